What follows belongs to an exercise in optimizing a design on an open flow for small area; a production flow would make more cautious choices. In this exercise RTL edits were held to simulation tests only and were not proved equivalent to the original. The runs stand in the order in which they began. Some may have run side by side, so a run need not build on the results above it, and the first need not be the original design. Not every run is shown, and edits may drop behaviour that the tests do not exercise. No activity file was given, so power comes from the tool's default toggle rates.

**ship.hex**
```
de
de
de
de
de
de
de
de
de
de
de
de
de
de
de
de
de
de
de
de
de
de
de
de
de
de
de
de
de
de
de
de
de
de
de
de
de
de
de
de
de
de
de
de
de
de
de
de
de
de
de
de
de
de
de
de
de
de
de
de
de
de
de
de
de
de
de
de
de
de
de
de
de
de
de
de
de
de
de
de
de
de
de
de
de
de
de
de
de
de
de
de
de
de
de
de
de
de
de
de
de
de
de
de
de
de
de
de
de
de
de
de
de
de
de
de
de
de
de
de
de
de
de
de
de
de
de
de
de
de
de
de
de
de
de
de
de
de
de
de
de
de
de
de
de
de
de
de
de
de
de
de
de
de
de
de
de
de
de
de
de
de
de
de
de
de
de
de
de
de
de
de
de
de
de
de
de
de
de
de
de
de
de
de
de
de
de
de
de
de
de
de
de
de
de
de
de
de
de
de
de
de
de
de
de
de
de
de
de
de
de
de
de
de
de
de
de
de
de
de
de
de
de
de
de
de
de
de
de
de
de
de
de
de
de
de
de
de
de
de
de
de
de
de
de
de
de
de
de
de
de
de
de
de
de
de
de
de
de
de
de
de
de
de
de
de
de
de
de
de
de
de
de
de
de
de
de
de
de
de
de
de
de
de
de
de
de
de
de
de
de
de
de
de
de
de
de
de
de
de
de
de
de
de
de
de
de
de
de
de
de
de
de
de
de
de
de
de
de
de
de
de
de
de
de
de
de
de
de
de
de
de
de
de
de
de
de
de
de
de
de
de
de
46
ec
ec
ec
ec
ec
ec
ec
ec
ec
ec
ec
ec
ec
ec
ec
ec
46
de
de
de
de
de
de
de
de
de
de
de
de
de
de
de
de
de
de
de
de
de
de
de
de
de
de
de
de
de
de
de
de
de
de
de
de
de
de
de
de
de
de
de
de
de
de
ec
ec
ec
ec
ec
ec
ec
ec
ec
ec
ec
ec
ec
ec
ec
ec
ec
ec
de
de
de
de
de
de
de
de
de
de
de
de
de
de
de
de
de
de
de
de
de
de
de
de
de
de
de
de
de
de
de
de
de
de
de
de
de
de
de
de
de
de
de
de
de
de
ec
ec
ec
ec
ec
ec
ec
ec
ec
ec
ec
ec
ec
ec
ec
ec
ec
ec
de
de
de
de
de
de
de
de
de
de
de
de
de
de
de
de
de
de
de
de
de
de
de
de
de
de
de
de
de
de
de
de
de
de
de
de
de
de
de
de
46
ec
ec
ec
ec
ec
ec
ec
ec
ec
ec
ec
ec
ec
ec
ec
ec
ec
ec
ec
ec
ec
ec
ec
ec
ec
ec
ec
ec
46
de
de
de
de
de
de
de
de
de
de
de
de
de
de
de
de
de
de
de
de
de
de
de
de
de
de
de
de
de
de
de
de
de
de
ec
ec
ec
ec
ec
ec
ec
ec
ec
ec
ec
ec
ec
ec
ec
ec
ec
ec
ec
ec
ec
ec
ec
ec
ec
ec
ec
ec
ec
ec
de
de
de
de
de
de
de
de
de
de
de
de
de
de
de
de
de
de
de
de
de
de
de
de
de
de
de
de
de
de
de
de
de
de
ec
ec
ec
ec
ec
ec
ec
ec
ec
ec
ec
ec
ec
ec
ec
ec
ec
ec
ec
ec
ec
ec
ec
ec
ec
ec
ec
ec
ec
ec
de
de
de
de
de
de
de
de
de
de
de
de
de
de
de
de
de
de
de
de
de
de
de
de
de
de
de
de
de
de
de
46
ec
ec
ec
ec
ec
ec
ec
ec
ec
ec
ec
ec
ec
ec
ec
ec
ec
ec
ec
ec
ec
ec
ec
ec
ec
ec
ec
ec
ec
ec
ec
ec
ec
ec
46
de
de
de
de
de
de
de
de
de
de
de
de
de
de
de
de
de
de
de
de
de
de
de
de
de
de
de
de
ec
ec
ec
ec
ec
ec
ec
ec
ec
ec
ec
ec
ec
ec
ec
ec
ec
ec
ec
ec
ec
ec
ec
ec
ec
ec
ec
ec
ec
ec
ec
ec
ec
ec
ec
ec
de
de
de
de
de
de
de
de
de
de
de
de
de
de
de
de
de
de
de
de
de
de
de
de
de
de
de
de
ec
ec
ec
ec
ec
ec
ec
ec
ec
ec
ec
ec
ec
ec
ec
ec
ec
ec
ec
ec
ec
ec
ec
ec
ec
ec
ec
ec
ec
ec
ec
ec
ec
ec
ec
ec
de
de
de
de
de
de
de
de
de
de
de
de
de
de
de
de
de
de
de
de
de
de
de
de
de
46
ec
ec
ec
ec
ec
de
de
de
ec
ec
ec
ec
ec
ec
de
de
de
ec
ec
ec
ec
ec
ec
de
de
de
ec
ec
ec
ec
ec
ec
de
de
de
ec
ec
ec
ec
ec
46
de
de
de
de
de
de
de
de
de
de
de
de
de
de
de
de
de
de
de
de
de
de
ec
ec
ec
ec
ec
ec
de
de
de
ec
ec
ec
ec
ec
ec
de
de
de
ec
ec
ec
ec
ec
ec
de
de
de
ec
ec
ec
ec
ec
ec
de
de
de
ec
ec
ec
ec
ec
ec
de
de
de
de
de
de
de
de
de
de
de
de
de
de
de
de
de
de
de
de
de
de
ec
ec
ec
ec
ec
ec
de
de
de
ec
ec
ec
ec
ec
ec
de
de
de
ec
ec
ec
ec
ec
ec
de
de
de
ec
ec
ec
ec
ec
ec
de
de
de
ec
ec
ec
ec
ec
ec
de
de
de
de
de
de
de
de
de
de
de
de
de
de
de
de
de
de
de
46
ec
ec
ec
ec
ec
ec
ec
ec
ec
ec
ec
ec
ec
ec
ec
ec
ec
ec
ec
ec
ec
ec
ec
ec
ec
ec
ec
ec
ec
ec
ec
ec
ec
ec
ec
ec
ec
ec
ec
ec
ec
ec
ec
ec
ec
ec
46
de
de
de
de
de
de
de
de
de
de
de
de
de
de
de
de
ec
ec
ec
ec
ec
ec
ec
ec
ec
ec
ec
ec
ec
ec
ec
ec
ec
ec
ec
ec
ec
ec
ec
ec
ec
ec
ec
ec
ec
ec
ec
ec
ec
ec
ec
ec
ec
ec
ec
ec
ec
ec
ec
ec
ec
ec
ec
ec
de
de
de
de
de
de
de
de
de
de
de
de
de
de
de
de
46
ec
ec
ec
ec
ec
ec
ec
ec
ec
ec
ec
ec
ec
ec
ec
ec
ec
ec
ec
ec
ec
ec
ec
ec
ec
ec
ec
ec
ec
ec
ec
ec
ec
ec
ec
ec
ec
ec
ec
ec
ec
ec
ec
ec
ec
ec
46
de
de
de
de
de
de
de
de
de
de
de
de
de
de
de
de
de
de
de
de
de
de
ec
ec
ec
ec
ec
ec
ec
ec
ec
de
de
de
de
de
de
ec
ec
ec
ec
ec
ec
de
de
de
de
de
de
ec
ec
ec
ec
ec
ec
ec
ec
ec
de
de
de
de
de
de
de
de
de
de
de
de
de
de
de
de
de
de
de
de
de
de
de
de
de
de
de
de
ec
ec
ec
ec
ec
ec
ec
ec
ec
de
de
de
de
de
de
ec
ec
ec
ec
ec
ec
de
de
de
de
de
de
ec
ec
ec
ec
ec
ec
ec
ec
ec
de
de
de
de
de
de
de
de
de
de
de
de
de
de
de
de
de
de
de
de
de
de
de
de
de
de
de
de
46
ec
ec
ec
ec
ec
ec
ec
46
de
de
de
de
de
de
46
ec
ec
ec
ec
46
de
de
de
de
de
de
46
ec
ec
ec
ec
ec
ec
ec
46
de
de
de
de
de
de
de
de
de
de
de
de
de
de
de
de
de
de
de
de
de
de
de
de
de
de
de
de
de
de
de
ec
ec
ec
de
de
de
de
de
de
de
de
de
de
de
de
de
de
de
de
de
de
de
de
de
de
de
de
ec
ec
ec
de
de
de
de
de
de
de
de
de
de
de
de
de
de
de
de
de
de
de
de
de
de
de
de
de
de
de
de
de
de
de
de
de
de
ec
ec
ec
de
de
de
de
de
de
de
de
de
de
de
de
de
de
de
de
de
de
de
de
de
de
de
de
ec
ec
ec
de
de
de
de
de
de
de
de
de
de
de
de
de
de
de
de
de
de
de
de
de
de
de
de
de
de
de
de
de
de
de
de
de
de
46
ec
46
de
de
de
de
de
de
de
de
de
de
de
de
de
de
de
de
de
de
de
de
de
de
de
de
46
ec
46
de
de
de
de
de
de
de
de
de
de
de
de
de
de
de
de
de
de
de
de
de
de
de
de
de
de
de
de
de
de
de
de
de
de
de
de
de
de
de
de
de
de
de
de
de
de
de
de
de
de
de
de
de
de
de
de
de
de
de
de
de
de
de
de
de
de
de
de
de
de
de
de
de
de
de
de
de
de
de
de
de
de
de
de
de
de
de
de
de
de
de
de
de
de
de
de
de
de
de
de
de
de
de
de
de
de
de
de
de
de
de
de
de
de
de
de
de
de
de
de
de
de
de
de
de
de
de
de
de
de
de
de
de
de
de
de
de
de
de
de
de
de
de
de
de
de
de
de
de
de
de
de
de
de
de
de
de
de
de
de
de
de
de
de
de
de
de
de
de
de
de
de
de
de
de
de
de
de
de
de
de
de
de
de
de
de
de
de
de
de
de
de
de
de
de
de
de
de
de
de
de
de
de
de
de
de
de
de
de
de
de
de
de
de
de
de
de
de
de
de
de
de
de
de
de
de
de
de
de
de
de
de
de
de
de
de
de
de
de
de
de
de
de
de
de
de
de
de
de
de
de
de
de
de
de
de
de
de
de
de
de
de
de
de
de
de
de
de
de
de
de
de
de
de
de
de
de
de
de
de
de
de
de
de
de
de
de
de
de
de
de
de
de
de
de
de
de
de
de
de
de
de
de
de
de
de
de
de
de
de
de
de
de
de
de
de
de
de
de
de
de
de
de
de
de
de
de
de
de
de
de
de
de
de
de
de
de
de
de
de
de
de
de
de
de
de
de
de
de
de
de
de
de
de
de
de
de
de
de
de
de
de
de
de
de
de
de
de
de
de
de
de
de
de
de
de
de
de
de
de
de
de
de
de
de
de
de
de
de
de
de
de
de
de
de
de
de
de
de
de
de
```
**config.mk**
```make
export PLATFORM = sky130hd
export DESIGN_NAME = TOP_VGA_DEMO_KBD
export DESIGN_NICKNAME = TOP_VGA_DEMO_KBD
export VERILOG_FILES = /design/flow/design.v
export SDC_FILE = /design/flow/constraint.sdc
export NUM_CORES = 4
export LEC_CHECK = 0
export CAP_MARGIN = 40
export CORE_MARGIN = 2
export CORE_UTILIZATION = 35
export SLEW_MARGIN = 40
export SYNTH_MEMORY_MAX_BITS = 131072
```
**digits.hex**
```
0000
0000
07e0
07e0
1878
1878
781e
781e
781e
781e
1e18
1e18
07e0
07e0
0000
0000
0000
0000
0780
0780
1f80
1f80
0780
0780
0780
0780
0780
0780
7ff8
7ff8
0000
0000
0000
0000
1ff8
1ff8
781e
781e
007e
007e
1ff8
1ff8
7e00
7e00
7ffe
7ffe
0000
0000
0000
0000
1ffe
1ffe
0078
0078
07e0
07e0
001e
001e
601e
601e
1ff8
1ff8
0000
0000
0000
0000
01f8
01f8
07f8
07f8
1e78
1e78
7878
7878
7ffe
7ffe
0078
0078
0000
0000
0000
0000
7ff8
7ff8
6000
6000
7ff8
7ff8
001e
001e
781e
781e
1ff8
1ff8
0000
0000
0000
0000
1ff8
1ff8
7800
7800
7ff8
7ff8
781e
781e
781e
781e
1ff8
1ff8
0000
0000
0000
0000
7ffe
7ffe
781e
781e
0078
0078
01e0
01e0
0780
0780
0780
0780
0000
0000
0000
0000
1ff8
1ff8
781e
781e
1ff8
1ff8
781e
781e
781e
781e
1ff8
1ff8
0000
0000
0000
0000
1ff8
1ff8
781e
781e
781e
781e
1ffe
1ffe
001e
001e
1ff8
1ff8
0000
0000
0000
0000
07e0
07e0
1ff8
1ff8
7ffe
7ffe
7ffe
7ffe
1ff8
1ff8
07e0
07e0
0000
0000
0000
0000
07e0
07e0
1ff8
1ff8
7ffe
7ffe
7ffe
7ffe
1ff8
1ff8
07e0
07e0
0000
0000
0000
0000
07e0
07e0
1ff8
1ff8
7ffe
7ffe
7ffe
7ffe
1ff8
1ff8
07e0
07e0
0000
0000
0000
0000
07e0
07e0
1ff8
1ff8
7ffe
7ffe
7ffe
7ffe
1ff8
1ff8
07e0
07e0
0000
0000
0000
0000
07e0
07e0
1ff8
1ff8
7ffe
7ffe
7ffe
7ffe
1ff8
1ff8
07e0
07e0
0000
0000
0000
0000
07e0
07e0
1ff8
1ff8
7ffe
7ffe
7ffe
7ffe
1ff8
1ff8
07e0
07e0
0000
0000
```
**design.v**
```verilog
module lpf 	
 #(parameter FILTER_SIZE = 4)
 ( 
 	input	   logic  clk,
	input	   logic  resetN, 
	input	   logic  in,
   output  logic 	out_filt	
  ) ;
 enum  logic [0:0] {ONE, ZERO}  nxt_st, cur_st;  
  logic [FILTER_SIZE-1:0] cntr, cntr_ns ; 
	always_ff @(posedge clk or negedge resetN)
	begin
		if (resetN == 1'b0) begin 
			cur_st <= ZERO ; 
			cntr <= {FILTER_SIZE{1'b0}}; ;
			end 	
		else begin 
			cur_st <= nxt_st;
			cntr <= cntr_ns ; 
		end ; 
	end  
	always_comb 
	begin
		cntr_ns = cntr   ; 
		nxt_st = cur_st  ;
		if (in == 1'b1) begin 
			if (cntr <  {FILTER_SIZE{1'b1}} )  
					cntr_ns = cntr + {{(FILTER_SIZE-1){1'b0}},1'b1} ;  
			else 
					nxt_st = ONE;
		end
		else begin 
			if (cntr >  {FILTER_SIZE{1'b0}} )
					cntr_ns = cntr - {{(FILTER_SIZE-1){1'b0}},1'b1} ; 
			else  
				nxt_st = ZERO;
		end ; 
	 if (cur_st == ONE) 	
						out_filt <= 1'b1 ;	
		else 
						out_filt <= 1'b0 ;	
	end  
endmodule
module bitrec 	
 ( 
   input	   logic  clk,
	input	   logic  resetN, 
	input	   logic  kbd_dat,
	input	   logic  kbd_clk,
   output  logic [7:0]	dout,	
   output  logic 	dout_new, 
	output  logic parity_ok,
	output  logic qualifier_out
  ) ;
 enum  logic [2:0] {IDLE_ST,  
						  LOW_CLK_ST,  
						  HI_CLK_ST,  
						  CHK_DATA_ST,  
						  NEW_DATA_ST  
						  }  pres_st  , next_st   ;
  logic [3:0] cntr, Next_Cntr   ; 
  logic [9:0] shift_reg, Next_Shift_Reg    ; 
  logic [7:0] Next_Dout    ; 
  localparam NUM_OF_BITS = 10 ; 
	always_ff @(posedge clk or negedge resetN)
	begin: fsm_sync_proc
		if (resetN == 1'b0) begin 
			pres_st <= IDLE_ST ; 
			cntr <= 4'h0  ;
			shift_reg <= 10'h000 ; 
			dout <= 8'h00 ;
			end 	
		else begin 
			pres_st <= next_st;
			cntr <= Next_Cntr ; 
			shift_reg <= Next_Shift_Reg ;
			dout <= Next_Dout  ; 
		end ; 
	end  
always_comb 
begin
		next_st = pres_st ;
		Next_Cntr = cntr  ; 
		Next_Shift_Reg = shift_reg  ;
		Next_Dout <= dout ; 
		dout_new <= 1'b0 ;
		qualifier_out = 1'b1;
	case(pres_st)
			IDLE_ST: begin
				Next_Cntr <= 4'h0  ;
				qualifier_out = 1'b0 ;
				if( (kbd_clk == 1'b0) && (kbd_dat == 1'b0) ) 
					next_st = LOW_CLK_ST;
			end  
			LOW_CLK_ST: begin
				if (kbd_clk == 1'b1)
					begin 
 						 Next_Shift_Reg = { kbd_dat,shift_reg [9:1] }  ;
						 if (cntr < NUM_OF_BITS) 
						 begin 
								next_st = HI_CLK_ST;
								Next_Cntr = cntr + 4'h1  ; 
						 end 
						 else begin
								next_st = CHK_DATA_ST;
						 end 
					end 
			end  
			HI_CLK_ST: begin
			if (kbd_clk == 1'b0)
								next_st = LOW_CLK_ST;
			end  
			CHK_DATA_ST: begin 
				if (parity_ok == 1'b1 ) 
					begin 
						Next_Dout <= shift_reg [7:0] ; 
						next_st = NEW_DATA_ST ;
					end 
				else 
					next_st = IDLE_ST ;
			end  
			 NEW_DATA_ST: begin 
					next_st = IDLE_ST ;
					dout_new <= 1'b1 ; 
			end  
		endcase  
end 
assign parity_ok = shift_reg[8] ^ shift_reg[7] ^ shift_reg[6] ^ shift_reg[5] ^ shift_reg[4] 
       ^ shift_reg[3] ^ shift_reg[2] ^ shift_reg[1] ^ shift_reg[0];
endmodule
module byterec 	
 ( 
   input	   logic  clk,
	input	   logic  resetN, 
	input	   logic  din_new,
	input	   logic  [7:0] din,
   output  logic [8:0]	keyCode,	
   output  logic 	make,	
   output  logic 	brakk,	
	output  logic qualifier_out
  ) ;
     enum  logic [3:0] { idle_ST     ,    
                   sample_nor_ST     ,    
                   new_make_ST       ,    
                   wait_rel_ST       ,    
                   sample_rel_ST     ,    
                   new_break_ST      ,    
                   wait_ext_ST       ,    
                   sample_ext_ST     ,    
                   wait_ext_rel_ST   ,    
                   sample_ext_rel_ST }    
	 present_state , next_state;
  logic extended  ;  
  logic oe  ;  
		assign nor_code  = (( din > 16'd00 ) &&  ( din < 16'd132 ))  ;  
		assign ext_code  =  ( din == 16'd224 );  
		assign rel_code  =  ( din == 16'd240 ) ;  
	always_ff @(posedge clk or negedge resetN)
	begin: fsm_sync_proc
		if (resetN == 1'b0) begin 
			present_state <= idle_ST ; 
			keyCode <= 8'h00 ;
  		end 	
		else begin 
	     present_state <= next_state;
        if (oe == 1'b1) 
				keyCode <= { extended, {din [7:0]}} ;
		end  
	end  
   always_comb  
   begin
      make  = 1'b0 ;
      brakk = 1'b0 ;
      oe    = 1'b0 ;
      extended   = 1'b0 ;
		next_state = present_state ;
		qualifier_out = 1'b1;
      case (present_state )
      idle_ST : begin 
 qualifier_out = 1'b0;
           if (din_new == 1'b1) 
			  begin; 
               if ( nor_code )
                  next_state = sample_nor_ST ;
						else if (rel_code )
							next_state = wait_rel_ST ;
							else if (ext_code )
								next_state = wait_ext_ST ;
			 end  
      end  
      sample_nor_ST : begin
          oe = 1'b1 ;
          next_state = new_make_ST ;
		end
      new_make_ST : begin
          make    = 1'b1 ;
          next_state = idle_ST ;
		end 
     wait_rel_ST : begin
          if  (din_new == 1'b1) 
			  begin 
               if (nor_code ) 
                  next_state = sample_rel_ST ;
               else
                  next_state = idle_ST ;
          end  
      end 
    sample_rel_ST : begin
         oe = 1'b1 ;
         next_state = new_break_ST ;
	end 
    new_break_ST : begin
         brakk   = 1'b1 ;
         next_state = idle_ST ;
 end 
 wait_ext_ST : begin
 qualifier_out = 1'b0;
         if (din_new == 1'b1 ) 
				begin 	
			      if   ( nor_code ) 
                  next_state <= sample_ext_ST ;
               else if (rel_code ) 
                  next_state = wait_ext_rel_ST ;
               else
                  next_state = idle_ST ;
         end ;
   end  
sample_ext_ST : begin
         oe  = 1'b1 ;
         extended = 1'b1 ;
         next_state = new_make_ST ;
 end  
 wait_ext_rel_ST : begin
        if (din_new == 1'b1 )
		   begin  
               if (nor_code ) 
                  next_state = sample_ext_rel_ST ;
               else
                  next_state = idle_ST ;
         end  
  end  
  sample_ext_rel_ST : begin
          oe  = 1'b1 ;
            extended = 1'b1 ;
            next_state = new_break_ST ;
  end 
   default : begin   
          next_state = idle_ST ;   
 end 
endcase
end  
endmodule
module keyPad_decoder 	
 ( 
   input	   logic  clk,
	input	   logic  resetN, 
   input  logic [8:0]	keyCode,	
   input  logic 	make,	
   input  logic 	brakee,   
   output  logic [3:0]	key,	 
   output  logic 	keyIsValid	 
  ) ;
  localparam NUM_OF_KEYS  = 10 ;
 logic[0:(NUM_OF_KEYS-1)][8:0] KEYS_ENCODEING =   
  {9'h070, 9'h069, 9'h072, 9'h07A, 9'h06B, 9'h073, 9'h074, 9'h06C, 9'h075, 9'h07D} ; 
always_ff @(posedge clk or negedge resetN) begin
 	if (resetN == 1'b0) begin 
			key <= 4'b0000 ; 	
			keyIsValid	<= 0 ; 
		end 
		else begin 
				for(int i = 0 ;i < NUM_OF_KEYS ; i++) begin  
					if (keyCode  == KEYS_ENCODEING[i] ) begin 
							if (make == 1'b1) begin ;   
									keyIsValid <= 1'b1 ;
									key <= i	; 
							end ; 
							if (brakee == 1'b1) begin  
								keyIsValid <= 1'b0 ;  
							end 
					end 
				end
		end 
end 
endmodule
module keyToggle_decoder 	
 ( 
   input	 logic     clk,
	input	 logic     resetN, 
   input  logic[8:0]	keyCode,	
   input  logic 	  make,	
   input  logic 	  brakee,   
   output logic  keyLatch,  
   output logic  keyRisingEdgePulse,	 
   output logic  keyIsPressed	 
  ) ;
   parameter KEY_VALUE = 9'h029 ;  
	logic keyIsPressed_d ;  
   assign keyRisingEdgePulse = ( keyIsPressed_d == 1'b0 ) && ( keyIsPressed == 1'b1 ) ;  
	always_ff @(posedge clk or negedge resetN)
		begin: fsm_sync_proc
			if (resetN == 1'b0) begin 
				keyIsPressed_d <= 0  ; 
				keyIsPressed  <= 0 ; 
				keyLatch <= 0 ;
			end 
			else begin 
			   if (keyCode  == KEY_VALUE ) begin
					if (make == 1'b1) keyIsPressed <= 1'b1 ; 
					if (brakee == 1'b1) keyIsPressed <= 1'b0 ; 
				end ; 
				keyIsPressed_d  <= keyIsPressed ;  
				keyLatch <= ( keyRisingEdgePulse ) ? ~keyLatch : keyLatch ;  
			end  
	end  
endmodule
module	VGA_Controller	(	 
					input		logic	[7:0]		RGBIn,
					output	logic	[10:0]	PixelX,
					output	logic	[10:0]	PixelY,
					output	logic			startOfFrame,
						output logic [28:0] oVGA,
					input		logic	clk,
					input		logic	resetN	);
logic			[10:0]	H_Cont;
logic			[10:0]	V_Cont;
logic      oVGA_HS;
logic      oVGA_HS_d;
logic      oVGA_VS;
const int	H_FRONT	=	16;
const int	H_SYNC	=	96;
const int	H_BACK	=	48;
const int	H_ACT	=	640;
const int	H_BLANK	=	H_FRONT+H_SYNC+H_BACK;
const int	H_TOTAL	=	H_FRONT+H_SYNC+H_BACK+H_ACT;
const int	V_FRONT	=	11;
const int	V_SYNC	=	2;
const int	V_BACK	=	31;
const int	V_ACT	=	480;
const int	V_BLANK	=	V_FRONT+V_SYNC+V_BACK;
const int	V_TOTAL	=	V_FRONT+V_SYNC+V_BACK+V_ACT;
logic VGA_VS_pulse;
logic VGA_VS_d;
int VGA_VS_pulse_cnt;
logic			timer_done;
assign	oVGA		=	{{1'b0},{~((H_Cont<H_BLANK)||(V_Cont<V_BLANK))},{1'b1},{oVGA_VS},{oVGA_HS},
                      {RGBIn[1:0], {6{RGBIn[0]}}},{RGBIn[4:2], {5{RGBIn[2]}}},{RGBIn[7:5], {5{RGBIn[5]}}}};
assign	PixelX	=	(H_Cont>=H_BLANK)	?	H_Cont-H_BLANK	:	11'h0	;
assign	PixelY	=	(V_Cont>=V_BLANK)	?	V_Cont-V_BLANK	:	11'h0	;
always_ff@(posedge clk or negedge resetN)
begin
	if(!resetN)
	begin
		H_Cont		<=	11'b0;
		 oVGA_HS		<=	1'b1;
		oVGA_HS_d		<=	11'b1;
	end
	else
	begin
		if(H_Cont<H_TOTAL) 			
					H_Cont	<=	H_Cont+1'b1;
		else
		H_Cont	<=	11'b0;
		if(H_Cont==H_FRONT-1'b1)			 
			oVGA_HS	<=	1'b0;
		if(H_Cont==H_FRONT+H_SYNC-1'b1)	 
			oVGA_HS	<=	1'b1;
		oVGA_HS_d <= oVGA_HS;
	end
end
always_ff@(posedge clk or negedge resetN)
begin
	if(!resetN)
	begin
		  V_Cont		<=	11'b0;
		  oVGA_VS	<=	1'b1;
		   VGA_VS_d	<= 1'b0;
	end
	else begin
		if (!oVGA_HS_d && oVGA_HS)     
	   begin
			if(V_Cont<V_TOTAL)
				V_Cont	<=	V_Cont+1'b1;
			else
				V_Cont	<=	11'b0;
			if(V_Cont==V_FRONT-1'b1)			 
				oVGA_VS	<=	1'b0;
			if(V_Cont==V_FRONT+V_SYNC-1'b1)	 
				oVGA_VS	<=	1'b1;
	   end
		VGA_VS_d	<= oVGA_VS;
	end
end
assign startOfFrame	= !oVGA_VS && VGA_VS_d; 
endmodule
module	square_object	(	
					input		logic	clk,
					input		logic	resetN,
					input 	logic signed	[10:0] pixelX, 
					input 	logic signed	[10:0] pixelY,
					input 	logic signed	[10:0] topLeftX,  
					input 	logic	signed [10:0] topLeftY,    
					output 	logic	[10:0] offsetX, 
					output 	logic	[10:0] offsetY,
					output	logic	drawingRequest,  
					output	logic	[7:0]	 RGBout  
);
parameter  int OBJECT_WIDTH_X = 100;
parameter  int OBJECT_HEIGHT_Y = 100;
parameter  logic [7:0] OBJECT_COLOR = 8'h5b ; 
localparam logic [7:0] TRANSPARENT_ENCODING = 8'hFF ; 
int rightX ;  
int bottomY ;
logic insideBracket ; 
assign rightX	= (topLeftX + OBJECT_WIDTH_X);
assign bottomY	= (topLeftY + OBJECT_HEIGHT_Y);
assign	insideBracket  = 	 ( (pixelX  >= topLeftX) &&  (pixelX < rightX)  
						   && (pixelY  >= topLeftY) &&  (pixelY < bottomY) )  ;  
always_ff@(posedge clk or negedge resetN)
begin
	if(!resetN) begin
		RGBout			<=	8'b0;
		drawingRequest	<=	1'b0;
		offsetX	<= 0;
		offsetY	<= 0;
	end
	else begin 
	      RGBout <= TRANSPARENT_ENCODING ;  
			drawingRequest <= 1'b0 ; 
			offsetX	<= 0;  
			offsetY	<= 0;  
		if (insideBracket)  
		begin 
			RGBout  <= OBJECT_COLOR ;	 
			drawingRequest <= 1'b1 ;
			offsetX	<= (pixelX - topLeftX);  
			offsetY	<= (pixelY - topLeftY);
		end 
	end
end 
endmodule 
module	game_controller	(	
			input	logic	clk,
			input	logic	resetN,
			input	logic	startOfFrame,   
			input logic playerDR,
			input	logic	missileDR,
			input	logic	aliensDR,
			input logic bombDR,
			input logic shipDR,
			input logic shieldsDR,
			input logic kavDR,
			output logic collision_aliens_missile,
			output logic SingleHitPulse,  
			output logic collision_bomb_player,
			output logic collision_ship_missile,
			output logic collision_shields_missile,
			output logic collision_shields_bomb,
			output logic gameover
);
assign collision_aliens_missile = (missileDR && aliensDR);
assign collision_bomb_player = (playerDR && bombDR);
assign collision_ship_missile = (shipDR && missileDR);
assign collision_shields_missile = (shieldsDR && missileDR);
assign collision_shields_bomb = (shieldsDR && bombDR);
assign gameover = (aliensDR && kavDR);
logic flag ;  
always_ff@(posedge clk or negedge resetN)
begin
	if(!resetN)
	begin 
		flag	<= 1'b0;
		SingleHitPulse <= 1'b0 ; 
	end 
	else begin 
			SingleHitPulse <= 1'b0 ;  
			if(startOfFrame) 
				flag <= 1'b0 ;  
			if ((collision_aliens_missile || collision_bomb_player || collision_ship_missile || collision_shields_missile || collision_shields_bomb || gameover) && (flag == 1'b0)) begin 
				flag	<= 1'b1;  
				SingleHitPulse <= 1'b1 ;
			end ;
	end 
end
endmodule
module	objects_mux	(	
					input		logic	clk,
					input		logic	resetN,
					input		logic	smileyDrawingRequest,  
					input		logic	[7:0] smileyRGB, 
					input		logic boxDrawingRequest,
					input		logic [7:0] boxRGB,
					input    logic HartDrawingRequest,  
					input		logic	[7:0] hartRGB,   
					input		logic	[7:0] backGroundRGB, 
					input		logic	missileDrawingRequest,  
					input		logic	[7:0] missileRGB, 
					input		logic	bombDrawingReq,  
					input		logic	[7:0] bombRGB, 
					input    logic shipDrawingReq,
					input    logic [7:0] shipRGB,
					input    logic scoreDrawingReq,
					input    logic [7:0] scoreRGB,
					input    logic shieldsDR,
					input 	logic [7:0] shieldsRGB,
					input		logic kavDR,
					input		logic [7:0] kavRGB,
					input 	logic gameover,
					input		logic screenDR,
					input		logic [7:0] screenRGB,
				   output	logic	[7:0] RGBOut
);
int gameState;
always_ff@(posedge clk or negedge resetN)
begin
	if(!resetN) begin
			RGBOut	<= 8'b0;
			gameState <= 0;
	end
	else begin
			if (gameState == 0) begin
				if (missileDrawingRequest == 1'b1)
					RGBOut <= missileRGB;   
				else if (scoreDrawingReq == 1'b1)
					RGBOut <= scoreRGB;
				else if (smileyDrawingRequest == 1'b1 )   
					RGBOut <= smileyRGB; 
				else if (shieldsDR == 1'b1)
					RGBOut <= shieldsRGB;
				else if (bombDrawingReq == 1'b1)
					RGBOut <= bombRGB;
				else if (shipDrawingReq == 1'b1)
					RGBOut <= shipRGB;
				else if (HartDrawingRequest == 1'b1)
					RGBOut <= hartRGB;
				else 
					RGBOut <= backGroundRGB ;  
			end
			if (gameState == 1) begin
				if (screenDR)
					RGBOut <= screenRGB;
				else
					RGBOut <= backGroundRGB;
			end
			if(gameover == 1'b1) 
				gameState <= 1;
		end
	end
endmodule
module	back_ground_draw	(	
					input	logic	clk,
					input	logic	resetN,
					input 	logic	[10:0]	pixelX,
					input 	logic	[10:0]	pixelY,
					input logic startOfFrame,
					output	logic	[7:0]	BG_RGB,
					output	logic		boardersDrawReq 
);
const int	xFrameSize	=	635;
const int	yFrameSize	=	475;
const int	bracketOffset =	30;
const int   COLOR_MARTIX_SIZE  = 16*8 ;  
int counter;
logic [10:0] counter2;
int upcounter;
logic [2:0] redBits;
logic [2:0] greenBits;
logic [1:0] blueBits;
localparam logic [2:0] DARK_COLOR = 3'b111 ; 
localparam logic [2:0] LIGHT_COLOR = 3'b000 ; 
localparam  int RED_TOP_Y  = 156 ;
localparam  int RED_LEFT_X  = 256 ;
localparam  int GREEN_RIGHT_X  = 32 ;
localparam  int BLUE_BOTTOM_Y  = 300 ;
localparam  int BLUE_RIGHT_X  = 200 ;
parameter  logic [10:0] COLOR_MATRIX_TOP_Y  = 100 ; 
parameter  logic [10:0] COLOR_MATRIX_LEFT_X = 100 ;
logic [0:159] bgmap [0:119];
initial $readmemh("bgmap.hex", bgmap);
logic [8:0] bgRow;
assign bgRow = pixelY[10:2] + counter2[10:2];
logic [0:159] bgRowBits;
assign bgRowBits = bgmap[bgRow];
always_ff@(posedge clk or negedge resetN)
begin
	if(!resetN) begin
				redBits <= DARK_COLOR ;	
				greenBits <= DARK_COLOR  ;	
				blueBits <= DARK_COLOR ;
				counter <= 0;
				counter2 <= 1'b0;
				BG_RGB <= 8'h00;
	end 
	else begin
		greenBits <= 3'b000 ; 
		redBits <= 3'b000 ;
		blueBits <= 2'b00;
		boardersDrawReq <= 	1'b0 ; 
		if((bgRow < 9'd120) && (pixelX[10:2] < 9'd160) && (bgRowBits[pixelX[10:2]] == 1'b1)) begin
			greenBits <= 3'b001 ; 
			redBits <= 3'b001 ;
			blueBits <= 2'b01;
		end
		if(startOfFrame == 1'b1) begin
			counter = counter + 1;
			if(counter == 5) begin
				counter <= 0;
				counter2 <= counter2 + 1'b1;
			end
		end
	BG_RGB <=  {redBits , greenBits , blueBits} ;  
	end; 	
end 
endmodule
module	end_screen	(	
					input	logic	clk,
					input	logic	resetN,
					input logic	[10:0] offsetX, 
					input logic	[10:0] offsetY,
					input	logic	InsideRectangle,  
					input logic [10:0] topleftX,
					input logic [10:0] topleftY,
					input logic startOfFrame,
					input logic win,
					output logic	drawingRequest,  
					output logic	[7:0] RGBout   
 ) ;
localparam logic [7:0] TRANSPARENT_ENCODING = 8'hde ; 
int counter;
wire [0:1] [0:5] [0:64]  title = {
{
65'b  01111100011100001110110000111100000001111000100010001111000100111,
65'b  10000100000010001001001001000010000010000100100010010000100101000,
65'b  10000100011110001001001001111110000010000100100010011111100110000,
65'b  01111100100010001001001001000000000010000100010100010000000100000,
65'b  00000100011111001001001000111110000001111000001000001111100100000,
65'b  11111000000000000000000000000000000000000000000000000000000000000
},
{
65'b  00000000001000100011110001000100000100000100100111100010000000000,
65'b  00000000001000100100001001000100000100100100100100010010000000000,
65'b  00000000001000100100001001000100000100100100100100010010000000000,
65'b  00000000000111100100001001000100000101010100100100010010000000000,
65'b  00000000000000100011110000111100000010001000100100010000000000000,
65'b  00000000001111000000000000000000000000000000000000000010000000000
}
};
always_ff@(posedge clk or negedge resetN)
begin
	if(!resetN) begin
		RGBout <=	8'h00;
	end
	else begin
		RGBout <= TRANSPARENT_ENCODING ;  
		if (InsideRectangle == 1'b1 ) begin 
		   if (title[win][offsetY[10:2] ][offsetX[10:2]] == 1'b1 ) begin 
				RGBout <= 8'hff;
			end
		end
		if (startOfFrame == 1'b1) begin
			counter = counter + 1;
		end
	end
end
assign drawingRequest = (RGBout != TRANSPARENT_ENCODING ) ? 1'b1 : 1'b0 ;  
endmodule
module	HartsMatrixBitMap	(	
					input	logic	clk,
					input	logic	resetN,
					input logic	[10:0] offsetX, 
					input logic	[10:0] offsetY,
					input	logic	InsideRectangle,  
					input logic collision_missile,
					input logic [10:0] missileX,
					input logic [10:0] missileY,
					input logic [10:0] topleftX,
					input logic [10:0] topleftY,
					input logic startOfFrame,
					output logic [10:0] monster_shootX,
					output logic [10:0] monster_shootY,
					output logic	drawingRequest,  
					output logic	[7:0] RGBout,   
					output logic win
 ) ;
localparam logic [7:0] TRANSPARENT_ENCODING = 8'hde ; 
logic [10:0] monster_shootX_ins;
logic [10:0] monster_shootY_ins;
int counterX;
int counterY; 
int anim_counter;
logic anim_type;
logic [2:0] monster_type;
int alienCounter;
logic [0:4] [0:9]  MazeBiMapMask;
wire [0:4] [0:9] MazeInit = {10'b	1111111111,
10'b	1111111111,
10'b	1111111111,
10'b	1111111111,
10'b	1111111111};
 logic [7:0] object_colors [0:8191];
initial $readmemh("aliens.hex", object_colors);
logic noMoreAliens;
always_ff@(posedge clk or negedge resetN)
begin
	if(!resetN) begin
		RGBout <=	8'h00;
		MazeBiMapMask <= MazeInit;
		counterX <= 0;
		counterY <= 0;
		monster_type <= 3'b00;
		anim_counter <= 0;
		anim_type <= 1'b0;
		monster_shootX_ins <= 11'd0;
		monster_shootY_ins <= 11'd0;
		noMoreAliens <= 1'b0;
		alienCounter <= 0;
	end
	else begin
		RGBout <= TRANSPARENT_ENCODING ;  
		if (InsideRectangle == 1'b1 ) begin 
		   if (MazeBiMapMask[offsetY[8:5] ][offsetX[8:5]] == 1'b1 ) begin 
				if 	 (offsetY[8:5] == 2'b00)
					monster_type <= 3'b000 | anim_type;
				else if(offsetY[8:5] == 2'b01)
					monster_type <= 3'b000 | anim_type;
				else if(offsetY[8:5] == 2'b10)
					monster_type <= 3'b110 | anim_type;
				else if(offsetY[8:5] == 2'b11)
					monster_type <= 3'b100 | anim_type;
				else if(offsetY[8:5] == 3'b100)
					monster_type <= 3'b010 | anim_type;
				RGBout <= object_colors[{monster_type, offsetY[4:0], offsetX[4:0]}] ;
			end
		end
		if (collision_missile == 1'b1) begin
			MazeBiMapMask[offsetY[8:5]] [offsetX[8:5]] = 1'b0;
			alienCounter <= alienCounter + 1;
		end
		if (alienCounter >= 50)
			noMoreAliens <= 1'b1;
		if (startOfFrame == 1'b1) begin
			anim_counter <= anim_counter + 1;
			if(anim_counter == 30) begin
				anim_counter <= 0;
				anim_type <= ~anim_type;
			end
			counterX <= counterX + 1;
			if (counterX > 9) begin
				counterX <= 0;
				counterY <= counterY + 1;
				if (counterY > 4)
					counterY <= 0;
			end
			if (counterX <= 9 && counterY <= 4 && MazeBiMapMask[counterY][counterX] == 1'b1) begin
				monster_shootX_ins <= topleftX + 16 + 32 * counterX;
				monster_shootY_ins <= topleftY + 16 + 32 * counterY;
			end
		end
	end
end
assign drawingRequest = (RGBout != TRANSPARENT_ENCODING ) ? 1'b1 : 1'b0 ;  
assign monster_shootX = monster_shootX_ins;
assign monster_shootY = monster_shootY_ins;
assign win = noMoreAliens;
endmodule
module	monsterMovement(	
					input	logic	clk,
					input	logic	resetN,
					input	logic	startOfFrame,   
					input	logic	[3:0] HitEdgeCode,  
					output	 logic signed 	[10:0]	topLeftX,  
					output	 logic signed	[10:0]	topLeftY,  
					output    logic rise
);
localparam int INITIAL_X = 33;
localparam int INITIAL_Y = 32;
localparam int INITIAL_X_SPEED = 15;
localparam int INITIAL_Y_SPEED = 0;
localparam int rise_int = 0;
const int	FIXED_POINT_MULTIPLIER	=	64;
int Xspeed, topLeftX_FixedPoint;  
int Yspeed, topLeftY_FixedPoint;
localparam int mat_width = 320;
localparam int spacing = 0;
always_ff@(posedge clk or negedge resetN)
begin
	if(!resetN) begin 
		Yspeed	<= INITIAL_Y_SPEED;
		topLeftY_FixedPoint	<= INITIAL_Y * FIXED_POINT_MULTIPLIER;
	end 
	else begin
		if (startOfFrame == 1'b1) begin
			if (topLeftX_FixedPoint + (mat_width + spacing) * FIXED_POINT_MULTIPLIER > (640 - 32) * FIXED_POINT_MULTIPLIER) begin
				topLeftY_FixedPoint	<= topLeftY_FixedPoint + 32 * FIXED_POINT_MULTIPLIER;
			end
			if (topLeftX_FixedPoint < (32 - spacing) * FIXED_POINT_MULTIPLIER) begin
				topLeftY_FixedPoint	<= topLeftY_FixedPoint + 32 * FIXED_POINT_MULTIPLIER;
			end
		end
	end
end 
always_ff@(posedge clk or negedge resetN)
begin
	if(!resetN)
	begin
		Xspeed	<= INITIAL_X_SPEED;
		topLeftX_FixedPoint	<= INITIAL_X * FIXED_POINT_MULTIPLIER;
	end
	else begin
		if (startOfFrame == 1'b1) begin
			if (topLeftX_FixedPoint + (mat_width + spacing) * FIXED_POINT_MULTIPLIER > (640 - 32) * FIXED_POINT_MULTIPLIER) begin
				Xspeed = - Xspeed - 5;
			end
			if (topLeftX_FixedPoint < (32 - spacing) * FIXED_POINT_MULTIPLIER) begin
				Xspeed = - Xspeed + 5;
			end
			topLeftX_FixedPoint  <= topLeftX_FixedPoint + Xspeed;
		end
	end
end
assign 	topLeftX = topLeftX_FixedPoint / FIXED_POINT_MULTIPLIER ;    
assign 	topLeftY = topLeftY_FixedPoint / FIXED_POINT_MULTIPLIER ;    
endmodule
module	missile_object	(	
					input	logic	clk,
					input	logic	resetN,
					input	logic	startOfFrame,   
					input logic collision,   
					input logic collision_ship,
					input	logic	[3:0] HitEdgeCode,  
					input logic shotPress,
					input logic [10:0] playerPosX,
					output	 logic signed 	[10:0]	topLeftX,  
					output	 logic signed	[10:0]	topLeftY,   
					output	 logic activeCheck					
);
localparam int INITIAL_X = 320;
localparam int INITIAL_Y = 420;
localparam int INITIAL_X_SPEED = 0;
localparam int INITIAL_Y_SPEED = -280;
localparam int yAcc = 1;
int counter;
const int	FIXED_POINT_MULTIPLIER	=	64;
const int	x_FRAME_SIZE	=	639 * FIXED_POINT_MULTIPLIER;  
const int	y_FRAME_SIZE	=	479 * FIXED_POINT_MULTIPLIER;
const int	bracketOffset =	30;
int Xspeed, topLeftX_FixedPoint;  
int Yspeed, topLeftY_FixedPoint;
logic active;
always_ff@(posedge clk or negedge resetN)
begin
	if(!resetN)
	begin
		active <= 1'b0;
		Yspeed	<= INITIAL_Y_SPEED;
		topLeftY_FixedPoint	<= INITIAL_Y * FIXED_POINT_MULTIPLIER;
		topLeftX_FixedPoint	<= INITIAL_X * FIXED_POINT_MULTIPLIER;
		counter <= 0;
	end
	else begin
		if (shotPress == 1'b1 && active == 1'b0) begin
			topLeftX_FixedPoint <= (((playerPosX  & 11'h7fc ) + 32) * FIXED_POINT_MULTIPLIER);
			topLeftY_FixedPoint	<= INITIAL_Y * FIXED_POINT_MULTIPLIER;
			active <= 1'b1;
		end
		if ((collision == 1'b1 || collision_ship == 1'b1) && active == 1'b1) begin
			active <= 1'b0;
		end
		if (topLeftY_FixedPoint <= 0 && active == 1'b1) begin
			active <= 1'b0;
		end
		if (startOfFrame == 1'b1 && active == 1'b1)
			topLeftY_FixedPoint <= topLeftY_FixedPoint + Yspeed;
	end
end
assign 	topLeftX = topLeftX_FixedPoint / FIXED_POINT_MULTIPLIER ;    
assign 	topLeftY = topLeftY_FixedPoint / FIXED_POINT_MULTIPLIER ;    
assign	activeCheck = active;
endmodule
module	bomb_object	(	
					input	logic	clk,
					input	logic	resetN,
					input	logic	startOfFrame,   
					input logic collision,   
					input	logic	[3:0] HitEdgeCode,  
					input logic [10:0] monsterX,
					input logic [10:0] monsterY,
					output	 logic signed 	[10:0]	topLeftX,  
					output	 logic signed	[10:0]	topLeftY,   
					output logic activeCheck
);
localparam int INITIAL_X = 0;
localparam int INITIAL_Y = 0;
localparam int INITIAL_X_SPEED = 0;
localparam int INITIAL_Y_SPEED = 200;
const int	FIXED_POINT_MULTIPLIER	=	64;
int Xspeed, topLeftX_FixedPoint;  
int Yspeed, topLeftY_FixedPoint;
logic active;
always_ff@(posedge clk or negedge resetN)
begin
	if(!resetN)
	begin
		active = 1'b1;
		Yspeed	<= INITIAL_Y_SPEED;
		topLeftY_FixedPoint	<= INITIAL_Y * FIXED_POINT_MULTIPLIER;
		topLeftX_FixedPoint	<= INITIAL_X * FIXED_POINT_MULTIPLIER;
	end
	else begin
		if (startOfFrame == 1'b1) begin
			if (active == 1'b0) begin  
				topLeftX_FixedPoint <= ((monsterX & 11'h7fc) * FIXED_POINT_MULTIPLIER);
				topLeftY_FixedPoint <= monsterY * FIXED_POINT_MULTIPLIER;
				active <= 1'b1;
			end
			if (active == 1'b1) begin
				topLeftY_FixedPoint <= topLeftY_FixedPoint + Yspeed;
				if (topLeftY_FixedPoint > 460 * FIXED_POINT_MULTIPLIER)
					active <= 1'b0;
			end
		end
		if (collision == 1'b1 && active == 1'b1) begin
			active <= 1'b0;
		end
	end
end
assign 	topLeftX = topLeftX_FixedPoint / FIXED_POINT_MULTIPLIER ;    
assign 	topLeftY = topLeftY_FixedPoint / FIXED_POINT_MULTIPLIER ;    
assign   activeCheck = active;
endmodule
module	shipMovement(	
					input	logic	clk,
					input	logic	resetN,
					input	logic	startOfFrame,   
					input logic collision,   
					input	logic	[3:0] HitEdgeCode,  
					output	 logic signed 	[10:0]	topLeftX,  
					output	 logic signed	[10:0]	topLeftY   
);
localparam int INITIAL_X = 640 + 64;
localparam int INITIAL_X_SPEED = 100;
const int	FIXED_POINT_MULTIPLIER	=	64;
const int	x_FRAME_SIZE	=	639 * FIXED_POINT_MULTIPLIER;  
const int	y_FRAME_SIZE	=	479 * FIXED_POINT_MULTIPLIER;
const int	bracketOffset =	30;
const int   OBJECT_WIDTH_X = 64;
int Xspeed, topLeftX_FixedPoint;  
int Yspeed, topLeftY_FixedPoint;
always_ff@(posedge clk or negedge resetN)
begin
	if(!resetN)
	begin
		topLeftX_FixedPoint	<= INITIAL_X * FIXED_POINT_MULTIPLIER;
		topLeftY_FixedPoint  <= 16 * FIXED_POINT_MULTIPLIER;
	end
	else begin
		if (startOfFrame == 1'b1) begin 
			if (topLeftX_FixedPoint >= (640 + 64 + 100) * FIXED_POINT_MULTIPLIER)
				topLeftX_FixedPoint	<= INITIAL_X * FIXED_POINT_MULTIPLIER;
			topLeftX_FixedPoint  <= topLeftX_FixedPoint + INITIAL_X_SPEED;
		end
		if(collision == 1'b1)
			topLeftX_FixedPoint	<= (640 + 64) * FIXED_POINT_MULTIPLIER;
	end
end
assign 	topLeftX = topLeftX_FixedPoint / FIXED_POINT_MULTIPLIER ;    
assign 	topLeftY = topLeftY_FixedPoint / FIXED_POINT_MULTIPLIER ;    
endmodule
 module shipBitMap (
					input	logic	clk, 
					input	logic	resetN, 
					input logic	[10:0] offsetX, 
					input logic	[10:0] offsetY, 
					input	logic	InsideRectangle,  
					output	logic	drawingRequest,  
					output	logic	[7:0] RGBout,   
					output	logic	[3:0] HitEdgeCode  
 ) ; 
localparam logic [7:0] TRANSPARENT_ENCODING = 8'hde ; 
logic [7:0] object_colors [0:2047];
initial $readmemh("ship.hex", object_colors);
 wire [0:3] [0:3] [3:0] hit_colors = 
		   {16'hC446,     
			16'h8C62,    
			16'h8932, 
			16'h9113}; 
always_ff@(posedge clk or negedge resetN) 
begin 
	if(!resetN) begin 
		RGBout <=	8'h00; 
		HitEdgeCode <= 4'h0; 
	end 
	else begin 
		RGBout <= TRANSPARENT_ENCODING ;  
		HitEdgeCode <= 4'h0; 
		if (InsideRectangle == 1'b1 ) 
		begin  
			HitEdgeCode <= hit_colors[offsetY >> 3][offsetX >> 4 ];  
			RGBout <= object_colors[{offsetY[4:0], offsetX[5:0]}]; 
		end  	 
	end 
end 
assign drawingRequest = (RGBout != TRANSPARENT_ENCODING ) ? 1'b1 : 1'b0 ;  
endmodule 
 module shooterBitMap (
					input	logic	clk, 
					input	logic	resetN, 
					input logic	[10:0] offsetX, 
					input logic	[10:0] offsetY, 
					input	logic	InsideRectangle,  
					output	logic	drawingRequest,  
					output	logic	[7:0] RGBout,   
					output	logic	[3:0] HitEdgeCode  
 ) ; 
localparam logic [7:0] TRANSPARENT_ENCODING = 8'hde ; 
logic [7:0] object_colors [0:2047];
initial $readmemh("shooter.hex", object_colors);
 wire [0:3] [0:3] [3:0] hit_colors = 
		   {16'hC446,     
			16'h8C62,    
			16'h8932, 
			16'h9113}; 
always_ff@(posedge clk or negedge resetN) 
begin 
	if(!resetN) begin 
		RGBout <=	8'h00; 
		HitEdgeCode <= 4'h0; 
	end 
	else begin 
		RGBout <= TRANSPARENT_ENCODING ;  
		HitEdgeCode <= 4'h0; 
		if (InsideRectangle == 1'b1 ) 
		begin  
			HitEdgeCode <= hit_colors[offsetY >> 3][offsetX >> 4 ];  
			RGBout <= object_colors[{offsetY[4:0], offsetX[5:0]}]; 
		end  	 
	end 
end 
assign drawingRequest = (RGBout != TRANSPARENT_ENCODING ) ? 1'b1 : 1'b0 ;  
endmodule 
module	smileyface_moveCollision	(	
					input	logic	clk,
					input	logic	resetN,
					input	logic	startOfFrame,   
					input logic collision,   
					input	logic	[3:0] HitEdgeCode,  
					input logic rightPress,
					input logic leftPress,
					output	 logic signed 	[10:0]	topLeftX,  
					output	 logic signed	[10:0]	topLeftY   
);
parameter int INITIAL_X = 320;
parameter int INITIAL_Y = 300;
parameter int INITIAL_X_SPEED = 0;
const int	FIXED_POINT_MULTIPLIER	=	64;
const int	x_FRAME_SIZE	=	639 * FIXED_POINT_MULTIPLIER;  
const int	y_FRAME_SIZE	=	479 * FIXED_POINT_MULTIPLIER;
const int	bracketOffset =	30;
const int   OBJECT_WIDTH_X = 64;
const int   x_speed = 120;
int Xspeed, topLeftX_FixedPoint;  
int Yspeed, topLeftY_FixedPoint;
always_ff@(posedge clk or negedge resetN)
begin
	if(!resetN) begin 
		Yspeed	<= 0;
		topLeftY_FixedPoint	<= INITIAL_Y * FIXED_POINT_MULTIPLIER;
	end 
	else begin
	end
end 
always_ff@(posedge clk or negedge resetN)
begin
	if(!resetN)
	begin
		Xspeed	<= INITIAL_X_SPEED;
		topLeftX_FixedPoint	<= INITIAL_X * FIXED_POINT_MULTIPLIER;
	end
	else begin
		if (startOfFrame == 1'b1) begin 
			if (rightPress == 1'b1 && topLeftX_FixedPoint + OBJECT_WIDTH_X * FIXED_POINT_MULTIPLIER < 630 * FIXED_POINT_MULTIPLIER)
				Xspeed <= x_speed;
			else if (leftPress == 1'b1 && topLeftX_FixedPoint > 10 * FIXED_POINT_MULTIPLIER)
				Xspeed <= -x_speed;
			else
				Xspeed <= 0;
		topLeftX_FixedPoint  <= topLeftX_FixedPoint + Xspeed;
		end
	end
end
assign 	topLeftX = topLeftX_FixedPoint / FIXED_POINT_MULTIPLIER ;    
assign 	topLeftY = topLeftY_FixedPoint / FIXED_POINT_MULTIPLIER ;    
endmodule
module	shields_mat	(	
					input	logic	clk,
					input	logic	resetN,
					input logic	[10:0] offsetX, 
					input logic	[10:0] offsetY,
					input	logic	InsideRectangle,  
					input logic collision,
					input logic [10:0] missileX,
					input logic [10:0] missileY,
					input logic [10:0] topleftX,
					input logic [10:0] topleftY,
					input logic startOfFrame,
					output logic	drawingRequest,  
					output logic	[7:0] RGBout   
 ) ;
localparam logic [7:0] TRANSPARENT_ENCODING = 8'hde ; 
localparam logic [1:0] monster_type = 2'b00;
logic [0:5] [0:108]  MazeBiMapMask;
wire [0:5] [0:108] MazeInit = {109'b	0011111100000000000000000000000000011111100000000000000000000000000011111100000000000000000000000000011111100,
109'b		0111111110000000000000000000000000111111110000000000000000000000000111111110000000000000000000000000111111110,
109'b		1111111111000000000000000000000001111111111000000000000000000000001111111111000000000000000000000001111111111,
109'b		1111111111000000000000000000000001111111111000000000000000000000001111111111000000000000000000000001111111111,
109'b		1110000111000000000000000000000001110000111000000000000000000000001110000111000000000000000000000001110000111,
109'b		1100000011000000000000000000000001100000011000000000000000000000001100000011000000000000000000000001100000011};
always_ff@(posedge clk or negedge resetN)
begin
	if(!resetN) begin
		RGBout <=	8'h00;
		MazeBiMapMask <= MazeInit;
	end
	else begin
		RGBout <= TRANSPARENT_ENCODING ;  
		if (InsideRectangle == 1'b1 ) begin 
		   if (MazeBiMapMask[offsetY[10:2] ][offsetX[10:2]] == 1'b1 ) begin 
				RGBout <= 8'h7c;
			end
		end
		if (collision == 1'b1) begin
			MazeBiMapMask[offsetY[10:2]] [offsetX[10:2]] = 1'b0;
		end
	end
end
assign drawingRequest = (RGBout != TRANSPARENT_ENCODING ) ? 1'b1 : 1'b0 ;  
endmodule
module scoreBoard	(	
					input		logic	clk,
					input		logic	resetN,
					input logic collision_aliens_missile,
					input logic collision_ship_missile,
					input logic startOfFrame,
					output logic [3:0] digit0,
					output logic [3:0] digit1,
					output logic [3:0] digit2,
					output logic [3:0] digit3,
					output logic [3:0] digit4
);
logic [3:0] score0;
logic [3:0] score1;
logic [3:0] score2;
logic [3:0] score3;
logic [3:0] score4;
assign digit0 = score0;
assign digit1 = score1;
assign digit2 = score2;
assign digit3 = score3;
assign digit4 = score4;
always_ff@(posedge clk or negedge resetN)
begin
	if(!resetN) begin
		score0 <= 4'b0000;
		score1 <= 4'b0000;
		score2 <= 4'b0000;
		score3 <= 4'b0000;
		score4 <= 4'b0000;
	end
	else begin
		if(collision_aliens_missile == 1'b1) begin
			score1 <= score1 + 4'b0001;
		end
		if (collision_ship_missile == 1'b1) begin
			score2 <= score2 + 4'b0001;
		end
		if(score1 == 4'b1010) begin
			score2 <= score2 + 4'b0001;
			score1 <= 4'b0000;
		end
		if(score2 == 4'b1010) begin
			score3 <= score3 + 4'b0001;
			score2 <= 4'b0000;
		end
		if(score3 == 4'b1010) begin
			score4 <= score4 + 4'b0001;
			score3 <= 4'b0000;
		end
	end 
end
endmodule
module	ScoreBoardDigits	(	
					input	logic	clk,
					input	logic	resetN,
					input   logic	[10:0] offsetX, 
					input   logic	[10:0] offsetY,
					input	logic	InsideRectangle,  
                    input logic [3:0] digit0,
                    input logic [3:0] digit1,
                    input logic [3:0] digit2,
                    input logic [3:0] digit3,
                    input logic [3:0] digit4,
					output logic	drawingRequest,  
					output logic	[7:0] RGBout   
 ) ;
localparam logic [7:0] TRANSPARENT_ENCODING = 8'hde ; 
logic [0:15] object_colors [0:255];
initial $readmemh("digits.hex", object_colors); 
localparam logic [7:0] digit_color = 8'hff ;  
logic [3:0] num_type;
logic [0:15] digRow;
assign digRow = object_colors[{num_type, offsetY[3:0]}];
always_ff@(posedge clk or negedge resetN)
begin
	if(!resetN) begin
		RGBout <=	8'h00;
		num_type <= 4'h0;
	end
	else begin
		RGBout <= TRANSPARENT_ENCODING ;  
		if (InsideRectangle == 1'b1 ) begin 
			if (offsetX[8:4] == 		5'b00000)
				num_type <= digit4;
			else if(offsetX[8:4] == 5'b00001)
				num_type <= digit3;
			else if(offsetX[8:4] == 5'b00010)
				num_type <= digit2;
			else if(offsetX[8:4] == 5'b00011)
				num_type <= digit1;
			else if(offsetX[8:4] == 5'b00100)
				num_type <= digit0;
         if(digRow[offsetX[3:0]] == 1) begin
             RGBout <= digit_color;
         end
		end
	end
end
assign drawingRequest = (RGBout != TRANSPARENT_ENCODING ) ? 1'b1 : 1'b0 ;  
endmodule
module KBDINTF
(
  input wire resetN,
  input wire PS2_CLK,
  input wire PS2_DAT,
  input wire CLOCK,
  output wire make,
  output wire brk,
  output wire [8:0] keyCode
);
  wire [7:0] d_bitrec;
  wire net_0;
  wire net_1;
  lpf #(.FILTER_SIZE(4)) inst5 (
    .clk(CLOCK),
    .resetN(resetN),
    .in(PS2_CLK),
    .out_filt(net_0)
  );
  bitrec inst4 (
    .clk(CLOCK),
    .resetN(resetN),
    .kbd_dat(PS2_DAT),
    .kbd_clk(net_0),
    .dout(d_bitrec[7:0]),
    .dout_new(net_1),
    .parity_ok(),
    .qualifier_out()
  );
  byterec inst3 (
    .clk(CLOCK),
    .resetN(resetN),
    .din_new(net_1),
    .din(d_bitrec[7:0]),
    .keyCode(keyCode[8:0]),
    .make(make),
    .brakk(brk),
    .qualifier_out()
  );
endmodule
module KEYBOARD_INTERFACE
(
  input wire resetN,
  input wire PS2_CLK,
  input wire PS2_DAT,
  input wire CLOCK,
  output wire [3:0] keyPad,
  output wire keyPadValid,
  output wire rightPress,
  output wire leftPress,
  output wire shotPress
);
  wire brake;
  wire [8:0] keyCode;
  wire make;
  wire net_0;
  wire net_1;
  keyPad_decoder inst2 (
    .clk(CLOCK),
    .resetN(resetN),
    .keyCode(keyCode[8:0]),
    .make(make),
    .brakee(brake),
    .key(keyPad[3:0]),
    .keyIsValid(keyPadValid)
  );
  KBDINTF inst (
    .CLOCK(CLOCK),
    .resetN(resetN),
    .PS2_CLK(PS2_CLK),
    .PS2_DAT(PS2_DAT),
    .keyCode(keyCode[8:0]),
    .make(make),
    .brk(brake)
  );
  keyToggle_decoder #(.KEY_VALUE(8'b01101011)) inst3 (
    .clk(CLOCK),
    .resetN(resetN),
    .keyCode(keyCode[8:0]),
    .make(make),
    .brakee(brake),
    .keyLatch(net_0),
    .keyRisingEdgePulse(net_1),
    .keyIsPressed(leftPress)
  );
  keyToggle_decoder #(.KEY_VALUE(8'b01110100)) inst1 (
    .clk(CLOCK),
    .resetN(resetN),
    .keyCode(keyCode[8:0]),
    .make(make),
    .brakee(brake),
    .keyLatch(),
    .keyRisingEdgePulse(),
    .keyIsPressed(rightPress)
  );
  keyToggle_decoder #(.KEY_VALUE(8'b01110011)) inst4 (
    .clk(CLOCK),
    .resetN(resetN),
    .keyCode(keyCode[8:0]),
    .make(make),
    .brakee(brake),
    .keyLatch(),
    .keyRisingEdgePulse(shotPress),
    .keyIsPressed()
  );
endmodule
module Bomb_Block
#(parameter initial_x_speed = 0, parameter initial_y = 320, parameter initial_x = 320, parameter initial_y_speed = 0)
(
  input wire clk,
  input wire resetN,
  input wire collision,
  input wire startOfFrame,
  input wire [10:0] pixelX,
  input wire [10:0] pixelY,
  input wire [10:0] monsterPosX,
  input wire [10:0] monsterPosY,
  output wire bombDR,
  output wire [7:0] bombRGB
);
  wire activeCheck;
  wire [10:0] bombX;
  wire [10:0] bombY;
  bomb_object inst (
    .clk(clk),
    .resetN(resetN),
    .startOfFrame(startOfFrame),
    .collision(collision),
    .HitEdgeCode('0),
    .monsterX(monsterPosX[10:0]),
    .monsterY(monsterPosY[10:0]),
    .topLeftX(bombX[10:0]),
    .topLeftY(bombY[10:0]),
    .activeCheck(activeCheck)
  );
  square_object #(.OBJECT_WIDTH_X(4), .OBJECT_HEIGHT_Y(16), .OBJECT_COLOR(8'b11111111)) inst6 (
    .clk(clk),
    .resetN(resetN),
    .pixelX(pixelX[10:0]),
    .pixelY(pixelY[10:0]),
    .topLeftX(bombX[10:0]),
    .topLeftY(bombY[10:0]),
    .offsetX(),
    .offsetY(),
    .drawingRequest(bombDR),
    .RGBout(bombRGB[7:0])
  );
endmodule
module END_GAME_SCREEN
(
  input wire resetN,
  input wire [10:0] pixelX,
  input wire [10:0] pixelY,
  input wire clk,
  input wire win,
  output wire screenDR,
  output wire [7:0] screenRGB
);
  wire boxHartDrawingRequest;
  wire [10:0] BoxHartTopLeftX;
  wire [10:0] BoxHartTopLeftY;
  wire [10:0] posX;
  wire [10:0] posY;
  wire startOfFrame;
  wire [10:0] topleftX;
  wire [10:0] topleftY;
  assign topleftX = '0;
  assign topleftY = '0;
  assign startOfFrame = 1'b0;
  assign posX[10:0] = 11'd190;   
  assign posY[10:0] = 11'd228;   
  square_object #(.OBJECT_WIDTH_X(260), .OBJECT_HEIGHT_Y(24), .OBJECT_COLOR(8'b01011011)) inst11 (
    .clk(clk),
    .resetN(resetN),
    .pixelX(pixelX[10:0]),
    .pixelY(pixelY[10:0]),
    .topLeftX(posX[10:0]),
    .topLeftY(posY[10:0]),
    .offsetX(BoxHartTopLeftX[10:0]),
    .offsetY(BoxHartTopLeftY[10:0]),
    .drawingRequest(boxHartDrawingRequest),
    .RGBout()
  );
  end_screen inst (
    .clk(clk),
    .resetN(resetN),
    .offsetX(BoxHartTopLeftX[10:0]),
    .offsetY(BoxHartTopLeftY[10:0]),
    .InsideRectangle(boxHartDrawingRequest),
    .topleftX(topleftX[10:0]),
    .topleftY(topleftY[10:0]),
    .startOfFrame(startOfFrame),
    .win(win),
    .drawingRequest(screenDR),
    .RGBout(screenRGB[7:0])
  );
endmodule
module HART_DISPLAY
#(parameter hart_topleftx = 32, parameter hart_toplefty = 32)
(
  input wire resetN,
  input wire [10:0] pixelX,
  input wire [10:0] pixelY,
  input wire clk,
  input wire collision_missile,
  input wire [10:0] missileX,
  input wire [10:0] missileY,
  input wire startOfFrame,
  output wire [7:0] hartRGB,
  output wire HartDrawingRequest,
  output wire [10:0] monster_shootY,
  output wire [10:0] monster_shootX,
  output wire win
);
  wire boxHartDrawingRequest;
  wire [10:0] BoxHartTopLeftX;
  wire [10:0] BoxHartTopLeftY;
  wire [10:0] topleftX;
  wire [10:0] topleftY;
  monsterMovement inst1 (
    .clk(clk),
    .resetN(resetN),
    .startOfFrame(startOfFrame),
    .HitEdgeCode('0),
    .topLeftX(topleftX[10:0]),
    .topLeftY(topleftY[10:0])
  );
  square_object #(.OBJECT_WIDTH_X(320), .OBJECT_HEIGHT_Y(160), .OBJECT_COLOR(8'b01011011)) inst11 (
    .clk(clk),
    .resetN(resetN),
    .pixelX(pixelX[10:0]),
    .pixelY(pixelY[10:0]),
    .topLeftX(topleftX[10:0]),
    .topLeftY(topleftY[10:0]),
    .offsetX(BoxHartTopLeftX[10:0]),
    .offsetY(BoxHartTopLeftY[10:0]),
    .drawingRequest(boxHartDrawingRequest),
    .RGBout()
  );
  HartsMatrixBitMap inst6 (
    .clk(clk),
    .resetN(resetN),
    .offsetX(BoxHartTopLeftX[10:0]),
    .offsetY(BoxHartTopLeftY[10:0]),
    .InsideRectangle(boxHartDrawingRequest),
    .collision_missile(collision_missile),
    .missileX(missileX[10:0]),
    .missileY(missileY[10:0]),
    .topleftX(topleftX[10:0]),
    .topleftY(topleftY[10:0]),
    .startOfFrame(startOfFrame),
    .monster_shootX(monster_shootX[10:0]),
    .monster_shootY(monster_shootY[10:0]),
    .drawingRequest(HartDrawingRequest),
    .RGBout(hartRGB[7:0]),
    .win(win)
  );
endmodule
module Missile_Block
#(parameter initial_x_speed = 0, parameter initial_y = 320, parameter initial_x = 320, parameter initial_y_speed = 0)
(
  input wire clk,
  input wire resetN,
  input wire collision,
  input wire startOfFrame,
  input wire [10:0] pixelX,
  input wire [10:0] pixelY,
  input wire shotPress,
  input wire [10:0] playerPosX,
  input wire collision_ship,
  output wire missileDR,
  output wire [7:0] missileRGB,
  output wire [10:0] missileX,
  output wire [10:0] missileY
);
  wire activeCheck;
  wire net_0;
  assign missileDR = net_0 & activeCheck;
  square_object #(.OBJECT_WIDTH_X(4), .OBJECT_HEIGHT_Y(16), .OBJECT_COLOR(8'b11111111)) inst6 (
    .clk(clk),
    .resetN(resetN),
    .pixelX(pixelX[10:0]),
    .pixelY(pixelY[10:0]),
    .topLeftX(missileX[10:0]),
    .topLeftY(missileY[10:0]),
    .offsetX(),
    .offsetY(),
    .drawingRequest(net_0),
    .RGBout(missileRGB[7:0])
  );
  missile_object inst (
    .clk(clk),
    .resetN(resetN),
    .startOfFrame(startOfFrame),
    .collision(collision),
    .collision_ship(collision_ship),
    .HitEdgeCode('0),
    .shotPress(shotPress),
    .playerPosX(playerPosX[10:0]),
    .topLeftX(missileX[10:0]),
    .topLeftY(missileY[10:0]),
    .activeCheck(activeCheck)
  );
endmodule
module SHIELDS_BLOCK
(
  input wire resetN,
  input wire [10:0] pixelX,
  input wire [10:0] pixelY,
  input wire clk,
  input wire [10:0] missileX,
  input wire [10:0] missileY,
  input wire startOfFrame,
  input wire collision,
  output wire [7:0] shieldsRGB,
  output wire shieldsDR
);
  wire boxHartDrawingRequest;
  wire [10:0] BoxHartTopLeftX;
  wire [10:0] BoxHartTopLeftY;
  wire [10:0] posX;
  wire [10:0] posY;
  wire [10:0] topleftX;
  wire [10:0] topleftY;
  square_object #(.OBJECT_WIDTH_X(436), .OBJECT_HEIGHT_Y(24), .OBJECT_COLOR(8'b01011011)) inst11 (
    .clk(clk),
    .resetN(resetN),
    .pixelX(pixelX[10:0]),
    .pixelY(pixelY[10:0]),
    .topLeftX(posX[10:0]),
    .topLeftY(posY[10:0]),
    .offsetX(BoxHartTopLeftX[10:0]),
    .offsetY(BoxHartTopLeftY[10:0]),
    .drawingRequest(boxHartDrawingRequest),
    .RGBout()
  );
  assign posY[10:0] = 11'd370;   
  shields_mat inst (
    .clk(clk),
    .resetN(resetN),
    .offsetX(BoxHartTopLeftX[10:0]),
    .offsetY(BoxHartTopLeftY[10:0]),
    .InsideRectangle(boxHartDrawingRequest),
    .collision(collision),
    .missileX(missileX[10:0]),
    .missileY(missileY[10:0]),
    .topleftX(topleftX[10:0]),
    .topleftY(topleftY[10:0]),
    .startOfFrame(startOfFrame),
    .drawingRequest(shieldsDR),
    .RGBout(shieldsRGB[7:0])
  );
  assign topleftX = '0;
  assign topleftY = '0;
  assign posX[10:0] = 11'd95;   
endmodule
module Ship_Block
#(parameter initial_x_speed = 0, parameter initial_y = 320, parameter initial_x = 320, parameter initial_y_speed = 0)
(
  input wire clk,
  input wire resetN,
  input wire collision,
  input wire startOfFrame,
  input wire [10:0] pixelX,
  input wire [10:0] pixelY,
  output wire shipDR,
  output wire [7:0] shipRGB
);
  wire [3:0] HitEdgeCode;
  wire [10:0] smileyOffsetX;
  wire [10:0] smileyOffsety;
  wire smileyRecDR;
  wire [10:0] SmileyTLX;
  wire [10:0] SmileyTLY;
  square_object #(.OBJECT_WIDTH_X(64), .OBJECT_HEIGHT_Y(32), .OBJECT_COLOR(2'b00)) inst6 (
    .clk(clk),
    .resetN(resetN),
    .pixelX(pixelX[10:0]),
    .pixelY(pixelY[10:0]),
    .topLeftX(SmileyTLX[10:0]),
    .topLeftY(SmileyTLY[10:0]),
    .offsetX(smileyOffsetX[10:0]),
    .offsetY(smileyOffsety[10:0]),
    .drawingRequest(smileyRecDR),
    .RGBout()
  );
  shipMovement inst1 (
    .clk(clk),
    .resetN(resetN),
    .startOfFrame(startOfFrame),
    .collision(collision),
    .HitEdgeCode(HitEdgeCode[3:0]),
    .topLeftX(SmileyTLX[10:0]),
    .topLeftY(SmileyTLY[10:0])
  );
  shipBitMap inst (
    .clk(clk),
    .resetN(resetN),
    .offsetX(smileyOffsetX[10:0]),
    .offsetY(smileyOffsety[10:0]),
    .InsideRectangle(smileyRecDR),
    .drawingRequest(shipDR),
    .RGBout(shipRGB[7:0]),
    .HitEdgeCode(HitEdgeCode[3:0])
  );
endmodule
module Smiley_Block
#(parameter initial_x_speed = 0, parameter initial_y = 320, parameter initial_x = 320, parameter initial_y_speed = 0)
(
  input wire clk,
  input wire resetN,
  input wire collision,
  input wire startOfFrame,
  input wire [10:0] pixelX,
  input wire [10:0] pixelY,
  input wire rightPress,
  input wire leftPress,
  output wire smileyDR,
  output wire [7:0] smileyRGB,
  output wire [10:0] playerPosX
);
  wire [3:0] HitEdgeCode;
  wire [10:0] smileyOffsetX;
  wire [10:0] smileyOffsety;
  wire smileyRecDR;
  wire [10:0] SmileyTLY;
  square_object #(.OBJECT_WIDTH_X(64), .OBJECT_HEIGHT_Y(32), .OBJECT_COLOR(2'b00)) inst6 (
    .clk(clk),
    .resetN(resetN),
    .pixelX(pixelX[10:0]),
    .pixelY(pixelY[10:0]),
    .topLeftX(playerPosX[10:0]),
    .topLeftY(SmileyTLY[10:0]),
    .offsetX(smileyOffsetX[10:0]),
    .offsetY(smileyOffsety[10:0]),
    .drawingRequest(smileyRecDR),
    .RGBout()
  );
  smileyface_moveCollision #(.INITIAL_X(initial_x), .INITIAL_Y(initial_y), .INITIAL_X_SPEED(initial_x_speed)) inst (
    .clk(clk),
    .resetN(resetN),
    .startOfFrame(startOfFrame),
    .collision(collision),
    .HitEdgeCode(HitEdgeCode[3:0]),
    .rightPress(rightPress),
    .leftPress(leftPress),
    .topLeftX(playerPosX[10:0]),
    .topLeftY(SmileyTLY[10:0])
  );
  shooterBitMap inst2 (
    .clk(clk),
    .resetN(resetN),
    .offsetX(smileyOffsetX[10:0]),
    .offsetY(smileyOffsety[10:0]),
    .InsideRectangle(smileyRecDR),
    .drawingRequest(smileyDR),
    .RGBout(smileyRGB[7:0]),
    .HitEdgeCode(HitEdgeCode[3:0])
  );
endmodule
module score_Block_Digits
(
  input wire clk,
  input wire resetN,
  input wire col_aliens_missile,
  input wire col_ship_missile,
  input wire [10:0] pixelX,
  input wire [10:0] pixelY,
  input wire startOfFrame,
  output wire scoreDR,
  output wire [7:0] ScoreRGB
);
  wire insideSq;
  wire [10:0] offsetX;
  wire [10:0] offsetY;
  wire [3:0] net_0;
  wire [3:0] net_1;
  wire [3:0] net_2;
  wire [3:0] net_3;
  wire [3:0] net_4;
  wire [10:0] net_5;
  wire [10:0] net_6;
  scoreBoard inst1 (
    .clk(clk),
    .resetN(resetN),
    .collision_aliens_missile(col_aliens_missile),
    .collision_ship_missile(col_ship_missile),
    .startOfFrame(startOfFrame),
    .digit0(net_0),
    .digit1(net_1),
    .digit2(net_2),
    .digit3(net_3),
    .digit4(net_4)
  );
  ScoreBoardDigits inst (
    .clk(clk),
    .resetN(resetN),
    .offsetX(offsetX[10:0]),
    .offsetY(offsetY[10:0]),
    .InsideRectangle(insideSq),
    .digit0(net_0),
    .digit1(net_1),
    .digit2(net_2),
    .digit3(net_3),
    .digit4(net_4),
    .drawingRequest(scoreDR),
    .RGBout(ScoreRGB[7:0])
  );
  square_object #(.OBJECT_WIDTH_X(80), .OBJECT_HEIGHT_Y(16), .OBJECT_COLOR(8'b01011011)) inst5 (
    .clk(clk),
    .resetN(resetN),
    .pixelX(pixelX[10:0]),
    .pixelY(pixelY[10:0]),
    .topLeftX(net_5),
    .topLeftY(net_6),
    .offsetX(offsetX[10:0]),
    .offsetY(offsetY[10:0]),
    .drawingRequest(insideSq),
    .RGBout()
  );
  assign net_6 = 11'd448;   
  assign net_5 = 11'd16;   
endmodule
module TOP_VGA_DEMO_KBD
(
  input wire clk,
  input wire PS2_CLK,
  input wire PS2_DAT,
  input wire resetN,
  output wire vga_hs,
  output wire vga_vs,
  output wire vga_blank,
  output wire [7:0] vga_rgb
);
  wire [28:0] OVGA;
  wire [7:0] BG_RGB;
  wire boardersDrawReq;
  wire keyIsValidOut;
  wire aliensDR;
  wire bombDR;
  wire [7:0] bombRGB;
  wire collision_aliens_missile;
  wire collision_bomb_player;
  wire collision_ship_missile;
  wire [10:0] detectorX;
  wire [10:0] detectorY;
  wire gameover;
  wire [7:0] hartRGB;
  wire kavDR;
  wire [7:0] kavRGB;
  wire [3:0] keyPad;
  wire missileDR;
  wire [7:0] missileRGB;
  wire [10:0] missileX;
  wire [10:0] missileY;
  wire [10:0] monster_shootX;
  wire [10:0] monster_shootY;
  wire [10:0] pixelX;
  wire [10:0] pixelY;
  wire [10:0] playerPosX;
  wire [7:0] RGB;
  wire [7:0] RGBNum;
  wire scoreDR;
  wire [7:0] scoreRGB;
  wire screenDR;
  wire [7:0] screenRGB;
  wire shields_bomb;
  wire shields_missile;
  wire shieldsDR;
  wire [7:0] shieldsRGB;
  wire shipDR;
  wire [7:0] shipRGB;
  wire shotPress;
  wire singleHit;
  wire smileyDR;
  wire [7:0] smileyRGB;
  wire startOfFrame;
  wire win;
  wire net_1;
  wire net_2;
  wire net_3;
  wire net_4;
  wire net_5;
  wire net_6;
  assign RGBNum = '0;
  VGA_Controller inst (
    .RGBIn(RGB[7:0]),
    .clk(clk),
    .resetN(resetN),
    .PixelX(pixelX[10:0]),
    .PixelY(pixelY[10:0]),
    .startOfFrame(startOfFrame),
    .oVGA(OVGA[28:0])
  );
  KEYBOARD_INTERFACE inst19 (
    .CLOCK(clk),
    .resetN(resetN),
    .PS2_CLK(PS2_CLK),
    .PS2_DAT(PS2_DAT),
    .rightPress(net_1),
    .leftPress(net_2),
    .keyPad(keyPad[3:0]),
    .keyPadValid(keyIsValidOut),
    .shotPress(shotPress)
  );
  Smiley_Block #(.initial_x_speed(0), .initial_y(420), .initial_x(320), .initial_y_speed(0)) inst1 (
    .pixelX(pixelX[10:0]),
    .pixelY(pixelY[10:0]),
    .clk(clk),
    .resetN(resetN),
    .startOfFrame(startOfFrame),
    .collision('0),
    .rightPress(net_1),
    .leftPress(net_2),
    .smileyDR(smileyDR),
    .smileyRGB(smileyRGB[7:0]),
    .playerPosX(playerPosX[10:0])
  );
  Bomb_Block #(.initial_x_speed(0), .initial_y(320), .initial_x(320), .initial_y_speed(0)) inst9 (
    .pixelX(pixelX[10:0]),
    .pixelY(pixelY[10:0]),
    .clk(clk),
    .resetN(resetN),
    .startOfFrame(startOfFrame),
    .collision(net_3),
    .monsterPosX(monster_shootX[10:0]),
    .monsterPosY(monster_shootY[10:0]),
    .bombDR(bombDR),
    .bombRGB(bombRGB[7:0])
  );
  Ship_Block #(.initial_x_speed(0), .initial_y(320), .initial_x(320), .initial_y_speed(0)) inst8 (
    .pixelX(pixelX[10:0]),
    .pixelY(pixelY[10:0]),
    .clk(clk),
    .resetN(resetN),
    .startOfFrame(startOfFrame),
    .collision(collision_ship_missile),
    .shipDR(shipDR),
    .shipRGB(shipRGB[7:0])
  );
  Missile_Block #(.initial_x_speed(0), .initial_y(420), .initial_x(320), .initial_y_speed(0)) inst11 (
    .pixelX(pixelX[10:0]),
    .pixelY(pixelY[10:0]),
    .clk(clk),
    .resetN(resetN),
    .startOfFrame(startOfFrame),
    .collision(collision_aliens_missile),
    .collision_ship(net_4),
    .shotPress(shotPress),
    .playerPosX(playerPosX[10:0]),
    .missileDR(missileDR),
    .missileRGB(missileRGB[7:0]),
    .missileX(missileX[10:0]),
    .missileY(missileY[10:0])
  );
  score_Block_Digits inst14 (
    .pixelX(pixelX[10:0]),
    .pixelY(pixelY[10:0]),
    .clk(clk),
    .resetN(resetN),
    .col_aliens_missile(collision_aliens_missile),
    .col_ship_missile(collision_ship_missile),
    .startOfFrame(startOfFrame),
    .scoreDR(scoreDR),
    .ScoreRGB(scoreRGB[7:0])
  );
  SHIELDS_BLOCK inst13 (
    .clk(clk),
    .resetN(resetN),
    .pixelX(pixelX[10:0]),
    .pixelY(pixelY[10:0]),
    .collision(net_5),
    .missileX('0),
    .missileY('0),
    .startOfFrame(startOfFrame),
    .shieldsDR(shieldsDR),
    .shieldsRGB(shieldsRGB[7:0])
  );
  assign net_5 = shields_missile | shields_bomb;
  assign net_3 = collision_bomb_player | shields_bomb;
  assign net_4 = collision_ship_missile | shields_missile;
  back_ground_draw #(.COLOR_MATRIX_TOP_Y(30), .COLOR_MATRIX_LEFT_X(30)) inst4 (
    .clk(clk),
    .resetN(resetN),
    .pixelX(pixelX[10:0]),
    .pixelY(pixelY[10:0]),
    .startOfFrame(startOfFrame),
    .BG_RGB(BG_RGB[7:0]),
    .boardersDrawReq(boardersDrawReq)
  );
  assign detectorX[10:0] = 11'd0;   
  assign detectorY[10:0] = 11'd370;   
  square_object #(.OBJECT_WIDTH_X(640), .OBJECT_HEIGHT_Y(10), .OBJECT_COLOR(8'b11100100)) inst17 (
    .clk(clk),
    .resetN(resetN),
    .pixelX(pixelX[10:0]),
    .pixelY(pixelY[10:0]),
    .topLeftX(detectorX[10:0]),
    .topLeftY(detectorY[10:0]),
    .offsetX(),
    .offsetY(),
    .drawingRequest(kavDR),
    .RGBout(kavRGB[7:0])
  );
  game_controller inst20 (
    .clk(clk),
    .resetN(resetN),
    .startOfFrame(startOfFrame),
    .playerDR(smileyDR),
    .missileDR(missileDR),
    .aliensDR(aliensDR),
    .bombDR(bombDR),
    .shipDR(shipDR),
    .shieldsDR(shieldsDR),
    .kavDR(kavDR),
    .collision_aliens_missile(collision_aliens_missile),
    .SingleHitPulse(singleHit),
    .collision_bomb_player(collision_bomb_player),
    .collision_ship_missile(collision_ship_missile),
    .collision_shields_missile(shields_missile),
    .collision_shields_bomb(shields_bomb),
    .gameover(gameover)
  );
  objects_mux inst16 (
    .clk(clk),
    .resetN(resetN),
    .smileyDrawingRequest(smileyDR),
    .smileyRGB(smileyRGB[7:0]),
    .boxDrawingRequest('0),
    .boxRGB(RGBNum[7:0]),
    .HartDrawingRequest(aliensDR),
    .hartRGB(hartRGB[7:0]),
    .backGroundRGB(BG_RGB[7:0]),
    .missileDrawingRequest(missileDR),
    .missileRGB(missileRGB[7:0]),
    .bombDrawingReq(bombDR),
    .bombRGB(bombRGB[7:0]),
    .shipDrawingReq(shipDR),
    .shipRGB(shipRGB[7:0]),
    .scoreDrawingReq(scoreDR),
    .scoreRGB(scoreRGB[7:0]),
    .shieldsDR(shieldsDR),
    .shieldsRGB(shieldsRGB[7:0]),
    .kavDR(kavDR),
    .kavRGB(kavRGB[7:0]),
    .gameover(net_6),
    .screenDR(screenDR),
    .screenRGB(screenRGB[7:0]),
    .RGBOut(RGB[7:0])
  );
  END_GAME_SCREEN inst26 (
    .clk(clk),
    .resetN(resetN),
    .pixelX(pixelX[10:0]),
    .pixelY(pixelY[10:0]),
    .win(win),
    .screenDR(screenDR),
    .screenRGB(screenRGB[7:0])
  );
  HART_DISPLAY #(.hart_topleftx(32), .hart_toplefty(32)) inst5 (
    .clk(clk),
    .resetN(resetN),
    .pixelX(pixelX[10:0]),
    .pixelY(pixelY[10:0]),
    .collision_missile(collision_aliens_missile),
    .missileX(missileX[10:0]),
    .missileY(missileY[10:0]),
    .startOfFrame(startOfFrame),
    .monster_shootX(monster_shootX[10:0]),
    .monster_shootY(monster_shootY[10:0]),
    .HartDrawingRequest(aliensDR),
    .hartRGB(hartRGB[7:0]),
    .win(win)
  );
  assign net_6 = gameover | win | collision_bomb_player;
  assign vga_blank = OVGA[27];
  assign vga_vs = OVGA[25];
  assign vga_hs = OVGA[24];
  assign vga_rgb = RGB;
endmodule
```
**shooter.hex**
```
de
de
de
de
de
de
de
de
de
de
de
de
de
de
de
de
de
de
de
de
de
de
de
de
de
de
de
de
de
de
de
de
de
de
de
de
de
de
de
de
de
de
de
de
de
de
de
de
de
de
de
de
de
de
de
de
de
de
de
de
de
de
de
de
de
de
de
de
de
de
de
de
de
de
de
de
de
de
de
de
de
de
de
de
de
de
de
de
de
de
de
de
de
de
de
de
de
de
de
de
de
de
de
de
de
de
de
de
de
de
de
de
de
de
de
de
de
de
de
de
de
de
de
de
de
de
de
de
de
de
de
de
de
de
de
de
de
de
de
de
de
de
de
de
de
de
de
de
de
de
de
de
de
de
de
de
de
de
de
de
de
de
de
de
de
de
de
de
de
de
de
de
de
de
de
de
de
de
de
de
de
de
de
de
de
de
de
de
de
de
de
de
de
de
de
de
de
de
de
de
de
de
de
de
de
de
de
de
de
de
de
de
de
de
de
de
de
de
de
de
de
de
de
de
de
de
de
de
de
de
de
de
de
de
de
de
de
de
de
de
de
de
de
de
de
de
de
de
de
de
de
de
de
de
de
de
de
de
de
de
de
de
de
de
de
de
de
de
de
de
de
de
de
de
de
de
de
de
de
de
de
de
de
de
de
de
de
de
de
de
de
de
de
de
de
de
de
de
de
de
de
de
de
de
de
de
de
de
de
de
de
de
de
de
de
de
de
de
de
de
de
de
de
de
de
de
de
de
de
de
de
de
de
de
de
de
de
de
de
de
de
de
de
de
de
de
de
de
de
de
de
de
de
de
de
de
de
de
de
de
de
de
de
de
de
de
de
de
de
de
de
de
de
de
de
de
de
de
de
de
de
de
de
de
de
de
de
de
de
de
de
de
de
de
de
de
de
de
de
de
de
de
de
de
de
de
de
de
de
de
de
de
de
de
de
0f
0f
de
de
de
de
de
de
de
de
de
de
de
de
de
de
de
de
de
de
de
de
de
de
de
de
de
de
de
de
de
de
de
de
de
de
de
de
de
de
de
de
de
de
de
de
de
de
de
de
de
de
de
de
de
de
de
de
de
de
de
de
de
de
0f
0f
de
de
de
de
de
de
de
de
de
de
de
de
de
de
de
de
de
de
de
de
de
de
de
de
de
de
de
de
de
de
de
de
de
de
de
de
de
de
de
de
de
de
de
de
de
de
de
de
de
de
de
de
de
de
de
de
de
de
de
de
0f
0f
0f
0f
0f
0f
de
de
de
de
de
de
de
de
de
de
de
de
de
de
de
de
de
de
de
de
de
de
de
de
de
de
de
de
de
de
de
de
de
de
de
de
de
de
de
de
de
de
de
de
de
de
de
de
de
de
de
de
de
de
de
de
de
de
0f
0f
0f
0f
0f
0f
de
de
de
de
de
de
de
de
de
de
de
de
de
de
de
de
de
de
de
de
de
de
de
de
de
de
de
de
de
de
de
de
de
de
de
de
de
de
de
de
de
de
de
de
de
de
de
de
de
de
de
de
de
de
de
de
0f
0f
0f
0f
0f
0f
0f
0f
0f
0f
de
de
de
de
de
de
de
de
de
de
de
de
de
de
de
de
de
de
de
de
de
de
de
de
de
de
de
de
de
de
de
de
de
de
de
de
de
de
de
de
de
de
de
de
de
de
de
de
de
de
de
de
de
de
0f
0f
0f
0f
0f
0f
0f
0f
0f
0f
de
de
de
de
de
de
de
de
de
de
de
de
de
de
de
de
de
de
de
de
de
de
de
de
de
de
de
de
de
de
de
de
de
de
de
de
de
de
de
de
de
de
de
de
de
de
de
de
de
de
de
de
de
de
0f
0f
0f
0f
0f
0f
0f
0f
0f
0f
de
de
de
de
de
de
de
de
de
de
de
de
de
de
de
de
de
de
de
de
de
de
de
de
de
de
de
de
de
de
de
de
de
de
de
de
de
de
de
de
de
de
de
de
de
de
de
de
de
de
de
de
de
de
0f
0f
0f
0f
0f
0f
0f
0f
0f
0f
de
de
de
de
de
de
de
de
de
de
de
de
de
de
de
de
de
de
de
de
de
de
de
de
de
de
de
de
de
de
de
de
de
de
de
de
de
0f
0f
0f
0f
0f
0f
0f
0f
0f
0f
0f
0f
0f
0f
0f
0f
0f
0f
0f
0f
0f
0f
0f
0f
0f
0f
0f
0f
0f
0f
0f
0f
0f
0f
0f
0f
0f
0f
0f
0f
0f
0f
0f
0f
de
de
de
de
de
de
de
de
de
de
de
de
de
de
de
de
de
de
de
de
0f
0f
0f
0f
0f
0f
0f
0f
0f
0f
0f
0f
0f
0f
0f
0f
0f
0f
0f
0f
0f
0f
0f
0f
0f
0f
0f
0f
0f
0f
0f
0f
0f
0f
0f
0f
0f
0f
0f
0f
0f
0f
0f
0f
de
de
de
de
de
de
de
de
de
de
de
de
de
de
de
de
de
de
0f
0f
0f
0f
0f
0f
0f
0f
0f
0f
0f
0f
0f
0f
0f
0f
0f
0f
0f
0f
0f
0f
0f
0f
0f
0f
0f
0f
0f
0f
0f
0f
0f
0f
0f
0f
0f
0f
0f
0f
0f
0f
0f
0f
0f
0f
0f
0f
de
de
de
de
de
de
de
de
de
de
de
de
de
de
de
de
0f
0f
0f
0f
0f
0f
0f
0f
0f
0f
0f
0f
0f
0f
0f
0f
0f
0f
0f
0f
0f
0f
0f
0f
0f
0f
0f
0f
0f
0f
0f
0f
0f
0f
0f
0f
0f
0f
0f
0f
0f
0f
0f
0f
0f
0f
0f
0f
de
de
de
de
de
de
de
de
de
de
de
de
de
de
de
de
0f
0f
0f
0f
0f
0f
0f
0f
0f
0f
0f
0f
0f
0f
0f
0f
0f
0f
0f
0f
0f
0f
0f
0f
0f
0f
0f
0f
0f
0f
0f
0f
0f
0f
0f
0f
0f
0f
0f
0f
0f
0f
0f
0f
0f
0f
0f
0f
de
de
de
de
de
de
de
de
de
de
de
de
de
de
de
de
0f
0f
0f
0f
0f
0f
0f
0f
0f
0f
0f
0f
0f
0f
0f
0f
0f
0f
0f
0f
0f
0f
0f
0f
0f
0f
0f
0f
0f
0f
0f
0f
0f
0f
0f
0f
0f
0f
0f
0f
0f
0f
0f
0f
0f
0f
0f
0f
de
de
de
de
de
de
de
de
de
de
de
de
de
de
de
de
0f
0f
0f
0f
0f
0f
0f
0f
0f
0f
0f
0f
0f
0f
0f
0f
0f
0f
0f
0f
0f
0f
0f
0f
0f
0f
0f
0f
0f
0f
0f
0f
0f
0f
0f
0f
0f
0f
0f
0f
0f
0f
0f
0f
0f
0f
0f
0f
de
de
de
de
de
de
de
de
de
de
de
de
de
de
de
de
0f
0f
0f
0f
0f
0f
0f
0f
0f
0f
0f
0f
0f
0f
0f
0f
0f
0f
0f
0f
0f
0f
0f
0f
0f
0f
0f
0f
0f
0f
0f
0f
0f
0f
0f
0f
0f
0f
0f
0f
0f
0f
0f
0f
0f
0f
0f
0f
de
de
de
de
de
de
de
de
de
de
de
de
de
de
de
de
0f
0f
0f
0f
0f
0f
0f
0f
0f
0f
0f
0f
0f
0f
0f
0f
0f
0f
0f
0f
0f
0f
0f
0f
0f
0f
0f
0f
0f
0f
0f
0f
0f
0f
0f
0f
0f
0f
0f
0f
0f
0f
0f
0f
0f
0f
0f
0f
de
de
de
de
de
de
de
de
de
de
de
de
de
de
de
de
0f
0f
0f
0f
0f
0f
0f
0f
0f
0f
0f
0f
0f
0f
0f
0f
0f
0f
0f
0f
0f
0f
0f
0f
0f
0f
0f
0f
0f
0f
0f
0f
0f
0f
0f
0f
0f
0f
0f
0f
0f
0f
0f
0f
0f
0f
0f
0f
de
de
de
de
de
de
de
de
de
de
de
de
de
de
de
de
de
de
de
de
de
de
de
de
de
de
de
de
de
de
de
de
de
de
de
de
de
de
de
de
de
de
de
de
de
de
de
de
de
de
de
de
de
de
de
de
de
de
de
de
de
de
de
de
de
de
de
de
de
de
de
de
de
de
de
de
de
de
de
de
de
de
de
de
de
de
de
de
de
de
de
de
de
de
de
de
de
de
de
de
de
de
de
de
de
de
de
de
de
de
de
de
de
de
de
de
de
de
de
de
de
de
de
de
de
de
de
de
de
de
de
de
de
de
de
de
de
de
de
de
de
de
de
de
de
de
de
de
de
de
de
de
de
de
de
de
de
de
de
de
de
de
de
de
de
de
de
de
de
de
de
de
de
de
de
de
de
de
de
de
de
de
de
de
de
de
de
de
de
de
de
de
de
de
de
de
de
de
de
de
de
de
de
de
de
de
de
de
de
de
de
de
de
de
de
de
de
de
de
de
de
de
de
de
de
de
de
de
de
de
de
de
de
de
de
de
de
de
de
de
de
de
de
de
de
de
de
de
de
de
de
de
de
de
de
de
de
de
de
de
de
de
de
de
de
de
de
de
de
de
de
de
de
de
de
de
de
de
de
de
de
de
de
de
de
de
de
de
de
de
de
de
de
de
de
de
de
de
de
de
de
de
de
de
de
de
de
de
de
de
de
de
de
de
de
de
de
de
de
de
de
de
de
de
de
de
de
de
de
de
de
de
de
de
de
de
de
de
de
de
de
de
de
de
de
de
de
de
de
de
de
de
de
de
de
de
de
de
de
de
de
de
de
de
de
de
de
de
de
de
de
de
de
de
de
de
de
de
de
de
de
de
de
de
de
de
de
de
de
de
de
de
de
de
de
de
de
de
de
de
de
de
de
de
de
de
de
de
de
de
de
de
de
de
de
de
de
de
de
de
de
de
de
de
de
de
de
de
de
de
de
de
de
de
de
de
de
de
de
de
de
de
de
de
de
de
de
de
de
de
de
de
de
de
de
de
de
de
de
de
de
de
de
de
de
de
de
de
de
de
de
de
de
de
de
de
de
de
de
de
de
de
de
de
de
de
de
de
de
de
de
de
de
de
de
de
de
de
de
de
de
de
de
de
de
de
de
de
de
de
de
de
de
de
de
de
de
de
de
de
```
**bgmap.hex**
```
0000000000000000000000000000000000000000
0000000000000000000000000000080200000000
0000000000000000000000000000000000000000
0000000000000000000000000000000000000000
0000000000000000000000000000000000000000
0000000000000000000000000000000000000000
0000000000000000000000000000000000000000
0000000000000000400000000000000000000000
0000020000000000000000100000000000000000
0000000000000000000000000000000000000000
0000000000000000000000000000000000000000
0000000000000000000000000400000000000000
0000000000000010000020000400000000000000
0000000000000000000000001f00000000000000
0000000000800000000000200400000000000000
0000000000000000000000000400000000000000
0000000000000000000000000000000000000000
0000000000000000000000000002000000000000
0000100000000000000000000000000000000000
0000100010000000000000000000000000000000
0000100000000000000000000000000000000000
0000100000000000000200000000000000000000
0008102000000000000000000000000100000000
0004104000000002000000004000008000000000
0002108000000000000000000000000010000000
0001bb0000000000000000000000000010000000
0001ff000000000000000000000000007c000000
0000fe0000000000000000000000000010000000
0001ff0000000000000000000020000010000000
00fffffe00000000000000000000000000000000
0001ff0000000000000000000000000000000000
0000fe0000000001000000000000000000000000
0001ff0000000001000000000000000000000000
0001bb0000000007c00000000000000000000000
0002108000000001000000000000000000080000
0004104000000001000020000000000000000000
0008102000000000002000000000100000000000
0000100000000000002000000000000000000000
000010000000000000f800000000000004000000
0000100000002008002000000000000000000000
0000100000000000002000000000000000000000
0000000000000000000000000000800000000000
0000000000000000000000000000800000000000
0000000040000000000000000003e00000000000
0000000000000000000000000000800000000000
0000000000000000000000000000800000000000
0000000000100000008000000000000000000000
0000000000100000000000000000000000000000
00002000807c0100000000000000000000000000
0000000000100000000000000000000000000000
0000000000100000000000000080000000000000
0000000000040800000000400000000000000000
0000000000000000000000000000000800000000
0000000000000000000000000000000000000000
0000000000000000000200040000000000000000
0000008000000000000000000000000000000000
0000000000000000000000000000000000000000
0000000000000000000000000000040000000000
0000000000000000000000000000000000000000
0000000000008000000000000000000000000000
0000000000000000000000000000000000000000
0000000000000000000000000200000000000000
0000000000000000000000060000000040000000
0000080000000000000200e90000000000000000
0000000000000001000001f10000000000000000
0000000000000000000003fa0000000000400000
0000000000000000000007fc0000000000000000
0000000000000000000007fc0080000000000000
0000000010000800000007fc0000000000000000
0000000000000000000003f80000000000000000
0000000100000000000005f00400000000000000
0000000104000000000008e00000000000000000
00000007c0001004000009000000000000000000
0000000100000004020006000000000000000000
0000000100000015000000000000000000000000
000000000000000e000000000000000000000000
000000000000007fc00000000000000000000000
000000000020040e000000000000000000000000
0000000000000015000000000000000000000000
0000000000000004000000000000000000000000
0000000000000004000000000800000000000000
0000000000000000000000000000000000000000
0000000000000000000000000000000000000000
0000000004000000000004000000000000000000
000000000e000004000000000000000000000000
0000000004000000000000000000000000000000
0000000000000000000000000000000000000000
0000000000000000000000000000000000000000
0000000000000000000800000000000000000000
0000000000000000000800000000000000100000
0000000000000000003e00020000000000000000
0000080002000000000800000000000000000000
0000000002000000000800004000000000000000
000000000f800000000080004000000000000000
000000000200000000000001f000000000000000
0000000002000000000100004000040000000000
0000000000000000000000004000020000000000
0000400000200000000004000000019000000000
000000040000000000000000000001e000000000
000000000000000000000000000000e000000000
000000000080000000000000000000f000000000
0000000000000000000000000000013000000000
0000000000000000000000000000000800000000
0000000000000000000000000000000400000000
0000000000000000000000000000000000000000
0000000000000000000000200000000000000000
0000000000000000000000000000000000000000
0000000000000800000000000000000000000000
0000000000000000000000000000000000000000
0000000000000000000000000000000000000000
0000000000000000000000000000000000000000
0000000000000000000008000000000000000000
0000000000000000000000000000000000000000
0000000000000000000000000000000000000000
0000000000002000000000000000000000000000
0000000000000000080000000000000000000000
0000000010000008000000000000000000000000
0000000000000000000000000000000000000000
0000000000000000000000000000000004000000
0000000000000000000000000000000000000000
```
**constraint.sdc**
```tcl
create_clock -name core_clock -period 40.0 [get_ports {clk}]
set_input_delay 8.0000 -clock core_clock [delete_from_list [all_inputs] [get_ports {clk}]]
set_output_delay 8.0000 -clock core_clock [all_outputs]
set_load 0.01 [all_outputs]
```
**aliens.hex**
```
de
de
de
de
de
de
de
de
de
de
de
de
de
de
de
de
de
de
de
de
de
de
de
de
de
de
de
de
de
de
de
de
de
de
de
de
de
de
de
de
de
de
de
de
de
de
de
de
de
de
de
de
de
de
de
de
de
de
de
de
de
de
de
de
de
de
de
de
de
de
de
de
de
de
de
de
de
de
de
de
de
de
de
de
de
de
de
de
de
de
de
de
de
de
de
de
de
de
de
de
de
de
de
de
de
de
de
de
de
de
de
de
de
de
de
de
de
de
de
de
de
de
de
de
de
de
de
de
de
de
de
de
de
de
de
de
de
de
de
de
de
de
de
de
de
de
de
de
de
de
de
de
de
de
de
de
de
de
de
de
de
de
de
de
de
de
de
de
de
de
de
de
de
de
de
de
de
de
de
de
de
de
de
de
de
de
de
de
de
de
de
de
de
de
de
de
de
de
de
de
de
de
de
de
de
de
de
de
de
de
de
de
de
de
de
de
de
de
de
de
de
de
de
de
de
de
de
de
de
de
de
de
de
de
de
de
de
de
de
de
de
de
de
de
de
de
de
de
de
de
de
de
de
de
de
de
de
de
de
de
de
de
de
de
de
1f
1f
de
de
de
de
de
de
de
de
de
de
1f
1f
de
de
de
de
de
de
de
de
de
de
de
de
de
de
de
de
de
de
1f
1f
de
de
de
de
de
de
de
de
de
de
1f
1f
de
de
de
de
de
de
de
de
de
de
de
de
de
de
de
de
de
de
de
de
1f
1f
de
de
de
de
de
de
1f
1f
de
de
de
de
de
de
de
de
de
de
de
de
de
de
de
de
de
de
de
de
de
de
1f
1f
de
de
de
de
de
de
1f
1f
de
de
de
de
de
de
de
de
de
de
de
de
de
de
de
de
de
de
de
de
1f
1f
1f
1f
1f
1f
1f
1f
1f
1f
1f
1f
1f
1f
de
de
de
de
de
de
de
de
de
de
de
de
de
de
de
de
de
de
1f
1f
1f
1f
1f
1f
1f
1f
1f
1f
1f
1f
1f
1f
de
de
de
de
de
de
de
de
de
de
de
de
de
de
de
de
1f
1f
1f
1f
de
de
1f
1f
1f
1f
1f
1f
de
de
1f
1f
1f
1f
de
de
de
de
de
de
de
de
de
de
de
de
de
de
1f
1f
1f
1f
de
de
1f
1f
1f
1f
1f
1f
de
de
1f
1f
1f
1f
de
de
de
de
de
de
de
de
de
de
de
de
1f
1f
1f
1f
1f
1f
1f
1f
1f
1f
1f
1f
1f
1f
1f
1f
1f
1f
1f
1f
1f
1f
de
de
de
de
de
de
de
de
de
de
1f
1f
1f
1f
1f
1f
1f
1f
1f
1f
1f
1f
1f
1f
1f
1f
1f
1f
1f
1f
1f
1f
de
de
de
de
de
de
de
de
de
de
1f
1f
de
de
1f
1f
1f
1f
1f
1f
1f
1f
1f
1f
1f
1f
1f
1f
de
de
1f
1f
de
de
de
de
de
de
de
de
de
de
1f
1f
de
de
1f
1f
1f
1f
1f
1f
1f
1f
1f
1f
1f
1f
1f
1f
de
de
1f
1f
de
de
de
de
de
de
de
de
de
de
1f
1f
de
de
1f
1f
de
de
de
de
de
de
de
de
de
de
1f
1f
de
de
1f
1f
de
de
de
de
de
de
de
de
de
de
1f
1f
de
de
1f
1f
de
de
de
de
de
de
de
de
de
de
1f
1f
de
de
1f
1f
de
de
de
de
de
de
de
de
de
de
de
de
de
de
de
de
1f
1f
1f
1f
de
de
1f
1f
1f
1f
de
de
de
de
de
de
de
de
de
de
de
de
de
de
de
de
de
de
de
de
de
de
1f
1f
1f
1f
de
de
1f
1f
1f
1f
de
de
de
de
de
de
de
de
de
de
de
de
de
de
de
de
de
de
de
de
de
de
de
de
de
de
de
de
de
de
de
de
de
de
de
de
de
de
de
de
de
de
de
de
de
de
de
de
de
de
de
de
de
de
de
de
de
de
de
de
de
de
de
de
de
de
de
de
de
de
de
de
de
de
de
de
de
de
de
de
de
de
de
de
de
de
de
de
de
de
de
de
de
de
de
de
de
de
de
de
de
de
de
de
de
de
de
de
de
de
de
de
de
de
de
de
de
de
de
de
de
de
de
de
de
de
de
de
de
de
de
de
de
de
de
de
de
de
de
de
de
de
de
de
de
de
de
de
de
de
de
de
de
de
de
de
de
de
de
de
de
de
de
de
de
de
de
de
de
de
de
de
de
de
de
de
de
de
de
de
de
de
de
de
de
de
de
de
de
de
de
de
de
de
de
de
de
de
de
de
de
de
de
de
de
de
de
de
de
de
de
de
de
de
de
de
de
de
de
de
de
de
de
de
de
de
de
de
de
de
de
de
de
de
de
de
de
de
de
de
de
de
de
de
de
de
de
de
de
de
de
de
de
de
de
de
de
de
de
de
de
de
de
de
de
de
de
de
de
de
de
de
de
de
de
de
de
de
de
de
de
de
de
de
de
de
de
de
de
de
de
de
de
de
de
de
de
de
de
de
de
de
de
de
de
de
de
de
de
de
de
de
de
de
de
de
de
de
de
de
de
de
de
de
de
de
de
de
de
de
de
de
de
de
de
de
de
de
de
de
de
de
de
de
de
de
de
de
de
de
de
de
de
de
de
de
de
de
de
de
de
de
de
de
de
de
de
de
de
de
de
de
de
de
de
de
de
de
de
de
de
de
de
de
de
de
de
de
de
de
de
de
de
de
de
de
de
de
de
de
de
de
de
de
de
de
de
de
de
de
de
de
de
de
de
de
de
de
de
de
de
de
de
de
de
de
de
de
de
de
de
de
de
de
de
de
de
de
de
de
de
de
de
de
de
de
de
de
de
de
de
de
de
de
de
de
de
de
de
de
de
de
de
de
de
de
de
de
de
de
de
de
de
de
de
de
de
de
de
de
de
de
de
de
de
de
de
de
de
de
de
de
de
de
de
de
de
de
de
de
de
de
de
de
de
de
de
de
de
de
de
de
de
de
de
de
de
de
de
de
de
de
de
de
de
de
de
de
de
de
de
de
1f
1f
de
de
de
de
de
de
de
de
de
de
1f
1f
de
de
de
de
de
de
de
de
de
de
de
de
de
de
de
de
de
de
1f
1f
de
de
de
de
de
de
de
de
de
de
1f
1f
de
de
de
de
de
de
de
de
de
de
de
de
de
de
1f
1f
de
de
de
de
1f
1f
de
de
de
de
de
de
1f
1f
de
de
de
de
1f
1f
de
de
de
de
de
de
de
de
de
de
1f
1f
de
de
de
de
1f
1f
de
de
de
de
de
de
1f
1f
de
de
de
de
1f
1f
de
de
de
de
de
de
de
de
de
de
1f
1f
de
de
1f
1f
1f
1f
1f
1f
1f
1f
1f
1f
1f
1f
1f
1f
de
de
1f
1f
de
de
de
de
de
de
de
de
de
de
1f
1f
de
de
1f
1f
1f
1f
1f
1f
1f
1f
1f
1f
1f
1f
1f
1f
de
de
1f
1f
de
de
de
de
de
de
de
de
de
de
1f
1f
1f
1f
1f
1f
de
de
1f
1f
1f
1f
1f
1f
de
de
1f
1f
1f
1f
1f
1f
de
de
de
de
de
de
de
de
de
de
1f
1f
1f
1f
1f
1f
de
de
1f
1f
1f
1f
1f
1f
de
de
1f
1f
1f
1f
1f
1f
de
de
de
de
de
de
de
de
de
de
1f
1f
1f
1f
1f
1f
1f
1f
1f
1f
1f
1f
1f
1f
1f
1f
1f
1f
1f
1f
1f
1f
de
de
de
de
de
de
de
de
de
de
1f
1f
1f
1f
1f
1f
1f
1f
1f
1f
1f
1f
1f
1f
1f
1f
1f
1f
1f
1f
1f
1f
de
de
de
de
de
de
de
de
de
de
de
de
1f
1f
1f
1f
1f
1f
1f
1f
1f
1f
1f
1f
1f
1f
1f
1f
1f
1f
de
de
de
de
de
de
de
de
de
de
de
de
de
de
1f
1f
1f
1f
1f
1f
1f
1f
1f
1f
1f
1f
1f
1f
1f
1f
1f
1f
de
de
de
de
de
de
de
de
de
de
de
de
de
de
de
de
1f
1f
de
de
de
de
de
de
de
de
de
de
1f
1f
de
de
de
de
de
de
de
de
de
de
de
de
de
de
de
de
de
de
1f
1f
de
de
de
de
de
de
de
de
de
de
1f
1f
de
de
de
de
de
de
de
de
de
de
de
de
de
de
de
de
1f
1f
de
de
de
de
de
de
de
de
de
de
de
de
de
de
1f
1f
de
de
de
de
de
de
de
de
de
de
de
de
de
de
1f
1f
de
de
de
de
de
de
de
de
de
de
de
de
de
de
1f
1f
de
de
de
de
de
de
de
de
de
de
de
de
de
de
de
de
de
de
de
de
de
de
de
de
de
de
de
de
de
de
de
de
de
de
de
de
de
de
de
de
de
de
de
de
de
de
de
de
de
de
de
de
de
de
de
de
de
de
de
de
de
de
de
de
de
de
de
de
de
de
de
de
de
de
de
de
de
de
de
de
de
de
de
de
de
de
de
de
de
de
de
de
de
de
de
de
de
de
de
de
de
de
de
de
de
de
de
de
de
de
de
de
de
de
de
de
de
de
de
de
de
de
de
de
de
de
de
de
de
de
de
de
de
de
de
de
de
de
de
de
de
de
de
de
de
de
de
de
de
de
de
de
de
de
de
de
de
de
de
de
de
de
de
de
de
de
de
de
de
de
de
de
de
de
de
de
de
de
de
de
de
de
de
de
de
de
de
de
de
de
de
de
de
de
de
de
de
de
de
de
de
de
de
de
de
de
de
de
de
de
de
de
de
de
de
de
de
de
de
de
de
de
de
de
de
de
de
de
de
de
de
de
de
de
de
de
de
de
de
de
de
de
de
de
de
de
de
de
de
de
de
de
de
de
de
de
de
de
de
de
de
de
de
de
de
de
de
de
de
de
de
de
de
de
de
de
de
de
de
de
de
de
de
de
de
de
de
de
de
de
de
de
de
de
de
de
de
de
de
de
de
de
de
de
de
de
de
de
de
de
de
de
de
de
de
de
de
de
de
de
de
de
de
de
de
de
de
de
de
de
de
de
de
de
de
de
de
de
de
de
de
de
de
de
de
de
de
de
de
de
de
de
de
de
de
de
de
de
de
de
de
de
de
de
de
de
de
de
de
de
de
de
de
de
de
de
de
de
de
de
de
de
de
de
de
de
de
de
de
de
de
de
de
de
de
de
de
de
de
de
de
de
de
de
de
de
de
de
de
de
de
de
de
de
de
de
de
de
de
de
de
de
de
de
de
de
de
de
de
de
de
de
de
de
de
de
de
de
de
de
de
de
de
de
de
de
de
de
de
de
de
de
de
de
de
de
de
de
de
de
de
de
de
de
de
de
de
de
de
de
de
de
de
de
de
de
de
de
de
de
de
de
de
de
de
de
de
de
de
de
de
de
de
de
de
de
de
de
de
de
de
de
de
de
de
de
de
de
de
de
de
de
de
de
de
de
de
de
de
de
de
de
de
de
de
de
de
de
de
de
de
de
de
de
de
de
de
de
de
de
de
de
de
de
de
de
de
de
de
de
de
de
de
de
de
de
de
de
de
de
de
de
de
de
de
ea
ea
ea
ea
de
de
de
de
de
de
de
de
de
de
de
de
de
de
de
de
de
de
de
de
de
de
de
de
de
de
de
de
ea
ea
ea
ea
de
de
de
de
de
de
de
de
de
de
de
de
de
de
de
de
de
de
de
de
de
de
de
de
ea
ea
ea
ea
ea
ea
ea
ea
ea
ea
ea
ea
de
de
de
de
de
de
de
de
de
de
de
de
de
de
de
de
de
de
de
de
ea
ea
ea
ea
ea
ea
ea
ea
ea
ea
ea
ea
de
de
de
de
de
de
de
de
de
de
de
de
de
de
de
de
de
de
ea
ea
ea
ea
de
de
ea
ea
ea
ea
de
de
ea
ea
ea
ea
de
de
de
de
de
de
de
de
de
de
de
de
de
de
de
de
ea
ea
ea
ea
de
de
ea
ea
ea
ea
de
de
ea
ea
ea
ea
de
de
de
de
de
de
de
de
de
de
de
de
de
de
de
de
ea
ea
ea
ea
ea
ea
ea
ea
ea
ea
ea
ea
ea
ea
ea
ea
de
de
de
de
de
de
de
de
de
de
de
de
de
de
de
de
ea
ea
ea
ea
ea
ea
ea
ea
ea
ea
ea
ea
ea
ea
ea
ea
de
de
de
de
de
de
de
de
de
de
de
de
de
de
de
de
de
de
de
de
ea
ea
de
de
de
de
ea
ea
de
de
de
de
de
de
de
de
de
de
de
de
de
de
de
de
de
de
de
de
de
de
de
de
ea
ea
de
de
de
de
ea
ea
de
de
de
de
de
de
de
de
de
de
de
de
de
de
de
de
de
de
de
de
de
de
ea
ea
de
de
ea
ea
ea
ea
de
de
ea
ea
de
de
de
de
de
de
de
de
de
de
de
de
de
de
de
de
de
de
de
de
ea
ea
de
de
ea
ea
ea
ea
de
de
ea
ea
de
de
de
de
de
de
de
de
de
de
de
de
de
de
de
de
de
de
ea
ea
de
de
de
de
de
de
de
de
de
de
de
de
ea
ea
de
de
de
de
de
de
de
de
de
de
de
de
de
de
de
de
ea
ea
de
de
de
de
de
de
de
de
de
de
de
de
ea
ea
de
de
de
de
de
de
de
de
de
de
de
de
de
de
de
de
de
de
de
de
de
de
de
de
de
de
de
de
de
de
de
de
de
de
de
de
de
de
de
de
de
de
de
de
de
de
de
de
de
de
de
de
de
de
de
de
de
de
de
de
de
de
de
de
de
de
de
de
de
de
de
de
de
de
de
de
de
de
de
de
de
de
de
de
de
de
de
de
de
de
de
de
de
de
de
de
de
de
de
de
de
de
de
de
de
de
de
de
de
de
de
de
de
de
de
de
de
de
de
de
de
de
de
de
de
de
de
de
de
de
de
de
de
de
de
de
de
de
de
de
de
de
de
de
de
de
de
de
de
de
de
de
de
de
de
de
de
de
de
de
de
de
de
de
de
de
de
de
de
de
de
de
de
de
de
de
de
de
de
de
de
de
de
de
de
de
de
de
de
de
de
de
de
de
de
de
de
de
de
de
de
de
de
de
de
de
de
de
de
de
de
de
de
de
de
de
de
de
de
de
de
de
de
de
de
de
de
de
de
de
de
de
de
de
de
de
de
de
de
de
de
de
de
de
de
de
de
de
de
de
de
de
de
de
de
de
de
de
de
de
de
de
de
de
de
de
de
de
de
de
de
de
de
de
de
de
de
de
de
de
de
de
de
de
de
de
de
de
de
de
de
de
de
de
de
de
de
de
de
de
de
de
de
de
de
de
de
de
de
de
de
de
de
de
de
de
de
de
de
de
de
de
de
de
de
de
de
de
de
de
de
de
de
de
de
de
de
de
de
de
de
de
de
de
de
de
de
de
de
de
de
de
de
de
de
de
de
de
de
de
de
de
de
de
de
de
de
de
de
de
de
de
de
de
de
de
de
de
de
de
de
de
de
de
de
de
de
de
de
de
de
de
de
de
de
de
de
de
de
de
de
de
de
de
de
de
de
de
de
de
de
de
de
de
de
de
de
de
de
de
de
de
de
de
de
de
de
de
de
de
de
de
de
de
de
de
de
de
de
de
de
de
de
de
de
de
de
de
de
de
de
de
de
de
de
de
de
de
de
de
de
de
de
de
de
de
de
de
de
de
de
de
de
de
de
de
de
de
de
de
de
de
de
de
de
de
de
de
de
de
de
de
de
de
de
de
de
de
de
de
de
de
de
de
de
de
de
de
de
de
de
de
de
de
de
de
de
de
de
de
de
de
de
de
de
de
de
de
de
de
de
de
de
de
de
de
de
de
de
de
de
de
de
de
de
de
de
de
de
de
de
de
de
de
de
de
de
de
de
de
de
de
de
de
de
de
de
de
de
de
de
de
de
de
de
de
de
de
de
de
de
de
de
de
de
de
de
de
de
de
de
de
de
de
de
de
de
de
ea
ea
ea
ea
de
de
de
de
de
de
de
de
de
de
de
de
de
de
de
de
de
de
de
de
de
de
de
de
de
de
de
de
ea
ea
ea
ea
de
de
de
de
de
de
de
de
de
de
de
de
de
de
de
de
de
de
de
de
de
de
de
de
ea
ea
ea
ea
ea
ea
ea
ea
ea
ea
ea
ea
de
de
de
de
de
de
de
de
de
de
de
de
de
de
de
de
de
de
de
de
ea
ea
ea
ea
ea
ea
ea
ea
ea
ea
ea
ea
de
de
de
de
de
de
de
de
de
de
de
de
de
de
de
de
de
de
ea
ea
ea
ea
de
de
ea
ea
ea
ea
de
de
ea
ea
ea
ea
de
de
de
de
de
de
de
de
de
de
de
de
de
de
de
de
ea
ea
ea
ea
de
de
ea
ea
ea
ea
de
de
ea
ea
ea
ea
de
de
de
de
de
de
de
de
de
de
de
de
de
de
de
de
ea
ea
ea
ea
ea
ea
ea
ea
ea
ea
ea
ea
ea
ea
ea
ea
de
de
de
de
de
de
de
de
de
de
de
de
de
de
de
de
ea
ea
ea
ea
ea
ea
ea
ea
ea
ea
ea
ea
ea
ea
ea
ea
de
de
de
de
de
de
de
de
de
de
de
de
de
de
de
de
de
de
de
de
ea
ea
de
de
de
de
ea
ea
de
de
de
de
de
de
de
de
de
de
de
de
de
de
de
de
de
de
de
de
de
de
de
de
ea
ea
de
de
de
de
ea
ea
de
de
de
de
de
de
de
de
de
de
de
de
de
de
de
de
de
de
de
de
de
de
de
de
ea
ea
de
de
de
de
ea
ea
de
de
de
de
de
de
de
de
de
de
de
de
de
de
de
de
de
de
de
de
de
de
de
de
ea
ea
de
de
de
de
ea
ea
de
de
de
de
de
de
de
de
de
de
de
de
de
de
de
de
de
de
de
de
de
de
ea
ea
de
de
ea
ea
ea
ea
de
de
ea
ea
de
de
de
de
de
de
de
de
de
de
de
de
de
de
de
de
de
de
de
de
ea
ea
de
de
ea
ea
ea
ea
de
de
ea
ea
de
de
de
de
de
de
de
de
de
de
de
de
de
de
de
de
de
de
ea
ea
de
de
de
de
de
de
de
de
de
de
de
de
ea
ea
de
de
de
de
de
de
de
de
de
de
de
de
de
de
de
de
ea
ea
de
de
de
de
de
de
de
de
de
de
de
de
ea
ea
de
de
de
de
de
de
de
de
de
de
de
de
de
de
de
de
de
de
de
de
de
de
de
de
de
de
de
de
de
de
de
de
de
de
de
de
de
de
de
de
de
de
de
de
de
de
de
de
de
de
de
de
de
de
de
de
de
de
de
de
de
de
de
de
de
de
de
de
de
de
de
de
de
de
de
de
de
de
de
de
de
de
de
de
de
de
de
de
de
de
de
de
de
de
de
de
de
de
de
de
de
de
de
de
de
de
de
de
de
de
de
de
de
de
de
de
de
de
de
de
de
de
de
de
de
de
de
de
de
de
de
de
de
de
de
de
de
de
de
de
de
de
de
de
de
de
de
de
de
de
de
de
de
de
de
de
de
de
de
de
de
de
de
de
de
de
de
de
de
de
de
de
de
de
de
de
de
de
de
de
de
de
de
de
de
de
de
de
de
de
de
de
de
de
de
de
de
de
de
de
de
de
de
de
de
de
de
de
de
de
de
de
de
de
de
de
de
de
de
de
de
de
de
de
de
de
de
de
de
de
de
de
de
de
de
de
de
de
de
de
de
de
de
de
de
de
de
de
de
de
de
de
de
de
de
de
de
de
de
de
de
de
de
de
de
de
de
de
de
de
de
de
de
de
de
de
de
de
de
de
de
de
de
de
de
de
de
de
de
de
de
de
de
de
de
de
de
de
de
de
de
de
de
de
de
de
de
de
de
de
de
de
de
de
de
de
de
de
de
de
de
de
de
de
de
de
de
de
de
de
de
de
de
de
de
de
de
de
de
de
de
de
de
de
de
de
de
de
de
de
de
de
de
de
de
de
de
de
de
de
de
de
de
de
de
de
de
de
de
de
de
de
de
de
de
de
de
de
de
de
de
de
de
de
de
de
de
de
de
de
de
de
de
de
de
de
de
de
de
de
de
de
de
de
de
de
de
de
de
de
de
de
de
de
de
de
de
de
de
de
de
de
de
de
de
de
de
de
de
de
de
de
de
de
de
de
de
de
de
de
de
de
de
de
de
de
de
de
de
de
de
de
de
de
de
de
de
de
de
de
de
de
de
de
de
de
de
de
de
de
de
de
de
de
de
de
de
de
de
de
de
de
de
de
de
de
de
de
de
de
de
de
de
de
de
de
de
de
de
de
de
de
e4
e4
e4
e4
de
de
de
de
de
de
de
de
de
de
de
de
de
de
de
de
de
de
de
de
de
de
de
de
de
de
de
de
e4
e4
e4
e4
de
de
de
de
de
de
de
de
de
de
de
de
de
de
de
de
de
de
de
de
de
de
de
de
de
de
e4
e4
e4
e4
e4
e4
e4
e4
de
de
de
de
de
de
de
de
de
de
de
de
de
de
de
de
de
de
de
de
de
de
de
de
e4
e4
e4
e4
e4
e4
e4
e4
de
de
de
de
de
de
de
de
de
de
de
de
de
de
de
de
de
de
de
de
de
de
e4
e4
e4
e4
e4
e4
e4
e4
e4
e4
e4
e4
de
de
de
de
de
de
de
de
de
de
de
de
de
de
de
de
de
de
de
de
e4
e4
e4
e4
e4
e4
e4
e4
e4
e4
e4
e4
de
de
de
de
de
de
de
de
de
de
de
de
de
de
de
de
de
de
e4
e4
e4
e4
de
de
e4
e4
e4
e4
de
de
e4
e4
e4
e4
de
de
de
de
de
de
de
de
de
de
de
de
de
de
de
de
e4
e4
e4
e4
de
de
e4
e4
e4
e4
de
de
e4
e4
e4
e4
de
de
de
de
de
de
de
de
de
de
de
de
de
de
de
de
e4
e4
e4
e4
e4
e4
e4
e4
e4
e4
e4
e4
e4
e4
e4
e4
de
de
de
de
de
de
de
de
de
de
de
de
de
de
de
de
e4
e4
e4
e4
e4
e4
e4
e4
e4
e4
e4
e4
e4
e4
e4
e4
de
de
de
de
de
de
de
de
de
de
de
de
de
de
de
de
de
de
e4
e4
de
de
e4
e4
e4
e4
de
de
e4
e4
de
de
de
de
de
de
de
de
de
de
de
de
de
de
de
de
de
de
de
de
e4
e4
de
de
e4
e4
e4
e4
de
de
e4
e4
de
de
de
de
de
de
de
de
de
de
de
de
de
de
de
de
de
de
e4
e4
de
de
de
de
de
de
de
de
de
de
de
de
e4
e4
de
de
de
de
de
de
de
de
de
de
de
de
de
de
de
de
e4
e4
de
de
de
de
de
de
de
de
de
de
de
de
e4
e4
de
de
de
de
de
de
de
de
de
de
de
de
de
de
de
de
de
de
e4
e4
de
de
de
de
de
de
de
de
e4
e4
de
de
de
de
de
de
de
de
de
de
de
de
de
de
de
de
de
de
de
de
e4
e4
de
de
de
de
de
de
de
de
e4
e4
de
de
de
de
de
de
de
de
de
de
de
de
de
de
de
de
de
de
de
de
de
de
de
de
de
de
de
de
de
de
de
de
de
de
de
de
de
de
de
de
de
de
de
de
de
de
de
de
de
de
de
de
de
de
de
de
de
de
de
de
de
de
de
de
de
de
de
de
de
de
de
de
de
de
de
de
de
de
de
de
de
de
de
de
de
de
de
de
de
de
de
de
de
de
de
de
de
de
de
de
de
de
de
de
de
de
de
de
de
de
de
de
de
de
de
de
de
de
de
de
de
de
de
de
de
de
de
de
de
de
de
de
de
de
de
de
de
de
de
de
de
de
de
de
de
de
de
de
de
de
de
de
de
de
de
de
de
de
de
de
de
de
de
de
de
de
de
de
de
de
de
de
de
de
de
de
de
de
de
de
de
de
de
de
de
de
de
de
de
de
de
de
de
de
de
de
de
de
de
de
de
de
de
de
de
de
de
de
de
de
de
de
de
de
de
de
de
de
de
de
de
de
de
de
de
de
de
de
de
de
de
de
de
de
de
de
de
de
de
de
de
de
de
de
de
de
de
de
de
de
de
de
de
de
de
de
de
de
de
de
de
de
de
de
de
de
de
de
de
de
de
de
de
de
de
de
de
de
de
de
de
de
de
de
de
de
de
de
de
de
de
de
de
de
de
de
de
de
de
de
de
de
de
de
de
de
de
de
de
de
de
de
de
de
de
de
de
de
de
de
de
de
de
de
de
de
de
de
de
de
de
de
de
de
de
de
de
de
de
de
de
de
de
de
de
de
de
de
de
de
de
de
de
de
de
de
de
de
de
de
de
de
de
de
de
de
de
de
de
de
de
de
de
de
de
de
de
de
de
de
de
de
de
de
de
de
de
de
de
de
de
de
de
de
de
de
de
de
de
de
de
de
de
de
de
de
de
de
de
de
de
de
de
de
de
de
de
de
de
de
de
de
de
de
de
de
de
de
de
de
de
de
de
de
de
de
de
de
de
de
de
de
de
de
de
de
de
de
de
de
de
de
de
de
de
de
de
de
de
de
de
de
de
de
de
de
de
de
de
de
de
de
de
de
de
de
de
de
de
de
de
de
de
de
de
de
de
de
de
de
de
de
de
de
de
de
de
de
de
de
de
de
de
de
de
de
de
de
de
de
de
de
de
de
de
de
de
de
de
de
de
de
de
de
de
de
de
de
de
de
de
de
de
de
de
de
e4
e4
e4
e4
de
de
de
de
de
de
de
de
de
de
de
de
de
de
de
de
de
de
de
de
de
de
de
de
de
de
de
de
e4
e4
e4
e4
de
de
de
de
de
de
de
de
de
de
de
de
de
de
de
de
de
de
de
de
de
de
de
de
de
de
e4
e4
e4
e4
e4
e4
e4
e4
de
de
de
de
de
de
de
de
de
de
de
de
de
de
de
de
de
de
de
de
de
de
de
de
e4
e4
e4
e4
e4
e4
e4
e4
de
de
de
de
de
de
de
de
de
de
de
de
de
de
de
de
de
de
de
de
de
de
e4
e4
e4
e4
e4
e4
e4
e4
e4
e4
e4
e4
de
de
de
de
de
de
de
de
de
de
de
de
de
de
de
de
de
de
de
de
e4
e4
e4
e4
e4
e4
e4
e4
e4
e4
e4
e4
de
de
de
de
de
de
de
de
de
de
de
de
de
de
de
de
de
de
e4
e4
e4
e4
de
de
e4
e4
e4
e4
de
de
e4
e4
e4
e4
de
de
de
de
de
de
de
de
de
de
de
de
de
de
de
de
e4
e4
e4
e4
de
de
e4
e4
e4
e4
de
de
e4
e4
e4
e4
de
de
de
de
de
de
de
de
de
de
de
de
de
de
de
de
e4
e4
e4
e4
e4
e4
e4
e4
e4
e4
e4
e4
e4
e4
e4
e4
de
de
de
de
de
de
de
de
de
de
de
de
de
de
de
de
e4
e4
e4
e4
e4
e4
e4
e4
e4
e4
e4
e4
e4
e4
e4
e4
de
de
de
de
de
de
de
de
de
de
de
de
de
de
de
de
de
de
de
de
e4
e4
de
de
de
de
e4
e4
de
de
de
de
de
de
de
de
de
de
de
de
de
de
de
de
de
de
de
de
de
de
de
de
e4
e4
de
de
de
de
e4
e4
de
de
de
de
de
de
de
de
de
de
de
de
de
de
de
de
de
de
de
de
de
de
e4
e4
de
de
e4
e4
e4
e4
de
de
e4
e4
de
de
de
de
de
de
de
de
de
de
de
de
de
de
de
de
de
de
de
de
e4
e4
de
de
e4
e4
e4
e4
de
de
e4
e4
de
de
de
de
de
de
de
de
de
de
de
de
de
de
de
de
de
de
e4
e4
de
de
e4
e4
de
de
de
de
e4
e4
de
de
e4
e4
de
de
de
de
de
de
de
de
de
de
de
de
de
de
de
de
e4
e4
de
de
e4
e4
de
de
de
de
e4
e4
de
de
e4
e4
de
de
de
de
de
de
de
de
de
de
de
de
de
de
de
de
de
de
de
de
de
de
de
de
de
de
de
de
de
de
de
de
de
de
de
de
de
de
de
de
de
de
de
de
de
de
de
de
de
de
de
de
de
de
de
de
de
de
de
de
de
de
de
de
de
de
de
de
de
de
de
de
de
de
de
de
de
de
de
de
de
de
de
de
de
de
de
de
de
de
de
de
de
de
de
de
de
de
de
de
de
de
de
de
de
de
de
de
de
de
de
de
de
de
de
de
de
de
de
de
de
de
de
de
de
de
de
de
de
de
de
de
de
de
de
de
de
de
de
de
de
de
de
de
de
de
de
de
de
de
de
de
de
de
de
de
de
de
de
de
de
de
de
de
de
de
de
de
de
de
de
de
de
de
de
de
de
de
de
de
de
de
de
de
de
de
de
de
de
de
de
de
de
de
de
de
de
de
de
de
de
de
de
de
de
de
de
de
de
de
de
de
de
de
de
de
de
de
de
de
de
de
de
de
de
de
de
de
de
de
de
de
de
de
de
de
de
de
de
de
de
de
de
de
de
de
de
de
de
de
de
de
de
de
de
de
de
de
de
de
de
de
de
de
de
de
de
de
de
de
de
de
de
de
de
de
de
de
de
de
de
de
de
de
de
de
de
de
de
de
de
de
de
de
de
de
de
de
de
de
de
de
de
de
de
de
de
de
de
de
de
de
de
de
de
de
de
de
de
de
de
de
de
de
de
de
de
de
de
de
de
de
de
de
de
de
de
de
de
de
de
de
de
de
de
de
de
de
de
de
de
de
de
de
de
de
de
de
de
de
de
de
de
de
de
de
de
de
de
de
de
de
de
de
de
de
de
de
de
de
de
de
de
de
de
de
de
de
de
de
de
de
de
de
de
de
de
de
de
de
de
de
de
de
de
de
de
de
de
de
de
de
de
de
de
de
de
de
de
de
de
de
de
de
de
de
de
de
de
de
de
de
de
de
de
de
de
de
de
de
de
de
de
de
de
de
de
de
de
de
de
de
de
de
de
de
de
de
de
de
de
de
de
de
de
de
de
de
de
de
de
de
de
de
de
de
de
de
de
de
de
de
de
de
de
de
de
de
de
de
de
de
de
de
de
de
de
de
de
de
de
de
de
de
de
de
de
de
de
de
de
de
de
de
de
de
de
de
de
de
de
de
de
de
de
de
de
de
de
de
de
de
ef
ef
ef
ef
ef
ef
ef
ef
de
de
de
de
de
de
de
de
de
de
de
de
de
de
de
de
de
de
de
de
de
de
de
de
ef
ef
ef
ef
ef
ef
ef
ef
de
de
de
de
de
de
de
de
de
de
de
de
de
de
de
de
de
de
ef
ef
ef
ef
ef
ef
ef
ef
ef
ef
ef
ef
ef
ef
ef
ef
ef
ef
ef
ef
de
de
de
de
de
de
de
de
de
de
de
de
ef
ef
ef
ef
ef
ef
ef
ef
ef
ef
ef
ef
ef
ef
ef
ef
ef
ef
ef
ef
de
de
de
de
de
de
de
de
de
de
ef
ef
ef
ef
ef
ef
ef
ef
ef
ef
ef
ef
ef
ef
ef
ef
ef
ef
ef
ef
ef
ef
ef
ef
de
de
de
de
de
de
de
de
ef
ef
ef
ef
ef
ef
ef
ef
ef
ef
ef
ef
ef
ef
ef
ef
ef
ef
ef
ef
ef
ef
ef
ef
de
de
de
de
de
de
de
de
ef
ef
ef
ef
ef
ef
de
de
de
de
ef
ef
ef
ef
de
de
de
de
ef
ef
ef
ef
ef
ef
de
de
de
de
de
de
de
de
ef
ef
ef
ef
ef
ef
de
de
de
de
ef
ef
ef
ef
de
de
de
de
ef
ef
ef
ef
ef
ef
de
de
de
de
de
de
de
de
ef
ef
ef
ef
ef
ef
ef
ef
ef
ef
ef
ef
ef
ef
ef
ef
ef
ef
ef
ef
ef
ef
ef
ef
de
de
de
de
de
de
de
de
ef
ef
ef
ef
ef
ef
ef
ef
ef
ef
ef
ef
ef
ef
ef
ef
ef
ef
ef
ef
ef
ef
ef
ef
de
de
de
de
de
de
de
de
de
de
de
de
de
de
ef
ef
ef
ef
de
de
de
de
ef
ef
ef
ef
de
de
de
de
de
de
de
de
de
de
de
de
de
de
de
de
de
de
de
de
ef
ef
ef
ef
de
de
de
de
ef
ef
ef
ef
de
de
de
de
de
de
de
de
de
de
de
de
de
de
de
de
de
de
ef
ef
ef
ef
de
de
ef
ef
ef
ef
de
de
ef
ef
ef
ef
de
de
de
de
de
de
de
de
de
de
de
de
de
de
de
de
ef
ef
ef
ef
de
de
ef
ef
ef
ef
de
de
ef
ef
ef
ef
de
de
de
de
de
de
de
de
de
de
de
de
ef
ef
ef
ef
de
de
de
de
de
de
de
de
de
de
de
de
de
de
de
de
ef
ef
ef
ef
de
de
de
de
de
de
de
de
ef
ef
ef
ef
de
de
de
de
de
de
de
de
de
de
de
de
de
de
de
de
ef
ef
ef
ef
de
de
de
de
de
de
de
de
de
de
de
de
de
de
de
de
de
de
de
de
de
de
de
de
de
de
de
de
de
de
de
de
de
de
de
de
de
de
de
de
de
de
de
de
de
de
de
de
de
de
de
de
de
de
de
de
de
de
de
de
de
de
de
de
de
de
de
de
de
de
de
de
de
de
de
de
de
de
de
de
de
de
de
de
de
de
de
de
de
de
de
de
de
de
de
de
de
de
de
de
de
de
de
de
de
de
de
de
de
de
de
de
de
de
de
de
de
de
de
de
de
de
de
de
de
de
de
de
de
de
de
de
de
de
de
de
de
de
de
de
de
de
de
de
de
de
de
de
de
de
de
de
de
de
de
de
de
de
de
de
de
de
de
de
de
de
de
de
de
de
de
de
de
de
de
de
de
de
de
de
de
de
de
de
de
de
de
de
de
de
de
de
de
de
de
de
de
de
de
de
de
de
de
de
de
de
de
de
de
de
de
de
de
de
de
de
de
de
de
de
de
de
de
de
de
de
de
de
de
de
de
de
de
de
de
de
de
de
de
de
de
de
de
de
de
de
de
de
de
de
de
de
de
de
de
de
de
de
de
de
de
de
de
de
de
de
de
de
de
de
de
de
de
de
de
de
de
de
de
de
de
de
de
de
de
de
de
de
de
de
de
de
de
de
de
de
de
de
de
de
de
de
de
de
de
de
de
de
de
de
de
de
de
de
de
de
de
de
de
de
de
de
de
de
de
de
de
de
de
de
de
de
de
de
de
de
de
de
de
de
de
de
de
de
de
de
de
de
de
de
de
de
de
de
de
de
de
de
de
de
de
de
de
de
de
de
de
de
de
de
de
de
de
de
de
de
de
de
de
de
de
de
de
de
de
de
de
de
de
de
de
de
de
de
de
de
de
de
de
de
de
de
de
de
de
de
de
de
de
de
de
de
de
de
de
de
de
de
de
de
de
de
de
de
de
de
de
de
de
de
de
de
de
de
de
de
de
de
de
de
de
de
de
de
de
de
de
de
de
de
de
de
de
de
de
de
de
de
de
de
de
de
de
de
de
de
de
de
de
de
de
de
de
de
de
de
de
de
de
de
de
de
de
de
de
de
de
de
de
de
de
de
de
de
de
de
de
de
de
de
de
de
de
de
de
de
de
de
de
de
de
de
de
de
de
de
de
de
de
de
de
de
de
de
de
de
de
de
ef
ef
ef
ef
ef
ef
ef
ef
de
de
de
de
de
de
de
de
de
de
de
de
de
de
de
de
de
de
de
de
de
de
de
de
ef
ef
ef
ef
ef
ef
ef
ef
de
de
de
de
de
de
de
de
de
de
de
de
de
de
de
de
de
de
ef
ef
ef
ef
ef
ef
ef
ef
ef
ef
ef
ef
ef
ef
ef
ef
ef
ef
ef
ef
de
de
de
de
de
de
de
de
de
de
de
de
ef
ef
ef
ef
ef
ef
ef
ef
ef
ef
ef
ef
ef
ef
ef
ef
ef
ef
ef
ef
de
de
de
de
de
de
de
de
de
de
ef
ef
ef
ef
ef
ef
ef
ef
ef
ef
ef
ef
ef
ef
ef
ef
ef
ef
ef
ef
ef
ef
ef
ef
de
de
de
de
de
de
de
de
ef
ef
ef
ef
ef
ef
ef
ef
ef
ef
ef
ef
ef
ef
ef
ef
ef
ef
ef
ef
ef
ef
ef
ef
de
de
de
de
de
de
de
de
ef
ef
ef
ef
ef
ef
de
de
de
de
ef
ef
ef
ef
de
de
de
de
ef
ef
ef
ef
ef
ef
de
de
de
de
de
de
de
de
ef
ef
ef
ef
ef
ef
de
de
de
de
ef
ef
ef
ef
de
de
de
de
ef
ef
ef
ef
ef
ef
de
de
de
de
de
de
de
de
ef
ef
ef
ef
ef
ef
ef
ef
ef
ef
ef
ef
ef
ef
ef
ef
ef
ef
ef
ef
ef
ef
ef
ef
de
de
de
de
de
de
de
de
ef
ef
ef
ef
ef
ef
ef
ef
ef
ef
ef
ef
ef
ef
ef
ef
ef
ef
ef
ef
ef
ef
ef
ef
de
de
de
de
de
de
de
de
de
de
de
de
ef
ef
ef
ef
ef
ef
de
de
de
de
ef
ef
ef
ef
ef
ef
de
de
de
de
de
de
de
de
de
de
de
de
de
de
de
de
ef
ef
ef
ef
ef
ef
de
de
de
de
ef
ef
ef
ef
ef
ef
de
de
de
de
de
de
de
de
de
de
de
de
de
de
ef
ef
ef
ef
de
de
de
de
ef
ef
ef
ef
de
de
de
de
ef
ef
ef
ef
de
de
de
de
de
de
de
de
de
de
de
de
ef
ef
ef
ef
de
de
de
de
ef
ef
ef
ef
de
de
de
de
ef
ef
ef
ef
de
de
de
de
de
de
de
de
de
de
de
de
de
de
ef
ef
ef
ef
de
de
de
de
de
de
de
de
ef
ef
ef
ef
de
de
de
de
de
de
de
de
de
de
de
de
de
de
de
de
ef
ef
ef
ef
de
de
de
de
de
de
de
de
ef
ef
ef
ef
de
de
de
de
de
de
de
de
de
de
de
de
de
de
de
de
de
de
de
de
de
de
de
de
de
de
de
de
de
de
de
de
de
de
de
de
de
de
de
de
de
de
de
de
de
de
de
de
de
de
de
de
de
de
de
de
de
de
de
de
de
de
de
de
de
de
de
de
de
de
de
de
de
de
de
de
de
de
de
de
de
de
de
de
de
de
de
de
de
de
de
de
de
de
de
de
de
de
de
de
de
de
de
de
de
de
de
de
de
de
de
de
de
de
de
de
de
de
de
de
de
de
de
de
de
de
de
de
de
de
de
de
de
de
de
de
de
de
de
de
de
de
de
de
de
de
de
de
de
de
de
de
de
de
de
de
de
de
de
de
de
de
de
de
de
de
de
de
de
de
de
de
de
de
de
de
de
de
de
de
de
de
de
de
de
de
de
de
de
de
de
de
de
de
de
de
de
de
de
de
de
de
de
de
de
de
de
de
de
de
de
de
de
de
de
de
de
de
de
de
de
de
de
de
de
de
de
de
de
de
de
de
de
de
de
de
de
de
de
de
de
de
de
de
de
de
de
de
de
de
de
de
de
de
de
de
de
de
de
de
de
de
de
de
```
**run.sh**
```bash
#!/bin/bash
# synth_recipe.tcl (not shown) runs the flow's synth.tcl, then flattens the netlist and writes it again
# the make line also repeats each setting of config.mk as NAME=value (left out here)
make -C /OpenROAD-flow-scripts/flow DESIGN_CONFIG=/design/flow/config.mk WORK_HOME=/design/flow/orfs CLKGATE_MAP_FILE= SYNTH_SCRIPT=/design/flow/synth_recipe.tcl finish
```
==> run_results.csv, run 1 <==
group,metric,value,unit
run_status,outcome,"finished clean",
floorplanning,row_count,186,
route,drt_iter0_drc,6698,
layout,layout.nets,10100,
timing,postLayoutSetupSlackWorst,28.88,ns
clock_network,cts_tree,"built",
logic_synthesis,synth_area_leaders,"dfrtp_1 (30%), dfstp_2 (7.3%), ha_1 (6.2%)",
power,p_leak,0.0401,uW
timing,fmax,89.9,MHz
logic_synthesis,synth-edff-count,0,
timing,maxSlewHeadroom,36.6,%
critical_path,start_kind,"register",
critical_path,cp.depth,5,
critical_path,endpoint,"vga_blank",
logic_synthesis,synth_area,90200,um2
layout,largest_register,"inst13.inst.MazeBiMapMask",
timing,rsz0062_at_grt,"false",
grt,track_usage,18.8,%
logic_synthesis,yosysTopAreaCell,"dfrtp_1",
logic_synthesis,syn_avg_cell_area,9.04,um2
clock_network,clk_latency,0.86,ns
clock_network,cts.sinks,1325,
floorplanning,pin_count,15,
logic_synthesis,ys_ff_latch,1325,
layout,drive_gt1_share,11.1,%
critical_path,critical_path.reg2reg.endpoint,"inst5.inst6.monster_shootY_ins[9]$_DFFE_PN0P_",
timing,worstMarginPinSlew,0.938,ns
floorplanning,die_area,262000,um2
route,via_per_inst,5.76,
critical_path,cpLargestDelayFamily,"buffers and inverters",
logic_synthesis,netlist_instances,9978,
place,place_ws,28.96,ns
timing,fin_crit,11.12,ns
critical_path,cp.required,32.00,ns
route,vias,75700,
floorplanning,core_area,256000,um2
critical_path,path_buf_inv,2,
route,firstDrtPassIters,9,
grt,grt_pass1_wl,410000,um
critical_path,crit_start,"inst.H_Cont[5]$_DFF_PN0_",
critical_path,worstSetupEndpointType,"primary output",
critical_path,rr_worst_depth,27,
timing,skew,0.0705,ns
route,ant_nets,0,
grt,grt_max_degree,152,
critical_path,crit-reg2reg-launch,"inst5.inst11.offsetY[5]$_DFF_PN0_",
timing,setup_viol,0,
route,wl_per_cell,19.1,um
logic_synthesis,synth_top_area_share,29.8,%
floorplanning,die_x,512,um
critical_path,critical-path-slowest-cell,"clkdlybuf4s50_1",
layout,area_growth,10.4,%
timing,finalCritPeriodShare,27.8,%
logic_synthesis,synth_top_flop_cell,"dfrtp_1",
place,gp_congestion,0.903,
critical_path,cp.arrival,3.12,ns
clock_network,root_buffer,"clkbuf_16",
floorplanning,die_y,512,um
power,ir_drop,44.2,uV
timing,finalSetupTns,0,ns
place,portBuffers,14,
flow_run,maxCapViolCount,0,
logic_synthesis,synth_cell_type_count,109,
critical_path,slowest_delay,0.66,ns
clock_network,ctsResizeCount,0,
layout,largest_register_ffs,654,
critical_path,cp_cell_sequence,"inv_1 > ha_1 > nand2b_1 > a21oi_1 > clkdlybuf4s50_1",
clock_network,clockBufferDepth,3,
clock_network,postCtsHoldBufs,0,
grt,grt_pass1_vias,74900,
floorplanning,initial_core_util,35.2,%
clock_network,path_clk_slew,0.06,ns
power,powerDensity,30.2,nW/um2
logic_synthesis,synthArstFlopShare,100,%
logic_synthesis,seq_area_frac_synth,37.1,%
grt,antenna_found_initial,2,
layout,reg_top3,"inst13.inst.MazeBiMapMask x654, inst5.inst6.MazeBiMapMask x50",
timing,hold_violations,0,
clock_network,post_cts_buffers,0,
critical_path,worstSetupPathType,"reg -> out",
critical_path,r2r_slack,30.96,ns
route,postRouteWirelength,251000,um
min_path,hold_path.class,"reg -> reg",
logic_synthesis,yosys_warnings,33,
grt,grt_overflow_total,0,
critical_path,critPathMaxFanout,9,
place,dpl.hpwl,166000,um
clock_network,htree_levels,4,
timing,final_max_slew_viol_count,0,
route,drcViolationCount,0,
clock_network,cts_buffers,156,
==> how the worst min path moves through the flow <==
stage,endpoint,slack (ns),cells past startpoint,from
finish,inst4.BG_RGB[6]$_DFF_PN0_,0.39,0,inst4.redBits[1]$_DFF_PN1_
global route,inst4.BG_RGB[6]$_DFF_PN0_,0.40,0,inst4.redBits[1]$_DFF_PN1_
CTS,inst4.BG_RGB[6]$_DFF_PN0_,0.39,0,inst4.redBits[1]$_DFF_PN1_
detailed placement,inst4.BG_RGB[6]$_DFF_PN0_,0.38,0,inst4.redBits[1]$_DFF_PN1_
global placement,inst4.BG_RGB[6]$_DFF_PN0_,0.38,0,inst4.redBits[1]$_DFF_PN1_
floorplan,inst19.inst4.keyIsPressed_d$_DFF_PN0_,0.36,0,inst19.inst4.keyIsPressed$_DFFE_PN0P_
==> through the flow <==
step	hold WS (ns)	area [um2]	instances	power, uW	util, %
after CTS	0.391	99400	13100	3050	38.8
after floorplan	0.362	90200	9980	1450	-
final	0.389	99500	13200	3010	38.8
after global routing	0.402	99500	13100	3120	38.8
after global placement	0.381	93400	12800	1500	36.4
after detailed placement	0.383	93800	12900	1510	36.6
==> worst register-to-register path, delay by kind of cell (launching register included) <==
family          cells  cell delay (ns)
fa+ha+maj           5             1.79
compound gates     11             3.43
xor+xnor            1             0.25
simple gates        6             2.24
buf+inv             3             0.45
flops               1             0.45
mux                 1             0.30
==> placed cells by master (no fill, tap or decap), types with 56 or more instances in the layout <==
cell type  Yosys  layout
dfstp_2      251     251
a21boi_0     683     683
a31oi_1      110     110
mux2i_1       58      58
o22ai_1       57      57
nor4_1       349     342
xnor2_1      388     379
a21o_1        76      76
nand4_1      124     124
ha_1         448     443
nand2b_1      89      88
mux4_2       225     225
nand3_1      524     524
buf_4          1      92
nor2_1       794     790
nor2b_1      109     108
dfrtp_1     1074    1070
and2_1        59      58
a21oi_1      394     392
inv_1        350     350
xor2_1       241     235
or3_1         67      67
nand2_1      885     882
and3_1        86      86
mux2_2        60      60
fa_1          58      56
nor3_1       598     593
a211oi_1      74      74
clkbuf_16      0     156
o21ai_0      449     446
==> metal layers <==
| layer | vias up | part of all wire [%] | global-route usage (%) |
|---|---|---|---|
| met5 | - | 0 | 0 |
| met4 | 0 | 2.9 | 6.03 |
| met2 | 2299 | 46 | 30.0 |
| met1 | 37400 | 45 | 26.2 |
| li1 | 35500 | - | - |
| met3 | 477 | 5.6 | 2.50 |
==> cells in the mapped netlist (all sizes together), types with 23 or more instances <==
library cell and number:
nor4 349, or2 30, clkbuf 576, o211ai 54, xnor2 389, and4 23, o21ai 451, a21boi 685
o21a 56, nand4 126, fa 58, a31oi 112, dfrtp 1074, nor3b 29, nand3 524, buf 85
mux2i 58, dfstp 251, nor2b 109, o311ai 25, o31ai 55, nand2 886, and3 86, a211oi 76
and2 60, a21o 76, nor3 599, nor2 794, mux4 225, mux2 65, inv 351, ha 448
nand2b 89, a21oi 395, or3 68, xor2 241, o22ai 57, o21bai 31
==> cell type report <==
cell class / count / area (um2)
sequential: 1325 / 33500
tap: 3384 / 4230
fill: 25300 / 157000
multi-input combinational: 7638 / 53300
antenna: 4 / 10.0
timing repair buffer: 151 / 1560
clock buffer: 219 / 4520
inverter: 356 / 1340
clock inverter: 73 / 1120
==> cell families (layout without fill, tap and decap cells) <==
| group | count (synthesis) | count (layout) | synth area share (%) |
|---|---|---|---|
| AOI/OAI and AO/OA | 2290 | 2290 | 17.0 |
| xor gates and xnor gates | 631 | 631 | 6.15 |
| adders and majority gates | 509 | 509 | 7.54 |
| and+or+nand+nor | 3856 | 3856 | 20.9 |
| other | 2 | 8 | 0.00833 |
| DFF | 1325 | 1325 | 37.1 |
| buffers and inverters | 1017 | 799 | 4.26 |
| muxes | 348 | 348 | 7.09 |
==> power by group <==
part	total (uW)	internal (uW)	switching (uW)
registers	1360	1350	8.22
logic	127	36.5	90.4
clock network	1530	900	628
==> run 2, diff against run 1 <==
==> design.v (replaced) <==
module star_rom(input wire [6:0] y, input wire [7:0] x, output wire pix);
  reg [255:0] r;
  always @* begin
    case (y)
      7'd1: r = 256'h40100000000000000000000000000000;
      7'd7: r = 256'h20000000000000000;
      7'd8: r = 256'h80000000000000000400000;
      7'd11: r = 256'h20000000000000000000000000;
      7'd12: r = 256'h20000400000800000000000000;
      7'd13: r = 256'hf8000000000000000000000000;
      7'd14: r = 256'h20040000000000010000000000;
      7'd15: r = 256'h20000000000000000000000000;
      7'd17: r = 256'h4000000000000000000000000000;
      7'd18: r = 256'h80000;
      7'd19: r = 256'h800080000;
      7'd20: r = 256'h80000;
      7'd21: r = 256'h40000000000000080000;
      7'd22: r = 256'h80000000000000000000000004081000;
      7'd23: r = 256'h1000002000000004000000002082000;
      7'd24: r = 256'h800000000000000000000000001084000;
      7'd25: r = 256'h800000000000000000000000000dd8000;
      7'd26: r = 256'h3e00000000000000000000000000ff8000;
      7'd27: r = 256'h8000000000000000000000000007f0000;
      7'd28: r = 256'h800000400000000000000000000ff8000;
      7'd29: r = 256'h7fffff00;
      7'd30: r = 256'hff8000;
      7'd31: r = 256'h80000000007f0000;
      7'd32: r = 256'h8000000000ff8000;
      7'd33: r = 256'h3e000000000dd8000;
      7'd34: r = 256'h100000000000000000008000000001084000;
      7'd35: r = 256'h400008000000002082000;
      7'd36: r = 256'h80000000004000000000004081000;
      7'd37: r = 256'h4000000000000080000;
      7'd38: r = 256'h200000000000001f000000000000080000;
      7'd39: r = 256'h4001004000000080000;
      7'd40: r = 256'h4000000000000080000;
      7'd41: r = 256'h10000000000000000000000000000;
      7'd42: r = 256'h10000000000000000000000000000;
      7'd43: r = 256'h7c000000000000000000200000000;
      7'd44: r = 256'h10000000000000000000000000000;
      7'd45: r = 256'h10000000000000000000000000000;
      7'd46: r = 256'h1000000080000000000;
      7'd47: r = 256'h80000000000;
      7'd48: r = 256'h803e0100040000;
      7'd49: r = 256'h80000000000;
      7'd50: r = 256'h100000000000000080000000000;
      7'd51: r = 256'h20000000010200000000000;
      7'd52: r = 256'h10000000000000000000000000000000;
      7'd54: r = 256'h200040000000000000000000;
      7'd55: r = 256'h1000000;
      7'd57: r = 256'h200000000000000000000000000000;
      7'd59: r = 256'h1000000000000;
      7'd61: r = 256'h40000000000000000000000000;
      7'd62: r = 256'h200000000600000000000000000000000;
      7'd63: r = 256'h970040000000000000100000;
      7'd64: r = 256'h8f8000008000000000000000;
      7'd65: r = 256'h200000000005fc000000000000000000000;
      7'd66: r = 256'h3fe000000000000000000000;
      7'd67: r = 256'h1003fe000000000000000000000;
      7'd68: r = 256'h3fe000000010000800000000;
      7'd69: r = 256'h1fc000000000000000000000;
      7'd70: r = 256'h200fa000000000000080000000;
      7'd71: r = 256'h71000000000002080000000;
      7'd72: r = 256'h90000020080003e0000000;
      7'd73: r = 256'h6000402000000080000000;
      7'd74: r = 256'ha800000080000000;
      7'd75: r = 256'h7000000000000000;
      7'd76: r = 256'h3fe00000000000000;
      7'd77: r = 256'h7020040000000000;
      7'd78: r = 256'ha800000000000000;
      7'd79: r = 256'h2000000000000000;
      7'd80: r = 256'h10000000002000000000000000;
      7'd83: r = 256'h2000000000002000000000;
      7'd84: r = 256'h2000007000000000;
      7'd85: r = 256'h2000000000;
      7'd88: r = 256'h10000000000000000000;
      7'd89: r = 256'h80000000000000010000000000000000000;
      7'd90: r = 256'h40007c000000000000000000;
      7'd91: r = 256'h10000000004000100000;
      7'd92: r = 256'h2000010000000004000000000;
      7'd93: r = 256'h200010000000001f000000000;
      7'd94: r = 256'hf800000000000004000000000;
      7'd95: r = 256'h200002000080000000004000000000;
      7'd96: r = 256'h400002000000000000000000000000;
      7'd97: r = 256'h9800000002000000000040000020000;
      7'd98: r = 256'h7800000000000000000000020000000;
      7'd99: r = 256'h7000000000000000000000000000000;
      7'd100: r = 256'hf000000000000000000010000000000;
      7'd101: r = 256'hc800000000000000000000000000000;
      7'd102: r = 256'h10000000000000000000000000000000;
      7'd103: r = 256'h20000000000000000000000000000000;
      7'd105: r = 256'h40000000000000000000000;
      7'd107: r = 256'h10000000000000;
      7'd111: r = 256'h1000000000000000000000;
      7'd114: r = 256'h4000000000000;
      7'd115: r = 256'h100000000000000000;
      7'd116: r = 256'h1000000800000000;
      7'd118: r = 256'h2000000000000000000000000000000000;
      default: r = 256'h0;
    endcase
  end
  assign pix = r[x];
endmodule
module title_rom(input wire [3:0] y, input wire [6:0] x, output wire pix);
  reg [127:0] r;
  always @* begin
    case (y)
      4'd0: r = 128'h1c8f111e03c370e3e;
      4'd1: r = 128'h2909121042491021;
      4'd2: r = 128'h19f912107e491e21;
      4'd3: r = 128'h808a2100249113e;
      4'd4: r = 128'h9f041e07c493e20;
      4'd5: r = 128'h1f;
      4'd8: r = 128'h479208223c4400;
      4'd9: r = 128'h48924822424400;
      4'd10: r = 128'h48924822424400;
      4'd11: r = 128'h4892a822427800;
      4'd12: r = 128'h891103c3c4000;
      4'd13: r = 128'h40000000003c00;
      default: r = 128'h0;
    endcase
  end
  assign pix = r[x];
endmodule
module alien_rom(input wire [7:0] y, input wire [4:0] x, output wire pix);
  reg [31:0] r;
  always @* begin
    case (y)
      8'd8: r = 32'h600600;
      8'd9: r = 32'h600600;
      8'd10: r = 32'h181800;
      8'd11: r = 32'h181800;
      8'd12: r = 32'h7ffe00;
      8'd13: r = 32'h7ffe00;
      8'd14: r = 32'h1e7e780;
      8'd15: r = 32'h1e7e780;
      8'd16: r = 32'h7ffffe0;
      8'd17: r = 32'h7ffffe0;
      8'd18: r = 32'h67ffe60;
      8'd19: r = 32'h67ffe60;
      8'd20: r = 32'h6600660;
      8'd21: r = 32'h6600660;
      8'd22: r = 32'h1e7800;
      8'd23: r = 32'h1e7800;
      8'd40: r = 32'h600600;
      8'd41: r = 32'h600600;
      8'd42: r = 32'h6181860;
      8'd43: r = 32'h6181860;
      8'd44: r = 32'h67ffe60;
      8'd45: r = 32'h67ffe60;
      8'd46: r = 32'h7e7e7e0;
      8'd47: r = 32'h7e7e7e0;
      8'd48: r = 32'h7ffffe0;
      8'd49: r = 32'h7ffffe0;
      8'd50: r = 32'h1ffff80;
      8'd51: r = 32'h1ffff80;
      8'd52: r = 32'h600600;
      8'd53: r = 32'h600600;
      8'd54: r = 32'h1800180;
      8'd55: r = 32'h1800180;
      8'd73: r = 32'h3c000;
      8'd74: r = 32'h3c000;
      8'd75: r = 32'h3ffc00;
      8'd76: r = 32'h3ffc00;
      8'd77: r = 32'hf3cf00;
      8'd78: r = 32'hf3cf00;
      8'd79: r = 32'hffff00;
      8'd80: r = 32'hffff00;
      8'd81: r = 32'hc3000;
      8'd82: r = 32'hc3000;
      8'd83: r = 32'h33cc00;
      8'd84: r = 32'h33cc00;
      8'd85: r = 32'hc00300;
      8'd86: r = 32'hc00300;
      8'd105: r = 32'h3c000;
      8'd106: r = 32'h3c000;
      8'd107: r = 32'h3ffc00;
      8'd108: r = 32'h3ffc00;
      8'd109: r = 32'hf3cf00;
      8'd110: r = 32'hf3cf00;
      8'd111: r = 32'hffff00;
      8'd112: r = 32'hffff00;
      8'd113: r = 32'hc3000;
      8'd114: r = 32'hc3000;
      8'd115: r = 32'hc3000;
      8'd116: r = 32'hc3000;
      8'd117: r = 32'h33cc00;
      8'd118: r = 32'h33cc00;
      8'd119: r = 32'hc00300;
      8'd120: r = 32'hc00300;
      8'd136: r = 32'h3c000;
      8'd137: r = 32'h3c000;
      8'd138: r = 32'hff000;
      8'd139: r = 32'hff000;
      8'd140: r = 32'h3ffc00;
      8'd141: r = 32'h3ffc00;
      8'd142: r = 32'hf3cf00;
      8'd143: r = 32'hf3cf00;
      8'd144: r = 32'hffff00;
      8'd145: r = 32'hffff00;
      8'd146: r = 32'h33cc00;
      8'd147: r = 32'h33cc00;
      8'd148: r = 32'hc00300;
      8'd149: r = 32'hc00300;
      8'd150: r = 32'h300c00;
      8'd151: r = 32'h300c00;
      8'd168: r = 32'h3c000;
      8'd169: r = 32'h3c000;
      8'd170: r = 32'hff000;
      8'd171: r = 32'hff000;
      8'd172: r = 32'h3ffc00;
      8'd173: r = 32'h3ffc00;
      8'd174: r = 32'hf3cf00;
      8'd175: r = 32'hf3cf00;
      8'd176: r = 32'hffff00;
      8'd177: r = 32'hffff00;
      8'd178: r = 32'hc3000;
      8'd179: r = 32'hc3000;
      8'd180: r = 32'h33cc00;
      8'd181: r = 32'h33cc00;
      8'd182: r = 32'hcc3300;
      8'd183: r = 32'hcc3300;
      8'd200: r = 32'hff000;
      8'd201: r = 32'hff000;
      8'd202: r = 32'h3ffffc0;
      8'd203: r = 32'h3ffffc0;
      8'd204: r = 32'hffffff0;
      8'd205: r = 32'hffffff0;
      8'd206: r = 32'hfc3c3f0;
      8'd207: r = 32'hfc3c3f0;
      8'd208: r = 32'hffffff0;
      8'd209: r = 32'hffffff0;
      8'd210: r = 32'h3c3c00;
      8'd211: r = 32'h3c3c00;
      8'd212: r = 32'hf3cf00;
      8'd213: r = 32'hf3cf00;
      8'd214: r = 32'hf0000f0;
      8'd215: r = 32'hf0000f0;
      8'd232: r = 32'hff000;
      8'd233: r = 32'hff000;
      8'd234: r = 32'h3ffffc0;
      8'd235: r = 32'h3ffffc0;
      8'd236: r = 32'hffffff0;
      8'd237: r = 32'hffffff0;
      8'd238: r = 32'hfc3c3f0;
      8'd239: r = 32'hfc3c3f0;
      8'd240: r = 32'hffffff0;
      8'd241: r = 32'hffffff0;
      8'd242: r = 32'hfc3f00;
      8'd243: r = 32'hfc3f00;
      8'd244: r = 32'h3c3c3c0;
      8'd245: r = 32'h3c3c3c0;
      8'd246: r = 32'hf00f00;
      8'd247: r = 32'hf00f00;
      default: r = 32'h0;
    endcase
  end
  assign pix = r[x];
endmodule
module ship_rom(input wire [4:0] y, input wire [5:0] x, output wire pix);
  reg [63:0] r;
  always @* begin
    case (y)
      5'd5: r = 64'h1ffff800000;
      5'd6: r = 64'h1ffff800000;
      5'd7: r = 64'h1ffff800000;
      5'd8: r = 64'h7ffffffe0000;
      5'd9: r = 64'h7ffffffe0000;
      5'd10: r = 64'h7ffffffe0000;
      5'd11: r = 64'h3ffffffffc000;
      5'd12: r = 64'h3ffffffffc000;
      5'd13: r = 64'h3ffffffffc000;
      5'd14: r = 64'h1f8fc7e3f1f800;
      5'd15: r = 64'h1f8fc7e3f1f800;
      5'd16: r = 64'h1f8fc7e3f1f800;
      5'd17: r = 64'hffffffffffff00;
      5'd18: r = 64'hffffffffffff00;
      5'd19: r = 64'hffffffffffff00;
      5'd20: r = 64'h3fe07e07fc000;
      5'd21: r = 64'h3fe07e07fc000;
      5'd22: r = 64'h3fe07e07fc000;
      5'd23: r = 64'h7000000e0000;
      5'd24: r = 64'h7000000e0000;
      5'd25: r = 64'h7000000e0000;
      default: r = 64'h0;
    endcase
  end
  assign pix = r[x];
endmodule
module ship_col(input wire [4:0] y, input wire [5:0] x, output wire pix);
  reg [63:0] r;
  always @* begin
    case (y)
      5'd5: r = 64'h10000800000;
      5'd8: r = 64'h400000020000;
      5'd11: r = 64'h2000000004000;
      5'd14: r = 64'h10000000000800;
      5'd17: r = 64'h80000000000100;
      5'd19: r = 64'h80000000000100;
      5'd22: r = 64'h2020420404000;
      5'd25: r = 64'h5000000a0000;
      default: r = 64'h0;
    endcase
  end
  assign pix = r[x];
endmodule
module shooter_rom(input wire [4:0] y, input wire [5:0] x, output wire pix);
  reg [63:0] r;
  always @* begin
    case (y)
      5'd6: r = 64'h180000000;
      5'd7: r = 64'h180000000;
      5'd8: r = 64'h7e0000000;
      5'd9: r = 64'h7e0000000;
      5'd10: r = 64'h1ff8000000;
      5'd11: r = 64'h1ff8000000;
      5'd12: r = 64'h1ff8000000;
      5'd13: r = 64'h1ff8000000;
      5'd14: r = 64'h3ffffffffffc00;
      5'd15: r = 64'h3ffffffffffc00;
      5'd16: r = 64'hffffffffffff00;
      5'd17: r = 64'hffffffffffff00;
      5'd18: r = 64'hffffffffffff00;
      5'd19: r = 64'hffffffffffff00;
      5'd20: r = 64'hffffffffffff00;
      5'd21: r = 64'hffffffffffff00;
      5'd22: r = 64'hffffffffffff00;
      5'd23: r = 64'hffffffffffff00;
      default: r = 64'h0;
    endcase
  end
  assign pix = r[x];
endmodule
module digit_rom(input wire [7:0] y, input wire [3:0] x, output wire pix);
  reg [15:0] r;
  always @* begin
    case (y)
      8'd2: r = 16'h7e0;
      8'd3: r = 16'h7e0;
      8'd4: r = 16'h1e18;
      8'd5: r = 16'h1e18;
      8'd6: r = 16'h781e;
      8'd7: r = 16'h781e;
      8'd8: r = 16'h781e;
      8'd9: r = 16'h781e;
      8'd10: r = 16'h1878;
      8'd11: r = 16'h1878;
      8'd12: r = 16'h7e0;
      8'd13: r = 16'h7e0;
      8'd18: r = 16'h1e0;
      8'd19: r = 16'h1e0;
      8'd20: r = 16'h1f8;
      8'd21: r = 16'h1f8;
      8'd22: r = 16'h1e0;
      8'd23: r = 16'h1e0;
      8'd24: r = 16'h1e0;
      8'd25: r = 16'h1e0;
      8'd26: r = 16'h1e0;
      8'd27: r = 16'h1e0;
      8'd28: r = 16'h1ffe;
      8'd29: r = 16'h1ffe;
      8'd34: r = 16'h1ff8;
      8'd35: r = 16'h1ff8;
      8'd36: r = 16'h781e;
      8'd37: r = 16'h781e;
      8'd38: r = 16'h7e00;
      8'd39: r = 16'h7e00;
      8'd40: r = 16'h1ff8;
      8'd41: r = 16'h1ff8;
      8'd42: r = 16'h7e;
      8'd43: r = 16'h7e;
      8'd44: r = 16'h7ffe;
      8'd45: r = 16'h7ffe;
      8'd50: r = 16'h7ff8;
      8'd51: r = 16'h7ff8;
      8'd52: r = 16'h1e00;
      8'd53: r = 16'h1e00;
      8'd54: r = 16'h7e0;
      8'd55: r = 16'h7e0;
      8'd56: r = 16'h7800;
      8'd57: r = 16'h7800;
      8'd58: r = 16'h7806;
      8'd59: r = 16'h7806;
      8'd60: r = 16'h1ff8;
      8'd61: r = 16'h1ff8;
      8'd66: r = 16'h1f80;
      8'd67: r = 16'h1f80;
      8'd68: r = 16'h1fe0;
      8'd69: r = 16'h1fe0;
      8'd70: r = 16'h1e78;
      8'd71: r = 16'h1e78;
      8'd72: r = 16'h1e1e;
      8'd73: r = 16'h1e1e;
      8'd74: r = 16'h7ffe;
      8'd75: r = 16'h7ffe;
      8'd76: r = 16'h1e00;
      8'd77: r = 16'h1e00;
      8'd82: r = 16'h1ffe;
      8'd83: r = 16'h1ffe;
      8'd84: r = 16'h6;
      8'd85: r = 16'h6;
      8'd86: r = 16'h1ffe;
      8'd87: r = 16'h1ffe;
      8'd88: r = 16'h7800;
      8'd89: r = 16'h7800;
      8'd90: r = 16'h781e;
      8'd91: r = 16'h781e;
      8'd92: r = 16'h1ff8;
      8'd93: r = 16'h1ff8;
      8'd98: r = 16'h1ff8;
      8'd99: r = 16'h1ff8;
      8'd100: r = 16'h1e;
      8'd101: r = 16'h1e;
      8'd102: r = 16'h1ffe;
      8'd103: r = 16'h1ffe;
      8'd104: r = 16'h781e;
      8'd105: r = 16'h781e;
      8'd106: r = 16'h781e;
      8'd107: r = 16'h781e;
      8'd108: r = 16'h1ff8;
      8'd109: r = 16'h1ff8;
      8'd114: r = 16'h7ffe;
      8'd115: r = 16'h7ffe;
      8'd116: r = 16'h781e;
      8'd117: r = 16'h781e;
      8'd118: r = 16'h1e00;
      8'd119: r = 16'h1e00;
      8'd120: r = 16'h780;
      8'd121: r = 16'h780;
      8'd122: r = 16'h1e0;
      8'd123: r = 16'h1e0;
      8'd124: r = 16'h1e0;
      8'd125: r = 16'h1e0;
      8'd130: r = 16'h1ff8;
      8'd131: r = 16'h1ff8;
      8'd132: r = 16'h781e;
      8'd133: r = 16'h781e;
      8'd134: r = 16'h1ff8;
      8'd135: r = 16'h1ff8;
      8'd136: r = 16'h781e;
      8'd137: r = 16'h781e;
      8'd138: r = 16'h781e;
      8'd139: r = 16'h781e;
      8'd140: r = 16'h1ff8;
      8'd141: r = 16'h1ff8;
      8'd146: r = 16'h1ff8;
      8'd147: r = 16'h1ff8;
      8'd148: r = 16'h781e;
      8'd149: r = 16'h781e;
      8'd150: r = 16'h781e;
      8'd151: r = 16'h781e;
      8'd152: r = 16'h7ff8;
      8'd153: r = 16'h7ff8;
      8'd154: r = 16'h7800;
      8'd155: r = 16'h7800;
      8'd156: r = 16'h1ff8;
      8'd157: r = 16'h1ff8;
      8'd162: r = 16'h7e0;
      8'd163: r = 16'h7e0;
      8'd164: r = 16'h1ff8;
      8'd165: r = 16'h1ff8;
      8'd166: r = 16'h7ffe;
      8'd167: r = 16'h7ffe;
      8'd168: r = 16'h7ffe;
      8'd169: r = 16'h7ffe;
      8'd170: r = 16'h1ff8;
      8'd171: r = 16'h1ff8;
      8'd172: r = 16'h7e0;
      8'd173: r = 16'h7e0;
      8'd178: r = 16'h7e0;
      8'd179: r = 16'h7e0;
      8'd180: r = 16'h1ff8;
      8'd181: r = 16'h1ff8;
      8'd182: r = 16'h7ffe;
      8'd183: r = 16'h7ffe;
      8'd184: r = 16'h7ffe;
      8'd185: r = 16'h7ffe;
      8'd186: r = 16'h1ff8;
      8'd187: r = 16'h1ff8;
      8'd188: r = 16'h7e0;
      8'd189: r = 16'h7e0;
      8'd194: r = 16'h7e0;
      8'd195: r = 16'h7e0;
      8'd196: r = 16'h1ff8;
      8'd197: r = 16'h1ff8;
      8'd198: r = 16'h7ffe;
      8'd199: r = 16'h7ffe;
      8'd200: r = 16'h7ffe;
      8'd201: r = 16'h7ffe;
      8'd202: r = 16'h1ff8;
      8'd203: r = 16'h1ff8;
      8'd204: r = 16'h7e0;
      8'd205: r = 16'h7e0;
      8'd210: r = 16'h7e0;
      8'd211: r = 16'h7e0;
      8'd212: r = 16'h1ff8;
      8'd213: r = 16'h1ff8;
      8'd214: r = 16'h7ffe;
      8'd215: r = 16'h7ffe;
      8'd216: r = 16'h7ffe;
      8'd217: r = 16'h7ffe;
      8'd218: r = 16'h1ff8;
      8'd219: r = 16'h1ff8;
      8'd220: r = 16'h7e0;
      8'd221: r = 16'h7e0;
      8'd226: r = 16'h7e0;
      8'd227: r = 16'h7e0;
      8'd228: r = 16'h1ff8;
      8'd229: r = 16'h1ff8;
      8'd230: r = 16'h7ffe;
      8'd231: r = 16'h7ffe;
      8'd232: r = 16'h7ffe;
      8'd233: r = 16'h7ffe;
      8'd234: r = 16'h1ff8;
      8'd235: r = 16'h1ff8;
      8'd236: r = 16'h7e0;
      8'd237: r = 16'h7e0;
      8'd242: r = 16'h7e0;
      8'd243: r = 16'h7e0;
      8'd244: r = 16'h1ff8;
      8'd245: r = 16'h1ff8;
      8'd246: r = 16'h7ffe;
      8'd247: r = 16'h7ffe;
      8'd248: r = 16'h7ffe;
      8'd249: r = 16'h7ffe;
      8'd250: r = 16'h1ff8;
      8'd251: r = 16'h1ff8;
      8'd252: r = 16'h7e0;
      8'd253: r = 16'h7e0;
      default: r = 16'h0;
    endcase
  end
  assign pix = r[x];
endmodule
module TOP_VGA_DEMO_KBD
(
  input wire clk,
  input wire PS2_CLK,
  input wire PS2_DAT,
  input wire resetN,
  output wire vga_hs,
  output wire vga_vs,
  output wire vga_blank,
  output wire [7:0] vga_rgb
);
  reg [9:0] xr, yr;
  wire [9:0] xc = (xr == 10'd640) ? 10'd864 : xr + 10'd1;
  wire [9:0] yn = (yr == 10'd480) ? 10'd980 : yr + 10'd1;
  wire [9:0] yc = (xr == 10'd976) ? yn : yr;
  always @(posedge clk or negedge resetN)
    if (!resetN) begin
      xr <= 10'd640;
      yr <= 10'd980;
    end else begin
      xr <= xc;
      yr <= yc;
    end
  assign vga_hs = !(xc >= 10'd880 && xc <= 10'd975);
  assign vga_vs = !(yc == 10'd991 || yc == 10'd992);
  assign vga_blank = !(xc[9] & xc[8]) & !yc[9];
  wire sof   = (xr == 10'd976) && (yr == 10'd990);    
  wire sof_d = (xr == 10'd977) && (yr == 10'd991);    
  wire [9:0] pxc = (xc[9] & xc[8]) ? 10'd0 : xc;
  wire [8:0] pyc = yc[9] ? 9'd0 : yc[8:0];
  wire [9:0] pxd = (xr[9] & xr[8]) ? 10'd0 : xr;
  wire [8:0] pyd = yr[9] ? 9'd0 : yr[8:0];
  reg [3:0] lcnt;
  reg       kclk;
  always @(posedge clk or negedge resetN)
    if (!resetN) begin
      lcnt <= 4'd0;
      kclk <= 1'b0;
    end else if (PS2_CLK) begin
      if (lcnt != 4'd15) lcnt <= lcnt + 4'd1;
      else kclk <= 1'b1;
    end else begin
      if (lcnt != 4'd0) lcnt <= lcnt - 4'd1;
      else kclk <= 1'b0;
    end
  localparam B_IDLE = 3'd0, B_LOW = 3'd1, B_HI = 3'd2, B_CHK = 3'd3, B_NEW = 3'd4;
  reg [2:0] bst;
  reg [3:0] bcnt;
  reg [8:0] sr;         
  always @(posedge clk or negedge resetN)
    if (!resetN) begin
      bst <= B_IDLE;
      bcnt <= 4'd0;
    end else begin
      case (bst)
        B_IDLE: begin
          bcnt <= 4'd0;
          if (!kclk && !PS2_DAT) bst <= B_LOW;
        end
        B_LOW: if (kclk) begin
          if (bcnt < 4'd10) begin
            bst <= B_HI;
            bcnt <= bcnt + 4'd1;
          end else bst <= B_CHK;
        end
        B_HI: if (!kclk) bst <= B_LOW;
        B_CHK: bst <= (^sr) ? B_NEW : B_IDLE;
        default: bst <= B_IDLE;
      endcase
    end
  always @(posedge clk)
    if (bst == B_LOW && kclk && bcnt < 4'd10) sr <= {PS2_DAT, sr[8:1]};
  wire din_new = (bst == B_NEW);
  wire [7:0] din = sr[7:0];
  wire nor_code = (din != 8'd0) && (din < 8'd132);
  wire ext_code = (din == 8'hE0);
  wire rel_code = (din == 8'hF0);
  localparam S_IDLE = 4'd0, S_NOR = 4'd1, S_MAKE = 4'd2, S_WREL = 4'd3, S_REL = 4'd4,
             S_BRK = 4'd5, S_WEXT = 4'd6, S_X = 4'd7, S_NX = 4'd8, S_WEREL = 4'd9;
  reg [3:0] kst;
  always @(posedge clk or negedge resetN)
    if (!resetN) kst <= S_IDLE;
    else begin
      case (kst)
        S_IDLE: if (din_new) begin
          if (nor_code) kst <= S_NOR;
          else if (rel_code) kst <= S_WREL;
          else if (ext_code) kst <= S_WEXT;
        end
        S_NOR: kst <= S_MAKE;
        S_WREL: if (din_new) kst <= nor_code ? S_REL : S_IDLE;
        S_REL: kst <= S_BRK;
        S_WEXT: if (din_new) begin
          if (nor_code) kst <= S_X;
          else if (rel_code) kst <= S_WEREL;
          else kst <= S_IDLE;
        end
        S_X: kst <= S_NX;
        S_WEREL: if (din_new) kst <= nor_code ? S_X : S_IDLE;
        default: kst <= S_IDLE;
      endcase
    end
  wire make = (kst == S_MAKE);
  wire brk  = (kst == S_BRK);
  reg leftPress, rightPress, firePress, firePress_d;
  always @(posedge clk or negedge resetN)
    if (!resetN) begin
      leftPress <= 1'b0;
      rightPress <= 1'b0;
      firePress <= 1'b0;
      firePress_d <= 1'b0;
    end else begin
      if (din == 8'h6B) begin
        if (make) leftPress <= 1'b1;
        if (brk) leftPress <= 1'b0;
      end
      if (din == 8'h74) begin
        if (make) rightPress <= 1'b1;
        if (brk) rightPress <= 1'b0;
      end
      if (din == 8'h73) begin
        if (make) firePress <= 1'b1;
        if (brk) firePress <= 1'b0;
      end
      firePress_d <= firePress;
    end
  wire shotPress = firePress & ~firePress_d;
  wire missileDR, bombDR, aliensDR, shieldsDR, smileyDR, shipDR, kavDR;
  wire col_aliens_missile = missileDR & aliensDR;
  wire col_bomb_player    = smileyDR & bombDR;
  wire col_ship_missile   = shipDR & missileDR;
  wire col_shields_missile = shieldsDR & missileDR;
  wire col_shields_bomb   = shieldsDR & bombDR;
  wire gameover_a         = aliensDR & kavDR;
  reg [12:0] ppos;
  reg [1:0]  pspd;
  always @(posedge clk or negedge resetN)
    if (!resetN) begin
      ppos <= 13'd2560;
      pspd <= 2'd0;
    end else if (sof) begin
      if (rightPress && ppos < 13'd4528) pspd <= 2'd1;
      else if (leftPress && ppos > 13'd80) pspd <= 2'd2;
      else pspd <= 2'd0;
      ppos <= ppos + (pspd[0] ? 13'd15 : pspd[1] ? -13'd15 : 13'd0);
    end
  wire [9:0] playerX = ppos[12:3];
  reg        mact;
  reg [11:0] my3;
  reg [7:0]  mx;
  wire mhit = col_aliens_missile | col_ship_missile | col_shields_missile;
  always @(posedge clk or negedge resetN)
    if (!resetN) mact <= 1'b0;
    else begin
      if (shotPress && !mact) mact <= 1'b1;
      if (mhit && mact) mact <= 1'b0;
      if (my3 == 12'd0 && mact) mact <= 1'b0;
    end
  always @(posedge clk) begin
    if (shotPress && !mact) begin
      mx <= playerX[9:2] + 8'd8;
      my3 <= 12'd3360;
    end
    if (sof && mact) my3 <= my3 - 12'd35;
  end
  wire [9:0] mdy = {1'b0, pyc} - {1'b0, my3[11:3]};
  reg msq;
  always @(posedge clk or negedge resetN)
    if (!resetN) msq <= 1'b0;
    else msq <= (pxc[9:2] == mx) && (mdy < 10'd16);
  assign missileDR = msq & mact;
  reg signed [23:0] axf, aspd;
  reg [5:0] ay;               
  wire a_right = axf > 24'sd18432;
  wire a_left  = axf < 24'sd2048;
  wire signed [23:0] aspd_n = a_right ? -aspd - 24'sd5 : a_left ? -aspd + 24'sd5 : aspd;
  always @(posedge clk or negedge resetN)
    if (!resetN) begin
      axf <= 24'sd2112;
      aspd <= 24'sd15;
      ay <= 6'd1;
    end else if (sof_d) begin
      aspd <= aspd_n;
      axf <= axf + aspd_n;
      if (a_right || a_left) ay <= ay + 6'd1;
    end
  wire [10:0] alienX = axf[16:6] + {10'd0, axf[23] && (axf[5:0] != 6'd0)};
  wire [10:0] alienY = {ay, 5'd0};
  reg [49:0] amask;
  reg [3:0]  cx;
  reg [2:0]  cy;
  reg [4:0]  acnt;
  reg        anim;
  reg [2:0]  mtype;
  reg [8:0]  shootX4;         
  reg [5:0]  shootY32;        
  reg [5:0]  acount;          
  reg        adr;
  reg [1:0]  acol;
  wire [10:0] adx = {1'b0, pxd} - alienX;
  wire [10:0] ady = {2'b0, pyd} - alienY;
  wire a_in = (adx < 11'd320) && (ady < 11'd160);
  wire [3:0] a_c = a_in ? adx[8:5] : 4'd0;
  wire [2:0] a_r = a_in ? ady[7:5] : 3'd0;
  wire [5:0] a_idx = a_r * 4'd10 + a_c;
  wire a_bit = amask[a_idx];
  wire a_pix;
  alien_rom u_alien_rom(.y({mtype, ady[4:0]}), .x(adx[4:0]), .pix(a_pix));
  wire [49:0] amask_n = col_aliens_missile ? (amask & ~(50'd1 << a_idx)) : amask;
  wire [5:0] s_idx = cy * 4'd10 + cx;
  wire s_bit = (cx <= 4'd9) && (cy <= 3'd4) && amask_n[s_idx];
  wire win = (acount == 6'd51);
  always @(posedge clk or negedge resetN)
    if (!resetN) begin
      amask <= {50{1'b1}};
      cx <= 4'd0;
      cy <= 3'd0;
      acnt <= 5'd0;
      anim <= 1'b0;
      acount <= 6'd0;
      adr <= 1'b0;
    end else begin
      amask <= amask_n;
      adr <= a_in && a_bit && a_pix;
      if (acount == 6'd50) acount <= 6'd51;
      else if (col_aliens_missile && acount != 6'd51) acount <= acount + 6'd1;
      if (sof) begin
        if (acnt == 5'd30) begin
          acnt <= 5'd0;
          anim <= ~anim;
        end else acnt <= acnt + 5'd1;
        if (cx > 4'd9) begin
          cx <= 4'd0;
          cy <= (cy > 3'd4) ? 3'd0 : cy + 3'd1;
        end else cx <= cx + 4'd1;
      end
    end
  always @(posedge clk) begin
    acol <= mtype[2:1];
    if (a_in && a_bit)
      mtype <= {(a_r == 3'd2 || a_r == 3'd3), (a_r == 3'd2 || a_r == 3'd4), anim};
    if (sof && s_bit) begin
      shootX4 <= alienX[10:2] + 9'd4 + {cx, 3'd0};
      shootY32 <= ay + {3'd0, cy};
    end
  end
  assign aliensDR = adr;
  reg        bact;
  reg [13:0] by3;
  reg [8:0]  bx;
  wire bhit = col_bomb_player | col_shields_bomb;
  always @(posedge clk or negedge resetN)
    if (!resetN) begin
      bact <= 1'b1;
      by3 <= 14'd0;
      bx <= 9'd0;
    end else begin
      if (sof) begin
        if (!bact) begin
          bx <= shootX4;
          by3 <= {shootY32, 8'h80};
          bact <= 1'b1;
        end else begin
          by3 <= by3 + 14'd25;
          if (by3 > 14'd3680) bact <= 1'b0;
        end
      end
      if (bhit && bact) bact <= 1'b0;
    end
  wire [10:0] bdy = {2'b0, pyc} - by3[13:3];
  reg bsq;
  always @(posedge clk or negedge resetN)
    if (!resetN) bsq <= 1'b0;
    else bsq <= !bx[8] && (pxc[9:2] == bx[7:0]) && (bdy < 11'd16);
  assign bombDR = bsq;
  reg [14:0] sz;
  reg csm_d;
  always @(posedge clk or negedge resetN)
    if (!resetN) begin
      sz <= 15'd11264;
      csm_d <= 1'b0;
    end else begin
      csm_d <= col_ship_missile;
      if (csm_d) sz <= 15'd11264;
      else if (sof_d) sz <= sz + 15'd25;
    end
  wire [10:0] sdx = {1'b0, pxd} - sz[14:4];
  wire s_in = (sdx < 11'd64) && (pyd >= 9'd16) && (pyd < 9'd48);
  wire [8:0] sdy = pyd - 9'd16;
  wire ship_pix, ship_c46;
  ship_rom u_ship_rom(.y(sdy[4:0]), .x(sdx[5:0]), .pix(ship_pix));
  ship_col u_ship_col(.y(sdy[4:0]), .x(sdx[5:0]), .pix(ship_c46));
  reg shdr, shcol;
  always @(posedge clk or negedge resetN)
    if (!resetN) shdr <= 1'b0;
    else shdr <= s_in && ship_pix;
  always @(posedge clk) shcol <= ship_c46;
  assign shipDR = shdr;
  wire [9:0] pdx = pxd - playerX;
  wire p_in = (pdx < 10'd64) && (pyd >= 9'd420) && (pyd < 9'd452);
  wire [8:0] pdy = pyd - 9'd420;
  wire p_pix;
  shooter_rom u_shooter_rom(.y(pdy[4:0]), .x(pdx[5:0]), .pix(p_pix));
  reg pdr;
  always @(posedge clk or negedge resetN)
    if (!resetN) pdr <= 1'b0;
    else pdr <= p_in && p_pix;
  assign smileyDR = pdr;
  localparam [59:0] SHAPE = {10'b1100000011, 10'b1110000111, 10'b1111111111,
                             10'b1111111111, 10'b0111111110, 10'b0011111100};
  wire [9:0] shx = pxd - 10'd95;
  wire [8:0] shy = pyd - 9'd370;
  wire sh_in = (pxd >= 10'd95) && (pxd < 10'd531) && (pyd >= 9'd370) && (pyd < 9'd394);
  wire [6:0] sh_c = shx[8:2];
  wire [2:0] sh_r = shy[4:2];
  wire col_shields = col_shields_missile | col_shields_bomb;
  reg [3:0] sh_k;
  reg [3:0] sh_lc;
  always @* begin
    sh_k = 4'd0;
    sh_lc = 4'd0;
    if (sh_c < 7'd10) begin sh_k = 4'b0001; sh_lc = sh_c[3:0]; end
    else if (sh_c >= 7'd33 && sh_c < 7'd43) begin sh_k = 4'b0010; sh_lc = sh_c - 7'd33; end
    else if (sh_c >= 7'd66 && sh_c < 7'd76) begin sh_k = 4'b0100; sh_lc = sh_c - 7'd66; end
    else if (sh_c >= 7'd99 && sh_c < 7'd109) begin sh_k = 4'b1000; sh_lc = sh_c - 7'd99; end
    if (!sh_in) sh_k = 4'b0000;
  end
  reg [239:0] smask;
  reg sh_bit;
  integer k, r, c;
  always @* begin
    sh_bit = 1'b0;
    for (k = 0; k < 4; k = k + 1)
      for (r = 0; r < 6; r = r + 1)
        for (c = 0; c < 10; c = c + 1)
          if (SHAPE[r*10 + 9 - c] && sh_k[k] && sh_r == r && sh_lc == c)
            sh_bit = sh_bit | smask[k*60 + r*10 + c];
  end
  always @(posedge clk or negedge resetN)
    if (!resetN) begin
      for (k = 0; k < 4; k = k + 1)
        for (r = 0; r < 6; r = r + 1)
          for (c = 0; c < 10; c = c + 1)
            smask[k*60 + r*10 + c] <= SHAPE[r*10 + 9 - c];
    end else begin
      for (k = 0; k < 4; k = k + 1)
        for (r = 0; r < 6; r = r + 1)
          for (c = 0; c < 10; c = c + 1)
            if (SHAPE[r*10 + 9 - c] && col_shields && sh_k[k] && sh_r == r && sh_lc == c)
              smask[k*60 + r*10 + c] <= 1'b0;
    end
  reg shdr_s;
  always @(posedge clk or negedge resetN)
    if (!resetN) shdr_s <= 1'b0;
    else shdr_s <= sh_bit;
  assign shieldsDR = shdr_s;
  assign kavDR = (pxd < 10'd640) && (pyd >= 9'd370) && (pyd < 9'd380);
  reg [3:0] score1, score2, score3, score4;
  always @(posedge clk or negedge resetN)
    if (!resetN) begin
      score1 <= 4'd0;
      score2 <= 4'd0;
      score3 <= 4'd0;
      score4 <= 4'd0;
    end else begin
      if (col_aliens_missile) score1 <= score1 + 4'd1;
      if (col_ship_missile) score2 <= score2 + 4'd1;
      if (score1 == 4'd10) begin
        score2 <= score2 + 4'd1;
        score1 <= 4'd0;
      end
      if (score2 == 4'd10) begin
        score3 <= score3 + 4'd1;
        score2 <= 4'd0;
      end
      if (score3 == 4'd10) begin
        score4 <= score4 + 4'd1;
        score3 <= 4'd0;
      end
    end
  wire sc_in = (pxd >= 10'd16) && (pxd < 10'd96) && (pyd >= 9'd448) && (pyd < 9'd464);
  reg [3:0] numt;
  wire d_pix;
  digit_rom u_digit_rom(.y({numt, pyd[3:0]}), .x(pxd[3:0]), .pix(d_pix));
  always @(posedge clk)
    if (sc_in)
      case (pxd[6:4])
        3'd1: numt <= score4;
        3'd2: numt <= score3;
        3'd3: numt <= score2;
        3'd4: numt <= score1;
        default: numt <= 4'd0;
      endcase
  reg scdr;
  always @(posedge clk or negedge resetN)
    if (!resetN) scdr <= 1'b0;
    else scdr <= sc_in && d_pix;
  wire [9:0] ex = pxd - 10'd190;
  wire [8:0] ey = pyd - 9'd228;
  wire e_in = (pxd >= 10'd190) && (pxd < 10'd450) && (pyd >= 9'd228) && (pyd < 9'd252);
  wire t_pix;
  title_rom u_title_rom(.y({win, ey[4:2]}), .x(ex[8:2]), .pix(t_pix));
  reg edr;
  always @(posedge clk or negedge resetN)
    if (!resetN) edr <= 1'b0;
    else edr <= e_in && t_pix;
  reg [2:0]  bgcnt;
  reg [10:0] scroll;
  reg        first;      
  reg [1:0]  bg;         
  wire [8:0] bgrow = {2'b0, pyd[8:2]} + scroll[10:2];
  wire star_pix;
  star_rom u_star_rom(.y(bgrow[6:0]), .x(pxd[9:2]), .pix(star_pix));
  wire star = (bgrow < 9'd120) && (pxd[9:2] < 8'd160) && star_pix;
  always @(posedge clk or negedge resetN)
    if (!resetN) begin
      bgcnt <= 3'd0;
      scroll <= 11'd0;
      first <= 1'b1;
      bg <= 2'd0;
    end else begin
      first <= 1'b0;
      bg <= first ? 2'd2 : {1'b0, star};
      if (sof) begin
        if (bgcnt == 3'd4) begin
          bgcnt <= 3'd0;
          scroll <= scroll + 11'd1;
        end else bgcnt <= bgcnt + 3'd1;
      end
    end
  wire [7:0] bgRGB = bg[1] ? 8'hFF : bg[0] ? 8'h25 : 8'h00;
  reg gstate;
  reg [7:0] rgb;
  wire [7:0] shipRGB = shcol ? 8'h46 : 8'hEC;
  reg [7:0] alienRGB;
  always @* begin
    case (acol)
      2'd0: alienRGB = 8'h1F;
      2'd1: alienRGB = 8'hEA;
      2'd2: alienRGB = 8'hE4;
      default: alienRGB = 8'hEF;
    endcase
  end
  always @(posedge clk or negedge resetN)
    if (!resetN) begin
      rgb <= 8'd0;
      gstate <= 1'b0;
    end else begin
      if (!gstate) begin
        if (missileDR) rgb <= 8'hFF;
        else if (scdr) rgb <= 8'hFF;
        else if (smileyDR) rgb <= 8'h0F;
        else if (shieldsDR) rgb <= 8'h7C;
        else if (bombDR) rgb <= 8'hFF;
        else if (shipDR) rgb <= shipRGB;
        else if (aliensDR) rgb <= alienRGB;
        else rgb <= bgRGB;
      end else begin
        if (edr) rgb <= 8'hFF;
        else rgb <= bgRGB;
      end
      if (gameover_a || win || col_bomb_player) gstate <= 1'b1;
    end
  assign vga_rgb = rgb;
endmodule
--- a/config.mk
+++ b/config.mk
@@ -7,2 +7,3 @@
 export LEC_CHECK = 0
+export ABC_AREA = 1
 export CAP_MARGIN = 40
removed: aliens.hex
removed: bgmap.hex
removed: digits.hex
removed: ship.hex
removed: shooter.hex
==> run 2 against run 1 <==
Effect of this change: still clean; cell count fell by 50%; via count decreased by 54%; register-to-register slack gained 1.1 ns; total power is 61% lower; combinational power fell by 49%; worst hold slack better by 0.060 ns; largest cell class unchanged.
==> run_results.csv, run 2 <==
group,metric,value,unit
power,ir_drop,37.6,uV
clock_network,post_cts_buffers,0,
clock_network,cts_buffers,59,
logic_synthesis,synthArstFlopShare,89.2,%
route,wl_per_cell,17.7,um
layout,stdcell_area,40600,um2
min_path,hold_path.class,"reg -> reg",
place,place_area,38400,um2
floorplanning,die_y,328,um
timing,fmax,82.2,MHz
min_path,hp-start,"smask[217]$_DFFE_PN1P_",
route,firstDrtPassIters,8,
logic_synthesis,yosys_warnings,8,
logic_synthesis,synth_top_area_share,17.8,%
layout,largest_register_ffs,176,
clock_network,root_buffer,"clkbuf_16",
logic_synthesis,yosysTopAreaCell,"dfstp_2",
min_path,min_to,"smask[217]$_DFFE_PN1P_",
critical_path,r2r_slack,32.04,ns
route,via_per_inst,5.32,
grt,grt_overflow_total,0,
logic_synthesis,synth_top_flop_cell,"dfstp_2",
power,fin_total_pwr,1180,uW
critical_path,cp_cell_sequence,"nor2_1 > nand2_1 > nor3_1 > nand2_1 > nor2_1 > a31oi_1 > a21oi_1 > clkinv_1 > nor2_1 > clkdlybuf4s50_1",
timing,maxSlewHeadroom,47.2,%
clock_network,clockBufferDepth,3,
logic_synthesis,synth_top_family_by_area,"simple AND/OR/NAND/NOR gates",
timing,final_max_slew_viol_count,0,
layout,largest_register,"smask",
grt,antenna_found_initial,1,
power,p_leak,0.0197,uW
grt,grt_pass1_vias,33500,
layout,nFillCells,10800,
logic_synthesis,netlist_instances,5169,
clock_network,ctsResizeCount,0,
power,powerDensity,29.0,nW/um2
critical_path,cp.arrival,4.17,ns
layout,reg_top3,"smask x176, amask x50",
clock_network,cts.sinks,499,
route,ant_nets,0,
critical_path,crit-reg2reg-launch,"axf[1]$_DFFE_PN0P_",
critical_path,critical_path.reg2reg.endpoint,"shootY32[2]$_DFFE_PP_",
critical_path,critPathMaxFanout,9,
floorplanning,die_x,328,um
floorplanning,initial_core_util,35.4,%
clock_network,clk_latency,0.70,ns
logic_synthesis,synth_cell_type_count,77,
logic_synthesis,synth.area.mux_share,0.0307,%
logic_synthesis,synth_most_common_cell,"nand2_1",
clock_network,postCtsHoldBufs,0,
place,gp_congestion,0.940,
route,vias,35100,
critical_path,worstSetupPathType,"reg -> out",
flow_run,maxCapViolCount,0,
logic_synthesis,synth_fa_ha_area_share,7.41,%
layout,area_growth,10.6,%
grt,grt_pass1_wl,186000,um
floorplanning,core_area,104000,um2
layout,drive_gt1_share,9.95,%
timing,fin_crit,12.17,ns
critical_path,cp.required,32.00,ns
logic_synthesis,synth_area,36700,um2
floorplanning,die_area,107000,um2
logic_synthesis,synthTopCellsByCount,"nand2_1 (1092), inv_1 (796), o21ai_0 (513), nor2_1 (507), nand3_1 (356)",
floorplanning,row_count,118,
timing,hold_violations,0,
place,dpl.hpwl,84800,um
timing,rsz0062_at_grt,"false",
logic_synthesis,synth-compound-area-share,17.5,%
logic_synthesis,syn_avg_cell_area,7.10,um2
timing,skew,0.0746,ns
min_path,hold-path-cell-count,2,
layout,layout.nets,5383,
layout,diodes,0,
layout,utilization,39.1,%
critical_path,slowest_delay,0.59,ns
timing,setup_viol,0,
route,drcViolationCount,0,
logic_synthesis,synth_xor_xnor_area_share,3.42,%
place,portBuffers,14,
clock_network,cts_tree,"built",
critical_path,worstSetupEndpointType,"primary output",
clock_network,htree_levels,2,
run_status,outcome,"finished clean",
logic_synthesis,synth-edff-count,51,
logic_synthesis,synth_area_leaders,"dfstp_2 (18%), dfrtp_1 (13%), nand2_1 (11%)",
timing,finalCritPeriodShare,30.4,%
grt,track_usage,21.4,%
timing,finalSetupTns,0,ns
grt,grt_max_degree,145,
timing,worstMarginPinSlew,0.772,ns
logic_synthesis,ys_ff_latch,499,
critical_path,crit_top_cell,"nor2_1",
layout,final_cell_mix,"nand2_1 (1092), inv_1 (796), o21ai_0 (512), nor2_1 (503), nand3_1 (356)",
critical_path,rr_worst_depth,48,
critical_path,critical-path-slowest-cell,"nor3_1",
clock_network,path_clk_slew,0.06,ns
route,postRouteWirelength,117000,um
logic_synthesis,seq_area_frac_synth,35.5,%
critical_path,path_buf_inv,2,
logic_synthesis,synth_simple_gate_area_share,26.0,%
layout,layout_commonest_cell,"nand2_1",
floorplanning,pin_count,15,
critical_path,start_kind,"register",
critical_path,cpLargestDelayFamily,"simple AND/OR/NAND/NOR gates",
route,drt_iter0_drc,3152,
==> run 2: final cells by class <==
| class | instances | area, um2 | share of cell area [%] |
|---|---|---|---|
| clock buffer | 81 | 1730 | 4.27 |
| clock inverter | 28 | 352 | 0.866 |
| inverter | 834 | 3130 | 7.72 |
| multi-input combinational | 3710 | 20000 | 49.3 |
| sequential | 499 | 13000 | 32.1 |
| tap | 1380 | 1730 | 4.25 |
| timing repair buffer | 63 | 573 | 1.41 |
==> run 2: worst reg2reg max path, delay by kind of cell (launching register included) <==
family,cells,cell delay (ns)
simple gates,31,4.46
fa+ha+maj,5,1.39
buf+inv,10,0.94
flops,1,0.44
xor+xnor,1,0.25
compound gates,1,0.16
==> run 2: metal layers <==
layer  up-vias  part of all wire, %  GRT usage (%)
met3       280                  6.1           3.00
met1     16500                   45           28.9
met5         -                0.015              0
met4         2                  3.9           8.35
li1      17100                    -              -
met2      1186                   45           34.4
==> run 2: logic make-up after synthesis <==
kind of cell,Yosys count
and+or+nand+nor,2238
buffers and inverters,960
adders and majority gates,212
DFF,499
other,1
muxes,1
AOI/OAI and AO/OA,1117
xor gates and xnor gates,141
==> run 2: worst max-delay path by stage <==
| stage | startpoint | endpoint | slack, ns | depth (start not counted) |
|---|---|---|---|---|
| after floorplan | xr[9]$_DFF_PN1_ | vga_vs | 29.69 | 11 |
| after global placement | xr[9]$_DFF_PN1_ | vga_blank | 28.51 | 10 |
| after detailed placement | xr[9]$_DFF_PN1_ | vga_blank | 28.53 | 10 |
| after CTS | xr[9]$_DFF_PN1_ | vga_blank | 27.83 | 10 |
| after global routing | xr[3]$_DFF_PN0_ | vga_blank | 27.61 | 10 |
| final | xr[3]$_DFF_PN0_ | vga_blank | 27.83 | 10 |
==> run 2: report_power, final <==
group / switching [uW] / internal [uW]
Sequential: 10.5 / 527
Clock: 237 / 337
Combinational: 41.5 / 23.0
==> run 2: metrics by stage <==
step	std cells	setup slack, ns	hold WS (ns)
2_1_floorplan	5169	29.69	0.346
3_3_place_gp	6484	28.51	0.439
3_5_place_dp	6484	28.53	0.440
4_1_cts	6593	27.83	0.449
5_1_grt	6595	27.61	0.461
6_report	6595	27.83	0.449
==> run 3, diff against run 2 <==
--- a/design.v
+++ b/design.v
@@ -103,19 +103,19 @@
 endmodule
-module title_rom(input wire [3:0] y, input wire [6:0] x, output wire pix);
-  reg [127:0] r;
+module title_rom(input wire [3:0] y, input wire [8:0] x, output wire pix);
+  reg [511:0] r;
   always @* begin
     case (y)
-      4'd0: r = 128'h1c8f111e03c370e3e;
-      4'd1: r = 128'h2909121042491021;
-      4'd2: r = 128'h19f912107e491e21;
-      4'd3: r = 128'h808a2100249113e;
-      4'd4: r = 128'h9f041e07c493e20;
-      4'd5: r = 128'h1f;
-      4'd8: r = 128'h479208223c4400;
-      4'd9: r = 128'h48924822424400;
-      4'd10: r = 128'h48924822424400;
-      4'd11: r = 128'h4892a822427800;
-      4'd12: r = 128'h891103c3c4000;
-      4'd13: r = 128'h40000000003c00;
-      default: r = 128'h0;
+      4'd1: r = 512'h1f8607f818181fe0007f8079f807e07fe000000000000000000000000;
+      4'd2: r = 512'h6618061818601801806186181800601800000000000000000000000;
+      4'd3: r = 512'h1e1ffe1818601801ffe186181fe0601800000000000000000000000;
+      4'd4: r = 512'h6000606606018000061861818187fe000000000000000000000000;
+      4'd5: r = 512'h61ff801801fe001ff8186187fe0600000000000000000000000000;
+      4'd6: r = 512'h1ff800000000000000000000000;
+      4'd9: r = 512'h181fe1860060060607f818180000000000000000000000000000;
+      4'd10: r = 512'h1860618618600606180618180000000000000000000000000000;
+      4'd11: r = 512'h1860618618600606180618180000000000000000000000000000;
+      4'd12: r = 512'h186061866660060618061fe00000000000000000000000000000;
+      4'd13: r = 512'h606181818007f807f818000000000000000000000000000000;
+      4'd14: r = 512'h1800000000000000000007f80000000000000000000000000000;
+      default: r = 512'h0;
     endcase
@@ -263,23 +263,23 @@
     case (y)
-      5'd5: r = 64'h1ffff800000;
-      5'd6: r = 64'h1ffff800000;
-      5'd7: r = 64'h1ffff800000;
-      5'd8: r = 64'h7ffffffe0000;
-      5'd9: r = 64'h7ffffffe0000;
-      5'd10: r = 64'h7ffffffe0000;
-      5'd11: r = 64'h3ffffffffc000;
-      5'd12: r = 64'h3ffffffffc000;
-      5'd13: r = 64'h3ffffffffc000;
-      5'd14: r = 64'h1f8fc7e3f1f800;
-      5'd15: r = 64'h1f8fc7e3f1f800;
-      5'd16: r = 64'h1f8fc7e3f1f800;
-      5'd17: r = 64'hffffffffffff00;
-      5'd18: r = 64'hffffffffffff00;
-      5'd19: r = 64'hffffffffffff00;
-      5'd20: r = 64'h3fe07e07fc000;
-      5'd21: r = 64'h3fe07e07fc000;
-      5'd22: r = 64'h3fe07e07fc000;
-      5'd23: r = 64'h7000000e0000;
-      5'd24: r = 64'h7000000e0000;
-      5'd25: r = 64'h7000000e0000;
+      5'd0: r = 64'h1f8fc7e3f1f800;
+      5'd1: r = 64'hffffffffffff00;
+      5'd2: r = 64'hffffffffffff00;
+      5'd3: r = 64'hffffffffffff00;
+      5'd4: r = 64'h3fe07e07fc000;
+      5'd5: r = 64'h3fe07e07fc000;
+      5'd6: r = 64'h3fe07e07fc000;
+      5'd7: r = 64'h7000000e0000;
+      5'd8: r = 64'h7000000e0000;
+      5'd9: r = 64'h7000000e0000;
+      5'd21: r = 64'h1ffff800000;
+      5'd22: r = 64'h1ffff800000;
+      5'd23: r = 64'h1ffff800000;
+      5'd24: r = 64'h7ffffffe0000;
+      5'd25: r = 64'h7ffffffe0000;
+      5'd26: r = 64'h7ffffffe0000;
+      5'd27: r = 64'h3ffffffffc000;
+      5'd28: r = 64'h3ffffffffc000;
+      5'd29: r = 64'h3ffffffffc000;
+      5'd30: r = 64'h1f8fc7e3f1f800;
+      5'd31: r = 64'h1f8fc7e3f1f800;
       default: r = 64'h0;
@@ -293,10 +293,10 @@
     case (y)
-      5'd5: r = 64'h10000800000;
-      5'd8: r = 64'h400000020000;
-      5'd11: r = 64'h2000000004000;
-      5'd14: r = 64'h10000000000800;
-      5'd17: r = 64'h80000000000100;
-      5'd19: r = 64'h80000000000100;
-      5'd22: r = 64'h2020420404000;
-      5'd25: r = 64'h5000000a0000;
+      5'd1: r = 64'h80000000000100;
+      5'd3: r = 64'h80000000000100;
+      5'd6: r = 64'h2020420404000;
+      5'd9: r = 64'h5000000a0000;
+      5'd21: r = 64'h10000800000;
+      5'd24: r = 64'h400000020000;
+      5'd27: r = 64'h2000000004000;
+      5'd30: r = 64'h10000000000800;
       default: r = 64'h0;
@@ -310,16 +310,12 @@
     case (y)
-      5'd6: r = 64'h180000000;
-      5'd7: r = 64'h180000000;
-      5'd8: r = 64'h7e0000000;
-      5'd9: r = 64'h7e0000000;
-      5'd10: r = 64'h1ff8000000;
-      5'd11: r = 64'h1ff8000000;
-      5'd12: r = 64'h1ff8000000;
-      5'd13: r = 64'h1ff8000000;
-      5'd14: r = 64'h3ffffffffffc00;
-      5'd15: r = 64'h3ffffffffffc00;
-      5'd16: r = 64'hffffffffffff00;
-      5'd17: r = 64'hffffffffffff00;
-      5'd18: r = 64'hffffffffffff00;
-      5'd19: r = 64'hffffffffffff00;
+      5'd10: r = 64'h180000000;
+      5'd11: r = 64'h180000000;
+      5'd12: r = 64'h7e0000000;
+      5'd13: r = 64'h7e0000000;
+      5'd14: r = 64'h1ff8000000;
+      5'd15: r = 64'h1ff8000000;
+      5'd16: r = 64'h1ff8000000;
+      5'd17: r = 64'h1ff8000000;
+      5'd18: r = 64'h3ffffffffffc00;
+      5'd19: r = 64'h3ffffffffffc00;
       5'd20: r = 64'hffffffffffff00;
@@ -328,2 +324,6 @@
       5'd23: r = 64'hffffffffffff00;
+      5'd24: r = 64'hffffffffffff00;
+      5'd25: r = 64'hffffffffffff00;
+      5'd26: r = 64'hffffffffffff00;
+      5'd27: r = 64'hffffffffffff00;
       default: r = 64'h0;
@@ -722,3 +722,3 @@
   wire [10:0] alienY = {ay, 5'd0};
-  reg [49:0] amask;
+  reg [49:0] adead;           
   reg [3:0]  cx;
@@ -734,13 +734,25 @@
   wire [10:0] adx = {1'b0, pxd} - alienX;
-  wire [10:0] ady = {2'b0, pyd} - alienY;
-  wire a_in = (adx < 11'd320) && (ady < 11'd160);
+  wire [5:0]  ady = {2'b0, pyd[8:5]} - ay;       
+  wire a_in = (adx < 11'd320) && (ady < 6'd5);
   wire [3:0] a_c = a_in ? adx[8:5] : 4'd0;
-  wire [2:0] a_r = a_in ? ady[7:5] : 3'd0;
-  wire [5:0] a_idx = a_r * 4'd10 + a_c;
-  wire a_bit = amask[a_idx];
+  wire [2:0] a_r = a_in ? ady[2:0] : 3'd0;
+  reg [49:0] a_sel;
+  integer ai;
+  always @*
+    for (ai = 0; ai < 50; ai = ai + 1)
+      a_sel[ai] = (a_r == ai / 10) && (a_c == ai % 10);
+  wire a_bit = !(|(a_sel & adead));
   wire a_pix;
-  alien_rom u_alien_rom(.y({mtype, ady[4:0]}), .x(adx[4:0]), .pix(a_pix));
-  wire [49:0] amask_n = col_aliens_missile ? (amask & ~(50'd1 << a_idx)) : amask;
-  wire [5:0] s_idx = cy * 4'd10 + cx;
-  wire s_bit = (cx <= 4'd9) && (cy <= 3'd4) && amask_n[s_idx];
+  alien_rom u_alien_rom(.y({mtype, pyd[4:0]}), .x(adx[4:0]), .pix(a_pix));
+  reg [9:0] s_row;
+  always @*
+    case (cy)
+      3'd0: s_row = adead[9:0];
+      3'd1: s_row = adead[19:10];
+      3'd2: s_row = adead[29:20];
+      3'd3: s_row = adead[39:30];
+      default: s_row = adead[49:40];
+    endcase
+  wire s_bit = (cx <= 4'd9) && (cy <= 3'd4) && !s_row[cx] &&
+               !(col_aliens_missile && a_r == cy && a_c == cx);
   wire win = (acount == 6'd51);
@@ -748,3 +760,3 @@
     if (!resetN) begin
-      amask <= {50{1'b1}};
+      adead <= 50'd0;
       cx <= 4'd0;
@@ -756,3 +768,3 @@
     end else begin
-      amask <= amask_n;
+      if (col_aliens_missile) adead <= adead | a_sel;
       adr <= a_in && a_bit && a_pix;
@@ -822,6 +834,5 @@
   wire s_in = (sdx < 11'd64) && (pyd >= 9'd16) && (pyd < 9'd48);
-  wire [8:0] sdy = pyd - 9'd16;
   wire ship_pix, ship_c46;
-  ship_rom u_ship_rom(.y(sdy[4:0]), .x(sdx[5:0]), .pix(ship_pix));
-  ship_col u_ship_col(.y(sdy[4:0]), .x(sdx[5:0]), .pix(ship_c46));
+  ship_rom u_ship_rom(.y(pyd[4:0]), .x(sdx[5:0]), .pix(ship_pix));
+  ship_col u_ship_col(.y(pyd[4:0]), .x(sdx[5:0]), .pix(ship_c46));
   reg shdr, shcol;
@@ -834,5 +845,4 @@
   wire p_in = (pdx < 10'd64) && (pyd >= 9'd420) && (pyd < 9'd452);
-  wire [8:0] pdy = pyd - 9'd420;
   wire p_pix;
-  shooter_rom u_shooter_rom(.y(pdy[4:0]), .x(pdx[5:0]), .pix(p_pix));
+  shooter_rom u_shooter_rom(.y(pyd[4:0]), .x(pdx[5:0]), .pix(p_pix));
   reg pdr;
@@ -844,37 +854,30 @@
                              10'b1111111111, 10'b0111111110, 10'b0011111100};
-  wire [9:0] shx = pxd - 10'd95;
-  wire [8:0] shy = pyd - 9'd370;
-  wire sh_in = (pxd >= 10'd95) && (pxd < 10'd531) && (pyd >= 9'd370) && (pyd < 9'd394);
-  wire [6:0] sh_c = shx[8:2];
-  wire [2:0] sh_r = shy[4:2];
   wire col_shields = col_shields_missile | col_shields_bomb;
-  reg [3:0] sh_k;
-  reg [3:0] sh_lc;
-  always @* begin
-    sh_k = 4'd0;
-    sh_lc = 4'd0;
-    if (sh_c < 7'd10) begin sh_k = 4'b0001; sh_lc = sh_c[3:0]; end
-    else if (sh_c >= 7'd33 && sh_c < 7'd43) begin sh_k = 4'b0010; sh_lc = sh_c - 7'd33; end
-    else if (sh_c >= 7'd66 && sh_c < 7'd76) begin sh_k = 4'b0100; sh_lc = sh_c - 7'd66; end
-    else if (sh_c >= 7'd99 && sh_c < 7'd109) begin sh_k = 4'b1000; sh_lc = sh_c - 7'd99; end
-    if (!sh_in) sh_k = 4'b0000;
-  end
-  reg [239:0] smask;
-  reg sh_bit;
+  wire [7:0] shq = pxc[9:2];
+  reg [39:0] s_col;
+  reg [5:0]  s_rowsel;
+  reg [239:0] sdead;       
   integer k, r, c;
   always @* begin
-    sh_bit = 1'b0;
     for (k = 0; k < 4; k = k + 1)
-      for (r = 0; r < 6; r = r + 1)
+      for (c = 0; c < 10; c = c + 1)
+        s_col[k*10 + c] = (shq == 24 + 33*k + c);
+    for (r = 0; r < 6; r = r + 1)
+      s_rowsel[r] = (pyd >= 370 + 4*r) && (pyd < 374 + 4*r);
+  end
+  reg [5:0] s_rowhit;
+  always @* begin
+    for (r = 0; r < 6; r = r + 1) begin
+      s_rowhit[r] = 1'b0;
+      for (k = 0; k < 4; k = k + 1)
         for (c = 0; c < 10; c = c + 1)
-          if (SHAPE[r*10 + 9 - c] && sh_k[k] && sh_r == r && sh_lc == c)
-            sh_bit = sh_bit | smask[k*60 + r*10 + c];
+          if (SHAPE[r*10 + 9 - c])
+            s_rowhit[r] = s_rowhit[r] | (s_col[k*10 + c] & ~sdead[k*60 + r*10 + c]);
+    end
   end
+  wire sh_bit = |(s_rowhit & s_rowsel);
+  wire [5:0] s_clrrow = s_rowsel & {6{col_shields}};
   always @(posedge clk or negedge resetN)
-    if (!resetN) begin
-      for (k = 0; k < 4; k = k + 1)
-        for (r = 0; r < 6; r = r + 1)
-          for (c = 0; c < 10; c = c + 1)
-            smask[k*60 + r*10 + c] <= SHAPE[r*10 + 9 - c];
-    end else begin
+    if (!resetN) sdead <= 240'd0;
+    else
       for (k = 0; k < 4; k = k + 1)
@@ -882,5 +885,4 @@
           for (c = 0; c < 10; c = c + 1)
-            if (SHAPE[r*10 + 9 - c] && col_shields && sh_k[k] && sh_r == r && sh_lc == c)
-              smask[k*60 + r*10 + c] <= 1'b0;
-    end
+            if (SHAPE[r*10 + 9 - c])
+              sdead[k*60 + r*10 + c] <= sdead[k*60 + r*10 + c] | (s_clrrow[r] & s_col[k*10 + c]);
   reg shdr_s;
@@ -931,7 +933,5 @@
     else scdr <= sc_in && d_pix;
-  wire [9:0] ex = pxd - 10'd190;
-  wire [8:0] ey = pyd - 9'd228;
-  wire e_in = (pxd >= 10'd190) && (pxd < 10'd450) && (pyd >= 9'd228) && (pyd < 9'd252);
+  wire e_in = (pyd >= 9'd228) && (pyd < 9'd252);
   wire t_pix;
-  title_rom u_title_rom(.y({win, ey[4:2]}), .x(ex[8:2]), .pix(t_pix));
+  title_rom u_title_rom(.y({win, pyd[4:2]}), .x(pxd[9:1]), .pix(t_pix));
   reg edr;
--- a/config.mk
+++ b/config.mk
@@ -8,6 +8,10 @@
 export ABC_AREA = 1
-export CAP_MARGIN = 40
+export CAP_MARGIN = 20
 export CORE_MARGIN = 2
-export CORE_UTILIZATION = 35
-export SLEW_MARGIN = 40
+export CORE_UTILIZATION = 55
+export CTS_BUF_LIST = sky130_fd_sc_hd__clkbuf_16
+export CTS_CLUSTER_DIAMETER = 60
+export CTS_CLUSTER_SIZE = 20
+export GPL_TIMING_DRIVEN = 0
+export SLEW_MARGIN = 20
 export SYNTH_MEMORY_MAX_BITS = 131072
==> run 3 against run 2 <==
Effect of this change: clock skew down 0.043 ns; clock-buffer cell count down 36; synthesized cell count down 2.7%; total power down 12%; synthesized area down 0.85%; sequential power about the same; cell count down 9.1%; critical path type unchanged; critical endpoint is now vga_vs; largest power group is now sequential cells.
==> run_results.csv, run 3 <==
group,metric,value,unit
run_status,outcome,"finished clean",
clock_network,ctsResizeCount,0,
timing,setup_viol,0,
clock_network,path_clk_slew,0.07,ns
critical_path,start_kind,"register",
clock_network,cts_tree,"built",
critical_path,critical_path.reg2reg.endpoint,"shootX4[1]$_DFFE_PP_",
critical_path,endpoint,"vga_vs",
timing,maxSlewHeadroom,25.4,%
power,pwr-share-clk,42.0,%
layout,utilization,59.9,%
logic_synthesis,synth_area,36400,um2
floorplanning,initial_core_util,55.5,%
route,drcViolationCount,0,
clock_network,cts.sinks,499,
power,intPower,770,uW
critical_path,worstSetupPathType,"reg -> out",
timing,finalSetupTns,0,ns
clock_network,cts_buffers,43,
timing,fin_crit,11.99,ns
critical_path,critPathMaxFanout,10,
critical_path,cp.required,32.00,ns
place,dpl.hpwl,91300,um
critical_path,slowest_delay,0.55,ns
power,p_leak,0.0191,uW
critical_path,cp_cell_sequence,"clkbuf_1 > inv_1 > ha_1 > nand2_1 > nor2_1 > nand2_1 > buf_6 > nor2_1 > xor2_1 > nor2_1 > inv_1 > nor3_1 > nand3_1 > a211oi_1 > o2111ai_1 > clkdlybuf4s50_1",
route,wl_per_cell,19.7,um
grt,antenna_found_initial,0,
layout,largest_register,"sdead",
critical_path,crit_start,"xr[0]$_DFF_PN0_",
route,vias,35300,
timing,worstMarginPinSlew,1.11,ns
floorplanning,die_y,261,um
layout,area_growth,7.93,%
layout,layout_commonest_cell,"nand2_1",
layout,layout.nets,5304,
critical_path,rr_worst_depth,18,
clock_network,htree_levels,2,
logic_synthesis,synth_top_flop_cell,"dfrtp_1",
layout,final_cell_mix,"nand2_1 (1085), inv_1 (648), nor2_1 (528), dfrtp_1 (423), o21ai_0 (361)",
clock_network,post_cts_buffers,0,
power,p_sw,269,uW
grt,grt_pass1_wl,184000,um
timing,final_max_slew_viol_count,0,
grt,grt_overflow_total,0,
layout,reg_top3,"sdead x176, adead x50",
route,drt_iter0_drc,3334,
clock_network,root_buffer,"clkbuf_16",
place,portBuffers,14,
floorplanning,row_count,94,
flow_run,maxCapViolCount,0,
clock_network,clk_latency,0.60,ns
timing,rsz0062_at_grt,"false",
floorplanning,pin_count,15,
logic_synthesis,synth_most_common_cell,"nand2_1",
timing,finalCritPeriodShare,30.0,%
clock_network,clockBufferDepth,3,
place,gp_congestion,1.03,
timing,hold_violations,0,
critical_path,worstSetupEndpointType,"primary output",
power,powerDensity,26.5,nW/um2
logic_synthesis,netlist_instances,5030,
floorplanning,die_x,261,um
route,firstDrtPassIters,8,
logic_synthesis,seq_area_frac_synth,35.0,%
route,postRouteWirelength,118000,um
layout,diodes,0,
route,via_per_inst,5.88,
critical_path,critical-path-slowest-cell,"clkdlybuf4s50_1",
clock_network,postCtsHoldBufs,0,
power,switching_share,25.9,%
floorplanning,die_area,68200,um2
logic_synthesis,syn_avg_cell_area,7.24,um2
logic_synthesis,synth_area_leaders,"dfrtp_1 (29%), nand2_1 (11%), inv_1 (6.6%)",
logic_synthesis,synth_cell_type_count,79,
min_path,hold_path.class,"reg -> reg",
logic_synthesis,yosys_warnings,8,
critical_path,r2r_slack,34.08,ns
grt,grt_max_degree,92,
timing,skew,0.0319,ns
power,p_seq_share,51.6,%
layout,largest_register_ffs,176,
critical_path,crit_top_cell,"nor2_1",
critical_path,crit-reg2reg-launch,"xr[8]$_DFF_PN0_",
floorplanning,core_area,65600,um2
logic_synthesis,synthTopCellsByCount,"nand2_1 (1085), inv_1 (643), nor2_1 (531), dfrtp_1 (423), o21ai_0 (361)",
power,ir_drop,40.8,uV
power,pwr-share-comb,6.4,%
logic_synthesis,yosysTopAreaCell,"dfrtp_1",
critical_path,cp.arrival,3.99,ns
timing,fmax,83.4,MHz
logic_synthesis,ys_ff_latch,499,
logic_synthesis,synth_top_area_share,29.1,%
route,ant_nets,0,
grt,track_usage,34.4,%
logic_synthesis,synth-edff-count,51,
grt,grt_pass1_vias,32900,
layout,drive_gt1_share,7.31,%
logic_synthesis,synthArstFlopShare,89.2,%
[run 3: final cells by class]
cell class | instances | area [um2]
buffer | 110 | 470
timing repair buffer | 23 | 313
tap | 864 | 1080
sequential | 499 | 12800
inverter | 718 | 2700
fill | 6303 | 26300
clock buffer | 45 | 1130
clock inverter | 35 | 332
multi-input combinational | 3703 | 20500
[run 3: power by group through the flow]
stage,logic [uW],registers [uW],clock network (uW)
6_report,66.9,536,436
3_5_place_dp,67.3,546,0
4_1_cts,67.7,536,445
3_3_place_gp,63.4,547,0
2_1_floorplan,44.8,543,0
5_1_grt,79.5,538,464
[run 3: layer usage]
layer | vias up | track usage [%] | share of wire, % | routed length (um)
met5 | - | 0 | 0 | 0
met4 | 0 | 16.4 | 5.4 | 6380
met3 | 353 | 3.98 | 6.5 | 7720
met2 | 1448 | 56.3 | 45 | 53700
met1 | 16500 | 45.5 | 43 | 50700
li1 | 16900 | - | - | -
[run 3: worst min-delay path by stage]
| stage | start | to | cells after the start |
|---|---|---|---|
| 3_5_place_dp | firePress$_DFFE_PN0P_ | firePress_d$_DFF_PN0_ | 0 |
| 2_1_floorplan | mtype[1]$_DFFE_PP_ | acol[0]$_DFF_P_ | 0 |
| 6_report | firePress$_DFFE_PN0P_ | firePress_d$_DFF_PN0_ | 0 |
| 3_3_place_gp | firePress$_DFFE_PN0P_ | firePress_d$_DFF_PN0_ | 0 |
| 4_1_cts | firePress$_DFFE_PN0P_ | firePress_d$_DFF_PN0_ | 0 |
| 5_1_grt | firePress$_DFFE_PN0P_ | firePress_d$_DFF_PN0_ | 0 |
[run 3: metrics by stage]
stage | cell area, um2 | setup WS (ns) | total power (uW) | std cells | hold WS [ns]
2_1_floorplan | 36400 | 29.77 | 588 | 5030 | 0.346
3_3_place_gp | 37600 | 10.78 | 610 | 5908 | 0.357
3_5_place_dp | 37800 | 28.69 | 614 | 5917 | 0.363
4_1_cts | 39300 | 28.04 | 1050 | 5997 | 0.396
5_1_grt | 39300 | 27.75 | 1080 | 5997 | 0.408
6_report | 39300 | 28.01 | 1040 | 5997 | 0.393
[run 3: worst max-delay path: cells and delay by family (launching register included)]
| family | cells | cell delay [ns] |
|---|---|---|
| AOI/OAI and AO/OA | 2 | 0.48 |
| buffers and inverters | 5 | 1.30 |
| DFF | 1 | 0.38 |
| xor gates and xnor gates | 1 | 0.15 |
| adders and majority gates | 1 | 0.22 |
| and+or+nand+nor | 7 | 0.88 |
[run 3: logic make-up after synthesis]
kind of cell	Yosys count	synth area share [%]
buf+inv	828	8.72
simple gates	2266	27.3
mux	1	0.0309
fa+ha+maj	202	7.15
flops	499	35.0
xor+xnor	140	3.52
compound gates	1093	18.2
other cells	1	0.0103
==> run 4, diff against run 3 <==
==> flow/run.sh (new file) <==
#!/bin/bash
set -euo pipefail
W=$(pwd)
{ cat "$W/flow/synth_prefix.tcl"; cat "$W/synth_recipe.tcl"; } > "$W/synth_area.tcl"
CTS="-sink_clustering_enable -repair_clock_nets -buf_list sky130_fd_sc_hd__clkbuf_16 -sink_clustering_size 20 -sink_clustering_max_diameter 60 -dont_use_dummy_load"
sed -e "s#SYNTH_SCRIPT=[^ ]*#SYNTH_SCRIPT=$W/synth_area.tcl#" \
    -e "s#\"\${@:-finish}\"#'CTS_ARGS=$CTS' \"\${@:-finish}\"#" \
    "$W/standard.sh" > "$W/standard_area.sh"
grep -q "SYNTH_SCRIPT=$W/synth_area.tcl" "$W/standard_area.sh"
grep -q "CTS_ARGS=" "$W/standard_area.sh"
export AREA_ABC_SCRIPT="$W/flow/area.abc"
export CTS_ARGS="$CTS"
bash "$W/standard_area.sh" finish > "$W/flow_make.log" 2>&1
test -f "$W/out/final.def"
==> flow/area.abc (new file) <==
strash
&get -n
&st
&deepsyn -T 120
&dch -f
&nf -a
&st
&dch -f
&nf -a
&put
topo
==> flow/synth_prefix.tcl (new file) <==
# Prepended to the standard flow's synth_recipe.tcl by run.sh.  Registers are mapped exactly
# as in the standard synthesis; only the combinational logic is mapped
# differently: no full/half adder cells are extracted (abc sees all logic)
# and abc runs the area-oriented script flow/area.abc.
proc extract_fa {args} {}
proc abc {args} {
  set i [lsearch -exact $args -script]
  if {$i >= 0} {
    lset args [expr {$i + 1}] $::env(AREA_ABC_SCRIPT)
  }
  yosys abc {*}$args
}
==> standard.sh (new file) <==
#!/bin/bash
# synth_recipe.tcl (not shown) runs the flow's synth.tcl, then flattens the netlist and writes it again
# the make line also repeats each setting of config.mk as NAME=value (left out here)
make -C /OpenROAD-flow-scripts/flow DESIGN_CONFIG=/design/flow/config.mk WORK_HOME=/design/flow/orfs CLKGATE_MAP_FILE= SYNTH_SCRIPT=/design/flow/synth_recipe.tcl "${@:-finish}"
--- a/config.mk
+++ b/config.mk
@@ -11,5 +11,2 @@
 export CORE_UTILIZATION = 55
-export CTS_BUF_LIST = sky130_fd_sc_hd__clkbuf_16
-export CTS_CLUSTER_DIAMETER = 60
-export CTS_CLUSTER_SIZE = 20
 export GPL_TIMING_DRIVEN = 0
removed: run.sh
==> run 4 against run 3 <==
Effect of this change: clock-buffer cell count decreased by 6; die area down 22%; setup slack worse by 1.7 ns; global-route usage shrank 0.62 points; final area down 22%; register-to-register slack got worse by 6.0 ns; critical path type unchanged.
==> run_results.csv, run 4 <==
group,metric,value,unit
critical_path,cpLargestDelayFamily,"simple AND/OR/NAND/NOR gates",
route,route.met2.wl,41300,um
power,powerDensity,30.4,nW/um2
power,p_sw,215,uW
route,ant_nets,0,
critical_path,start_kind,"register",
place,placed_cells,3860,
clock_network,cts_buffers,39,
route,drt_iter0_drc,2969,
clock_network,clk_latency,0.60,ns
grt,grt_pass1_wl,141000,um
layout,largest_register,"sdead",
layout,layout_commonest_cell,"nand2_1",
logic_synthesis,synth_area,28200,um2
route,top_layer,"met4",
critical_path,rr_worst_depth,30,
floorplanning,core_area,50400,um2
power,p_seq_share,57.6,%
timing,maxSlewHeadroom,18.8,%
layout,area_growth,8.08,%
power,ir_drop,38.3,uV
flow_run,maxCapViolCount,0,
route,met3_length,7580,um
route,wl_per_cell,23.1,um
timing,fmax,72.8,MHz
critical_path,r2r_slack,28.11,ns
floorplanning,die_y,230,um
power,switching_share,23.2,%
min_path,hold-path-cell-count,0,
place,dpl.hpwl,65500,um
layout,diodes,0,
logic_synthesis,syn_avg_cell_area,8.93,um2
place,place_area,29500,um2
grt,track_usage,33.8,%
timing,finalSetupTns,0,ns
floorplanning,die_x,230,um
critical_path,crit_top_cell,"nand4_1",
clock_network,ctsResizeCount,0,
critical_path,crit-reg2reg-launch,"axf[3]$_DFFE_PN0P_",
route,wirelength_met1,36900,um
logic_synthesis,synthTopCellsByCount,"nand2_1 (429), dfrtp_1 (423), nor2_1 (337), a21oi_1 (235), o21bai_1 (192)",
logic_synthesis,yosys_warnings,8,
critical_path,cp_cell_sequence,"nor2b_1 > nand4_1 > or3_1 > nor2_1 > nand2_1 > nand2b_1 > nand4_1 > o21ai_0 > clkinv_1 > a21oi_1 > clkdlybuf4s50_1",
critical_path,cp.arrival,5.74,ns
power,intPower,711,uW
grt,grt_max_degree,104,
critical_path,critical-path-slowest-cell,"nor2b_1",
route,firstDrtPassIters,7,
power,p_leak,0.0130,uW
timing,final_max_slew_viol_count,0,
logic_synthesis,synth_area_leaders,"dfrtp_1 (38%), nand2_1 (5.7%), edfxtp_1 (5.4%)",
layout,layout.nets,3233,
min_path,hold_path.class,"reg -> reg",
timing,fin_crit,13.74,ns
logic_synthesis,seq_area_frac_synth,45.2,%
layout,largest_register_ffs,176,
critical_path,critPathMaxFanout,16,
critical_path,worstSetupPathType,"reg -> out",
layout,drive_gt1_share,2.94,%
timing,rsz0062_at_grt,"false",
place,portBuffers,14,
power,pwr-share-clk,37.4,%
power,fin_total_pwr,926,uW
clock_network,path_clk_slew,0.06,ns
logic_synthesis,ys_ff_latch,499,
power,pwr-share-comb,5.0,%
logic_synthesis,synth_most_common_cell,"nand2_1",
clock_network,cts.sinks,499,
grt,grt_overflow_total,0,
logic_synthesis,synthArstFlopShare,89.2,%
min_path,hp-start,"first$_DFF_PN1_",
logic_synthesis,synth_top_flop_cell,"dfrtp_1",
layout,reg_top3,"sdead x176, adead x50",
layout,stdcell_area,30500,um2
route,vias,26200,
logic_synthesis,yosysTopAreaCell,"dfrtp_1",
timing,hold_violations,0,
timing,setup_viol,0,
grt,grt_pass1_vias,25200,
min_path,min_to,"bg[1]$_DFF_PN0_",
critical_path,cp.depth,11,
route,via_per_inst,6.71,
logic_synthesis,synth_cell_type_count,71,
critical_path,critical_path.reg2reg.endpoint,"axf[23]$_DFFE_PN0P_",
clock_network,clockBufferDepth,3,
critical_path,slowest_delay,0.96,ns
logic_synthesis,netlist_instances,3159,
critical_path,worstSetupEndpointType,"primary output",
clock_network,post_cts_buffers,0,
run_status,outcome,"finished clean",
logic_synthesis,synth-edff-count,51,
floorplanning,row_count,82,
clock_network,cts_tree,"built",
floorplanning,pin_count,15,
route,drcViolationCount,0,
timing,hold_ws,0.435,ns
place,gp_congestion,1.00,
timing,worstMarginPinSlew,1.21,ns
logic_synthesis,synth_top_area_share,37.5,%
floorplanning,initial_core_util,56.0,%
critical_path,cp.required,32.00,ns
clock_network,postCtsHoldBufs,0,
timing,finalCritPeriodShare,34.3,%
route,postRouteWirelength,90300,um
timing,skew,0.0791,ns
critical_path,path_buf_inv,2,
clock_network,htree_levels,2,
layout,final_cell_mix,"nand2_1 (428), dfrtp_1 (421), nor2_1 (335), a21oi_1 (235), o21bai_1 (192)",
clock_network,root_buffer,"clkbuf_16",
grt,antenna_found_initial,2,
floorplanning,die_area,53100,um2
layout,instances_no_fill,3899,
-- run 4: cell types whose count changed after synthesis, moves of 85 or more --
cell / before / now
xnor2_1: 37 / 122
nand3_1: 337 / 88
inv_1: 643 / 0
nor2_1: 531 / 337
nand2_1: 1085 / 429
o21ai_0: 361 / 182
ha_1: 192 / 0
-- run 4: per-stage QoR --
stage / utilization, % / setup slack (ns)
finish: 60.5 / 26.26
CTS: 60.5 / 26.18
floorplan: - / 28.65
detailed placement: 58.6 / 26.82
global placement: 57.9 / 12.06
global route: 60.5 / 25.97
-- run 4: area by class of cell --
| type | count | area, um2 |
|---|---|---|
| clock buffer | 39 | 976 |
| tap | 672 | 841 |
| fill | 4342 | 19900 |
| multi-input combinational | 2620 | 15400 |
| timing repair buffer | 29 | 385 |
| sequential | 499 | 12800 |
| inverter | 40 | 150 |
-- run 4: routing by layer --
layer	up-vias	global-route usage, %
li1	11900	-
met1	12700	44.7
met2	1242	54.3
met3	284	6.32
met4	0	14.9
met5	-	0
-- run 4: cells by family after synthesis --
family	share of synthesized area, %
and+or+nand+nor	21.3
AOI/OAI and AO/OA	24.9
DFF	45.2
xor gates and xnor gates	6.52
buffers and inverters	0.532
adders and majority gates	1.03
muxes	0.528
other	0.0133
-- run 4: worst max-delay path by stage --
stage / startpoint / end
4_1_cts: xr[8]$_DFF_PN0_ / vga_hs
3_5_place_dp: xr[8]$_DFF_PN0_ / vga_hs
3_3_place_gp: resetN / bst[2]$_DFFE_PN0P_
5_1_grt: xr[8]$_DFF_PN0_ / vga_hs
2_1_floorplan: xr[9]$_DFF_PN1_ / vga_hs
6_report: xr[4]$_DFF_PN0_ / vga_blank
-- run 4: power by group through the flow --
stage	Clock (uW)	Sequential (uW)	Combinational [uW]
finish	346	534	46.3
global route	370	536	52.5
CTS	352	533	46.8
detailed placement	0	543	46.4
global placement	0	543	42.7
floorplan	0	540	28.7
-- run 4: worst reg2reg max path: cells and delay by family, from the launching register on --
kind | cells | cell delay, ns
DFF | 1 | 0.42
AOI/OAI and AO/OA | 5 | 1.39
xor gates and xnor gates | 2 | 0.42
and+or+nand+nor | 1 | 0.55
adders and majority gates | 22 | 9.03

-- re-timing with driven ports --
The results above use ideal ports. As a check the final layouts listed here were re-extracted and re-timed, cells and wires unchanged.
Step 1, drivers: a clkbuf_16 drives clk and a buf_2 each remaining input, both assumed.
Step 2, shift: input delay + t, output delay - t, t = (earliest + latest rising clock arrival at the registers) / 2. This alone moves slack from input paths to output paths.
a / b / c = no drivers / after step 1 / after step 2; a / b = the first two.
| run | t, ns | slack for setup (ns) | worst setup path at the end | worst register clock-pin slew, ns |
|---|---|---|---|---|
| run 1 | 0.911 | 28.876 / 28.783 / 29.323 | input, reset recovery | 0.07 / 0.07 |
| run 2 | 0.731 | 27.827 / 27.760 / 28.491 | register to output | 0.07 / 0.07 |
| run 3 | 0.653 | 28.008 / 27.942 / 28.595 | register to output | 0.08 / 0.08 |
| run 4 | 0.627 | 26.260 / 26.196 / 26.823 | register to output | 0.08 / 0.08 |
After both steps setup and hold are still met in every run listed. Setup slack includes reset recovery checks.
